This design comes from an exercise in tuning for small area, a short achievable clock period and few clock cycles on the open sky130 flow, not from production work.
Where RTL was checked, it was by simulation tests only, not by an equivalence proof against the original.
Runs are listed by start time; runs that overlapped did not see each other's results, and the first one shown may already differ from the original design.
The series may have gaps, and a smaller design here may also do less where the tests do not look.
Only the layout flow was run in runs 5 to 7, 9 to 13, 21 and 22; the RTL was not checked for function there.
Power and IR drop assume default switching activity.

$ cat flow/design.v
`default_nettype	none
module	div(i_clk, i_rst, i_wr, i_signed, i_numerator, i_denominator,
		o_busy, o_valid, o_err, o_quotient, o_flags);
	parameter		BW=32, LGBW = 5;
	input	wire		i_clk, i_rst;
	input	wire		i_wr, i_signed;
	input	wire [(BW-1):0]	i_numerator, i_denominator;
	output	reg		o_busy, o_valid, o_err;
	output	reg [(BW-1):0]	o_quotient;
	output	wire	[3:0]	o_flags;
	reg			r_busy;
	reg	[(2*BW-2):0]	r_divisor;
	reg	[(BW-1):0]	r_dividend;
	wire	[(BW):0]	diff;  
	assign	diff = r_dividend - r_divisor[(BW-1):0];
	reg		r_sign, pre_sign, r_z, r_c, last_bit;
	reg	[(LGBW-1):0]	r_bit;
	reg	zero_divisor;
	always @(posedge i_clk)
		if (i_rst)
			r_busy <= 1'b0;
		else if (i_wr)
			r_busy <= 1'b1;
		else if ((last_bit)||(zero_divisor))
			r_busy <= 1'b0;
	always @(posedge i_clk)
		if (i_rst)
			o_busy <= 1'b0;
		else if (i_wr)
			o_busy <= 1'b1;
		else if (((last_bit)&&(!r_sign))||(zero_divisor))
			o_busy <= 1'b0;
		else if (!r_busy)
			o_busy <= 1'b0;
	always @(posedge i_clk)
		if (i_rst)
			zero_divisor <= 1'b0;
		else if (i_wr)
			zero_divisor <= (i_denominator == 0);
		else if (!r_busy)
			zero_divisor <= 1'b0;
	always @(posedge i_clk)
		if (i_rst)
			o_valid <= 1'b0;
		else if (r_busy)
		begin
			if ((last_bit)||(zero_divisor))
				o_valid <= (zero_divisor)||(!r_sign);
		end else if (r_sign)
		begin
			o_valid <= (!zero_divisor);  
		end else
			o_valid <= 1'b0;
	always @(posedge i_clk)
		if((i_rst)||(o_valid))
			o_err <= 1'b0;
		else if (((r_busy)||(r_sign))&&(zero_divisor))
			o_err <= 1'b1;
		else
			o_err <= 1'b0;
	always @(posedge i_clk)
		if ((r_busy)&&(!pre_sign))
			r_bit <= r_bit + {(LGBW){1'b1}};
		else
			r_bit <= {(LGBW){1'b1}};
	always @(posedge i_clk)
		if (r_busy)
			last_bit <= (r_bit == {{(LGBW-1){1'b0}},1'b1});
		else
			last_bit <= 1'b0;
	always @(posedge i_clk)
		if (i_wr)
			pre_sign <= i_signed;
		else
			pre_sign <= 1'b0;
	always @(posedge i_clk)
		if (i_wr)
			r_z <= 1'b1;
		else if((r_busy)&&(r_divisor[(2*BW-2):(BW)] == 0)&&(!diff[BW]))
			r_z <= 1'b0;
		else if ((!r_busy)&&(!r_sign))
			r_z <= 1'b1;
	always @(posedge i_clk)
		if (pre_sign)
		begin
			if (r_dividend[BW-1])
				r_dividend <= -r_dividend;
		end else if((r_busy)&&(r_divisor[(2*BW-2):(BW)]==0)&&(!diff[BW]))
			r_dividend <= diff[(BW-1):0];
		else if (!r_busy)
			r_dividend <=  i_numerator;
	always @(posedge i_clk)
		if (pre_sign)
		begin
			if (r_divisor[(2*BW-2)])
				r_divisor[(2*BW-2):(BW-1)]
					<= -r_divisor[(2*BW-2):(BW-1)];
		end else if (r_busy)
			r_divisor <= { 1'b0, r_divisor[(2*BW-2):1] };
		else
			r_divisor <= {  i_denominator, {(BW-1){1'b0}} };
	always @(posedge i_clk)
		if (pre_sign)
			r_sign <= ((r_divisor[(2*BW-2)])^(r_dividend[(BW-1)]));
		else if (r_busy)
			r_sign <= (r_sign)&&(!zero_divisor);
		else
			r_sign <= 1'b0;
	always @(posedge i_clk)
		if (r_busy)
		begin
			o_quotient <= { o_quotient[(BW-2):0], 1'b0 };
			if ((r_divisor[(2*BW-2):(BW)] == 0)&&(!diff[BW]))
			begin
				o_quotient[0] <= 1'b1;
			end
		end else if (r_sign)
			o_quotient <= -o_quotient;
		else
			o_quotient <= 0;
	always @(posedge i_clk)
		r_c <= (r_busy)&&((diff == 0)||(r_dividend == 0));
	wire	w_n;
	assign w_n = o_quotient[(BW-1)];
	assign o_flags = { 1'b0, w_n, r_c, r_z };
endmodule
$ cat flow/run.sh
#!/bin/bash
# synth_recipe.tcl (not shown) runs the flow's synth.tcl, then flattens the netlist and writes it again
# the make line also repeats each setting of config.mk as NAME=value (left out here)
make -C /OpenROAD-flow-scripts/flow DESIGN_CONFIG=/design/flow/config.mk WORK_HOME=/design/flow/orfs CLKGATE_MAP_FILE= SYNTH_SCRIPT=/design/flow/synth_recipe.tcl finish
$ cat flow/config.mk
export PLATFORM = sky130hd
export DESIGN_NAME = div
export DESIGN_NICKNAME = div
export VERILOG_FILES = /design/flow/design.v
export SDC_FILE = /design/flow/constraint.sdc
export NUM_CORES = 4
export LEC_CHECK = 0
export CAP_MARGIN = 20
export CORE_MARGIN = 2
export CORE_UTILIZATION = 40
export SLEW_MARGIN = 20
$ cat flow/constraint.sdc
create_clock -name core_clock -period 5.0 [get_ports {i_clk}]
set_input_delay 1.0000 -clock core_clock [delete_from_list [all_inputs] [get_ports {i_clk}]]
set_output_delay 1.0000 -clock core_clock [all_outputs]
set_load 0.01 [all_outputs]
==> flow_metrics.env, run 1 <==
export IMPL_crit_path_frequent_cell="o31ai_1"
export IMPL_die_w_um=161.8
export IMPL_syn_inst=1118
export IMPL_clock_root_buffer="clkbuf_16"
export IMPL_cts_resized=0
export IMPL_cpMaxStageDelayCell="o31ai_1"
export IMPL_fin_crit_sh_pct=80.01
export IMPL_switchingPower_uw=1198
export IMPL_synth_cell_type_count=83
export IMPL_place_ws_ns=0.9748
export IMPL_netlist_area_um2=9955
export IMPL_postRouteWirelength_um=27490
export IMPL_drive_above_1_share_pct=4.809
export IMPL_critPathMaxStageDelay_ns=0.64
export IMPL_drc=0
export IMPL_syn_area_per_cell_um2=8.904
export IMPL_hp_class="reg2reg"
export IMPL_cts_setup_buffers=0
export IMPL_tightest_slew_ns=1.014
export IMPL_grt_max_degree=74
export IMPL_ys_flop_type="edfxtp_1"
export IMPL_drt_wirelength_per_cell_um=17.97
export IMPL_synth_top_cell_area_share_pct=28.36
export IMPL_yosys_register_bits=142
export IMPL_worstPathArrival_ns=4.36
export IMPL_switching_share_pct=33.17
export IMPL_vias_per_cell=5.739
export IMPL_cp_start_kind="flip-flop"
export IMPL_grt_pass1_wl_um=44330
export IMPL_ant_nets=0
export IMPL_pwr_share_clk_pct=33.5
export IMPL_drt_pass1_iterations=5
export IMPL_core_area_um2=24390
export IMPL_ys_seq_area_share_pct=38.01
export IMPL_hold_buffers=0
export IMPL_synth_top_family_by_area="simple AND/OR/NAND/NOR gates"
export IMPL_io_pin_count=107
export IMPL_path_clk_slew_ns=0.06
export IMPL_finish_utilization_pct=48.17
export IMPL_setup_viol_count_final=0
export IMPL_ff2ff_setup_slack_ns=1.0
export IMPL_synthTopCellsByArea="edfxtp_1, dfxtp_1, mux2i_1"
export IMPL_ys_warnings_count=1
export IMPL_hold_ws_ns=0.4256
export IMPL_synthAdderAreaFrac_pct=4.977
export IMPL_grt_use_total_pct=21.01
export IMPL_fin_nets=1300
export IMPL_vias=8780
export IMPL_rsz0062_at_grt="false"
export IMPL_clock_sinks=142
export IMPL_synth_top_area_cell="edfxtp_1"
export IMPL_h_tree_depth=4
export IMPL_p_per_area_nw_per_um2=307.4
export IMPL_drv_max_cap_violation_count=0
export IMPL_syn_to_final_growth_pct=18.02
export IMPL_clockBufferDepth=2
export IMPL_cts_tree="done"
export IMPL_first_global_vias=8361
export IMPL_period_needed_ns=4.001
export IMPL_fin_worst_skew_ns=0.01819
export IMPL_drtIter0Drc=551
export IMPL_critPathKind="reg2reg"
export IMPL_crit_chain="inv_1 > ha_1 > nor2b_1 > o31ai_1 > a2111oi_1 > o31ai_1 > nor3b_1 > o221ai_1 > nor4_1 > nand4_1 > nand2_1"
export IMPL_floorplan_rows=57
export IMPL_io_buffer_count=105
export IMPL_power_report_internal_total_uw=2413
export IMPL_p_seq_share_pct=40.7
export IMPL_async_flop_share_pct=0
export IMPL_critPathRequiredTime_ns=5.36
export IMPL_synth_xor_xnor_area_share_pct=6.511
export IMPL_power_frac_comb_pct=25.9
export IMPL_slew_headroom_pct=30.67
export IMPL_synthSimpleGateAreaFrac_pct=19.97
export IMPL_crit_family="compound AO/OA/AOI/OAI gates"
export IMPL_hold_viol=0
export IMPL_gr_total_overflow=0
export IMPL_vdd_drop_max_uv=229.6
export IMPL_synth_mux_area_share_pct=5.568
export IMPL_start_util_pct=40.81
export IMPL_numCtsBuffers=17
export IMPL_die_h_um=161.8
export IMPL_status="complete, no violations"
export IMPL_setup_slack_ns=0.9993
export IMPL_fmax_ghz=0.2500
export IMPL_cp_max_fo=6
export IMPL_die_area_um2=26160
export IMPL_synth_edff_count=94
export IMPL_diodes=0
export IMPL_synth_compound_area_share_pct=19.44
export IMPL_setup_tns_final_ns=0
export IMPL_clk_latency_ns=0.43
export IMPL_leakagePower_uw=0.004285
export IMPL_antenna_found_initial=0
export IMPL_slew_viol_final=0
export IMPL_dp_hpwl_um=19710
export IMPL_crit_buf_inv=1
export IMPL_fillers=2410
export IMPL_globalplace_congestion=0.8700
export IMPL_synth_fp_nets=1225
export IMPL_end_kind="flip-flop"
synthesized netlist by cell type (11+ instances only):
library cell and count:
a21oi_1 53, a22o_1 15, a31oi_1 15, clkbuf_1 38
dfxtp_1 48, edfxtp_1 94, ha_1 38, inv_1 70
mux2i_1 52, nand2_1 80, nand2b_1 11, nand3_1 17
nand4_1 18, nor2_1 102, nor2b_1 18, nor3_1 41
nor4_1 29, o21a_1 12, o21ai_0 38, o21ai_1 15
o22ai_1 61, or3_1 12, or4_1 12, xnor2_1 39
xor2_1 35
kinds of logic (layout without fill, tap and decap cells):
kind of cell	after synthesis	in the layout
AO/OA/AOI/OAI	292	292
XOR/XNOR	74	74
adder cells (fa/ha/maj)	39	39
buffers and inverters	129	217
flip-flops	142	142
multiplexers	55	55
other	1	1
AND/OR/NAND/NOR	386	386
metal layers:
layer  up-vias  track usage [%]  part of all wire (%)  wire length, µm
li1       4344                -                     -                -
met1      4194            30.14                    48            13320
met2       221            33.37                    45            12450
met3        21            3.728                   5.4             1494
met4         0            4.304                  0.79              218
met5         -                0                     0                0
power by group through the flow:
stage	combinational, µW	sequential (µW)	clock, µW
floorplan	679	1450	0
global placement	919	1490	0
detailed placement	922	1490	0
CTS	927	1470	1230
global route	1040	1480	1280
finish	934	1470	1210
area by class of cell:
| class | count | area [µm²] | area share (%) |
|---|---|---|---|
| Clock inverter | 11 | 83.83 | 0.7135 |
| Inverter | 72 | 270.3 | 2.300 |
| Timing Repair Buffer | 113 | 1111 | 9.457 |
| Tap cell | 324 | 405.4 | 3.450 |
| Sequential cell | 142 | 3789 | 32.25 |
| Multi-Input combinational cell | 847 | 5629 | 47.91 |
| Clock buffer | 21 | 460.4 | 3.919 |
final timing paths:
path | from | end | cells after the start
worst max-delay path | r_divisor[1] | r_c | 11
worst min-delay path | r_bit[0] | r_bit[0] | 1
worst max register to register | r_divisor[1] | r_c | 11
worst min register to register | r_bit[0] | r_bit[0] | 1
placed cells by master, fill, tap and decap left out, types with 18 or more instances in the layout:
cell type          n
o21ai_0           38
nand2_1           80
o22ai_1           61
nor3_1            41
a21oi_1           53
nor4_1            29
edfxtp_1          94
nor2b_1           18
nor2_1           102
dfxtp_1           46
nand4_1           18
clkdlybuf4s50_1  105
inv_1             70
ha_1              38
mux2i_1           52
xnor2_1           39
xor2_1            35
sequential cells by signal, indices dropped and copies added, names as in the netlist:
name          count
o_quotient       32
o_err             1
last_bit          1
r_divisor        63
r_z               1
o_busy            1
r_busy            1
r_bit             5
r_sign            1
pre_sign          1
r_dividend       32
r_c               1
o_valid           1
zero_divisor      1
metrics by stage:
| step | area (µm²) | cells | total power, µW |
|---|---|---|---|
| final | 11750 | 1530 | 3611 |
| after global placement | 11200 | 1498 | 2410 |
| after global routing | 11750 | 1530 | 3799 |
| after CTS | 11750 | 1530 | 3626 |
| after floorplan | 9955 | 1118 | 2129 |
| after detailed placement | 11200 | 1498 | 2413 |
Testbench counts, summed over its fixed seeds: cycles 107,916.
==> inputs of run 2 (changes only) <==
==> flow/design.v (replaced) <==
`default_nettype	none
module	div(i_clk, i_rst, i_wr, i_signed, i_numerator, i_denominator,
		o_busy, o_valid, o_err, o_quotient, o_flags);
	parameter		BW=32, LGBW = 5;
	input	wire		i_clk, i_rst;
	input	wire		i_wr, i_signed;
	input	wire [(BW-1):0]	i_numerator, i_denominator;
	output	wire		o_busy;
	output	reg		o_valid, o_err;
	output	reg [(BW-1):0]	o_quotient;
	output	wire	[3:0]	o_flags;
	reg			r_norm, r_iter, r_sign, r_c;
	reg	[(BW-1):0]	r_dividend, r_divisor;
	reg	[(LGBW-1):0]	r_cnt;
	wire		n_neg, d_neg;
	assign	n_neg = (i_signed)&&(i_numerator[BW-1]);
	assign	d_neg = (i_signed)&&(i_denominator[BW-1]);
	wire	[BW:0]	diff;
	assign	diff = { 1'b0, r_dividend } - { 1'b0, r_divisor };
	wire	ge;
	assign	ge = !diff[BW];
	wire	zero_divisor, early, last;
	assign	zero_divisor = (r_divisor == 0);
	assign	early = (!ge)||(zero_divisor);
	assign	last  = (r_cnt == 0);
	function [LGBW-1:0] clz;
		input	[BW-1:0]	v;
		integer			i;
		begin
			clz = 0;
			for(i=0; i<BW; i=i+1)
				if (v[i])
					clz = BW-1-i;
		end
	endfunction
	wire	[(LGBW-1):0]	shift, rot;
	assign	shift = clz(r_divisor) - clz(r_dividend);
	assign	rot = (r_norm) ? shift : {(LGBW){1'b1}};
	assign	o_busy = ((r_norm)&&(!early))||((r_iter)&&(!last));
	always @(posedge i_clk)
	if (i_rst)
	begin
		r_norm  <= 1'b0;
		r_iter  <= 1'b0;
		o_valid <= 1'b0;
	end else begin
		r_norm  <= i_wr;
		r_iter  <= ((r_norm)&&(!early))||((r_iter)&&(!last));
		o_valid <= ((r_norm)&&(early))||((r_iter)&&(last));
	end
	always @(posedge i_clk)
		o_err <= (r_norm)&&(zero_divisor);
	always @(posedge i_clk)
	if (i_wr)
		r_sign <= (n_neg)^(d_neg);
	always @(posedge i_clk)
	if (i_wr)
		r_dividend <= (n_neg) ? -i_numerator : i_numerator;
	else if ((ge)&&((r_iter)||((r_norm)&&(r_sign))))
		r_dividend <= diff[(BW-1):0];
	wire	[(2*BW-1):0]	rotated;
	assign	rotated = { r_divisor, r_divisor } << rot;
	always @(posedge i_clk)
	if (i_wr)
		r_divisor <= (d_neg) ? -i_denominator : i_denominator;
	else
		r_divisor <= rotated[(2*BW-1):BW];
	always @(posedge i_clk)
	if (r_norm)
		r_cnt <= shift;
	else
		r_cnt <= r_cnt - 1'b1;
	always @(posedge i_clk)
	if (r_norm)
		o_quotient <= {(BW){(r_sign)&&(!early)}};
	else
		o_quotient <= { o_quotient[(BW-2):0], (ge ^ r_sign) };
	always @(posedge i_clk)
		r_c <= (!r_sign)&&((r_dividend == 0)||(diff[(BW-1):0] == 0));
	assign o_flags = { 1'b0, o_quotient[BW-1], r_c, (o_quotient == 0) };
endmodule
--- a/flow/config.mk
+++ b/flow/config.mk
@@ -6,4 +6,5 @@
 export NUM_CORES = 4
 export LEC_CHECK = 0
+export ABC_AREA = 1
 export CAP_MARGIN = 20
 export CORE_MARGIN = 2
==> run 2 against run 1 <==
  * Global-route usage increased by 2.1 points
  * Die area decreased by 1.7%
  * Register-to-register slack got worse by 0.50 ns
  * Clock-buffer cell count decreased by 12
  * Via count increased by 17%
  * Final cell count increased by 31%
  * Non-clock buffer count increased by 17
  * Worst hold slack improved by 0.045 ns
  * Final area decreased by 1.6%
  * Sequential share of layout area decreased by 11 points
  * Utilization decreased by 0.37 points
  * Synthesized cell count increased by 44%
  * Critical path type is now reg2out
  * Largest cell class unchanged
  * Highest routed layer unchanged
==> flow_metrics.env, run 2 <==
export IMPL_syn_to_final_growth_pct=18.20
export IMPL_first_global_vias=9491
export IMPL_ys_seq_area_share_pct=25.29
export IMPL_fin_nets=1792
export IMPL_io_buffer_count=105
export IMPL_fin_worst_skew_ns=0.009459
export IMPL_crit_chain="buf_4 > ha_1 > fa_1 > nand3b_1 > nand2_1 > nand2_1 > nand3_2 > nand2_2 > nand2_2 > inv_2 > o21ai_4 > a21oi_2 > o21ai_4 > nand3_2 > nand2_2 > nand2_2 > nand2_2 > inv_2 > o21ai_4 > nand2_2 > nor2_4 > inv_1 > nand2_1 > dlymetal6s2s_1"
export IMPL_place_ws_ns=0.4439
export IMPL_synth_compound_area_share_pct=20.14
export IMPL_synth_fp_nets=1715
export IMPL_core_area_um2=24180
export IMPL_ant_nets=0
export IMPL_whs_endpoint="o_quotient[27]"
export IMPL_setup_slack_ns=0.4889
export IMPL_synthTopCellsByArea="nand2_1, dfxtp_1, edfxtp_1"
export IMPL_synth_cell_type_count=55
export IMPL_crit_buf_inv=5
export IMPL_crit_path_frequent_cell="nand2_2"
export IMPL_synth_mux_area_share_pct=0.1024
export IMPL_cp_start_kind="flip-flop"
export IMPL_drt_pass1_iterations=6
export IMPL_synthSimpleGateAreaFrac_pct=32.21
export IMPL_top_regs="o_quotient: 32 flops, r_dividend: 32 flops, r_divisor: 32 flops"
export IMPL_end_kind="output port"
export IMPL_yosys_register_bits=107
export IMPL_clock_root_buffer="clkbuf_16"
export IMPL_critPathMaxStageDelay_ns=0.41
export IMPL_cts_tree="done"
export IMPL_path_clk_slew_ns=0.08
export IMPL_antenna_found_initial=0
export IMPL_clock_sinks=107
export IMPL_rsz0062_at_grt="true"
export IMPL_drc=0
export IMPL_reg2reg_from="r_dividend[1]"
export IMPL_die_h_um=160.3
export IMPL_dp_hpwl_um=23750
export IMPL_clockBufferDepth=2
export IMPL_hold_buffers=0
export IMPL_h_tree_depth=3
export IMPL_cpMaxStageDelayCell="fa_1"
export IMPL_tightest_slew_ns=0.5666
export IMPL_hp_class="reg2reg"
export IMPL_synth_top_cell_area_share_pct=16.47
export IMPL_syn_area_per_cell_um2=6.092
export IMPL_slew_viol_final=0
export IMPL_setup_viol_count_final=0
export IMPL_finish_utilization_pct=47.80
export IMPL_setup_tns_final_ns=0
export IMPL_hold_ws_ns=0.4711
export IMPL_numCtsBuffers=9
export IMPL_io_pin_count=107
export IMPL_critPathRequiredTime_ns=4.00
export IMPL_ys_flop_type="dfxtp_1"
export IMPL_fillers=2602
export IMPL_syn_inst=1605
export IMPL_die_w_um=160.3
export IMPL_synth_top_family_by_area="simple AND/OR/NAND/NOR gates"
export IMPL_hold_viol=0
export IMPL_slew_headroom_pct=61.88
export IMPL_gr_total_overflow=0
export IMPL_grt_pass1_wl_um=47980
export IMPL_yosysMostFrequentCell="nand2_1"
export IMPL_worstPathArrival_ns=3.51
export IMPL_postRouteWirelength_um=29830
export IMPL_drtIter0Drc=766
export IMPL_drt_wirelength_per_cell_um=14.83
export IMPL_clk_latency_ns=0.37
export IMPL_ff2ff_setup_slack_ns=0.50
export IMPL_critPathKind="reg2out"
export IMPL_synth_xor_xnor_area_share_pct=4.658
export IMPL_period_needed_ns=4.511
export IMPL_synth_top_area_cell="nand2_1"
export IMPL_vias=10240
export IMPL_worst_r2r_cell_count=45
export IMPL_min_from="o_quotient[26]"
export IMPL_synth_edff_count=33
export IMPL_min_path_cells=2
export IMPL_status="complete, no violations"
export IMPL_die_area_um2=25710
export IMPL_synthAdderAreaFrac_pct=5.529
export IMPL_vias_per_cell=5.094
export IMPL_final_cell_mix="nand2_1, inv_1, o21ai_0, nor2_1, a21oi_1"
export IMPL_grt_use_total_pct=23.10
export IMPL_floorplan_rows=57
export IMPL_drive_above_1_share_pct=5.809
export IMPL_start_util_pct=40.44
export IMPL_yosys_top_cells_count="nand2_1, inv_1, o21ai_0"
export IMPL_grt_max_degree=66
export IMPL_layout_commonest_cell="nand2_1"
export IMPL_fmax_ghz=0.2217
export IMPL_drv_max_cap_violation_count=0
export IMPL_netlist_area_um2=9777
export IMPL_diodes=0
export IMPL_ys_warnings_count=1
export IMPL_async_flop_share_pct=0
export IMPL_r2r_end="r_divisor[28]"
export IMPL_crit_family="simple AND/OR/NAND/NOR gates"
export IMPL_cp_max_fo=3
export IMPL_globalplace_congestion=0.9409
export IMPL_fin_crit_sh_pct=90.22
-- run 2: worst max-delay path by stage --
stage / start / endpoint / slack, ns / cells after the start
after floorplan: r_dividend[1] / r_divisor[13] / 0.83 / 44
after global placement: r_dividend[1] / r_divisor[7] / 0.44 / 45
after detailed placement: r_dividend[1] / r_divisor[7] / 0.44 / 45
after CTS: r_divisor[0] / o_busy / 0.07 / 24
after global routing: r_divisor[1] / r_divisor[24] / -0.009 / 44
final: r_divisor[0] / o_busy / 0.49 / 24
-- run 2: cells by family after synthesis --
| family | after synthesis |
|---|---|
| AO/OA/AOI/OAI | 357 |
| XOR/XNOR | 52 |
| adder cells (fa/ha/maj) | 42 |
| buffers and inverters | 302 |
| flip-flops | 107 |
| multiplexers | 1 |
| other | 1 |
| AND/OR/NAND/NOR | 743 |
-- run 2: repair_timing --
item | 4_1_cts | 5_1_grt
hold endpoints to repair | 0 | 0
setup buffers | 0 | 1
resized for setup | 0 | 31
endpoints found under the setup margin | 0 | 29
-- run 2: worst min-delay path: stages (launching register included) --
cell and delay (ns):
dfxtp_1 0.33, nand2_1 0.06, nand2_1 0.04
-- run 2: cell type report --
type                            instances  area (µm²)  area share [%]
Tap cell                              324       405.4           3.508
Clock inverter                          7       86.33          0.7471
Sequential cell                       107        2472           21.39
Timing Repair Buffer                  130        1304           11.28
Clock buffer                            9       225.2           1.949
Inverter                              238       893.4           7.731
Multi-Input combinational cell       1196        6170           53.39
-- run 2: layer usage --
layer	vias up	GRT usage (%)	share of wire (%)
li1	5349	-	-
met1	4588	32.20	48
met2	275	38.86	45
met3	32	2.763	5.4
met4	0	4.259	1.3
met5	-	0	0
-- run 2: metrics by stage --
step | instances | instance area, µm²
CTS | 2009 | 11500
detailed placement | 1993 | 11190
finish | 2011 | 11560
global placement | 1993 | 11190
global route | 2011 | 11560
floorplan | 1605 | 9777
Testbench counts for the RTL of run 2, summed over its fixed seeds: cycles 21,943.
Power of run 2 is not shown: the default activity estimate is doubtful for this run.
==> inputs of run 3 (changes only) <==
--- a/flow/config.mk
+++ b/flow/config.mk
@@ -6,7 +6,7 @@
 export NUM_CORES = 4
 export LEC_CHECK = 0
-export ABC_AREA = 1
 export CAP_MARGIN = 20
 export CORE_MARGIN = 2
 export CORE_UTILIZATION = 40
+export SETUP_SLACK_MARGIN = 1.5
 export SLEW_MARGIN = 20
==> run 3 against run 2 <==
  * Utilization up 4.2 points
  * Sequential cell count is the same
  * Synthesized cell count is 25% lower
  * Final area grew 5.2%
  * Final cell count decreased by 18%
  * Clock-buffer cell count grew 2
  * Wire length rose by 1.0%
  * First-iteration DRC count rose by 9.3%
  * Critical path depth decreased by 5
  * Non-clock buffer count grew 32
  * Area after synthesis fell by 2.8%
  * Die area down 2.8%
  * Critical path type is now reg2reg
==> flow_metrics.env, run 3 <==
export IMPL_antenna_found_initial=0
export IMPL_whs_endpoint="o_quotient[5]"
export IMPL_first_global_vias=8814
export IMPL_final_cell_mix="mux2i_1, nand2_1, clkdlybuf4s50_1, inv_1, nor2_1"
export IMPL_ys_flop_type="dfxtp_1"
export IMPL_ys_warnings_count=1
export IMPL_crit_start="r_divisor[3]"
export IMPL_fin_nets=1435
export IMPL_cts_tree="done"
export IMPL_yosys_register_bits=107
export IMPL_fin_worst_skew_ns=0.006928
export IMPL_async_flop_share_pct=0
export IMPL_synth_top_cell_area_share_pct=15.59
export IMPL_cp_start_kind="flip-flop"
export IMPL_io_buffer_count=105
export IMPL_synth_edff_count=33
export IMPL_die_h_um=158.1
export IMPL_vias=9322
export IMPL_layout_commonest_cell="mux2i_1"
export IMPL_io_pin_count=107
export IMPL_ant_nets=0
export IMPL_cpMaxStageDelayCell="fa_2"
export IMPL_vias_per_cell=5.653
export IMPL_synthTopCellsByArea="dfxtp_1, mux2i_1, edfxtp_1"
export IMPL_end_kind="flip-flop"
export IMPL_ff2ff_setup_slack_ns=0.65
export IMPL_drv_max_cap_violation_count=0
export IMPL_setup_viol_count_final=0
export IMPL_slew_headroom_pct=28.30
export IMPL_start_util_pct=40.60
export IMPL_netlist_area_um2=9500
export IMPL_drt_pass1_iterations=5
export IMPL_gr_total_overflow=0
export IMPL_worst_r2r_cell_count=19
export IMPL_hp_class="reg2reg"
export IMPL_reg2reg_from="r_divisor[3]"
export IMPL_synth_top_area_cell="dfxtp_1"
export IMPL_crit_chain="o311ai_2 > a311oi_2 > o31ai_1 > a211oi_1 > nor3_1 > nor3_1 > o311ai_1 > a311oi_1 > nor3_2 > fa_2 > buf_6 > nand2b_4 > a21oi_4 > mux2i_1 > mux2i_1 > mux2i_1 > and3_1 > a211oi_2 > a31oi_1"
export IMPL_clk_latency_ns=0.37
export IMPL_yosysMostFrequentCell="mux2i_1"
export IMPL_postRouteWirelength_um=30130
export IMPL_top_regs="o_quotient: 32 flops, r_dividend: 32 flops, r_divisor: 32 flops"
export IMPL_syn_to_final_growth_pct=27.97
export IMPL_syn_inst=1201
export IMPL_tightest_slew_ns=1.074
export IMPL_place_ws_ns=0.3849
export IMPL_min_from="o_quotient[4]"
export IMPL_globalplace_congestion=0.8871
export IMPL_ys_seq_area_share_pct=26.02
export IMPL_critPathMaxStageDelay_ns=0.55
export IMPL_synth_cell_type_count=73
export IMPL_worstPathArrival_ns=4.57
export IMPL_setup_tns_final_ns=0
export IMPL_hold_viol=0
export IMPL_drtIter0Drc=837
export IMPL_drt_wirelength_per_cell_um=18.27
export IMPL_critPathKind="reg2reg"
export IMPL_syn_area_per_cell_um2=7.910
export IMPL_numCtsBuffers=9
export IMPL_clockBufferDepth=2
export IMPL_r2r_end="r_divisor[1]"
export IMPL_fmax_ghz=0.2301
export IMPL_setup_slack_ns=0.6535
export IMPL_clock_root_buffer="clkbuf_16"
export IMPL_floorplan_rows=56
export IMPL_cp_max_fo=7
export IMPL_grt_use_total_pct=24.16
export IMPL_period_needed_ns=4.347
export IMPL_path_clk_slew_ns=0.07
export IMPL_critPathRequiredTime_ns=5.22
export IMPL_rsz0062_at_grt="true"
export IMPL_min_path_cells=2
export IMPL_dp_hpwl_um=22250
export IMPL_clock_sinks=107
export IMPL_hold_buffers=0
export IMPL_diodes=0
export IMPL_crit_path_frequent_cell="mux2i_1"
export IMPL_slew_viol_final=0
export IMPL_drc=0
export IMPL_grt_max_degree=67
export IMPL_status="complete, no violations"
export IMPL_yosys_top_cells_count="mux2i_1, nand2_1, nor2_1"
export IMPL_die_w_um=158.1
export IMPL_fillers=2263
export IMPL_fin_crit_sh_pct=86.93
export IMPL_core_area_um2=23400
export IMPL_grt_pass1_wl_um=47160
export IMPL_h_tree_depth=3
export IMPL_die_area_um2=25000
export IMPL_drive_above_1_share_pct=14.89
export IMPL_synth_fp_nets=1311
==> run 3: cell types whose count changed in the layout (fill, tap and decap cells not counted), sizes merged, moves of 33 or more <==
cell | previous run | this run
inv | 242 | 94
o21ai | 199 | 128
buf | 25 | 58
nand2 | 446 | 109
nor2 | 157 | 93
nand3 | 68 | 16
mux2i | 1 | 140
==> run 3: cell families after synthesis <==
kind of cell               share of synthesized area (%)
buffers and inverters                              6.216
and+or+nand+nor                                    17.23
adders and majority gates                          5.689
other                                            0.03947
muxes                                              15.22
AOI/OAI and AO/OA                                  21.47
xor gates and xnor gates                           8.113
DFF                                                26.02
==> run 3: routing by layer <==
| layer | track usage [%] | share of wire [%] | up-vias |
|---|---|---|---|
| li1 | - | - | 4591 |
| met1 | 32.14 | 45 | 4383 |
| met2 | 39.50 | 47 | 291 |
| met3 | 4.298 | 5.7 | 57 |
| met4 | 8.237 | 2.7 | 0 |
| met5 | 0 | 0 | - |
==> run 3: area by class of cell <==
cell class,count,area (µm²),share of cell area [%]
clock buffer,11,264.0,2.171
clock inverter,5,47.55,0.3911
sequential,107,2484,20.43
inverter,90,337.8,2.779
timing repair buffer,162,1593,13.10
tap,319,399.1,3.283
multi-input combinational,955,7033,57.85
==> run 3: repair_timing <==
action,CTS,global route
gates cloned,8,0
setup buffers,39,9
gates resized for setup,114,27
setup endpoints to repair,69,106
pin swaps,27,10
==> run 3: worst max-delay path: cells and delay by family (launching register included) <==
family / cells / cell delay (ns)
flip-flops: 1 / 0.36
AND/OR/NAND/NOR: 5 / 0.96
multiplexers: 3 / 0.45
buffers and inverters: 1 / 0.15
adder cells (fa/ha/maj): 1 / 0.55
AO/OA/AOI/OAI: 9 / 1.74
==> run 3: worst max path at each step <==
stage / end / slack (ns) / depth (start not counted)
floorplan: r_divisor[1] / 1.34 / 21
global placement: r_divisor[1] / 0.49 / 22
finish: r_divisor[1] / 0.65 / 19
CTS: o_busy / 0.77 / 11
global route: r_divisor[1] / 0.44 / 22
detailed placement: r_divisor[1] / 0.38 / 20
==> run 3: through the flow <==
step / std cells / hold WS, ns / cell area, µm² / utilization, %
4_1_cts: 1640 / 0.4644 / 11940 / 51.01
5_1_grt: 1649 / 0.4840 / 12160 / 51.95
2_1_floorplan: 1201 / 0.4408 / 9622 / -
3_5_place_dp: 1577 / 0.4509 / 10860 / 46.39
3_3_place_gp: 1577 / 0.4479 / 10860 / 46.39
6_report: 1649 / 0.4578 / 12160 / 51.95
Power of run 3 is not shown: the default activity estimate is doubtful for this run.
==> inputs of run 4 (changes only) <==
--- a/flow/config.mk
+++ b/flow/config.mk
@@ -9,4 +9,4 @@
 export CORE_MARGIN = 2
 export CORE_UTILIZATION = 40
-export SETUP_SLACK_MARGIN = 1.5
+export SETUP_SLACK_MARGIN = 2.5
 export SLEW_MARGIN = 20
==> run 4 against run 3 <==
  * Clock skew hardly changed
  * Still clean
  * Via count rose by 4.1%
  * Critical endpoint is now r_divisor[27]
  * Critical path type unchanged
  * Utilization up 5.1 points
  * Critical path depth is 1 lower
==> flow_metrics.env, run 4 <==
export IMPL_status="complete, no violations"
export IMPL_syn_to_final_growth_pct=40.66
export IMPL_postRouteWirelength_um=31890
export IMPL_ys_seq_area_share_pct=26.02
export IMPL_finish_utilization_pct=57.10
export IMPL_synth_xor_xnor_area_share_pct=8.113
export IMPL_die_w_um=158.1
export IMPL_worstPathArrival_ns=4.69
export IMPL_die_area_um2=25000
export IMPL_critPathRequiredTime_ns=5.26
export IMPL_vias_per_cell=5.697
export IMPL_globalplace_congestion=0.8974
export IMPL_yosys_top_cells_count="mux2i_1, nand2_1, nor2_1"
export IMPL_core_area_um2=23400
export IMPL_cp_max_fo=7
export IMPL_synthTopCellsByArea="dfxtp_1, mux2i_1, edfxtp_1"
export IMPL_synth_top_cell_area_share_pct=15.59
export IMPL_diodes=0
export IMPL_drtIter0Drc=807
export IMPL_first_global_vias=8982
export IMPL_hold_buffers=0
export IMPL_critPathKind="reg2reg"
export IMPL_rsz0062_at_grt="true"
export IMPL_die_h_um=158.1
export IMPL_ys_flop_type="dfxtp_1"
export IMPL_final_cell_mix="mux2i_1, nand2_1, inv_1, nor2_1, clkdlybuf4s50_1"
export IMPL_clockBufferDepth=2
export IMPL_yosys_register_bits=107
export IMPL_drt_pass1_iterations=5
export IMPL_grt_max_degree=66
export IMPL_grt_use_total_pct=24.94
export IMPL_layout_commonest_cell="mux2i_1"
export IMPL_slew_viol_final=0
export IMPL_top_regs="o_quotient: 32 flops, r_dividend: 32 flops, r_divisor: 32 flops"
export IMPL_synthAdderAreaFrac_pct=5.689
export IMPL_fin_nets=1490
export IMPL_min_from="o_quotient[15]"
export IMPL_async_flop_share_pct=0
export IMPL_setup_viol_count_final=0
export IMPL_yosysMostFrequentCell="mux2i_1"
export IMPL_antenna_found_initial=0
export IMPL_setup_tns_final_ns=0
export IMPL_drt_wirelength_per_cell_um=18.71
export IMPL_clock_sinks=107
export IMPL_clk_latency_ns=0.38
export IMPL_end_kind="flip-flop"
export IMPL_fin_crit_sh_pct=88.61
export IMPL_synth_top_family_by_area="compound AO/OA/AOI/OAI gates"
export IMPL_slew_headroom_pct=26.94
export IMPL_drv_max_cap_violation_count=0
export IMPL_ant_nets=0
export IMPL_dp_hpwl_um=22770
export IMPL_period_needed_ns=4.431
export IMPL_hp_class="reg2reg"
export IMPL_path_clk_slew_ns=0.08
export IMPL_fillers=2136
export IMPL_synth_cell_type_count=73
export IMPL_h_tree_depth=3
export IMPL_io_buffer_count=105
export IMPL_regArea_um2=2500
export IMPL_netlist_area_um2=9500
export IMPL_hold_viol=0
export IMPL_tightest_slew_ns=1.094
export IMPL_syn_inst=1201
export IMPL_synth_compound_area_share_pct=21.47
export IMPL_floorplan_rows=56
export IMPL_fin_worst_skew_ns=0.006899
export IMPL_synth_top_area_cell="dfxtp_1"
export IMPL_io_pin_count=107
export IMPL_drive_above_1_share_pct=26.71
export IMPL_clock_root_buffer="clkbuf_16"
export IMPL_multiInputGateArea_um2=7811
export IMPL_gr_total_overflow=0
export IMPL_synth_mux_area_share_pct=15.22
export IMPL_drc=0
export IMPL_synth_edff_count=33
export IMPL_cts_tree="done"
export IMPL_start_util_pct=40.60
export IMPL_synthSimpleGateAreaFrac_pct=17.23
export IMPL_cp_start_kind="flip-flop"
export IMPL_numCtsBuffers=9
export IMPL_synth_fp_nets=1311
export IMPL_ys_warnings_count=1
export IMPL_vias=9708
export IMPL_fmax_ghz=0.2257
export IMPL_crit_start="r_divisor[3]"
export IMPL_grt_pass1_wl_um=48400
export IMPL_syn_area_per_cell_um2=7.910
export IMPL_reg2reg_from="r_divisor[3]"
## run 4: cells by family (layout without fill, tap and decap cells)
kind of cell | Yosys count | after routing
multiplexers | 143 | 143
AO/OA/AOI/OAI | 332 | 333
buffers and inverters | 146 | 319
XOR/XNOR | 88 | 88
AND/OR/NAND/NOR | 342 | 352
other | 1 | 1
flip-flops | 107 | 107
adder cells (fa/ha/maj) | 42 | 42
## run 4: worst paths after layout
kind         slack, ns        endpoint  cells after the start
max               0.57   r_divisor[27]                     18
min               0.47  o_quotient[16]                      2
max reg2reg       0.57   r_divisor[27]                     18
min reg2reg       0.47  o_quotient[16]                      2
## run 4: cell type report
class / instances / area share [%]
Inverter: 90 / 2.547
Tap cell: 319 / 2.987
Timing Repair Buffer: 213 / 15.01
Clock buffer: 9 / 1.685
Multi-Input combinational cell: 959 / 58.46
Sequential cell: 107 / 18.71
Clock inverter: 7 / 0.6086
## run 4: repair_timing
| item | in CTS | in global routing |
|---|---|---|
| pin swaps | 46 | 42 |
| buffers inserted | 58 | 38 |
| endpoints found under the setup margin | 137 | 130 |
| gates cloned | 10 | 2 |
| resized for setup | 211 | 106 |
## run 4: routing by layer
layer  up-vias  track usage [%]  routed length [µm]  share of wire, %
met1      4630            33.79               14460                45
met5         -                0                   0                 0
met4         0            6.821                 836               2.6
met3        56            3.449                1595               5.0
met2       306            41.61               14990                47
li1       4716                -                   -                 -
## run 4: critical path: stages (launching register included)
cell and delay, ns:
dfxtp_4 0.37, o311ai_4 0.28, a311oi_2 0.14, o31ai_2 0.24
a211oi_1 0.11, nor3_1 0.27, nor3_1 0.08, o311ai_1 0.26
a311oi_1 0.15, nor3_2 0.26, fa_2 0.55, nand2b_4 0.22
buf_4 0.20, a21oi_2 0.17, mux2i_1 0.17, mux2i_1 0.29
mux2i_1 0.14, mux2i_1 0.29, o21ai_1 0.11
## run 4: through the flow
step,cells,area (µm²),hold slack (ns),setup slack (ns)
final,1704,13360,0.4663,0.5695
after global routing,1704,13360,0.4969,0.3591
after CTS,1664,12560,0.4605,0.7795
after detailed placement,1580,11100,0.4491,0.3300
after global placement,1580,11100,0.4451,0.4104
after floorplan,1201,9852,0.4407,1.344
Power of run 4 is not shown: the default activity estimate is doubtful for this run.
==> inputs of run 5 (changes only) <==
==> flow/design.v (replaced) <==
`default_nettype	none
module	div(i_clk, i_rst, i_wr, i_signed, i_numerator, i_denominator,
		o_busy, o_valid, o_err, o_quotient, o_flags);
	parameter		BW=32, LGBW = 5;
	input	wire		i_clk, i_rst;
	input	wire		i_wr, i_signed;
	input	wire [(BW-1):0]	i_numerator, i_denominator;
	output	reg		o_busy, o_valid, o_err;
	output	reg [(BW-1):0]	o_quotient;
	output	wire	[3:0]	o_flags;
	reg			r_norm, r_iter, r_sign, r_dneg, r_c;
	reg	[(BW-1):0]	r_dividend, r_divisor;
	reg	[(LGBW-1):0]	r_cnt;
	wire			n_neg, d_neg;
	wire	[(BW-1):0]	n_ones, d_ones;
	assign	n_neg = (i_signed)&&(i_numerator[BW-1]);
	assign	d_neg = (i_signed)&&(i_denominator[BW-1]);
	assign	n_ones = i_numerator ^ {(BW){n_neg}};
	assign	d_ones = i_denominator ^ {(BW){d_neg}};
	reg	[(BW-1):0]	n_smear;
	integer			k;
	always @(*)
	begin
		n_smear[BW-1] = n_ones[BW-1];
		for(k=BW-2; k>=0; k=k-1)
			n_smear[k] = n_smear[k+1] | n_ones[k];
	end
	wire	[(BW-1):0]	n_reach;
	wire			n_small;
	assign	n_reach = (n_neg) ? { n_smear[(BW-2):0], 1'b1 } : n_smear;
	assign	n_small = |(d_ones & ~n_reach);
	wire	[(BW+1):0]	sum;
	wire	[BW:0]		diff;
	assign	sum = { 1'b0, r_dividend, 1'b1 } + { 1'b0, ~r_divisor, !r_dneg };
	assign	diff = sum[(BW+1):1];
	wire	ge;
	assign	ge = diff[BW];
	wire	zero_divisor, early, last;
	assign	zero_divisor = (r_divisor == 0)&&(!r_dneg);
	assign	early = (!ge)||(zero_divisor);
	assign	last  = (r_cnt == 0);
	function [LGBW-1:0] clz;
		input	[BW-1:0]	v;
		integer			i;
		begin
			clz = BW-1;
			for(i=1; i<BW; i=i+1)
				if (v[i])
					clz = BW-1-i;
		end
	endfunction
	wire	[(LGBW-1):0]	shift;
	assign	shift = clz(d_ones) - clz(n_ones) + { {(LGBW-1){1'b0}}, n_neg };
	wire	[(2*BW-1):0]	shifted;
	assign	shifted = { r_divisor, {(BW){r_dneg}} } << r_cnt;
	always @(posedge i_clk)
	if (i_rst)
	begin
		r_norm  <= 1'b0;
		r_iter  <= 1'b0;
		o_valid <= 1'b0;
		o_busy  <= 1'b0;
	end else begin
		r_norm  <= i_wr;
		r_iter  <= ((r_norm)&&(!early))||((r_iter)&&(!last));
		o_valid <= ((r_norm)&&(early))||((r_iter)&&(last));
		if (i_wr)
			o_busy <= !n_small;
		else
			o_busy <= ((r_norm)&&(!early)&&(!last))
				||((r_iter)&&(r_cnt[(LGBW-1):1] != 0));
	end
	always @(posedge i_clk)
		o_err <= (r_norm)&&(zero_divisor);
	always @(posedge i_clk)
	if (i_wr)
	begin
		r_sign <= (n_neg)^(d_neg);
		r_dneg <= d_neg;
	end
	always @(posedge i_clk)
	if (i_wr)
		r_dividend <= n_ones + { {(BW-1){1'b0}}, n_neg };
	else if ((ge)&&((r_iter)||((r_norm)&&(r_sign))))
		r_dividend <= diff[(BW-1):0];
	always @(posedge i_clk)
	if (i_wr)
		r_divisor <= d_ones;
	else if (r_norm)
		r_divisor <= shifted[(2*BW-1):BW];
	else
		r_divisor <= r_divisor >> 1;
	always @(posedge i_clk)
	if (i_wr)
		r_cnt <= shift;
	else if (!r_norm)
		r_cnt <= r_cnt - 1'b1;
	always @(posedge i_clk)
	if (r_norm)
		o_quotient <= {(BW){(r_sign)&&(!early)}};
	else
		o_quotient <= { o_quotient[(BW-2):0], (ge ^ r_sign) };
	always @(posedge i_clk)
		r_c <= (!r_sign)&&((r_dividend == 0)||(diff[(BW-1):0] == 0));
	assign o_flags = { 1'b0, o_quotient[BW-1], r_c, (o_quotient == 0) };
endmodule
--- a/flow/config.mk
+++ b/flow/config.mk
@@ -9,4 +9,4 @@
 export CORE_MARGIN = 2
 export CORE_UTILIZATION = 40
-export SETUP_SLACK_MARGIN = 2.5
+export SETUP_SLACK_MARGIN = 1.5
 export SLEW_MARGIN = 20
==> run 5 against run 4 <==
  * Wire length up 32%
  * Register-to-register slack better by 0.67 ns
  * Utilization down 6.6 points
  * Sequential cell count up 2
  * Via count up 30%
  * Worst hold slack about the same
  * Largest cell class unchanged
==> flow_metrics.env, run 5 <==
export IMPL_ys_flop_type="dfxtp_1"
export IMPL_synth_top_cell_area_share_pct=11.75
export IMPL_floorplan_rows=62
export IMPL_top_regs="o_quotient: 32 flops, r_dividend: 32 flops, r_divisor: 32 flops"
export IMPL_yosys_top_cells_count="nand2_1, o21ai_0, nor2_1"
export IMPL_die_area_um2=30330
export IMPL_critPathMaxStageDelay_ns=0.39
export IMPL_grt_pass1_wl_um=63850
export IMPL_io_buffer_count=105
export IMPL_period_needed_ns=4.422
export IMPL_synthTopCellsByArea="dfxtp_1, edfxtp_1, o21ai_0"
export IMPL_cp_start_kind="input port"
export IMPL_core_area_um2=28630
export IMPL_grt_use_met3_pct=3.303
export IMPL_dp_hpwl_um=33310
export IMPL_fin_worst_skew_ns=0.01532
export IMPL_synth_fp_nets=1751
export IMPL_drt_pass1_iterations=5
export IMPL_antenna_found_initial=0
export IMPL_drc=0
export IMPL_synth_top_family_by_area="compound AO/OA/AOI/OAI gates"
export IMPL_cp_max_fo=3
export IMPL_synth_xor_xnor_area_share_pct=7.563
export IMPL_die_h_um=174.2
export IMPL_synth_cell_type_count=81
export IMPL_rsz0062_at_grt="true"
export IMPL_ys_seq_area_share_pct=22.39
export IMPL_slew_headroom_pct=31.51
export IMPL_path_clk_slew_ns=0.09
export IMPL_postRouteWirelength_um=42160
export IMPL_cts_tree="done"
export IMPL_vias=12650
export IMPL_clk_latency_ns=0.37
export IMPL_total_power_uw=6137
export IMPL_critPathKind="in2reg"
export IMPL_fillers=2821
export IMPL_multiInputGateArea_um2=8544
export IMPL_grt_use_met1_pct=34.65
export IMPL_die_w_um=174.2
export IMPL_regArea_um2=2596
export IMPL_ant_nets=0
export IMPL_io_pin_count=107
export IMPL_setup_viol_count_final=0
export IMPL_slew_viol_final=0
export IMPL_synth_edff_count=41
export IMPL_worstPathArrival_ns=4.53
export IMPL_layout_commonest_cell="nand2_1"
export IMPL_grt_use_met2_pct=44.80
export IMPL_crit_chain="buf_8 > nor2_4 > nor3_2 > o311a_1 > o32ai_2 > a22oi_1 > o22ai_1 > o21ai_2 > a221oi_2 > inv_1 > a311oi_2 > a21oi_2 > ha_4 > inv_4 > fa_2 > inv_2 > a21o_1 > a21oi_2 > xor2_1 > xnor2_1 > xnor2_1 > a21oi_1"
export IMPL_clock_root_buffer="clkbuf_16"
export IMPL_syn_inst=1637
export IMPL_cpMaxStageDelayCell="fa_2"
export IMPL_fin_nets=1870
export IMPL_grt_max_degree=66
export IMPL_drive_above_1_share_pct=16.58
export IMPL_fmax_ghz=0.2261
export IMPL_start_util_pct=40.46
export IMPL_clock_sinks=109
export IMPL_hp_class="reg2reg"
export IMPL_fin_crit_sh_pct=88.44
export IMPL_diodes=0
export IMPL_hold_ws_ns=0.4666
export IMPL_vias_per_cell=5.896
export IMPL_h_tree_depth=3
export IMPL_critPathRequiredTime_ns=5.11
export IMPL_tightest_slew_ns=1.026
export IMPL_yosysMostFrequentCell="nand2_1"
export IMPL_ys_warnings_count=1
export IMPL_synth_top_area_cell="dfxtp_1"
export IMPL_final_cell_mix="nand2_1, o21ai_0, nor2_1, buf_4, a21oi_1"
export IMPL_setup_slack_ns=0.5778
export IMPL_globalplace_congestion=0.9828
export IMPL_stdcell_count=2145
export IMPL_drtIter0Drc=1153
export IMPL_synthAdderAreaFrac_pct=5.099
export IMPL_yosys_register_bits=109
export IMPL_clockBufferDepth=2
export IMPL_gr_total_overflow=0
export IMPL_synthSimpleGateAreaFrac_pct=23.61
export IMPL_first_global_vias=11550
export IMPL_dp_cells=2118
export IMPL_leakagePower_uw=0.005791
export IMPL_vdd_drop_max_uv=223.8
export IMPL_busiest_layer="met2"
export IMPL_synth_mux_area_share_pct=6.331
export IMPL_place_ws_ns=-0.4114
export IMPL_grt_use_total_pct=26.71
export IMPL_numCtsBuffers=9
export IMPL_syn_area_per_cell_um2=7.075
export IMPL_drt_wirelength_per_cell_um=19.65
export IMPL_hold_viol=0
export IMPL_p_per_area_nw_per_um2=424.4
export IMPL_synth_compound_area_share_pct=26.99
export IMPL_end_kind="flip-flop"
export IMPL_syn_to_final_growth_pct=24.85
export IMPL_status="complete, no violations"
export IMPL_drv_max_cap_violation_count=0
export IMPL_netlist_area_um2=11580
export IMPL_async_flop_share_pct=0
run 5: cell types whose count changed in the layout (fill, tap and decap cells not counted), moves of 22 or more:
cell,delta
a21oi_1,+52
buf_4,+45
mux2i_1,-93
nand2_1,+94
nand3_1,+29
nor2_1,+42
o211ai_1,+22
o21ai_0,+113
o21ai_1,-26
xnor2_1,+45
xor2_1,-24
run 5: metal layers:
| metal | wire, µm | share of wire (%) |
|---|---|---|
| met5 | 0 | 0 |
| met4 | 1869 | 4.4 |
| met3 | 2508 | 5.9 |
| met2 | 19580 | 46 |
| met1 | 18200 | 43 |
run 5: timing repair:
action / 4_1_cts / 5_1_grt
pin swaps: 41 / 50
setup endpoints to repair: 88 / 80
gates resized for setup: 102 / 100
buffers inserted: 4 / 6
hold buffers: 0 / 0
gates cloned: 1 / 0
run 5: kinds of logic after synthesis:
| family | count (synthesis) |
|---|---|
| compound gates | 507 |
| xor+xnor | 100 |
| fa+ha+maj | 46 |
| buf+inv | 242 |
| flops | 109 |
| mux | 54 |
| other cells | 1 |
| simple gates | 578 |
run 5: critical path: cells and delay by family:
kind / cells / cell delay, ns
simple gates: 2 / 0.13
xor+xnor: 3 / 0.49
fa+ha+maj: 2 / 0.71
buf+inv: 4 / 0.28
compound gates: 11 / 1.90
run 5: cell type report:
class | count | share of cell area [%]
inverter | 108 | 2.873
clock inverter | 7 | 0.5365
timing repair buffer | 242 | 14.66
sequential | 109 | 17.96
multi-input combinational | 1286 | 59.09
clock buffer | 9 | 1.558
tap | 384 | 3.323
run 5: per-stage QoR:
stage / setup TNS (ns) / instance area (µm²) / utilization (%)
finish: 0 / 14460 / 50.51
global route: 0 / 14460 / 50.51
CTS: 0 / 14200 / 49.59
detailed placement: -0.4611 / 13660 / 47.72
global placement: -0.3330 / 13660 / 47.72
floorplan: 0 / 11800 / -
run 5: path summary, 6_finish.rpt:
path / from / end / slack (ns) / cells after the start
setup / recovery: i_numerator[3] / r_cnt[4] / 0.58 / 22
hold reg to reg: o_quotient[28] / o_quotient[29] / 0.47 / 2
hold / removal: o_quotient[28] / o_quotient[29] / 0.47 / 2
setup reg to reg: r_divisor[0] / r_c / 1.24 / 14
run 5: power breakdown:
part / leakage, µW / total, µW / internal (µW) / switching [µW]
combinational: 0.00466 / 3880 / 1600 / 2280
sequential: 0.000981 / 1510 / 1240 / 267
clock: 0.000146 / 747 / 359 / 388
==> inputs of run 6 (changes only) <==
--- a/flow/design.v
+++ b/flow/design.v
@@ -18,20 +18,7 @@
 	assign	n_ones = i_numerator ^ {(BW){n_neg}};
 	assign	d_ones = i_denominator ^ {(BW){d_neg}};
-	reg	[(BW-1):0]	n_smear;
-	integer			k;
-	always @(*)
-	begin
-		n_smear[BW-1] = n_ones[BW-1];
-		for(k=BW-2; k>=0; k=k-1)
-			n_smear[k] = n_smear[k+1] | n_ones[k];
-	end
-	wire	[(BW-1):0]	n_reach;
-	wire			n_small;
-	assign	n_reach = (n_neg) ? { n_smear[(BW-2):0], 1'b1 } : n_smear;
-	assign	n_small = |(d_ones & ~n_reach);
-	wire	[(BW+1):0]	sum;
-	wire	[BW:0]		diff;
-	assign	sum = { 1'b0, r_dividend, 1'b1 } + { 1'b0, ~r_divisor, !r_dneg };
-	assign	diff = sum[(BW+1):1];
+	wire	[BW:0]	diff;
+	assign	diff = { 1'b0, r_dividend } + { 1'b0, ~r_divisor }
+				+ { {(BW){1'b0}}, !r_dneg };
 	wire	ge;
 	assign	ge = diff[BW];
@@ -50,6 +37,9 @@
 		end
 	endfunction
-	wire	[(LGBW-1):0]	shift;
-	assign	shift = clz(d_ones) - clz(n_ones) + { {(LGBW-1){1'b0}}, n_neg };
+	wire	[LGBW:0]	shift;
+	wire			n_small;
+	assign	shift = { 1'b0, clz(d_ones) } - { 1'b0, clz(n_ones) }
+				+ { {(LGBW){1'b0}}, n_neg };
+	assign	n_small = shift[LGBW];
 	wire	[(2*BW-1):0]	shifted;
 	assign	shifted = { r_divisor, {(BW){r_dneg}} } << r_cnt;
@@ -93,5 +83,5 @@
 	always @(posedge i_clk)
 	if (i_wr)
-		r_cnt <= shift;
+		r_cnt <= shift[(LGBW-1):0];
 	else if (!r_norm)
 		r_cnt <= r_cnt - 1'b1;
--- a/flow/config.mk
+++ b/flow/config.mk
@@ -9,4 +9,4 @@
 export CORE_MARGIN = 2
 export CORE_UTILIZATION = 40
-export SETUP_SLACK_MARGIN = 1.5
+export SETUP_SLACK_MARGIN = 1.0
 export SLEW_MARGIN = 20
==> run 6 against run 5 <==
  * Highest routed layer is now met5
  * Die area is 3.7% lower
  * Largest power group unchanged
  * Clock skew grew 0.00096 ns
  * Utilization fell by 2.5 points
  * Still clean
==> flow_metrics.env, run 6 <==
export IMPL_io_buffer_count=105
export IMPL_slew_headroom_pct=44.66
export IMPL_p_per_area_nw_per_um2=472.3
export IMPL_io_pin_count=107
export IMPL_slew_viol_final=0
export IMPL_synth_fp_nets=1611
export IMPL_drive_above_1_share_pct=14.08
export IMPL_fin_worst_skew_ns=0.01628
export IMPL_status="complete, no violations"
export IMPL_worstPathArrival_ns=4.38
export IMPL_fin_nets=1687
export IMPL_final_cell_mix="nand2_1, nor2_1, o21ai_0, a21oi_1, inv_1"
export IMPL_pwr_share_clk_pct=11.5
export IMPL_clk_latency_ns=0.37
export IMPL_synth_cell_type_count=86
export IMPL_clock_sinks=109
export IMPL_stdcell_area_um2=13250
export IMPL_crit_start="i_signed"
export IMPL_yosys_register_bits=109
export IMPL_post_dp_cell_area_um2=12560
export IMPL_die_h_um=170.9
export IMPL_grt_max_degree=64
export IMPL_setup_tns_final_ns=0
export IMPL_reg2reg_from="r_dneg"
export IMPL_ff2ff_setup_slack_ns=1.17
export IMPL_gr_total_overflow=0
export IMPL_grt_pass1_wl_um=56000
export IMPL_period_needed_ns=4.171
export IMPL_drt_pass1_iterations=5
export IMPL_end_kind="flip-flop"
export IMPL_crit_cells=20
export IMPL_grt_use_total_pct=24.41
export IMPL_crit_family="compound AO/OA/AOI/OAI gates"
export IMPL_power_report_internal_total_uw=3259
export IMPL_ys_seq_area_share_pct=23.27
export IMPL_synth_top_area_cell="dfxtp_1"
export IMPL_crit_chain="buf_8 > nand2_8 > inv_6 > or4_4 > o211ai_1 > a311o_1 > a21boi_1 > o41ai_2 > o22ai_1 > a21oi_1 > o21ai_1 > a32oi_1 > ha_1 > ha_1 > a21o_1 > a21oi_2 > o21bai_1 > a21oi_1 > xor2_1 > a221oi_1"
export IMPL_setup_viol_count_final=0
export IMPL_netlist_area_um2=11140
export IMPL_hold_buffers=0
export IMPL_clock_root_buffer="clkbuf_16"
export IMPL_critPathRequiredTime_ns=5.21
export IMPL_synth_edff_count=41
export IMPL_ys_flop_type="dfxtp_1"
export IMPL_switchingPower_uw=3001
export IMPL_dp_hpwl_um=27520
export IMPL_switching_share_pct=47.94
export IMPL_syn_area_per_cell_um2=7.448
export IMPL_crit_buf_inv=2
export IMPL_ant_nets=0
export IMPL_h_tree_depth=3
export IMPL_globalplace_congestion=0.9729
export IMPL_drv_max_cap_violation_count=0
export IMPL_die_w_um=170.9
export IMPL_critPathMaxStageDelay_ns=0.46
export IMPL_yosysMostFrequentCell="nand2_1"
export IMPL_diodes=0
export IMPL_yosys_top_cells_count="nand2_1, o21ai_0, nor2_1"
export IMPL_floorplan_rows=61
export IMPL_async_flop_share_pct=0
export IMPL_tightest_slew_ns=0.8225
export IMPL_core_area_um2=27630
export IMPL_cp_max_fo=3
export IMPL_power_frac_comb_pct=63.5
export IMPL_syn_to_final_growth_pct=18.96
export IMPL_drt_wirelength_per_cell_um=18.42
export IMPL_cp_start_kind="input port"
export IMPL_antenna_found_initial=1
export IMPL_vias_per_cell=5.810
export IMPL_drc=0
export IMPL_fillers=2811
export IMPL_p_seq_share_pct=25.1
export IMPL_start_util_pct=40.33
export IMPL_endpoint="o_busy"
export IMPL_clockBufferDepth=2
export IMPL_r2r_end="o_quotient[12]"
export IMPL_synthTopCellsByArea="dfxtp_1, edfxtp_1, xnor2_1"
export IMPL_rsz0062_at_grt="true"
export IMPL_syn_inst=1496
export IMPL_path_clk_slew_ns=0.08
export IMPL_leakagePower_uw=0.005157
export IMPL_drtIter0Drc=1118
export IMPL_postRouteWirelength_um=36010
export IMPL_worst_r2r_cell_count=13
export IMPL_vias=11360
export IMPL_hold_viol=0
export IMPL_fmax_ghz=0.2397
export IMPL_top_regs="o_quotient: 32 flops, r_dividend: 32 flops, r_divisor: 32 flops"
export IMPL_critPathKind="in2reg"
export IMPL_synth_top_cell_area_share_pct=12.22
export IMPL_cts_tree="done"
export IMPL_first_global_vias=10280
export IMPL_fin_crit_sh_pct=83.43
export IMPL_cpMaxStageDelayCell="or4_4"
export IMPL_die_area_um2=29210
export IMPL_layout_commonest_cell="nand2_1"
export IMPL_numCtsBuffers=9
export IMPL_hp_class="reg2reg"
export IMPL_ys_warnings_count=1
export IMPL_vdd_drop_max_uv=197.5
==> run 6: cell count changes in the layout (fill, tap and decap cells not counted), moves of 7 or more <==
cell | before | now
a21oi_1 | 112 | 102
nand2b_1 | 22 | 12
dlygate4sd2_1 | 3 | 21
nor3_1 | 35 | 28
o21ai_2 | 6 | 32
o21ai_0 | 178 | 124
clkbuf_2 | 11 | 0
and3_1 | 25 | 18
a211oi_1 | 7 | 18
nand2_1 | 191 | 178
inv_1 | 98 | 90
nor4_1 | 24 | 31
buf_4 | 125 | 64
or3_1 | 20 | 11
==> run 6: how the worst min path moves through the flow <==
stage	from	endpoint	slack, ns	depth (start not counted)
after floorplan	r_iter	o_valid	0.48	2
after global placement	o_quotient[3]	o_quotient[4]	0.46	2
after detailed placement	o_quotient[22]	o_quotient[23]	0.46	2
after CTS	o_quotient[3]	o_quotient[4]	0.47	2
after global routing	o_quotient[15]	o_quotient[16]	0.48	2
final	o_quotient[27]	o_quotient[28]	0.47	2
==> run 6: power by group through the flow <==
stage	Sequential, µW	Clock [µW]	Combinational (µW)
6_report	1570	717	3970
5_1_grt	1600	758	4360
4_1_cts	1560	731	3860
3_5_place_dp	1580	0	3790
3_3_place_gp	1580	0	3790
2_1_floorplan	1520	0	2680
==> run 6: repair_timing <==
item,in CTS,in global routing
resized for setup,95,25
pin swaps,45,38
endpoints found under the setup margin,39,70
cloned,1,1
setup buffers,19,3
==> run 6: kinds of logic (layout without fill, tap and decap cells) <==
kind of cell	after synthesis	in the layout	synth area share [%]
muxes	59	59	7.322
adders and majority gates	47	47	5.480
DFF	109	109	23.27
AOI/OAI and AO/OA	445	445	25.81
xor gates and xnor gates	101	101	7.939
other	1	1	0.03366
buffers and inverters	215	294	8.063
and+or+nand+nor	519	521	22.09
==> run 6: per-stage QoR <==
step	std cells	total power, µW	setup slack (ns)	utilization [%]	hold slack [ns]
5_1_grt	1955	6722	0.5243	47.97	0.4826
4_1_cts	1951	6147	0.7487	47.43	0.4709
2_1_floorplan	1496	4201	0.7781	-	0.4769
3_3_place_gp	1915	5362	0.06168	45.48	0.4557
6_report	1955	6260	0.8286	47.97	0.4699
3_5_place_dp	1915	5364	-0.1046	45.48	0.4596
==> run 6: per-layer routing <==
| layer | up-vias | track usage (%) | wire length (µm) |
|---|---|---|---|
| li1 | 5538 | - | - |
| met5 | - | 0 | 12 |
| met1 | 5272 | 35.32 | 16740 |
| met4 | 2 | 8.990 | 1098 |
| met2 | 489 | 36.91 | 15370 |
| met3 | 57 | 3.308 | 2788 |
==> run 6: cell type report <==
| class | count | area, µm² | share of cell area, % |
|---|---|---|---|
| Multi-Input combinational cell | 1174 | 7886 | 59.50 |
| Clock buffer | 10 | 239.0 | 1.803 |
| Timing Repair Buffer | 180 | 1629 | 12.29 |
| Tap cell | 378 | 473.0 | 3.568 |
| Clock inverter | 6 | 53.80 | 0.4059 |
| Sequential cell | 109 | 2597 | 19.60 |
| Inverter | 98 | 375.4 | 2.832 |
==> run 6: worst min-delay path: cells and delay by family, from the launching register on <==
kind | cells | cell delay, ns
AOI/OAI and AO/OA | 1 | 0.04
buffers and inverters | 1 | 0.06
DFF | 1 | 0.33
==> inputs of run 7 (changes only) <==
--- a/flow/config.mk
+++ b/flow/config.mk
@@ -9,4 +9,3 @@
 export CORE_MARGIN = 2
 export CORE_UTILIZATION = 40
-export SETUP_SLACK_MARGIN = 1.0
 export SLEW_MARGIN = 20
==> run 7 against run 6 <==
  * Still clean on timing, DRC and antenna
  * Fmax shrank 10%
  * First-iteration DRC count shrank 3.3%
  * Register-to-register slack lost 0.36 ns
  * Non-clock buffer count shrank 21
  * Sequential cell count is the same
  * Area after synthesis is the same
  * Sequential share of layout area grew 0.59 points
  * Total power shrank 0.95%
  * Combinational power shrank 2%
  * Global-route usage shrank 0.085 points
  * Utilization shrank 1.4 points
  * Critical path type unchanged
  * Largest cell class unchanged
==> flow_metrics.env, run 7 <==
export IMPL_status="complete, no violations"
export IMPL_start_util_pct=40.33
export IMPL_period_needed_ns=4.639
export IMPL_drt_wirelength_per_cell_um=18.52
export IMPL_critPathKind="in2reg"
export IMPL_yosys_top_cells_count="nand2_1, o21ai_0, nor2_1"
export IMPL_rsz0062_at_grt="false"
export IMPL_end_kind="flip-flop"
export IMPL_die_w_um=170.9
export IMPL_top_regs="o_quotient: 32 flops, r_dividend: 32 flops, r_divisor: 32 flops"
export IMPL_drc=0
export IMPL_worstPathArrival_ns=4.85
export IMPL_ff2ff_setup_slack_ns=0.81
export IMPL_gr_total_overflow=0
export IMPL_finish_utilization_pct=46.55
export IMPL_clock_root_buffer="clkbuf_16"
export IMPL_postRouteWirelength_um=35780
export IMPL_vias_per_cell=5.774
export IMPL_fmax_ghz=0.2156
export IMPL_clockBufferDepth=2
export IMPL_setup_tns_final_ns=0
export IMPL_numCtsBuffers=9
export IMPL_p_per_area_nw_per_um2=482.1
export IMPL_ys_flop_type="dfxtp_1"
export IMPL_grt_max_degree=77
export IMPL_io_buffer_count=105
export IMPL_setup_viol_count_final=0
export IMPL_synthTopCellsByArea="dfxtp_1, edfxtp_1, xnor2_1"
export IMPL_clock_sinks=109
export IMPL_multiInputGateArea_um2=7667
export IMPL_hp_class="reg2reg"
export IMPL_r2r_end="r_c"
export IMPL_reg2reg_from="r_dneg"
export IMPL_syn_area_per_cell_um2=7.448
export IMPL_final_cell_mix="nand2_1, o21ai_0, nor2_1, a21oi_1, clkdlybuf4s50_1"
export IMPL_grt_pass1_wl_um=55790
export IMPL_crit_buf_inv=2
export IMPL_critPathMaxStageDelay_ns=0.49
export IMPL_layout_commonest_cell="nand2_1"
export IMPL_cp_start_kind="input port"
export IMPL_vdd_drop_max_uv=236.4
export IMPL_drive_above_1_share_pct=10.10
export IMPL_hold_viol=0
export IMPL_min_from="o_quotient[3]"
export IMPL_ys_seq_area_share_pct=23.27
export IMPL_leakagePower_uw=0.004963
export IMPL_globalplace_congestion=0.9376
export IMPL_async_flop_share_pct=0
export IMPL_syn_inst=1496
export IMPL_syn_to_final_growth_pct=15.43
export IMPL_die_area_um2=29210
export IMPL_fin_crit_sh_pct=92.78
export IMPL_clk_latency_ns=0.38
export IMPL_fin_nets=1664
export IMPL_antenna_found_initial=1
export IMPL_die_h_um=170.9
export IMPL_synth_top_cell_area_share_pct=12.22
export IMPL_tightest_slew_ns=0.8610
export IMPL_synth_top_area_cell="dfxtp_1"
export IMPL_drt_pass1_iterations=6
export IMPL_regArea_um2=2596
export IMPL_floorplan_rows=61
export IMPL_yosysMostFrequentCell="nand2_1"
export IMPL_core_area_um2=27630
export IMPL_drtIter0Drc=1081
export IMPL_h_tree_depth=3
export IMPL_dp_cells=1916
export IMPL_ys_warnings_count=1
export IMPL_min_path_cells=2
export IMPL_crit_chain="clkdlybuf4s50_1 > nand2_1 > inv_2 > or4_1 > o211ai_1 > a311o_1 > a21boi_1 > o41ai_2 > o22ai_1 > a21oi_1 > o21ai_0 > a32oi_1 > ha_1 > ha_1 > a21o_1 > a21oi_2 > o21bai_1 > a21oi_1 > xor2_1 > a221oi_1"
export IMPL_crit_family="compound AO/OA/AOI/OAI gates"
export IMPL_stdcell_count=1932
export IMPL_cp_max_fo=3
export IMPL_path_clk_slew_ns=0.07
export IMPL_synth_cell_type_count=86
export IMPL_diodes=0
export IMPL_cpMaxStageDelayCell="or4_1"
export IMPL_cts_tree="done"
export IMPL_critPathRequiredTime_ns=5.21
export IMPL_yosys_register_bits=109
export IMPL_ant_nets=0
export IMPL_first_global_vias=10130
export IMPL_synth_fp_nets=1611
export IMPL_grt_use_total_pct=24.33
export IMPL_vias=11160
export IMPL_synth_edff_count=41
export IMPL_slew_viol_final=0
export IMPL_netlist_area_um2=11140
export IMPL_worst_r2r_cell_count=13
export IMPL_dp_hpwl_um=27960
export IMPL_drv_max_cap_violation_count=0
export IMPL_io_pin_count=107
export IMPL_slew_headroom_pct=42.07
export IMPL_whs_endpoint="o_quotient[4]"
export IMPL_fin_worst_skew_ns=0.02412
export IMPL_fillers=2860
-- run 7: cell types whose count changed in the layout (fill, tap and decap cells not counted), sizes merged, moves of 3 or more --
cell and delta:
clkdlybuf4s50 +32, buf -26, dlygate4sd2 -21, clkdlybuf4s15 -4, clkinv -3
-- run 7: cells by family after synthesis --
kind of cell	count (synthesis)	synth area share [%]
AO/OA/AOI/OAI	445	25.81
buffers and inverters	215	8.063
other	1	0.03366
multiplexers	59	7.322
XOR/XNOR	101	7.939
AND/OR/NAND/NOR	519	22.09
adder cells (fa/ha/maj)	47	5.480
flip-flops	109	23.27
-- run 7: power by group --
group	total [µW]	leakage (µW)	internal (µW)	switching, µW
registers	1560	0.000982	1280	284
clock network	750	0.000151	391	359
logic	3890	0.00383	1580	2310
total	6200	0.00496	3250	2950
-- run 7: timing repair --
action | CTS | global route
gates resized for setup | 0 | 4
endpoints found under the hold margin | 0 | 0
setup endpoints to repair | 0 | 2
setup buffers | 0 | 0
hold buffers | 0 | 0
-- run 7: how the worst max path moves through the flow --
stage | slack [ns] | to | from | cells past startpoint
floorplan | 0.53 | o_busy | i_numerator[31] | 20
global placement | -0.007 | o_busy | i_signed | 20
detailed placement | -0.17 | o_busy | i_signed | 20
CTS | 0.20 | o_busy | i_signed | 20
global route | 0.02 | o_busy | i_signed | 20
finish | 0.36 | o_busy | i_signed | 20
-- run 7: cell type report --
cell class,count,share of cell area (%)
Multi-Input combinational cell,1172,59.62
Sequential cell,109,20.19
Timing Repair Buffer,159,11.30
Tap cell,378,3.677
Inverter,98,2.860
Clock buffer,12,2.082
Clock inverter,4,0.2724
-- run 7: layer usage --
layer	vias to the layer above	GRT usage (%)	part of all wire [%]
li1	5470	-	-
met1	5240	36.72	49
met2	399	37.04	43
met3	44	2.151	6.0
met4	2	6.338	2.1
met5	-	0	0.022
-- run 7: worst reg2reg max path: stages (launching register included) --
cell,delay (ns)
edfxtp_1,0.54
fa_1,0.30
inv_1,0.07
fa_1,0.41
a21o_1,0.21
a22o_1,0.27
o32ai_2,0.41
xor2_1,0.28
nand2_1,0.13
a2111oi_2,0.45
nand4_1,0.17
nor4_1,0.36
and4b_1,0.30
a41o_1,0.22
-- run 7: stage by stage --
step / area, µm² / setup slack [ns] / hold WS, ns / total power (µW)
6_report: 12860 / 0.3612 / 0.4676 / 6201
5_1_grt: 12860 / 0.01992 / 0.4914 / 6651
4_1_cts: 12850 / 0.2050 / 0.4719 / 6149
3_5_place_dp: 12550 / -0.1743 / 0.4606 / 5379
3_3_place_gp: 12550 / -0.006736 / 0.4556 / 5381
2_1_floorplan: 11140 / 0.5262 / 0.4769 / 4193
==> inputs of run 8 (changes only) <==
==> flow/design.v (replaced) <==
`default_nettype	none
module	div(i_clk, i_rst, i_wr, i_signed, i_numerator, i_denominator,
		o_busy, o_valid, o_err, o_quotient, o_flags);
	parameter		BW=32, LGBW = 5;
	input	wire		i_clk, i_rst;
	input	wire		i_wr, i_signed;
	input	wire [(BW-1):0]	i_numerator, i_denominator;
	output	wire		o_busy;
	output	reg		o_valid, o_err;
	output	reg [(BW-1):0]	o_quotient;
	output	wire	[3:0]	o_flags;
	reg			r_norm, r_iter, r_sign, r_c;
	reg	[(BW-1):0]	r_dividend, r_divisor;
	reg	[(LGBW-1):0]	r_cnt;
	wire		n_neg, d_neg;
	assign	n_neg = (i_signed)&&(i_numerator[BW-1]);
	assign	d_neg = (i_signed)&&(i_denominator[BW-1]);
	wire	[BW:0]	diff;
	assign	diff = { 1'b0, r_dividend } - { 1'b0, r_divisor };
	wire	ge;
	assign	ge = !diff[BW];
	wire	zero_divisor, early, last;
	assign	zero_divisor = (r_divisor == 0);
	assign	early = (!ge)||(zero_divisor);
	assign	last  = (r_cnt == 0);
	function [LGBW-1:0] clz;
		input	[BW-1:0]	v;
		integer			i;
		begin
			clz = 0;
			for(i=0; i<BW; i=i+1)
				if (v[i])
					clz = BW-1-i;
		end
	endfunction
	wire	[(LGBW-1):0]	shift, rot;
	assign	shift = clz(r_divisor) - clz(r_dividend);
	assign	rot = (r_norm) ? shift : {(LGBW){1'b1}};
	assign	o_busy = ((r_norm)&&(!early))||((r_iter)&&(!last));
	always @(posedge i_clk)
	if (i_rst)
	begin
		r_norm  <= 1'b0;
		r_iter  <= 1'b0;
		o_valid <= 1'b0;
	end else begin
		r_norm  <= i_wr;
		r_iter  <= ((r_norm)&&(!early))||((r_iter)&&(!last));
		o_valid <= ((r_norm)&&(early))||((r_iter)&&(last));
	end
	always @(posedge i_clk)
		o_err <= (r_norm)&&(zero_divisor);
	always @(posedge i_clk)
	if (i_wr)
		r_sign <= (n_neg)^(d_neg);
	always @(posedge i_clk)
	if (i_wr)
		r_dividend <= (n_neg) ? -i_numerator : i_numerator;
	else if ((ge)&&((r_iter)||((r_norm)&&(r_sign))))
		r_dividend <= diff[(BW-1):0];
	wire	[(2*BW-1):0]	rotated;
	assign	rotated = { r_divisor, r_divisor } << rot;
	always @(posedge i_clk)
	if (i_wr)
		r_divisor <= (d_neg) ? -i_denominator : i_denominator;
	else
		r_divisor <= rotated[(2*BW-1):BW];
	always @(posedge i_clk)
	if (r_norm)
		r_cnt <= shift;
	else
		r_cnt <= r_cnt - 1'b1;
	always @(posedge i_clk)
	if (r_norm)
		o_quotient <= {(BW){(r_sign)&&(!early)}};
	else
		o_quotient <= { o_quotient[(BW-2):0], (ge ^ r_sign) };
	always @(posedge i_clk)
		r_c <= (!r_sign)&&((r_dividend == 0)||(diff[(BW-1):0] == 0));
	assign o_flags = { 1'b0, o_quotient[BW-1], r_c, (o_quotient == 0) };
endmodule
==> run 8 against run 7 <==
  * Die area is 14% lower
  * Critical endpoint is now o_busy
  * Still clean
  * Final area decreased by 13%
  * Final cell count decreased by 17%
  * Wire length is 21% lower
==> flow_metrics.env, run 8 <==
export IMPL_status="complete, no violations"
export IMPL_end_kind="output port"
export IMPL_die_w_um=158.1
export IMPL_synthTopCellsByArea="dfxtp_1, mux2i_1, edfxtp_1"
export IMPL_vias=8936
export IMPL_clockBufferDepth=2
export IMPL_drt_pass1_iterations=6
export IMPL_stdcell_area_um2=11160
export IMPL_r2r_end="r_divisor[16]"
export IMPL_dp_cells=1584
export IMPL_synth_cell_type_count=73
export IMPL_io_pin_count=107
export IMPL_clock_root_buffer="clkbuf_16"
export IMPL_critPathMaxStageDelay_ns=0.55
export IMPL_fin_worst_skew_ns=0.008658
export IMPL_clock_sinks=107
export IMPL_floorplan_rows=56
export IMPL_hp_class="reg2reg"
export IMPL_diodes=0
export IMPL_synth_fp_nets=1311
export IMPL_fin_nets=1386
export IMPL_ys_seq_area_share_pct=26.02
export IMPL_vias_per_cell=5.585
export IMPL_dp_hpwl_um=22690
export IMPL_whs_endpoint="o_quotient[4]"
export IMPL_crit_path_frequent_cell="a211oi_2"
export IMPL_cpMaxStageDelayCell="clkdlybuf4s50_1"
export IMPL_min_path_cells=2
export IMPL_yosys_register_bits=107
export IMPL_post_dp_cell_area_um2=10830
export IMPL_drtIter0Drc=680
export IMPL_period_needed_ns=4.745
export IMPL_final_cell_mix="mux2i_1, nand2_1, clkdlybuf4s50_1, nor2_1"
export IMPL_yosys_top_cells_count="mux2i_1, nand2_1, nor2_1"
export IMPL_postRouteWirelength_um=28280
export IMPL_io_buffer_count=105
export IMPL_critPathRequiredTime_ns=4.00
export IMPL_grt_max_degree=65
export IMPL_antenna_found_initial=0
export IMPL_cp_start_kind="flip-flop"
export IMPL_die_h_um=158.1
export IMPL_grt_pass1_wl_um=44230
export IMPL_top_regs="o_quotient: 32 flops, r_dividend: 32 flops, r_divisor: 32 flops"
export IMPL_drive_above_1_share_pct=5.074
export IMPL_netlist_area_um2=9500
export IMPL_synth_edff_count=33
export IMPL_worst_r2r_cell_count=18
export IMPL_tightest_slew_ns=0.8552
export IMPL_layout_commonest_cell="mux2i_1"
export IMPL_reg2reg_from="r_divisor[3]"
export IMPL_drt_wirelength_per_cell_um=17.68
export IMPL_clk_latency_ns=0.37
export IMPL_ff2ff_setup_slack_ns=0.27
export IMPL_syn_area_per_cell_um2=7.910
export IMPL_drc=0
export IMPL_min_from="o_quotient[3]"
export IMPL_stdcell_count=1600
export IMPL_synth_top_area_cell="dfxtp_1"
export IMPL_cts_setup_buffers=0
export IMPL_ys_flop_type="dfxtp_1"
export IMPL_core_area_um2=23400
export IMPL_hold_ws_ns=0.4591
export IMPL_ys_warnings_count=1
export IMPL_numCtsBuffers=9
export IMPL_async_flop_share_pct=0
export IMPL_slew_viol_final=0
export IMPL_syn_to_final_growth_pct=17.42
export IMPL_setup_tns_final_ns=0
export IMPL_critPathKind="reg2out"
export IMPL_cp_max_fo=5
export IMPL_syn_inst=1201
export IMPL_yosysMostFrequentCell="mux2i_1"
export IMPL_ant_nets=0
export IMPL_crit_chain="inv_1 > ha_1 > nand2_1 > or3_1 > a221oi_2 > a211oi_2 > a211oi_2 > o21ai_1 > a21oi_2 > a22o_1 > clkdlybuf4s50_1"
export IMPL_first_global_vias=8261
export IMPL_grt_use_total_pct=22.64
export IMPL_setup_viol_count_final=0
export IMPL_h_tree_depth=3
export IMPL_hold_viol=0
export IMPL_worstPathArrival_ns=3.75
export IMPL_gr_total_overflow=0
export IMPL_fmax_ghz=0.2107
export IMPL_cts_tree="done"
export IMPL_synth_top_cell_area_share_pct=15.59
export IMPL_drv_max_cap_violation_count=0
export IMPL_start_util_pct=40.60
export IMPL_fin_crit_sh_pct=94.91
export IMPL_die_area_um2=25000
export IMPL_globalplace_congestion=0.9462
export IMPL_slew_headroom_pct=42.46
export IMPL_path_clk_slew_ns=0.08
run 8: cell types whose count changed after synthesis, moves of 10 or more:
| cell | change |
|---|---|
| o21ai_0 | -46 |
| nand2_1 | -71 |
| xnor2_1 | -36 |
| o211ai_1 | -22 |
| nand3_1 | -24 |
| clkbuf_1 | -52 |
| o21ai_2 | -29 |
| a211oi_1 | -10 |
| a21oi_1 | -17 |
| xor2_1 | +23 |
| nor2_1 | -34 |
| o21ai_1 | +35 |
| mux2i_1 | +108 |
| mux4_2 | -15 |
run 8: what timing repair did:
| item | in CTS | in global routing |
|---|---|---|
| gates resized for setup | 0 | 4 |
| hold buffers | 0 | 0 |
| setup endpoints to repair | 0 | 13 |
run 8: metrics by stage:
step	worst slack [ns]	util, %
6_report	0.2547	47.67
5_1_grt	-0.01320	47.67
4_1_cts	0.2505	47.59
3_5_place_dp	0.2916	46.27
3_3_place_gp	0.4397	46.27
2_1_floorplan	0.8334	-
run 8: how the worst max path moves through the flow:
stage | startpoint | end | slack [ns] | depth (start not counted)
CTS | r_divisor[0] | r_divisor[1] | 0.25 | 20
finish | r_divisor[11] | o_busy | 0.25 | 11
detailed placement | r_divisor[0] | r_divisor[1] | 0.29 | 20
floorplan | r_dividend[10] | r_dividend[0] | 0.83 | 10
global route | r_divisor[0] | r_divisor[16] | -0.01 | 19
global placement | r_dividend[1] | r_divisor[20] | 0.44 | 21
run 8: cells by family after synthesis:
kind of cell	Yosys count	synth area share [%]
adders and majority gates	42	5.689
xor gates and xnor gates	88	8.113
AOI/OAI and AO/OA	332	21.47
other	1	0.03947
muxes	143	15.22
DFF	107	26.02
buffers and inverters	146	6.216
and+or+nand+nor	342	17.23
run 8: area by class of cell:
class	count	area [µm²]
clock buffers	9	225.2
clock inverters	7	83.83
fillers	2337	12250
inverters	90	337.8
multi-input cells	948	6464
flip-flops and latches	107	2472
well taps	319	399.1
repair buffers	120	1174
run 8: critical path: cells and delay by family (launching register included):
| kind | cells | cell delay [ns] |
|---|---|---|
| flops | 1 | 0.43 |
| simple gates | 2 | 0.57 |
| compound gates | 6 | 1.32 |
| buf+inv | 2 | 0.67 |
| fa+ha+maj | 1 | 0.40 |
run 8: layer usage:
metal,vias up,track usage [%],wire length (µm)
met5,-,0,0
met4,0,5.620,447
met3,24,3.531,1383
met2,203,37.35,13190
met1,4232,30.95,13260
li1,4477,-,-
Testbench counts for the RTL of run 8, summed over its fixed seeds: cycles 21,943.
Power of run 8 is not shown: the default activity estimate is doubtful for this run.
==> inputs of run 9 (changes only) <==
==> flow/design.v (replaced) <==
`default_nettype	none
module	div(i_clk, i_rst, i_wr, i_signed, i_numerator, i_denominator,
		o_busy, o_valid, o_err, o_quotient, o_flags);
	parameter		BW=32, LGBW = 5;
	input	wire		i_clk, i_rst;
	input	wire		i_wr, i_signed;
	input	wire [(BW-1):0]	i_numerator, i_denominator;
	output	wire		o_busy;
	output	reg		o_valid, o_err;
	output	wire [(BW-1):0]	o_quotient;
	output	wire	[3:0]	o_flags;
	reg			r_norm, r_iter, r_sign, r_nneg, r_dneg, r_c, r_zero;
	reg	[(BW-1):0]	r_dividend, r_divisor, r_quotient;
	reg	[(LGBW-1):0]	r_cnt, r_nlz;
	function [LGBW-1:0] clz;
		input	[BW-1:0]	v;
		integer			i;
		begin
			clz = BW-1;
			for(i=1; i<BW; i=i+1)
				if (v[i])
					clz = BW-1-i;
		end
	endfunction
	wire			n_neg, d_neg;
	wire	[(BW-1):0]	n_ones, d_ones;
	assign	n_neg = (i_signed)&&(i_numerator[BW-1]);
	assign	d_neg = (i_signed)&&(i_denominator[BW-1]);
	assign	n_ones = i_numerator ^ {(BW){n_neg}};
	assign	d_ones = i_denominator ^ {(BW){d_neg}};
	wire	[LGBW:0]	shift;
	wire			n_small;
	assign	shift = { 1'b0, r_cnt } - { 1'b0, r_nlz }
				+ { {(LGBW){1'b0}}, r_nneg };
	assign	n_small = shift[LGBW];
	wire	[(BW+1):0]	sum;
	wire	[(BW-1):0]	diff;
	wire			ge;
	assign	sum = { 1'b0, r_dividend, 1'b1 } + { 1'b0, ~r_divisor, !r_dneg };
	assign	diff = sum[BW:1];
	assign	ge = sum[BW+1];
	wire	zero_divisor, quick, early, last;
	assign	zero_divisor = (r_divisor == 0)&&(!r_dneg);
	assign	quick = (n_small)||(zero_divisor);
	assign	early = (quick)||(!ge);
	assign	last  = (r_cnt == 0);
	assign	o_busy = ((r_norm)&&(!quick))||((r_iter)&&(!last));
	wire	[(2*BW-1):0]	shifted;
	assign	shifted = { r_divisor, {(BW){r_dneg}} } << shift[(LGBW-1):0];
	always @(posedge i_clk)
	if (i_rst)
	begin
		r_norm  <= 1'b0;
		r_iter  <= 1'b0;
		o_valid <= 1'b0;
	end else begin
		r_norm  <= i_wr;
		r_iter  <= ((r_norm)&&(!early))||((r_iter)&&(!last));
		o_valid <= ((r_norm)&&(early))||((r_iter)&&(last));
	end
	always @(posedge i_clk)
		o_err <= (r_norm)&&(zero_divisor);
	always @(posedge i_clk)
	if (i_wr)
	begin
		r_sign <= (n_neg)^(d_neg);
		r_nneg <= n_neg;
		r_dneg <= d_neg;
		r_nlz  <= clz(n_ones);
	end
	always @(posedge i_clk)
	if (i_wr)
		r_dividend <= n_ones + { {(BW-1){1'b0}}, n_neg };
	else if ((ge)&&((r_iter)||((r_norm)&&(r_sign))))
		r_dividend <= diff;
	always @(posedge i_clk)
	if (i_wr)
		r_divisor <= d_ones;
	else if (r_norm)
		r_divisor <= shifted[(2*BW-1):BW];
	else
		r_divisor <= r_divisor >> 1;
	always @(posedge i_clk)
	if (i_wr)
		r_cnt <= clz(d_ones);
	else if (r_norm)
		r_cnt <= shift[(LGBW-1):0];
	else
		r_cnt <= r_cnt - 1'b1;
	always @(posedge i_clk)
	if (r_norm)
		r_zero <= early;
	always @(posedge i_clk)
	if (r_norm)
		r_quotient <= {(BW){r_sign}};
	else
		r_quotient <= { r_quotient[(BW-2):0], (ge ^ r_sign) };
	assign	o_quotient = r_quotient & {(BW){!r_zero}};
	always @(posedge i_clk)
		r_c <= (!r_sign)&&((r_dividend == 0)||(diff == 0));
	assign o_flags = { 1'b0, o_quotient[BW-1], r_c, (o_quotient == 0) };
endmodule
--- a/flow/config.mk
+++ b/flow/config.mk
@@ -9,3 +9,4 @@
 export CORE_MARGIN = 2
 export CORE_UTILIZATION = 40
+export SETUP_SLACK_MARGIN = 1.0
 export SLEW_MARGIN = 20
==> run 9 against run 8 <==
  * Die area grew 15%
  * Worst hold slack gained 0.00080 ns
  * Critical path depth grew 2
  * Still clean
  * Register-to-register slack improved by 0.93 ns
==> flow_metrics.env, run 9 <==
export IMPL_crit_family="compound AO/OA/AOI/OAI gates"
export IMPL_clockBufferDepth=2
export IMPL_wl_met2_um=15950
export IMPL_die_h_um=169.6
export IMPL_setup_slack_ns=1.150
export IMPL_critPathMaxStageDelay_ns=0.35
export IMPL_r2r_end="r_dividend[0]"
export IMPL_slew_viol_final=0
export IMPL_fin_worst_skew_ns=0.01454
export IMPL_pwr_share_clk_pct=16.1
export IMPL_path_clk_slew_ns=0.07
export IMPL_critPathRequiredTime_ns=4.00
export IMPL_drive_above_1_share_pct=8.068
export IMPL_place_ws_ns=0.5473
export IMPL_cts_tree="done"
export IMPL_status="complete, no violations"
export IMPL_vias=11270
export IMPL_hold_buffers=0
export IMPL_yosysMostFrequentCell="nand2_1"
export IMPL_p_seq_share_pct=20.4
export IMPL_numCtsBuffers=17
export IMPL_drt_pass1_iterations=6
export IMPL_worstPathArrival_ns=2.85
export IMPL_power_frac_comb_pct=63.5
export IMPL_gr_total_overflow=0
export IMPL_core_area_um2=26950
export IMPL_cp_start_kind="flip-flop"
export IMPL_setup_tns_final_ns=0
export IMPL_die_w_um=169.6
export IMPL_clk_latency_ns=0.44
export IMPL_clock_sinks=115
export IMPL_worst_r2r_cell_count=13
export IMPL_drtIter0Drc=1051
export IMPL_top_regs="r_dividend: 32 flops, r_divisor: 32 flops, r_quotient: 32 flops"
export IMPL_switching_share_pct=50.20
export IMPL_critPathKind="reg2out"
export IMPL_min_path_cells=2
export IMPL_p_per_area_nw_per_um2=607.4
export IMPL_diodes=0
export IMPL_leakagePower_uw=0.005160
export IMPL_yosys_register_bits=115
export IMPL_cp_max_fo=3
export IMPL_power_report_internal_total_uw=3937
export IMPL_antenna_found_initial=0
export IMPL_layout_commonest_cell="nand2_1"
export IMPL_ant_nets=0
export IMPL_dp_hpwl_um=27310
export IMPL_grt_max_degree=79
export IMPL_min_from="r_quotient[2]"
export IMPL_async_flop_share_pct=0
export IMPL_floorplan_rows=60
export IMPL_syn_to_final_growth_pct=18.65
export IMPL_total_power_uw=7906
export IMPL_synth_cell_type_count=84
export IMPL_globalplace_congestion=0.9286
export IMPL_fmax_ghz=0.2597
export IMPL_stdcell_count=1878
export IMPL_top_layer="met4"
export IMPL_reg2reg_from="r_divisor[12]"
export IMPL_cpMaxStageDelayCell="dfxtp_2"
export IMPL_hp_class="reg2reg"
export IMPL_postRouteWirelength_um=35840
export IMPL_tightest_slew_ns=1.103
export IMPL_start_util_pct=40.71
export IMPL_period_needed_ns=3.850
export IMPL_die_area_um2=28770
export IMPL_crit_chain="inv_1 > ha_1 > inv_1 > ha_1 > a21o_1 > a21oi_4 > o21bai_1 > a21oi_2 > xor2_2 > nor2_2 > nand2_1 > nand2_1 > clkdlybuf4s15_1"
export IMPL_h_tree_depth=4
export IMPL_rsz0062_at_grt="false"
export IMPL_crit_buf_inv=3
export IMPL_synth_fp_nets=1586
export IMPL_end_kind="output port"
export IMPL_io_pin_count=107
export IMPL_dp_cells=1840
export IMPL_synth_top_area_cell="dfxtp_1"
export IMPL_drv_max_cap_violation_count=0
export IMPL_yosys_top_cells_count="nand2_1, o21ai_0, nor2_1"
export IMPL_io_buffer_count=105
export IMPL_fin_crit_sh_pct=77.00
export IMPL_vias_per_cell=6.003
export IMPL_ys_warnings_count=1
export IMPL_hold_viol=0
export IMPL_vdd_drop_max_uv=467.4
export IMPL_syn_inst=1471
export IMPL_synth_top_cell_area_share_pct=13.14
export IMPL_ff2ff_setup_slack_ns=1.20
export IMPL_synthTopCellsByArea="dfxtp_1, edfxtp_1, o21ai_0"
export IMPL_clock_root_buffer="clkbuf_16"
export IMPL_wl_met1_um=16190
export IMPL_grt_use_total_pct=24.47
export IMPL_whs_endpoint="r_quotient[3]"
export IMPL_ys_seq_area_share_pct=24.91
export IMPL_setup_viol_count_final=0
export IMPL_ys_flop_type="dfxtp_1"
export IMPL_grt_pass1_wl_um=55430
export IMPL_final_cell_mix="nand2_1, o21ai_0, nor2_1, clkdlybuf4s50_1, inv_1"
export IMPL_first_global_vias=10150
export IMPL_switchingPower_uw=3968
export IMPL_slew_headroom_pct=25.44
export IMPL_fin_nets=1639
export IMPL_fillers=2738
export IMPL_netlist_area_um2=10970
export IMPL_met3_length_um=2747
export IMPL_syn_area_per_cell_um2=7.458
export IMPL_drc=0
export IMPL_synth_edff_count=43
export IMPL_drt_wirelength_per_cell_um=19.08
==> run 9: changes by cell type after synthesis, moves of 30 or more <==
| cell | change |
|---|---|
| nand2_1 | +68 |
| o21ai_1 | -37 |
| o21ai_0 | +49 |
| clkbuf_1 | +52 |
| nor2_1 | +37 |
| xnor2_1 | +30 |
| mux2i_1 | -114 |
==> run 9: area by class of cell <==
cell class	instances	area (µm²)	area share, %
timing repair buffer	135	1299	9.978
clock inverter	14	151.4	1.163
clock buffer	18	450.4	3.461
sequential	115	2735	21.01
inverter	98	371.6	2.855
tap	341	426.7	3.278
multi-input combinational	1157	7582	58.25
==> run 9: stage by stage <==
step / hold WS (ns) / util (%) / cell area (µm²)
2_1_floorplan: 0.4363 / - / 10980
3_3_place_gp: 0.4408 / 45.52 / 12270
3_5_place_dp: 0.4512 / 45.52 / 12270
4_1_cts: 0.4631 / 47.93 / 12920
5_1_grt: 0.4907 / 48.30 / 13020
6_report: 0.4599 / 48.30 / 13020
==> run 9: metal layers <==
layer	track usage (%)	vias up
li1	-	5447
met1	33.91	5283
met2	38.56	468
met3	4.501	76
met4	7.729	0
met5	0	-
==> run 9: logic make-up after synthesis <==
family                   after synthesis  share of synthesized area [%]
multiplexers                          45                          5.657
flip-flops                           115                          24.91
AND/OR/NAND/NOR                      538                          23.52
AO/OA/AOI/OAI                        425                          25.34
other                                  1                        0.03418
XOR/XNOR                             101                          8.063
adder cells (fa/ha/maj)               47                          5.497
buffers and inverters                199                          6.980
==> run 9: worst max path at each step <==
stage               startpoint        endpoint  slack (ns)  cells after the start
2_1_floorplan         i_signed  r_dividend[30]        1.05                     16
3_3_place_gp   i_numerator[31]  r_dividend[30]        0.63                     14
3_5_place_dp   i_numerator[31]  r_dividend[30]        0.55                     14
4_1_cts               r_cnt[0]          o_busy        1.05                     13
5_1_grt               r_cnt[0]          o_busy        1.03                     13
6_report              r_cnt[0]          o_busy        1.15                     13
==> run 9: repair_timing <==
item / 4_1_cts / 5_1_grt
pin swaps: 3 / 3
buffers inserted: 1 / 5
resized for setup: 9 / 15
endpoints found under the setup margin: 23 / 50
hold endpoints to repair: 0 / 0
==> run 9: power groups by stage <==
stage | Combinational (µW) | Clock [µW] | Sequential [µW]
detailed placement | 4770 | 0 | 1620
global placement | 4740 | 0 | 1620
CTS | 4840 | 1280 | 1600
global route | 5450 | 1320 | 1640
floorplan | 3480 | 0 | 1480
finish | 5020 | 1270 | 1620
==> run 9: worst reg2reg max path, stage by stage (launching register included) <==
cell and delay (ns):
dfxtp_1 0.49, inv_1 0.14, ha_1 0.38, a21o_1 0.23, a21oi_2 0.21, o21ai_2 0.11, a221o_1 0.41, a211oi_2 0.29
nor2_1 0.14, a311oi_2 0.33, o21bai_1 0.15, a21oi_4 0.27, o21bai_4 0.21, buf_12 0.21
==> inputs of run 10 (changes only) <==
--- a/flow/design.v
+++ b/flow/design.v
@@ -46,6 +46,10 @@
 	assign	last  = (r_cnt == 0);
 	assign	o_busy = ((r_norm)&&(!quick))||((r_iter)&&(!last));
-	wire	[(2*BW-1):0]	shifted;
-	assign	shifted = { r_divisor, {(BW){r_dneg}} } << shift[(LGBW-1):0];
+	wire	[(BW-1):0]	sh0, sh1, sh2, sh3, shifted;
+	assign	sh0 = (shift[0]) ? { r_divisor[(BW-2):0], r_dneg } : r_divisor;
+	assign	sh1 = (shift[1]) ? { sh0[(BW-3):0], {( 2){r_dneg}} } : sh0;
+	assign	sh2 = (shift[2]) ? { sh1[(BW-5):0], {( 4){r_dneg}} } : sh1;
+	assign	sh3 = (shift[3]) ? { sh2[(BW-9):0], {( 8){r_dneg}} } : sh2;
+	assign	shifted = (shift[4]) ? { sh3[(BW-17):0], {(16){r_dneg}} } : sh3;
 	always @(posedge i_clk)
 	if (i_rst)
@@ -69,7 +73,15 @@
 		r_nlz  <= clz(n_ones);
 	end
+	reg	[(BW-1):0]	n_below;
+	integer		k;
+	always @(*)
+	begin
+		n_below[0] = 1'b0;
+		for(k=1; k<BW; k=k+1)
+			n_below[k] = n_below[k-1] | i_numerator[k-1];
+	end
 	always @(posedge i_clk)
 	if (i_wr)
-		r_dividend <= n_ones + { {(BW-1){1'b0}}, n_neg };
+		r_dividend <= i_numerator ^ ({(BW){n_neg}} & n_below);
 	else if ((ge)&&((r_iter)||((r_norm)&&(r_sign))))
 		r_dividend <= diff;
@@ -78,5 +90,5 @@
 		r_divisor <= d_ones;
 	else if (r_norm)
-		r_divisor <= shifted[(2*BW-1):BW];
+		r_divisor <= shifted;
 	else
 		r_divisor <= r_divisor >> 1;
@@ -99,4 +111,4 @@
 	always @(posedge i_clk)
 		r_c <= (!r_sign)&&((r_dividend == 0)||(diff == 0));
-	assign o_flags = { 1'b0, o_quotient[BW-1], r_c, (o_quotient == 0) };
+	assign o_flags = { 1'b0, o_quotient[BW-1], r_c, r_zero };
 endmodule
==> run 10 against run 9 <==
  * Critical path type unchanged
  * Largest power group unchanged
  * Critical endpoint unchanged
  * Sequential power fell by 2%
  * Clock-buffer cell count shrank 1
  * Highest routed layer unchanged
  * First-iteration DRC count grew 19%
  * Die area decreased by 2.9%
==> flow_metrics.env, run 10 <==
export IMPL_crit_start="r_cnt[1]"
export IMPL_ys_flop_type="dfxtp_1"
export IMPL_post_dp_cell_area_um2=11930
export IMPL_clock_sinks=115
export IMPL_stdcell_count=1849
export IMPL_grt_max_degree=73
export IMPL_die_w_um=167.1
export IMPL_grt_use_total_pct=23.43
export IMPL_vdd_drop_max_uv=281.5
export IMPL_place_ws_ns=0.6195
export IMPL_fin_worst_skew_ns=0.01241
export IMPL_ff2ff_setup_slack_ns=1.21
export IMPL_gr_total_overflow=0
export IMPL_vias_per_cell=5.853
export IMPL_top_regs="r_dividend: 32 flops, r_divisor: 32 flops, r_quotient: 32 flops"
export IMPL_reg2reg_from="r_divisor[19]"
export IMPL_postRouteWirelength_um=33640
export IMPL_path_clk_slew_ns=0.06
export IMPL_synth_cell_type_count=79
export IMPL_dp_hpwl_um=25380
export IMPL_critPathRequiredTime_ns=4.00
export IMPL_setup_slack_ns=1.148
export IMPL_hold_viol=0
export IMPL_r2r_end="r_dividend[29]"
export IMPL_async_flop_share_pct=0
export IMPL_regArea_um2=2738
export IMPL_start_util_pct=40.85
export IMPL_fmax_ghz=0.2596
export IMPL_status="complete, no violations"
export IMPL_die_area_um2=27930
export IMPL_slew_headroom_pct=33.47
export IMPL_synthTopCellsByArea="dfxtp_1, edfxtp_1, nand2_1"
export IMPL_drt_wirelength_per_cell_um=18.19
export IMPL_io_pin_count=107
export IMPL_min_from="r_quotient[18]"
export IMPL_drc=0
export IMPL_core_area_um2=26060
export IMPL_dp_cells=1813
export IMPL_fin_crit_sh_pct=77.04
export IMPL_synth_top_cell_area_share_pct=13.54
export IMPL_endpoint="o_busy"
export IMPL_h_tree_depth=4
export IMPL_layout_commonest_cell="nand2_1"
export IMPL_netlist_area_um2=10650
export IMPL_ant_nets=0
export IMPL_fin_nets=1615
export IMPL_p_per_area_nw_per_um2=610.0
export IMPL_multiInputGateArea_um2=7238
export IMPL_drt_pass1_iterations=5
export IMPL_clock_root_buffer="clkbuf_16"
export IMPL_ys_seq_area_share_pct=25.67
export IMPL_fillers=2628
export IMPL_cp_max_fo=3
export IMPL_numCtsBuffers=17
export IMPL_syn_inst=1453
export IMPL_synth_edff_count=43
export IMPL_die_h_um=167.1
export IMPL_stdcell_area_um2=12660
export IMPL_yosysMostFrequentCell="nand2_1"
export IMPL_globalplace_congestion=0.9886
export IMPL_synth_top_area_cell="dfxtp_1"
export IMPL_leakagePower_uw=0.005043
export IMPL_cts_tree="done"
export IMPL_setup_tns_final_ns=0
export IMPL_drv_max_cap_violation_count=0
export IMPL_worstPathArrival_ns=2.85
export IMPL_drive_above_1_share_pct=7.662
export IMPL_clockBufferDepth=2
export IMPL_synth_fp_nets=1567
export IMPL_slew_viol_final=0
export IMPL_diodes=0
export IMPL_tightest_slew_ns=0.9943
export IMPL_io_buffer_count=105
export IMPL_final_cell_mix="nand2_1, o21ai_0, nor2_1, clkdlybuf4s50_1, inv_1"
export IMPL_grt_pass1_wl_um=52960
export IMPL_drtIter0Drc=1248
export IMPL_floorplan_rows=59
export IMPL_syn_area_per_cell_um2=7.326
export IMPL_yosys_top_cells_count="nand2_1, o21ai_0, nor2_1"
export IMPL_rsz0062_at_grt="false"
export IMPL_cp_start_kind="flip-flop"
export IMPL_period_needed_ns=3.852
export IMPL_critPathKind="reg2out"
export IMPL_first_global_vias=9873
export IMPL_antenna_found_initial=0
export IMPL_yosys_register_bits=115
export IMPL_worst_r2r_cell_count=14
export IMPL_ys_warnings_count=1
export IMPL_total_power_uw=7721
export IMPL_clk_latency_ns=0.43
export IMPL_syn_to_final_growth_pct=18.89
export IMPL_hp_class="reg2reg"
export IMPL_vias=10820
export IMPL_setup_viol_count_final=0
export IMPL_end_kind="output port"
==> run 10: changes by cell type in the layout (fill, tap and decap cells not counted), sizes merged, moves of 7 or more <==
| cell | before | now |
|---|---|---|
| nor4 | 30 | 23 |
| a31oi | 21 | 6 |
| nand3 | 45 | 36 |
| nand2 | 177 | 188 |
| and2 | 12 | 3 |
| xnor2 | 72 | 60 |
==> run 10: logic make-up after synthesis <==
group           Yosys count  share of synthesized area (%)
simple gates            536                          23.90
compound gates          425                          25.68
buf+inv                 202                          7.311
flops                   115                          25.67
xor+xnor                 89                          7.322
fa+ha+maj                46                          5.548
mux                      39                          4.537
other cells               1                        0.03523
==> run 10: per-stage QoR <==
stage	hold slack, ns	utilization [%]
floorplan	0.4363	-
global placement	0.4486	45.76
detailed placement	0.4521	45.76
CTS	0.4612	48.19
global route	0.4874	48.57
finish	0.4542	48.57
==> run 10: how the worst min path moves through the flow <==
stage                endpoint  slack [ns]  cells past startpoint
3_3_place_gp   r_quotient[25]        0.45                      2
3_5_place_dp   r_quotient[24]        0.45                      2
4_1_cts        r_quotient[19]        0.46                      2
2_1_floorplan  r_quotient[10]        0.44                      2
5_1_grt         r_quotient[6]        0.49                      2
6_report       r_quotient[19]        0.45                      2
==> run 10: layout make-up <==
type / count / share of cell area (%)
sequential: 115 / 21.63
inverter: 98 / 2.936
clock buffer: 17 / 3.361
timing repair buffer: 133 / 10.10
tap: 335 / 3.312
clock inverter: 15 / 1.463
multi-input combinational: 1136 / 57.19
==> run 10: what timing repair did <==
action / 4_1_cts / 5_1_grt
buffers inserted: 0 / 4
cloned: 0 / 0
hold endpoints to repair: 0 / 0
hold buffers: 0 / 0
setup endpoints to repair: 2 / 41
pin swaps: 1 / 8
gates resized for setup: 6 / 19
==> run 10: routing by layer <==
metal | track usage [%] | share of wire [%]
met1 | 32.38 | 46
met2 | 36.27 | 45
met3 | 5.011 | 6.7
met4 | 8.175 | 2.7
met5 | 0 | 0
==> run 10: where the power goes <==
| part | leakage [µW] | switching, µW | internal [µW] |
|---|---|---|---|
| clock network | 0.000299 | 528 | 760 |
| logic | 0.00372 | 3050 | 1800 |
| registers | 0.00103 | 273 | 1310 |
| total | 0.00504 | 3850 | 3870 |
==> run 10: worst max-delay path, cell delays in order, from the launching register on <==
cell and delay (ns):
dfxtp_2 0.35, ha_1 0.34, ha_1 0.29, a21o_1 0.21, a21oi_4 0.18, o21bai_1 0.10, a21oi_2 0.23, xor2_4 0.27
nor2_2 0.06, nand2_1 0.08, nand2_1 0.07, clkdlybuf4s15_1 0.25
==> inputs of run 11 (changes only) <==
--- a/flow/config.mk
+++ b/flow/config.mk
@@ -9,4 +9,4 @@
 export CORE_MARGIN = 2
 export CORE_UTILIZATION = 40
-export SETUP_SLACK_MARGIN = 1.0
+export SETUP_SLACK_MARGIN = 1.5
 export SLEW_MARGIN = 20
==> run 11 against run 10 <==
  * Still clean on timing, DRC and antenna
  * Wire length is 5.2% higher
  * Synthesized cell count stayed put
  * Clock skew is 0.0037 ns lower
  * Utilization is 2.1 points higher
  * Combinational power is 9.3% higher
  * Final area is 4.2% higher
  * First-iteration DRC count is 10% lower
  * Critical path depth is 3 lower
  * Final cell count is 1.4% higher
  * Critical endpoint unchanged
==> flow_metrics.env, run 11 <==
export IMPL_min_path_cells=2
export IMPL_final_cell_mix="nand2_1, nor2_1, o21ai_0, inv_1, clkdlybuf4s50_1"
export IMPL_vias_per_cell=5.847
export IMPL_rsz0062_at_grt="true"
export IMPL_synth_top_area_cell="dfxtp_1"
export IMPL_status="complete, no violations"
export IMPL_drv_max_cap_violation_count=0
export IMPL_drive_above_1_share_pct=13.64
export IMPL_hp_class="reg2reg"
export IMPL_drc=0
export IMPL_worstPathArrival_ns=2.62
export IMPL_period_needed_ns=3.617
export IMPL_ys_warnings_count=1
export IMPL_min_from="r_quotient[23]"
export IMPL_cp_max_fo=5
export IMPL_ant_nets=0
export IMPL_floorplan_rows=59
export IMPL_fin_nets=1641
export IMPL_layout_commonest_cell="nand2_1"
export IMPL_path_clk_slew_ns=0.06
export IMPL_synth_fp_nets=1567
export IMPL_vias=10960
export IMPL_postRouteWirelength_um=35380
export IMPL_syn_inst=1453
export IMPL_switchingPower_uw=4078
export IMPL_clock_root_buffer="clkbuf_16"
export IMPL_power_report_internal_total_uw=4042
export IMPL_h_tree_depth=4
export IMPL_die_area_um2=27930
export IMPL_grt_use_met1_pct=34.27
export IMPL_busiest_layer="met2"
export IMPL_ff2ff_setup_slack_ns=1.40
export IMPL_r2r_end="r_divisor[30]"
export IMPL_first_global_vias=9731
export IMPL_crit_path_frequent_cell="nand2_2"
export IMPL_io_buffer_count=105
export IMPL_grt_max_degree=71
export IMPL_critPathKind="reg2out"
export IMPL_globalplace_congestion=0.9571
export IMPL_drt_pass1_iterations=5
export IMPL_ys_seq_area_share_pct=25.67
export IMPL_io_pin_count=107
export IMPL_critPathMaxStageDelay_ns=0.51
export IMPL_grt_use_met2_pct=37.59
export IMPL_tightest_slew_ns=1.266
export IMPL_die_w_um=167.1
export IMPL_slew_viol_final=0
export IMPL_cp_start_kind="flip-flop"
export IMPL_syn_to_final_growth_pct=23.91
export IMPL_grt_use_total_pct=24.00
export IMPL_antenna_found_initial=0
export IMPL_reg2reg_from="r_nlz[0]"
export IMPL_fin_crit_sh_pct=72.34
export IMPL_synth_top_cell_area_share_pct=13.54
export IMPL_clock_sinks=115
export IMPL_grt_pass1_wl_um=53930
export IMPL_dp_hpwl_um=25980
export IMPL_netlist_area_um2=10650
export IMPL_diodes=0
export IMPL_cpMaxStageDelayCell="edfxtp_1"
export IMPL_drt_wirelength_per_cell_um=18.87
export IMPL_yosys_register_bits=115
export IMPL_gr_total_overflow=0
export IMPL_pwr_share_clk_pct=15.1
export IMPL_stdcell_count=1875
export IMPL_slew_headroom_pct=14.44
export IMPL_cts_tree="done"
export IMPL_worst_r2r_cell_count=10
export IMPL_fin_worst_skew_ns=0.008735
export IMPL_setup_tns_final_ns=0
export IMPL_critPathRequiredTime_ns=4.00
export IMPL_p_seq_share_pct=19.7
export IMPL_whs_endpoint="r_quotient[24]"
export IMPL_crit_chain="buf_4 > nor4_1 > nand4_1 > nor3_2 > nor2_4 > nand2_2 > nand2_2 > buf_6"
export IMPL_numCtsBuffers=17
export IMPL_hold_viol=0
export IMPL_clk_latency_ns=0.44
export IMPL_grt_use_met3_pct=4.065
export IMPL_p_per_area_nw_per_um2=615.6
export IMPL_top_regs="r_dividend: 32 flops, r_divisor: 32 flops, r_quotient: 32 flops"
export IMPL_leakagePower_uw=0.005203
export IMPL_drtIter0Drc=1117
export IMPL_yosysMostFrequentCell="nand2_1"
export IMPL_dp_cells=1811
export IMPL_start_util_pct=40.85
export IMPL_die_h_um=167.1
export IMPL_async_flop_share_pct=0
export IMPL_switching_share_pct=50.22
export IMPL_synth_edff_count=43
export IMPL_ys_flop_type="dfxtp_1"
export IMPL_setup_viol_count_final=0
export IMPL_fmax_ghz=0.2765
export IMPL_synthTopCellsByArea="dfxtp_1, edfxtp_1, nand2_1"
export IMPL_power_frac_comb_pct=65.2
export IMPL_clockBufferDepth=2
export IMPL_synth_cell_type_count=79
export IMPL_yosys_top_cells_count="nand2_1, o21ai_0, nor2_1"
export IMPL_vdd_drop_max_uv=275.7
export IMPL_core_area_um2=26060
export IMPL_syn_area_per_cell_um2=7.326
export IMPL_end_kind="output port"
## run 11: cell families after synthesis
kind of cell | count (synthesis) | synth area share [%]
buf+inv | 202 | 7.311
compound gates | 425 | 25.68
xor+xnor | 89 | 7.322
other cells | 1 | 0.03523
simple gates | 536 | 23.90
mux | 39 | 4.537
flops | 115 | 25.67
fa+ha+maj | 46 | 5.548
## run 11: routing by layer
metal  part of all wire (%)  vias to the layer above
met5                      0                        -
met4                    2.0                        0
met3                    6.2                       50
met2                     45                      349
met1                     47                     5178
li1                       -                     5386
## run 11: power groups by stage
| stage | logic [µW] | registers, µW | clock network, µW |
|---|---|---|---|
| 2_1_floorplan | 3380 | 1460 | 0 |
| 3_3_place_gp | 4620 | 1600 | 0 |
| 3_5_place_dp | 4640 | 1600 | 0 |
| 4_1_cts | 4800 | 1580 | 1240 |
| 5_1_grt | 5770 | 1620 | 1280 |
| 6_report | 5300 | 1600 | 1220 |
## run 11: worst max-delay path, delay by kind of cell (launching register included)
family / cells / cell delay [ns]
AND/OR/NAND/NOR: 6 / 1.33
flip-flops: 1 / 0.51
buffers and inverters: 2 / 0.33
## run 11: area by class of cell
cell class                      count  area, µm²
Fill cell                        2546      12870
Multi-Input combinational cell   1136       7562
Sequential cell                   115       2751
Timing Repair Buffer              158       1493
Clock buffer                       18      450.4
Tap cell                          335      419.2
Inverter                           98      379.1
Clock inverter                     14      127.6
Timing Repair inverter              1      7.507
## run 11: through the flow
| stage | area, µm² | setup WS, ns | util (%) | total power [µW] | hold slack (ns) |
|---|---|---|---|---|---|
| floorplan | 10670 | 1.268 | - | 4835 | 0.4363 |
| global placement | 11920 | 0.6530 | 45.74 | 6221 | 0.4476 |
| detailed placement | 11920 | 0.6213 | 45.74 | 6239 | 0.4517 |
| CTS | 12750 | 1.378 | 48.94 | 7613 | 0.4616 |
| global route | 13190 | 1.273 | 50.62 | 8666 | 0.4908 |
| finish | 13190 | 1.383 | 50.62 | 8120 | 0.4563 |
## run 11: worst max-delay path by stage
stage,startpoint,endpoint,slack [ns]
global route,r_nlz[0],o_busy,1.27
finish,r_dneg,o_busy,1.38
floorplan,i_numerator[1],r_dividend[30],1.27
CTS,r_nlz[0],o_busy,1.38
global placement,i_numerator[1],r_dividend[30],0.65
detailed placement,i_numerator[1],r_dividend[30],0.62
## run 11: repair_timing
action | in CTS | in global routing
cloned | 0 | 4
gates resized for setup | 80 | 79
setup buffers | 14 | 14
hold buffers | 0 | 0
setup endpoints to repair | 65 | 75
pin swaps | 17 | 25
==> inputs of run 12 (changes only) <==
--- a/flow/design.v
+++ b/flow/design.v
@@ -41,5 +41,6 @@
 	assign	ge = sum[BW+1];
 	wire	zero_divisor, quick, early, last;
-	assign	zero_divisor = (r_divisor == 0)&&(!r_dneg);
+	assign	zero_divisor = (r_cnt == {(LGBW){1'b1}})&&(!r_divisor[0])
+				&&(!r_dneg);
 	assign	quick = (n_small)||(zero_divisor);
 	assign	early = (quick)||(!ge);
@@ -105,10 +106,14 @@
 	always @(posedge i_clk)
 	if (r_norm)
-		r_quotient <= {(BW){r_sign}};
+		r_quotient <= {(BW){(r_sign)&&(!early)}};
 	else
 		r_quotient <= { r_quotient[(BW-2):0], (ge ^ r_sign) };
-	assign	o_quotient = r_quotient & {(BW){!r_zero}};
+	assign	o_quotient = r_quotient;
 	always @(posedge i_clk)
-		r_c <= (!r_sign)&&((r_dividend == 0)||(diff == 0));
+	if (r_norm)
+		r_c <= (!r_sign)&&(r_nlz == {(LGBW){1'b1}})
+				&&(!r_dividend[0])&&(!r_nneg);
+	else if (r_iter)
+		r_c <= (r_c)||((!r_sign)&&(diff == 0));
 	assign o_flags = { 1'b0, o_quotient[BW-1], r_c, r_zero };
 endmodule
==> flow/flow/run.sh (new file) <==
#!/bin/bash
# Standard layout, with the smallest buffer on every input and output port.
set -euo pipefail
export BUFFER_PORTS_ARGS="-buffer_cell sky130_fd_sc_hd__buf_1"
bash standard.sh > standard.log 2>&1
==> flow/standard.sh (new file) <==
#!/bin/bash
# synth_recipe.tcl (not shown) runs the flow's synth.tcl, then flattens the netlist and writes it again
# the make line also repeats each setting of config.mk as NAME=value (left out here)
make -C /OpenROAD-flow-scripts/flow DESIGN_CONFIG=/design/flow/config.mk WORK_HOME=/design/flow/orfs CLKGATE_MAP_FILE= SYNTH_SCRIPT=/design/flow/synth_recipe.tcl "${@:-finish}"
--- a/flow/config.mk
+++ b/flow/config.mk
@@ -9,4 +9,4 @@
 export CORE_MARGIN = 2
 export CORE_UTILIZATION = 40
-export SETUP_SLACK_MARGIN = 1.5
+export SETUP_SLACK_MARGIN = 1.0
 export SLEW_MARGIN = 20
removed: flow/run.sh
==> run 12 against run 11 <==
  * Worst setup slack got worse by 0.25 ns
  * Final cell count fell by 5.4%
  * Die area down 1.8%
  * Synthesized cell count is 5.1% lower
  * Sequential cell count unchanged
  * Non-clock buffer count down 32
  * Still clean
  * First-iteration DRC count shrank 9.8%
  * Total power is 5.9% lower
  * Register-to-register slack worse by 0.17 ns
  * Largest cell class unchanged
==> flow_metrics.env, run 12 <==
export IMPL_worstPathArrival_ns=2.87
export IMPL_ys_seq_area_share_pct=26.25
export IMPL_clk_latency_ns=0.42
export IMPL_synthTopCellsByArea="dfxtp_1, edfxtp_1, o21ai_0"
export IMPL_slew_viol_final=0
export IMPL_globalplace_congestion=0.9640
export IMPL_yosys_register_bits=115
export IMPL_fin_worst_skew_ns=0.01335
export IMPL_fmax_ghz=0.2585
export IMPL_slew_headroom_pct=37.80
export IMPL_critPathKind="reg2out"
export IMPL_ant_nets=0
export IMPL_fin_nets=1541
export IMPL_die_h_um=165.6
export IMPL_path_clk_slew_ns=0.06
export IMPL_setup_slack_ns=1.132
export IMPL_period_needed_ns=3.868
export IMPL_gr_total_overflow=0
export IMPL_drtIter0Drc=1007
export IMPL_io_pin_count=107
export IMPL_core_area_um2=25840
export IMPL_drt_pass1_iterations=5
export IMPL_hold_ws_ns=0.4391
export IMPL_io_buffer_count=105
export IMPL_leakagePower_uw=0.004602
export IMPL_syn_inst=1379
export IMPL_finish_utilization_pct=45.16
export IMPL_ys_warnings_count=1
export IMPL_hold_viol=0
export IMPL_fin_crit_sh_pct=77.36
export IMPL_dp_hpwl_um=25090
export IMPL_cp_start_kind="flip-flop"
export IMPL_p_per_area_nw_per_um2=655.1
export IMPL_async_flop_share_pct=0
export IMPL_yosysMostFrequentCell="nand2_1"
export IMPL_drt_wirelength_per_cell_um=18.50
export IMPL_synth_top_area_cell="dfxtp_1"
export IMPL_critPathRequiredTime_ns=4.00
export IMPL_synth_fp_nets=1494
export IMPL_h_tree_depth=4
export IMPL_grt_pass1_wl_um=51540
export IMPL_netlist_area_um2=10450
export IMPL_synth_top_cell_area_share_pct=13.60
export IMPL_grt_max_degree=85
export IMPL_cts_tree="done"
export IMPL_layout_commonest_cell="nand2_1"
export IMPL_place_ws_ns=1.275
export IMPL_setup_viol_count_final=0
export IMPL_antenna_found_initial=0
export IMPL_clock_sinks=115
export IMPL_final_cell_mix="nand2_1, o21ai_0, inv_1, buf_1, nor2_1"
export IMPL_post_dp_cell_area_um2=11040
export IMPL_first_global_vias=9233
export IMPL_syn_to_final_growth_pct=11.68
export IMPL_synth_cell_type_count=86
export IMPL_synth_edff_count=44
export IMPL_clockBufferDepth=2
export IMPL_crit_family="compound AO/OA/AOI/OAI gates"
export IMPL_status="complete, no violations"
export IMPL_clock_root_buffer="clkbuf_16"
export IMPL_die_area_um2=27430
export IMPL_numCtsBuffers=17
export IMPL_drc=0
export IMPL_crit_chain="inv_1 > ha_1 > inv_1 > ha_1 > a21o_1 > a21oi_4 > o21bai_1 > a21oi_1 > xnor2_1 > o31ai_1 > o21ai_1 > buf_1"
export IMPL_floorplan_rows=59
export IMPL_vias=10410
export IMPL_postRouteWirelength_um=32820
export IMPL_setup_tns_final_ns=0
export IMPL_die_w_um=165.6
export IMPL_cp_max_fo=4
export IMPL_syn_area_per_cell_um2=7.576
export IMPL_tightest_slew_ns=0.9264
export IMPL_ys_flop_type="dfxtp_1"
export IMPL_cpMaxStageDelayCell="dfxtp_1"
export IMPL_start_util_pct=40.44
export IMPL_hp_class="reg2reg"
export IMPL_vdd_drop_max_uv=359.0
export IMPL_grt_use_total_pct=23.30
export IMPL_rsz0062_at_grt="false"
export IMPL_drive_above_1_share_pct=6.741
export IMPL_stdcell_area_um2=11670
export IMPL_critPathMaxStageDelay_ns=0.40
export IMPL_top_regs="r_dividend: 32 flops, r_divisor: 32 flops, r_quotient: 32 flops"
export IMPL_yosys_top_cells_count="nand2_1, o21ai_0, inv_1"
export IMPL_end_kind="output port"
export IMPL_crit_buf_inv=3
export IMPL_drv_max_cap_violation_count=0
export IMPL_diodes=0
export IMPL_vias_per_cell=5.870
## run 12: final timing paths
path	startpoint	to	slack (ns)	depth (start not counted)
max	r_cnt[0]	o_busy	1.13	12
min	r_quotient[15]	r_quotient[16]	0.44	2
max reg2reg	r_cnt[0]	r_divisor[30]	1.23	12
min reg2reg	r_quotient[15]	r_quotient[16]	0.44	2
## run 12: per-layer routing
metal  part of all wire (%)  track usage [%]
met5                      0                0
met4                    2.2            6.616
met3                    7.4            4.922
met2                     45            35.76
met1                     46            33.08
## run 12: worst min-delay path, stage by stage, from the launching register on
cell	delay, ns
dfxtp_1	0.31
inv_1	0.05
o21ai_1	0.05
## run 12: layout make-up
| class | count | area (µm²) |
|---|---|---|
| repair buffers | 126 | 555.5 |
| clock buffers | 18 | 450.4 |
| inverters | 106 | 397.9 |
| flip-flops and latches | 115 | 2744 |
| clock inverters | 14 | 138.9 |
| well taps | 335 | 419.2 |
| multi-input cells | 1060 | 6962 |
| fillers | 2640 | 14170 |
## run 12: cells by family (layout without fill, tap and decap cells)
family	after synthesis	in the layout	share of synthesized area (%)
AND/OR/NAND/NOR	456	456	20.73
AO/OA/AOI/OAI	422	422	26.50
buffers and inverters	204	264	7.677
flip-flops	115	115	26.25
XOR/XNOR	95	95	7.964
adder cells (fa/ha/maj)	47	47	5.772
multiplexers	39	39	5.066
other	1	1	0.03589
## run 12: where the power goes
| part | internal (µW) | switching, µW | total, µW |
|---|---|---|---|
| logic | 1780 | 3050 | 4830 |
| registers | 1340 | 234 | 1580 |
| clock network | 728 | 511 | 1240 |
| total | 3850 | 3790 | 7640 |
## run 12: what timing repair did
| item | 4_1_cts | 5_1_grt |
|---|---|---|
| resized for setup | 2 | 3 |
| setup buffers | 0 | 1 |
| hold buffers | 0 | 0 |
| setup endpoints to repair | 1 | 36 |
| pin swaps | 0 | 1 |
## run 12: per-stage QoR
stage               std cells  total power, µW
floorplan                1379             4975
global placement         1741             6237
detailed placement       1741             6252
CTS                      1773             7533
global route             1774             8202
finish                   1774             7643
==> inputs of run 13 (changes only) <==
==> flow/run.sh (new file) <==
#!/bin/bash
# synth_recipe.tcl (not shown) runs the flow's synth.tcl, then flattens the netlist and writes it again
# the make line also repeats each setting of config.mk as NAME=value (left out here)
make -C /OpenROAD-flow-scripts/flow DESIGN_CONFIG=/design/flow/config.mk WORK_HOME=/design/flow/orfs CLKGATE_MAP_FILE= SYNTH_SCRIPT=/design/flow/synth_recipe.tcl finish
removed: flow/flow/run.sh
removed: flow/standard.sh
==> run 13 against run 12 <==
  * Combinational power increased by 3%
  * Sequential cell count unchanged
  * Fmax increased by 1.8%
  * Wire length decreased by 0.39%
  * Via count decreased by 0.94%
  * Clock skew about the same
  * Final cell count about the same
  * Highest routed layer unchanged
  * Utilization increased by 2.6 points
  * Sequential power about the same
  * Worst hold slack improved by 0.0024 ns
  * Critical path type unchanged
  * Clock power increased by 4%
==> flow_metrics.env, run 13 <==
export IMPL_vias_per_cell=5.811
export IMPL_synth_top_family_by_area="compound AO/OA/AOI/OAI gates"
export IMPL_busiest_layer="met2"
export IMPL_async_flop_share_pct=0
export IMPL_synthAdderAreaFrac_pct=5.772
export IMPL_hold_ws_ns=0.4416
export IMPL_period_needed_ns=3.799
export IMPL_rsz0062_at_grt="false"
export IMPL_syn_to_final_growth_pct=18.18
export IMPL_first_global_vias=9417
export IMPL_p_per_area_nw_per_um2=633.0
export IMPL_synthSimpleGateAreaFrac_pct=20.73
export IMPL_ant_nets=0
export IMPL_critPathKind="reg2out"
export IMPL_setup_tns_final_ns=0
export IMPL_antenna_found_initial=0
export IMPL_start_util_pct=40.44
export IMPL_synth_compound_area_share_pct=26.50
export IMPL_fin_worst_skew_ns=0.01328
export IMPL_worstPathArrival_ns=2.80
export IMPL_syn_area_per_cell_um2=7.576
export IMPL_cp_max_fo=3
export IMPL_ys_seq_area_share_pct=26.25
export IMPL_final_cell_mix="nand2_1, o21ai_0, inv_1, clkdlybuf4s50_1, nor2_1"
export IMPL_slew_viol_final=0
export IMPL_fin_crit_sh_pct=75.98
export IMPL_fin_nets=1542
export IMPL_syn_inst=1379
export IMPL_synth_fp_nets=1494
export IMPL_io_pin_count=107
export IMPL_drive_above_1_share_pct=6.944
export IMPL_die_h_um=165.6
export IMPL_netlist_area_um2=10450
export IMPL_synth_mux_area_share_pct=5.066
export IMPL_clock_root_buffer="clkbuf_16"
export IMPL_layout_commonest_cell="nand2_1"
export IMPL_vdd_drop_max_uv=275.5
export IMPL_drtIter0Drc=1124
export IMPL_critPathMaxStageDelay_ns=0.37
export IMPL_total_power_uw=7816
export IMPL_globalplace_congestion=0.9070
export IMPL_gr_total_overflow=0
export IMPL_grt_use_total_pct=23.27
export IMPL_drt_pass1_iterations=5
export IMPL_synth_top_area_cell="dfxtp_1"
export IMPL_status="complete, no violations"
export IMPL_io_buffer_count=105
export IMPL_cpMaxStageDelayCell="edfxtp_1"
export IMPL_ys_flop_type="dfxtp_1"
export IMPL_fillers=2611
export IMPL_cp_start_kind="flip-flop"
export IMPL_critPathRequiredTime_ns=4.00
export IMPL_synthTopCellsByArea="dfxtp_1, edfxtp_1, o21ai_0"
export IMPL_regArea_um2=2745
export IMPL_path_clk_slew_ns=0.07
export IMPL_grt_use_met2_pct=36.79
export IMPL_ys_warnings_count=1
export IMPL_vias=10320
export IMPL_crit_family="compound AO/OA/AOI/OAI gates"
export IMPL_clockBufferDepth=2
export IMPL_numCtsBuffers=17
export IMPL_floorplan_rows=59
export IMPL_drv_max_cap_violation_count=0
export IMPL_dp_hpwl_um=24840
export IMPL_finish_utilization_pct=47.79
export IMPL_drt_wirelength_per_cell_um=18.42
export IMPL_synth_edff_count=44
export IMPL_cts_tree="done"
export IMPL_grt_pass1_wl_um=51560
export IMPL_synth_xor_xnor_area_share_pct=7.964
export IMPL_synth_top_cell_area_share_pct=13.60
export IMPL_die_w_um=165.6
export IMPL_clock_sinks=115
export IMPL_leakagePower_uw=0.004882
export IMPL_crit_path_frequent_cell="ha_1"
export IMPL_yosys_top_cells_count="nand2_1, o21ai_0, inv_1"
export IMPL_clk_latency_ns=0.43
export IMPL_slew_headroom_pct=32.97
export IMPL_hold_buffers=0
export IMPL_end_kind="output port"
export IMPL_core_area_um2=25840
export IMPL_crit_chain="inv_1 > ha_1 > ha_1 > a21o_1 > a21oi_4 > o21bai_1 > a21oi_1 > xnor2_1 > o31ai_1 > o21ai_1 > dlygate4sd2_1"
export IMPL_hold_viol=0
export IMPL_crit_buf_inv=2
export IMPL_synth_cell_type_count=86
export IMPL_postRouteWirelength_um=32700
export IMPL_grt_max_degree=81
export IMPL_hp_class="reg2reg"
export IMPL_yosysMostFrequentCell="nand2_1"
export IMPL_setup_viol_count_final=0
export IMPL_grt_use_met3_pct=3.823
export IMPL_h_tree_depth=4
export IMPL_yosys_register_bits=115
export IMPL_grt_use_met1_pct=32.80
export IMPL_fmax_ghz=0.2632
export IMPL_multiInputGateArea_um2=6960
export IMPL_place_ws_ns=0.9352
export IMPL_die_area_um2=27430
export IMPL_cts_setup_buffers=0
export IMPL_setup_slack_ns=1.201
export IMPL_top_regs="r_dividend: 32 flops, r_divisor: 32 flops, r_quotient: 32 flops"
export IMPL_tightest_slew_ns=1.001
export IMPL_diodes=0
export IMPL_drc=0
[run 13: cell counts after synthesis]
Identical to the previous run, type by type.
[run 13: worst paths after layout]
| check | from | to | slack [ns] | depth (start not counted) |
|---|---|---|---|---|
| setup / recovery | r_nlz[1] | o_busy | 1.20 | 11 |
| hold / removal | r_quotient[30] | r_quotient[31] | 0.44 | 2 |
| setup reg to reg | r_cnt[0] | r_divisor[30] | 1.24 | 13 |
| hold reg to reg | r_quotient[30] | r_quotient[31] | 0.44 | 2 |
[run 13: per-stage QoR]
| step | area (µm²) | std cells |
|---|---|---|
| after floorplan | 10450 | 1379 |
| after global placement | 11710 | 1743 |
| after detailed placement | 11710 | 1743 |
| after CTS | 12320 | 1775 |
| after global routing | 12350 | 1775 |
| final | 12350 | 1775 |
[run 13: worst reg2reg max path, cell delays in order (launching register included)]
cell,delay [ns]
dfxtp_2,0.35
inv_1,0.09
ha_1,0.28
inv_1,0.06
ha_4,0.16
fa_1,0.55
buf_4,0.28
clkinvlp_4,0.38
mux2i_1,0.35
nor2_1,0.07
a21oi_1,0.27
mux2i_1,0.17
a22oi_1,0.29
o311ai_0,0.18
[run 13: kinds of logic (layout without fill, tap and decap cells)]
kind of cell,count (synthesis),in the layout
compound gates,422,422
buf+inv,204,265
xor+xnor,95,95
other cells,1,1
flops,115,115
mux,39,39
simple gates,456,456
fa+ha+maj,47,47
[run 13: repair_timing]
action,4_1_cts,5_1_grt
endpoints found under the setup margin,1,44
cloned,0,0
resized for setup,4,3
[run 13: per-layer routing]
layer | part of all wire [%] | wire (µm) | vias to the layer above
li1 | - | - | 5064
met1 | 45 | 14810 | 4772
met2 | 45 | 14810 | 427
met3 | 7.2 | 2348 | 52
met4 | 2.2 | 728 | 0
met5 | 0 | 0 | -
[run 13: report_power, final]
group | total (µW) | switching (µW) | internal [µW] | leakage [µW]
logic | 4960 | 3030 | 1930 | 0.00356
clock network | 1290 | 547 | 742 | 0.000299
registers | 1570 | 223 | 1340 | 0.00102
[run 13: final cells by class]
| class | instances | share of cell area [%] |
|---|---|---|
| multi-input cells | 1060 | 56.37 |
| well taps | 335 | 3.395 |
| clock buffers | 18 | 3.648 |
| flip-flops and latches | 115 | 22.23 |
| repair buffers | 127 | 9.820 |
| inverters | 106 | 3.253 |
| clock inverters | 14 | 1.277 |
==> inputs of run 14 (changes only) <==
--- a/flow/design.v
+++ b/flow/design.v
@@ -29,9 +29,10 @@
 	assign	n_ones = i_numerator ^ {(BW){n_neg}};
 	assign	d_ones = i_denominator ^ {(BW){d_neg}};
-	wire	[LGBW:0]	shift;
+	wire	[(BW-1):0]	n_lead;
+	assign	n_lead = (n_neg) ? { n_ones[(BW-2):0], 1'b1 } : i_numerator;
+	wire	[(LGBW-1):0]	shift;
 	wire			n_small;
-	assign	shift = { 1'b0, r_cnt } - { 1'b0, r_nlz }
-				+ { {(LGBW){1'b0}}, r_nneg };
-	assign	n_small = shift[LGBW];
+	assign	shift = r_cnt - r_nlz;
+	assign	n_small = (r_nlz > r_cnt);
 	wire	[(BW+1):0]	sum;
 	wire	[(BW-1):0]	diff;
@@ -72,17 +73,9 @@
 		r_nneg <= n_neg;
 		r_dneg <= d_neg;
-		r_nlz  <= clz(n_ones);
-	end
-	reg	[(BW-1):0]	n_below;
-	integer		k;
-	always @(*)
-	begin
-		n_below[0] = 1'b0;
-		for(k=1; k<BW; k=k+1)
-			n_below[k] = n_below[k-1] | i_numerator[k-1];
+		r_nlz  <= clz(n_lead);
 	end
 	always @(posedge i_clk)
 	if (i_wr)
-		r_dividend <= i_numerator ^ ({(BW){n_neg}} & n_below);
+		r_dividend <= (n_neg) ? -i_numerator : i_numerator;
 	else if ((ge)&&((r_iter)||((r_norm)&&(r_sign))))
 		r_dividend <= diff;
==> flow/flow/run.sh (new file) <==
#!/bin/bash
# Standard layout, with the smallest buffer on every input and output port.
set -euo pipefail
export BUFFER_PORTS_ARGS="-buffer_cell sky130_fd_sc_hd__buf_1"
bash standard.sh > standard.log 2>&1
==> flow/standard.sh (new file) <==
#!/bin/bash
# synth_recipe.tcl (not shown) runs the flow's synth.tcl, then flattens the netlist and writes it again
# the make line also repeats each setting of config.mk as NAME=value (left out here)
make -C /OpenROAD-flow-scripts/flow DESIGN_CONFIG=/design/flow/config.mk WORK_HOME=/design/flow/orfs CLKGATE_MAP_FILE= SYNTH_SCRIPT=/design/flow/synth_recipe.tcl "${@:-finish}"
removed: flow/run.sh
==> run 14 against run 13 <==
  * Combinational power shrank 28%
  * Area after synthesis down 3.0%
  * Largest cell class unchanged
  * Wire length decreased by 4.9%
  * First-iteration DRC count is 23% lower
  * Final area fell by 8.4%
  * Register-to-register slack barely moved
  * Via count decreased by 4.1%
  * Utilization fell by 2.6 points
  * Fmax up 1.3%
==> flow_metrics.env, run 14 <==
export IMPL_die_w_um=163.2
export IMPL_ff2ff_setup_slack_ns=1.25
export IMPL_io_pin_count=107
export IMPL_drt_wirelength_per_cell_um=18.35
export IMPL_critPathRequiredTime_ns=5.29
export IMPL_antenna_found_initial=0
export IMPL_cp_start_kind="flip-flop"
export IMPL_hold_viol=0
export IMPL_drv_max_cap_violation_count=0
export IMPL_grt_pass1_wl_um=49240
export IMPL_period_needed_ns=3.749
export IMPL_first_global_vias=9065
export IMPL_syn_area_per_cell_um2=7.753
export IMPL_async_flop_share_pct=0
export IMPL_drc=0
export IMPL_yosysMostFrequentCell="nand2_1"
export IMPL_h_tree_depth=4
export IMPL_worst_r2r_cell_count=14
export IMPL_ys_flop_type="dfxtp_1"
export IMPL_ys_warnings_count=1
export IMPL_synth_fp_nets=1418
export IMPL_io_buffer_count=105
export IMPL_critPathKind="reg2reg"
export IMPL_vias_per_cell=5.837
export IMPL_min_path_cells=2
export IMPL_start_util_pct=40.47
export IMPL_hp_class="reg2reg"
export IMPL_dp_hpwl_um=23190
export IMPL_crit_chain="inv_1 > ha_1 > a21o_1 > a21o_1 > a21oi_2 > o21ai_1 > a311o_1 > o221a_4 > o22a_1 > a31oi_4 > o21a_1 > nand4b_1 > buf_4 > o21ai_0"
export IMPL_clk_latency_ns=0.44
export IMPL_grt_max_degree=76
export IMPL_vdd_drop_max_uv=227.7
export IMPL_clockBufferDepth=2
export IMPL_rsz0062_at_grt="false"
export IMPL_core_area_um2=25040
export IMPL_synth_top_cell_area_share_pct=14.03
export IMPL_slew_headroom_pct=31.81
export IMPL_fin_crit_sh_pct=74.98
export IMPL_final_cell_mix="nand2_1, o21ai_0, buf_1, inv_1, a21oi_1"
export IMPL_postRouteWirelength_um=31100
export IMPL_fmax_ghz=0.2667
export IMPL_setup_tns_final_ns=0
export IMPL_worstPathArrival_ns=4.04
export IMPL_cp_max_fo=32
export IMPL_slew_viol_final=0
export IMPL_floorplan_rows=58
export IMPL_vias=9894
export IMPL_whs_endpoint="r_quotient[9]"
export IMPL_reg2reg_from="r_divisor[9]"
export IMPL_die_h_um=163.2
export IMPL_layout_commonest_cell="nand2_1"
export IMPL_critPathMaxStageDelay_ns=0.41
export IMPL_setup_viol_count_final=0
export IMPL_fin_nets=1463
export IMPL_syn_inst=1307
export IMPL_tightest_slew_ns=1.016
export IMPL_r2r_end="r_quotient[31]"
export IMPL_cpMaxStageDelayCell="dfxtp_1"
export IMPL_die_area_um2=26620
export IMPL_total_power_uw=6270
export IMPL_top_regs="r_dividend: 32 flops, r_divisor: 32 flops, r_quotient: 32 flops"
export IMPL_ant_nets=0
export IMPL_clock_root_buffer="clkbuf_16"
export IMPL_crit_path_frequent_cell="a21o_1"
export IMPL_globalplace_congestion=0.9160
export IMPL_drive_above_1_share_pct=6.520
export IMPL_min_from="r_quotient[8]"
export IMPL_cts_tree="done"
export IMPL_end_kind="flip-flop"
export IMPL_leakagePower_uw=0.004439
export IMPL_synthTopCellsByArea="dfxtp_1, edfxtp_1, nand2_1"
export IMPL_synth_edff_count=44
export IMPL_ys_seq_area_share_pct=27.07
export IMPL_drtIter0Drc=870
export IMPL_numCtsBuffers=17
export IMPL_grt_use_total_pct=23.32
export IMPL_diodes=0
export IMPL_synth_top_area_cell="dfxtp_1"
export IMPL_clock_sinks=115
export IMPL_p_per_area_nw_per_um2=554.4
export IMPL_gr_total_overflow=0
export IMPL_drt_pass1_iterations=5
export IMPL_status="complete, no violations"
export IMPL_fin_worst_skew_ns=0.01137
export IMPL_syn_to_final_growth_pct=11.61
export IMPL_netlist_area_um2=10130
export IMPL_synth_cell_type_count=81
export IMPL_yosys_register_bits=115
export IMPL_yosys_top_cells_count="nand2_1, o21ai_0, inv_1"
export IMPL_path_clk_slew_ns=0.07
## run 14: how the worst max path moves through the flow
stage	end	slack, ns	start	cells after the start
2_1_floorplan	r_dividend[0]	1.42	r_divisor[11]	12
3_3_place_gp	r_cnt[0]	1.06	i_signed	15
3_5_place_dp	r_cnt[0]	0.98	i_signed	15
4_1_cts	r_c	1.27	r_divisor[9]	14
5_1_grt	r_c	1.01	r_divisor[0]	14
6_report	r_quotient[31]	1.25	r_divisor[9]	14
## run 14: stage by stage
stage / utilization (%) / setup WS [ns] / std cells / area, µm² / hold WS [ns]
after floorplan: - / 1.424 / 1307 / 10140 / 0.4324
after global placement: 42.80 / 1.062 / 1662 / 10720 / 0.4257
after detailed placement: 42.80 / 0.9812 / 1662 / 10720 / 0.4353
after CTS: 45.12 / 1.269 / 1694 / 11300 / 0.4494
after global routing: 45.17 / 1.007 / 1695 / 11310 / 0.4663
final: 45.17 / 1.251 / 1695 / 11310 / 0.4426
## run 14: kinds of logic after synthesis
kind of cell             after synthesis  share of synthesized area (%)
AND/OR/NAND/NOR                      420                          19.92
AO/OA/AOI/OAI                        385                          24.52
buffers and inverters                195                          7.569
flip-flops                           115                          27.07
XOR/XNOR                              96                          8.297
multiplexers                          52                          7.137
adder cells (fa/ha/maj)               43                          5.457
other                                  1                        0.03701
## run 14: what timing repair did
item                       CTS  global route
setup buffers                0             0
resized for setup            0             1
setup endpoints to repair    0             1
hold buffers                 0             0
## run 14: worst max-delay path, delay by kind of cell (launching register included)
| family | cells | cell delay [ns] |
|---|---|---|
| AOI/OAI and AO/OA | 10 | 2.28 |
| DFF | 1 | 0.41 |
| buffers and inverters | 2 | 0.38 |
| adders and majority gates | 1 | 0.38 |
| and+or+nand+nor | 1 | 0.15 |
## run 14: final cells by class
cell class / count / area [µm²]
Fill cell: 2535 / 13730
Multi-Input combinational cell: 997 / 6656
Sequential cell: 115 / 2744
Timing Repair Buffer: 127 / 563.0
Clock buffer: 17 / 425.4
Tap cell: 330 / 412.9
Inverter: 94 / 352.8
Clock inverter: 15 / 155.1
## run 14: routing by layer
| layer | track usage, % | vias to the layer above | wire [µm] |
|---|---|---|---|
| li1 | - | 4818 | - |
| met1 | 32.74 | 4671 | 14290 |
| met2 | 36.92 | 367 | 14170 |
| met3 | 3.987 | 38 | 2046 |
| met4 | 6.356 | 0 | 604 |
| met5 | 0 | - | 0 |
## run 14: power breakdown
| group | switching [µW] | internal [µW] |
|---|---|---|
| combinational | 2170 | 1390 |
| sequential | 198 | 1280 |
| clock | 565 | 668 |
| total | 2930 | 3340 |
Testbench counts for the RTL of run 14, summed over its fixed seeds: cycles 22,269.
==> inputs of run 15 (changes only) <==
--- a/flow/config.mk
+++ b/flow/config.mk
@@ -9,4 +9,4 @@
 export CORE_MARGIN = 2
 export CORE_UTILIZATION = 40
-export SETUP_SLACK_MARGIN = 1.0
+export SETUP_SLACK_MARGIN = 1.5
 export SLEW_MARGIN = 20
==> run 15 against run 14 <==
  * Critical endpoint is now r_c
  * Critical path type unchanged
  * Sequential share of layout area down 0.69 points
  * Fmax up 10%
  * Utilization up 1.7 points
  * First-iteration DRC count down 1.6%
  * Synthesized cell count unchanged
  * Sequential power about the same
  * Combinational power up 8.4%
  * Critical path depth unchanged
==> flow_metrics.env, run 15 <==
export IMPL_status="complete, no violations"
export IMPL_crit_path_frequent_cell="nand4b_1"
export IMPL_first_global_vias=9078
export IMPL_drt_pass1_iterations=5
export IMPL_regArea_um2=2769
export IMPL_h_tree_depth=4
export IMPL_ff2ff_setup_slack_ns=1.60
export IMPL_yosysMostFrequentCell="nand2_1"
export IMPL_floorplan_rows=58
export IMPL_die_w_um=163.2
export IMPL_fillers=2515
export IMPL_hp_class="reg2reg"
export IMPL_postRouteWirelength_um=31610
export IMPL_syn_area_per_cell_um2=7.753
export IMPL_total_power_uw=6563
export IMPL_clock_root_buffer="clkbuf_16"
export IMPL_multiInputGateArea_um2=6880
export IMPL_dp_hpwl_um=23160
export IMPL_synth_cell_type_count=81
export IMPL_antenna_found_initial=0
export IMPL_fmax_ghz=0.2940
export IMPL_hold_buffers=0
export IMPL_hold_viol=0
export IMPL_diodes=0
export IMPL_fin_worst_skew_ns=0.01993
export IMPL_synth_fp_nets=1418
export IMPL_cpMaxStageDelayCell="ha_2"
export IMPL_top_regs="r_dividend: 32 flops, r_divisor: 32 flops, r_quotient: 32 flops"
export IMPL_vias=10010
export IMPL_die_h_um=163.2
export IMPL_setup_tns_final_ns=0
export IMPL_drtIter0Drc=856
export IMPL_clock_sinks=115
export IMPL_synth_edff_count=44
export IMPL_gr_total_overflow=0
export IMPL_yosys_register_bits=115
export IMPL_finish_utilization_pct=46.92
export IMPL_ys_seq_area_share_pct=27.07
export IMPL_fin_nets=1486
export IMPL_period_needed_ns=3.402
export IMPL_vias_per_cell=5.824
export IMPL_ys_flop_type="dfxtp_1"
export IMPL_crit_chain="buf_4 > inv_1 > ha_2 > and3_4 > and2_1 > nand4_1 > o31a_1 > and2_4 > xnor2_2 > and4_1 > nand4b_1 > and4bb_1 > nand4b_1 > o31ai_2"
export IMPL_leakagePower_uw=0.004583
export IMPL_io_buffer_count=105
export IMPL_critPathMaxStageDelay_ns=0.43
export IMPL_cts_tree="done"
export IMPL_p_per_area_nw_per_um2=558.7
export IMPL_tightest_slew_ns=0.9912
export IMPL_clk_latency_ns=0.44
export IMPL_synth_top_cell_area_share_pct=14.03
export IMPL_netlist_area_um2=10130
export IMPL_crit_buf_inv=2
export IMPL_ant_nets=0
export IMPL_path_clk_slew_ns=0.06
export IMPL_yosys_top_cells_count="nand2_1, o21ai_0, inv_1"
export IMPL_globalplace_congestion=0.9376
export IMPL_slew_viol_final=0
export IMPL_synthTopCellsByArea="dfxtp_1, edfxtp_1, nand2_1"
export IMPL_rsz0062_at_grt="true"
export IMPL_cp_start_kind="flip-flop"
export IMPL_die_area_um2=26620
export IMPL_slew_headroom_pct=33.45
export IMPL_drv_max_cap_violation_count=0
export IMPL_place_ws_ns=0.8669
export IMPL_core_area_um2=25040
export IMPL_io_pin_count=107
export IMPL_grt_use_total_pct=23.43
export IMPL_syn_to_final_growth_pct=15.93
export IMPL_fin_crit_sh_pct=68.03
export IMPL_drt_wirelength_per_cell_um=18.40
export IMPL_drive_above_1_share_pct=11.60
export IMPL_critPathKind="reg2reg"
export IMPL_async_flop_share_pct=0
export IMPL_setup_slack_ns=1.598
export IMPL_setup_viol_count_final=0
export IMPL_worstPathArrival_ns=3.68
export IMPL_syn_inst=1307
export IMPL_cp_max_fo=7
export IMPL_clockBufferDepth=2
export IMPL_vdd_drop_max_uv=237.6
export IMPL_end_kind="flip-flop"
export IMPL_drc=0
export IMPL_ys_warnings_count=1
export IMPL_start_util_pct=40.47
export IMPL_numCtsBuffers=17
export IMPL_final_cell_mix="nand2_1, o21ai_0, buf_1, inv_1, nor2_1"
export IMPL_critPathRequiredTime_ns=5.27
export IMPL_grt_pass1_wl_um=49070
export IMPL_crit_family="simple AND/OR/NAND/NOR gates"
export IMPL_synth_top_area_cell="dfxtp_1"
export IMPL_layout_commonest_cell="nand2_1"
export IMPL_grt_max_degree=82
run 15: repair_timing:
item | 4_1_cts | 5_1_grt
gates resized for setup | 16 | 59
gates cloned | 1 | 1
endpoints found under the setup margin | 69 | 75
buffers inserted | 6 | 11
pin swaps | 1 | 28
run 15: worst reg2reg max path, cell delays in order, from the launching register on:
cell and delay, ns:
dfxtp_1 0.30, buf_4 0.16, inv_1 0.09, ha_2 0.43
and3_4 0.23, and2_1 0.19, nand4_1 0.11, o31a_1 0.36
and2_4 0.19, xnor2_2 0.18, and4_1 0.24, nand4b_1 0.10
and4bb_1 0.27, nand4b_1 0.17, o31ai_2 0.24
run 15: metrics by stage:
| stage | std cells | cell area, µm² | hold WS [ns] |
|---|---|---|---|
| finish | 1718 | 11750 | 0.4435 |
| CTS | 1706 | 11460 | 0.4454 |
| floorplan | 1307 | 10140 | 0.4324 |
| detailed placement | 1667 | 10760 | 0.4361 |
| global placement | 1667 | 10760 | 0.4295 |
| global route | 1718 | 11750 | 0.4527 |
run 15: path summary, 6_finish.rpt:
check,startpoint,endpoint,cells after the start
worst max-delay path,r_divisor[14],r_c,14
worst min-delay path,r_quotient[30],r_quotient[31],2
worst max register to register,r_divisor[14],r_c,14
worst min register to register,r_quotient[30],r_quotient[31],2
run 15: kinds of logic (layout without fill, tap and decap cells):
logic type                 Yosys count  after routing  synth area share, %
and+or+nand+nor                    420            421                19.92
muxes                               52             52                7.137
DFF                                115            115                27.07
adders and majority gates           43             43                5.457
AOI/OAI and AO/OA                  385            385                24.52
xor gates and xnor gates            96             96                8.297
buffers and inverters              195            275                7.569
other                                1              1              0.03701
run 15: cell type report:
cell class	instances	area share, %
clock buffer	17	3.621
clock inverter	15	1.321
inverter	94	3.035
multi-input combinational	998	58.57
sequential	115	23.57
tap	330	3.515
timing repair buffer	148	6.327
timing repair inverter	1	0.04260
run 15: routing by layer:
metal  part of all wire [%]  GRT usage (%)
met5                      0              0
met4                    3.0          7.804
met3                    6.2          4.038
met2                     45          36.11
met1                     46          33.13
run 15: power breakdown:
part	internal (µW)	switching [µW]	total, µW
Sequential	1290	199	1490
Clock	666	549	1220
Combinational	1570	2290	3860
Total	3530	3030	6560
==> inputs of run 16 (changes only) <==
--- a/flow/config.mk
+++ b/flow/config.mk
@@ -9,4 +9,4 @@
 export CORE_MARGIN = 2
 export CORE_UTILIZATION = 40
-export SETUP_SLACK_MARGIN = 1.5
+export SETUP_SLACK_MARGIN = 2.0
 export SLEW_MARGIN = 20
==> run 16 against run 15 <==
  * Still clean on timing, DRC and antenna
  * Total power grew 14%
  * Synthesized cell count unchanged
  * Largest power group unchanged
  * Clock skew fell by 0.0059 ns
  * Highest routed layer unchanged
  * Die area stayed put
  * Register-to-register slack barely moved
  * Non-clock buffer count grew 55
==> flow_metrics.env, run 16 <==
export IMPL_status="complete, no violations"
export IMPL_synthSimpleGateAreaFrac_pct=19.92
export IMPL_yosys_register_bits=115
export IMPL_finish_utilization_pct=52.50
export IMPL_h_tree_depth=4
export IMPL_yosys_top_cells_count="nand2_1, o21ai_0, inv_1"
export IMPL_synth_fp_nets=1418
export IMPL_start_util_pct=40.47
export IMPL_gr_total_overflow=0
export IMPL_clock_root_buffer="clkbuf_16"
export IMPL_end_kind="flip-flop"
export IMPL_yosysMostFrequentCell="nand2_1"
export IMPL_clockBufferDepth=2
export IMPL_power_frac_comb_pct=63.7
export IMPL_fin_worst_skew_ns=0.01402
export IMPL_cpMaxStageDelayCell="edfxtp_1"
export IMPL_synth_top_family_by_area="compound AO/OA/AOI/OAI gates"
export IMPL_vdd_drop_max_uv=294.1
export IMPL_drv_max_cap_violation_count=0
export IMPL_switching_share_pct=45.50
export IMPL_synth_edff_count=44
export IMPL_die_h_um=163.2
export IMPL_syn_inst=1307
export IMPL_crit_chain="fa_2 > nand2b_4 > a21boi_2 > o21ai_2 > nand2b_1 > a21oi_1 > o21ai_1 > nor2b_1 > o311a_1 > nand4b_1 > nor4bb_1 > nand4b_1 > o31ai_2"
export IMPL_diodes=0
export IMPL_syn_to_final_growth_pct=29.72
export IMPL_p_seq_share_pct=20.1
export IMPL_critPathMaxStageDelay_ns=0.51
export IMPL_p_per_area_nw_per_um2=570.6
export IMPL_path_clk_slew_ns=0.07
export IMPL_postRouteWirelength_um=34560
export IMPL_setup_viol_count_final=0
export IMPL_min_path_cells=2
export IMPL_switchingPower_uw=3413
export IMPL_fin_nets=1543
export IMPL_clk_latency_ns=0.44
export IMPL_synthTopCellsByArea="dfxtp_1, edfxtp_1, nand2_1"
export IMPL_io_buffer_count=105
export IMPL_synth_xor_xnor_area_share_pct=8.297
export IMPL_power_report_internal_total_uw=4088
export IMPL_syn_area_per_cell_um2=7.753
export IMPL_grt_max_degree=77
export IMPL_core_area_um2=25040
export IMPL_fin_crit_sh_pct=68.02
export IMPL_drt_pass1_iterations=5
export IMPL_cp_max_fo=2
export IMPL_ant_nets=0
export IMPL_worst_r2r_cell_count=13
export IMPL_cp_start_kind="flip-flop"
export IMPL_drc=0
export IMPL_first_global_vias=9578
export IMPL_layout_commonest_cell="nand2_1"
export IMPL_rsz0062_at_grt="true"
export IMPL_vias=10460
export IMPL_hold_viol=0
export IMPL_slew_viol_final=0
export IMPL_grt_pass1_wl_um=52050
export IMPL_floorplan_rows=58
export IMPL_netlist_area_um2=10130
export IMPL_synth_compound_area_share_pct=24.52
export IMPL_drt_wirelength_per_cell_um=19.47
export IMPL_antenna_found_initial=0
export IMPL_clock_sinks=115
export IMPL_io_pin_count=107
export IMPL_numCtsBuffers=17
export IMPL_critPathKind="reg2reg"
export IMPL_die_w_um=163.2
export IMPL_die_area_um2=26620
export IMPL_async_flop_share_pct=0
export IMPL_ys_flop_type="dfxtp_1"
export IMPL_ys_warnings_count=1
export IMPL_period_needed_ns=3.401
export IMPL_setup_tns_final_ns=0
export IMPL_drive_above_1_share_pct=24.08
export IMPL_pwr_share_clk_pct=16.2
export IMPL_grt_use_total_pct=24.86
export IMPL_synthAdderAreaFrac_pct=5.457
export IMPL_critPathRequiredTime_ns=5.27
export IMPL_tightest_slew_ns=0.7586
export IMPL_dp_hpwl_um=23160
export IMPL_synth_mux_area_share_pct=7.137
export IMPL_top_regs="r_dividend: 32 flops, r_divisor: 32 flops, r_quotient: 32 flops"
export IMPL_globalplace_congestion=0.9078
export IMPL_slew_headroom_pct=49.43
export IMPL_cts_tree="done"
export IMPL_fmax_ghz=0.2940
export IMPL_vias_per_cell=5.894
export IMPL_synth_top_area_cell="dfxtp_1"
export IMPL_hp_class="reg2reg"
export IMPL_drtIter0Drc=980
export IMPL_crit_path_frequent_cell="nand4b_1"
export IMPL_final_cell_mix="nand2_1, buf_1, inv_1, o21ai_0, nor2_1"
export IMPL_ys_seq_area_share_pct=27.07
export IMPL_synth_top_cell_area_share_pct=14.03
export IMPL_leakagePower_uw=0.005107
export IMPL_synth_cell_type_count=81
export IMPL_ff2ff_setup_slack_ns=1.60
export IMPL_worstPathArrival_ns=3.67
==> run 16: final timing paths <==
kind | startpoint | endpoint
min reg2reg | r_quotient[1] | r_quotient[2]
max | r_dneg | r_c
max reg2reg | r_dneg | r_c
min | r_quotient[1] | r_quotient[2]
==> run 16: final cells by class <==
class | instances | area, µm²
multi-input cells | 999 | 7566
flip-flops and latches | 115 | 2789
clock buffers | 17 | 425.4
fillers | 2294 | 11890
repair inverters | 2 | 13.76
clock inverters | 15 | 157.7
inverters | 94 | 375.4
repair buffers | 203 | 1405
well taps | 330 | 412.9
==> run 16: repair_timing <==
action | 4_1_cts | 5_1_grt
pin swaps | 36 | 44
gates cloned | 8 | 2
setup endpoints to repair | 113 | 114
hold buffers | 0 | 0
resized for setup | 108 | 169
setup buffers | 36 | 37
==> run 16: cells by family (layout without fill, tap and decap cells) <==
kind of cell / Yosys count / count (layout)
compound gates: 385 / 386
xor+xnor: 96 / 97
fa+ha+maj: 43 / 43
buf+inv: 195 / 331
flops: 115 / 115
mux: 52 / 52
other cells: 1 / 1
simple gates: 420 / 420
==> run 16: per-stage QoR <==
stage / total power [µW] / setup WS, ns / instances / cell area [µm²] / hold WS (ns)
after global placement: 4976 / 1.051 / 1660 / 10820 / 0.4316
after CTS: 6742 / 1.671 / 1736 / 12230 / 0.4350
after global routing: 7912 / 1.464 / 1775 / 13150 / 0.4602
after floorplan: 4096 / 1.764 / 1307 / 10320 / 0.4324
final: 7501 / 1.599 / 1775 / 13150 / 0.4415
after detailed placement: 4978 / 0.9981 / 1660 / 10820 / 0.4322
==> run 16: critical path, delay by kind of cell, from the launching register on <==
kind / cells / cell delay [ns]
AND/OR/NAND/NOR: 6 / 1.23
AO/OA/AOI/OAI: 6 / 1.23
flip-flops: 1 / 0.51
adder cells (fa/ha/maj): 1 / 0.28
==> run 16: layer usage <==
| layer | GRT usage (%) | part of all wire (%) |
|---|---|---|
| met1 | 33.28 | 43 |
| met2 | 38.70 | 46 |
| met3 | 4.952 | 7.0 |
| met4 | 11.22 | 4.0 |
| met5 | 0 | 0 |
==> run 16: power by group through the flow <==
stage / logic, µW / clock network (µW) / registers (µW)
global route: 5120 / 1260 / 1530
finish: 4780 / 1210 / 1510
CTS: 4030 / 1230 / 1490
global placement: 3480 / 0 / 1500
floorplan: 2650 / 0 / 1450
detailed placement: 3480 / 0 / 1490
==> inputs of run 17 (changes only) <==
--- a/flow/design.v
+++ b/flow/design.v
@@ -10,5 +10,5 @@
 	output	wire [(BW-1):0]	o_quotient;
 	output	wire	[3:0]	o_flags;
-	reg			r_norm, r_iter, r_sign, r_nneg, r_dneg, r_c, r_zero;
+	reg			r_norm, r_iter, r_sign, r_dneg, r_c, r_zero;
 	reg	[(BW-1):0]	r_dividend, r_divisor, r_quotient;
 	reg	[(LGBW-1):0]	r_cnt, r_nlz;
@@ -71,5 +71,4 @@
 	begin
 		r_sign <= (n_neg)^(d_neg);
-		r_nneg <= n_neg;
 		r_dneg <= d_neg;
 		r_nlz  <= clz(n_lead);
@@ -106,5 +105,5 @@
 	if (r_norm)
 		r_c <= (!r_sign)&&(r_nlz == {(LGBW){1'b1}})
-				&&(!r_dividend[0])&&(!r_nneg);
+				&&(!r_dividend[0]);
 	else if (r_iter)
 		r_c <= (r_c)||((!r_sign)&&(diff == 0));
--- a/flow/config.mk
+++ b/flow/config.mk
@@ -8,5 +8,5 @@
 export CAP_MARGIN = 20
 export CORE_MARGIN = 2
-export CORE_UTILIZATION = 40
-export SETUP_SLACK_MARGIN = 2.0
+export CORE_UTILIZATION = 60
+export SETUP_SLACK_MARGIN = 1.5
 export SLEW_MARGIN = 20
==> run 17 against run 16 <==
  * Register-to-register slack worse by 0.34 ns
  * Final cell count fell by 8.5%
  * Worst hold slack gained 0.0023 ns
  * Total power fell by 9.9%
  * Die area fell by 33%
  * Area after synthesis is 0.30% lower
  * Sequential share of layout area is 2.4 points higher
  * Sequential cell count is 1 lower
  * Via count decreased by 2.8%
  * Utilization grew 17 points
  * Fmax down 9.1%
  * Clock-buffer cell count is the same
  * Critical endpoint unchanged
  * Largest cell class unchanged
  * Highest routed layer unchanged
==> flow_metrics.env, run 17 <==
export IMPL_status="complete, no violations"
export IMPL_switchingPower_uw=3063
export IMPL_syn_inst=1314
export IMPL_h_tree_depth=4
export IMPL_setup_tns_final_ns=0
export IMPL_pwr_share_clk_pct=18.3
export IMPL_syn_to_final_growth_pct=14.43
export IMPL_die_h_um=133.8
export IMPL_power_report_internal_total_uw=3693
export IMPL_drtIter0Drc=1021
export IMPL_crit_chain="inv_1 > ha_1 > nor2b_2 > o2111ai_2 > a31oi_2 > o211ai_1 > o21ai_1 > o211a_1 > o31a_1 > or3_4 > a2111o_1 > or4_4 > o31ai_2"
export IMPL_synth_cell_type_count=72
export IMPL_vdd_drop_max_uv=329.1
export IMPL_grt_max_degree=88
export IMPL_critPathRequiredTime_ns=5.26
export IMPL_leakagePower_uw=0.004625
export IMPL_dp_hpwl_um=22620
export IMPL_postRouteWirelength_um=30990
export IMPL_critPathKind="reg2reg"
export IMPL_post_dp_cell_area_um2=10640
export IMPL_busiest_layer="met2"
export IMPL_fillers=1434
export IMPL_synth_edff_count=43
export IMPL_fin_nets=1502
export IMPL_yosys_top_cells_count="nand2_1, o21ai_0, inv_1"
export IMPL_hold_buffers=0
export IMPL_gr_total_overflow=0
export IMPL_grt_use_met1_pct=48.56
export IMPL_worstPathArrival_ns=4.00
export IMPL_ys_seq_area_share_pct=26.85
export IMPL_slew_viol_final=0
export IMPL_cpMaxStageDelayCell="or4_4"
export IMPL_netlist_area_um2=10100
export IMPL_grt_use_met3_pct=6.202
export IMPL_cp_start_kind="flip-flop"
export IMPL_grt_use_total_pct=34.43
export IMPL_end_kind="flip-flop"
export IMPL_synthTopCellsByArea="dfxtp_1, edfxtp_1, o21ai_0"
export IMPL_synth_fp_nets=1425
export IMPL_diodes=0
export IMPL_stdcell_area_um2=11560
export IMPL_drive_above_1_share_pct=10.04
export IMPL_switching_share_pct=45.34
export IMPL_first_global_vias=9128
export IMPL_period_needed_ns=3.740
export IMPL_die_w_um=133.8
export IMPL_drv_max_cap_violation_count=0
export IMPL_fin_worst_skew_ns=0.01033
export IMPL_critPathMaxStageDelay_ns=0.54
export IMPL_synth_top_area_cell="dfxtp_1"
export IMPL_clock_sinks=114
export IMPL_synth_top_cell_area_share_pct=14.07
export IMPL_power_frac_comb_pct=60.1
export IMPL_slew_headroom_pct=28.91
export IMPL_clk_latency_ns=0.43
export IMPL_core_area_um2=16520
export IMPL_top_regs="r_dividend: 32 flops, r_divisor: 32 flops, r_quotient: 32 flops"
export IMPL_cts_tree="done"
export IMPL_vias_per_cell=6.259
export IMPL_grt_use_met2_pct=53.76
export IMPL_path_clk_slew_ns=0.06
export IMPL_drc=0
export IMPL_die_area_um2=17890
export IMPL_total_power_uw=6756
export IMPL_ant_nets=0
export IMPL_syn_area_per_cell_um2=7.689
export IMPL_floorplan_rows=47
export IMPL_start_util_pct=61.14
export IMPL_yosys_register_bits=114
export IMPL_rsz0062_at_grt="true"
export IMPL_clock_root_buffer="clkbuf_16"
export IMPL_io_buffer_count=105
export IMPL_ys_flop_type="dfxtp_1"
export IMPL_fin_crit_sh_pct=74.80
export IMPL_vias=10170
export IMPL_globalplace_congestion=0.9504
export IMPL_antenna_found_initial=0
export IMPL_p_per_area_nw_per_um2=584.4
export IMPL_yosysMostFrequentCell="nand2_1"
export IMPL_fmax_ghz=0.2674
export IMPL_tightest_slew_ns=1.061
export IMPL_io_pin_count=107
export IMPL_hold_ws_ns=0.4438
export IMPL_hp_class="reg2reg"
export IMPL_numCtsBuffers=17
export IMPL_hold_viol=0
export IMPL_grt_pass1_wl_um=48960
export IMPL_drt_wirelength_per_cell_um=19.08
export IMPL_clockBufferDepth=2
export IMPL_p_seq_share_pct=21.6
export IMPL_layout_commonest_cell="nand2_1"
export IMPL_ys_warnings_count=1
export IMPL_setup_viol_count_final=0
export IMPL_final_cell_mix="nand2_1, o21ai_0, buf_1, inv_1, a21oi_1"
export IMPL_drt_pass1_iterations=5
export IMPL_async_flop_share_pct=0
export IMPL_cp_max_fo=6
[run 17: cells by family (layout without fill, tap and decap cells)]
| kind of cell | after synthesis | in the layout | synth area share [%] |
|---|---|---|---|
| AOI/OAI and AO/OA | 408 | 408 | 25.78 |
| xor gates and xnor gates | 94 | 94 | 8.149 |
| adders and majority gates | 43 | 43 | 5.474 |
| buffers and inverters | 194 | 284 | 7.368 |
| DFF | 114 | 114 | 26.85 |
| muxes | 53 | 53 | 7.232 |
| other | 1 | 1 | 0.03712 |
| and+or+nand+nor | 407 | 407 | 19.11 |
[run 17: repair_timing]
action                     4_1_cts  5_1_grt
setup endpoints to repair       25       82
pin swaps                        9       17
gates resized for setup         10       43
buffers inserted                17        5
[run 17: path summary, 6_finish.rpt]
check | from | end | slack (ns) | cells past startpoint
worst max-delay path | r_divisor[0] | r_c | 1.26 | 13
worst min-delay path | r_quotient[19] | r_quotient[20] | 0.44 | 2
worst max register to register | r_divisor[0] | r_c | 1.26 | 13
worst min register to register | r_quotient[19] | r_quotient[20] | 0.44 | 2
[run 17: layout make-up]
| type | count | area, µm² | share of cell area [%] |
|---|---|---|---|
| clock inverter | 15 | 160.2 | 1.385 |
| multi-input combinational | 1006 | 6815 | 58.95 |
| timing repair buffer | 149 | 769.5 | 6.656 |
| sequential | 114 | 2729 | 23.60 |
| clock buffer | 17 | 425.4 | 3.680 |
| inverter | 103 | 386.6 | 3.344 |
| tap | 220 | 275.3 | 2.381 |
[run 17: stage by stage]
step,worst slack (ns),instances,util (%)
3_5_place_dp,1.140,1570,64.38
5_1_grt,1.117,1624,69.96
6_report,1.260,1624,69.96
2_1_floorplan,1.524,1314,-
3_3_place_gp,1.218,1570,64.38
4_1_cts,1.266,1619,68.90
[run 17: critical path, delay by kind of cell, from the launching register on]
| kind | cells | cell delay [ns] |
|---|---|---|
| fa+ha+maj | 1 | 0.29 |
| simple gates | 3 | 1.05 |
| flops | 1 | 0.38 |
| compound gates | 8 | 1.78 |
| buf+inv | 1 | 0.08 |
[run 17: power by group through the flow]
stage	Clock (µW)	Combinational [µW]	Sequential, µW
4_1_cts	1240	3710	1450
3_5_place_dp	0	3430	1460
6_report	1240	4060	1460
2_1_floorplan	0	2550	1430
3_3_place_gp	0	3420	1460
5_1_grt	1280	4400	1480
[run 17: metal layers]
metal,part of all wire [%],vias to the layer above
li1,-,4914
met2,46,453
met1,44,4741
met4,2.6,0
met5,0,-
met3,7.4,57
Testbench counts for the RTL of run 17, summed over its fixed seeds: cycles 22,269.
==> inputs of run 18 (changes only) <==
--- a/flow/config.mk
+++ b/flow/config.mk
@@ -8,5 +8,7 @@
 export CAP_MARGIN = 20
 export CORE_MARGIN = 2
-export CORE_UTILIZATION = 60
+export CORE_UTILIZATION = 40
+export CTS_BUF_LIST = sky130_fd_sc_hd__clkbuf_8
+export CTS_CLUSTER_SIZE = 30
 export SETUP_SLACK_MARGIN = 1.5
 export SLEW_MARGIN = 20
==> run 18 against run 17 <==
  * Still clean on timing, DRC and antenna
  * Sequential power about the same
  * Sequential cell count did not move
  * Fmax grew 0.92%
  * Synthesized cell count did not move
  * Critical path type unchanged
  * Critical endpoint unchanged
  * Highest routed layer unchanged
==> flow_metrics.env, run 18 <==
export IMPL_tightest_slew_ns=0.9005
export IMPL_h_tree_depth=4
export IMPL_floorplan_rows=58
export IMPL_end_kind="flip-flop"
export IMPL_clockBufferDepth=2
export IMPL_synth_top_family_by_area="compound AO/OA/AOI/OAI gates"
export IMPL_period_needed_ns=3.706
export IMPL_fmax_ghz=0.2698
export IMPL_yosys_register_bits=114
export IMPL_antenna_found_initial=0
export IMPL_synthTopCellsByArea="dfxtp_1, edfxtp_1, o21ai_0"
export IMPL_drt_wirelength_per_cell_um=18.07
export IMPL_die_h_um=162.9
export IMPL_drv_max_cap_violation_count=0
export IMPL_hp_class="reg2reg"
export IMPL_min_from="r_quotient[22]"
export IMPL_grt_pass1_wl_um=48980
export IMPL_p_per_area_nw_per_um2=540.4
export IMPL_syn_to_final_growth_pct=14.69
export IMPL_first_global_vias=9050
export IMPL_status="complete, no violations"
export IMPL_synth_compound_area_share_pct=25.78
export IMPL_critPathRequiredTime_ns=5.29
export IMPL_yosys_top_cells_count="nand2_1, o21ai_0, inv_1"
export IMPL_synth_top_cell_area_share_pct=14.07
export IMPL_setup_viol_count_final=0
export IMPL_io_pin_count=107
export IMPL_slew_viol_final=0
export IMPL_top_regs="r_dividend: 32 flops, r_divisor: 32 flops, r_quotient: 32 flops"
export IMPL_fin_crit_sh_pct=74.13
export IMPL_start_util_pct=40.47
export IMPL_dp_hpwl_um=23270
export IMPL_gr_total_overflow=0
export IMPL_synth_xor_xnor_area_share_pct=8.149
export IMPL_drtIter0Drc=969
export IMPL_numCtsBuffers=17
export IMPL_fin_nets=1506
export IMPL_synthSimpleGateAreaFrac_pct=19.11
export IMPL_worstPathArrival_ns=4.00
export IMPL_drc=0
export IMPL_cp_start_kind="flip-flop"
export IMPL_diodes=0
export IMPL_reg2reg_from="r_dividend[0]"
export IMPL_grt_max_degree=85
export IMPL_ys_flop_type="dfxtp_1"
export IMPL_synth_cell_type_count=72
export IMPL_drive_above_1_share_pct=10.37
export IMPL_globalplace_congestion=0.8766
export IMPL_synth_top_area_cell="dfxtp_1"
export IMPL_syn_inst=1314
export IMPL_post_dp_cell_area_um2=10780
export IMPL_ys_warnings_count=1
export IMPL_vias_per_cell=5.799
export IMPL_synth_mux_area_share_pct=7.232
export IMPL_grt_use_total_pct=23.33
export IMPL_drt_pass1_iterations=8
export IMPL_leakagePower_uw=0.004522
export IMPL_cts_tree="done"
export IMPL_netlist_area_um2=10100
export IMPL_cp_max_fo=4
export IMPL_syn_area_per_cell_um2=7.689
export IMPL_yosysMostFrequentCell="nand2_1"
export IMPL_clock_root_buffer="clkbuf_8"
export IMPL_ant_nets=0
export IMPL_slew_headroom_pct=39.74
export IMPL_setup_tns_final_ns=0
export IMPL_die_area_um2=26550
export IMPL_clock_sinks=114
export IMPL_crit_start="r_dividend[0]"
export IMPL_final_cell_mix="nand2_1, o21ai_0, buf_1, inv_1, a21oi_1"
export IMPL_die_w_um=162.9
export IMPL_clk_latency_ns=0.46
export IMPL_path_clk_slew_ns=0.08
export IMPL_hold_viol=0
export IMPL_fin_worst_skew_ns=0.02106
export IMPL_io_buffer_count=105
export IMPL_rsz0062_at_grt="true"
export IMPL_async_flop_share_pct=0
export IMPL_critPathKind="reg2reg"
export IMPL_synthAdderAreaFrac_pct=5.474
export IMPL_vias=10080
export IMPL_core_area_um2=24960
export IMPL_postRouteWirelength_um=31400
export IMPL_layout_commonest_cell="nand2_1"
export IMPL_ys_seq_area_share_pct=26.85
export IMPL_vdd_drop_max_uv=242.3
export IMPL_synth_edff_count=43
export IMPL_synth_fp_nets=1425
export IMPL_stdcell_area_um2=11590
==> run 18: layout make-up <==
| cell class | instances | area, µm² |
|---|---|---|
| clock buffers | 17 | 234.0 |
| fillers | 2562 | 13380 |
| flip-flops and latches | 114 | 2741 |
| inverters | 103 | 390.4 |
| repair buffers | 152 | 767.0 |
| multi-input cells | 1007 | 6880 |
| well taps | 330 | 412.9 |
| clock inverters | 15 | 161.4 |
==> run 18: critical path: stages (launching register included) <==
cell	delay [ns]
edfxtp_1	0.41
ha_1	0.30
nor2b_1	0.15
o2111ai_2	0.26
a31oi_4	0.13
o211ai_1	0.20
buf_4	0.16
o21ai_1	0.06
o211a_1	0.11
o31a_1	0.28
or3_4	0.34
a2111o_1	0.42
or4_4	0.56
o31ai_4	0.17
==> run 18: through the flow <==
step,std cells,setup WS [ns],total power (µW),hold slack (ns),util (%)
after floorplan,1314,1.524,3983,0.4324,-
after global placement,1680,1.106,4884,0.4347,43.17
after detailed placement,1680,1.055,4882,0.4436,43.17
after CTS,1730,1.261,6049,0.4549,45.56
after global routing,1738,1.131,6695,0.4726,46.42
final,1738,1.294,6262,0.4525,46.42
==> run 18: timing repair <==
action,4_1_cts,5_1_grt
hold endpoints to repair,0,0
resized for setup,15,33
buffers inserted,17,7
hold buffers,0,0
endpoints found under the setup margin,34,70
pin swaps,9,12
gates cloned,1,0
==> run 18: cells by family (layout without fill, tap and decap cells) <==
family	after synthesis	count (layout)
adder cells (fa/ha/maj)	43	43
multiplexers	53	53
AO/OA/AOI/OAI	408	408
flip-flops	114	114
buffers and inverters	194	287
AND/OR/NAND/NOR	407	408
other	1	1
XOR/XNOR	94	94
==> run 18: final timing paths <==
check,endpoint,slack (ns),cells past startpoint
max,r_c,1.29,13
min,r_quotient[23],0.45,2
min reg2reg,r_quotient[23],0.45,2
max reg2reg,r_c,1.29,13
==> run 18: where the power goes <==
group / leakage [µW] / internal, µW / switching (µW)
logic: 0.00331 / 1630 / 2250
registers: 0.00101 / 1270 / 198
clock network: 0.000201 / 418 / 492
==> run 18: layer usage <==
metal | share of wire [%] | routed length, µm | global-route usage (%) | vias to the layer above
met5 | 0 | 0 | 0 | -
met4 | 2.4 | 769 | 7.160 | 0
met3 | 6.3 | 1968 | 3.412 | 45
met2 | 46 | 14450 | 36.27 | 362
met1 | 45 | 14220 | 33.40 | 4739
li1 | - | - | - | 4933
==> inputs of run 19 (changes only) <==
==> flow/config.mk (replaced) <==
export PLATFORM = sky130hd
export DESIGN_NAME = div
export DESIGN_NICKNAME = div
export VERILOG_FILES = /design/flow/design.v
export SDC_FILE = /design/flow/constraint.sdc
export NUM_CORES = 4
export LEC_CHECK = 0
export ABC_AREA = 1
export CAP_MARGIN = 20
export CORE_MARGIN = 2
export CORE_UTILIZATION = 40
export SETUP_SLACK_MARGIN = 2.0
export SLEW_MARGIN = 20
==> run 19 against run 18 <==
  * Wire length grew 1.7%
  * Final cell count grew 13%
  * First-iteration DRC count shrank 13%
  * Synthesized cell count grew 11%
  * Fmax grew 13%
  * Clock power grew 32%
  * Clock skew shrank 0.011 ns
  * Combinational power grew 25%
  * Register-to-register slack gained 0.46 ns
  * Critical path depth shrank 2
  * Worst hold slack lost 0.010 ns
  * Still clean
  * Utilization grew 6.5 points
==> flow_metrics.env, run 19 <==
export IMPL_status="complete, no violations"
export IMPL_die_h_um=160.1
export IMPL_netlist_area_um2=9748
export IMPL_floorplan_rows=57
export IMPL_ys_flop_type="dfxtp_1"
export IMPL_fin_crit_sh_pct=65.59
export IMPL_first_global_vias=9466
export IMPL_syn_inst=1461
export IMPL_yosys_top_cells_count="nand2_1, inv_1, o21ai_0"
export IMPL_hold_ws_ns=0.4423
export IMPL_final_cell_mix="nand2_1, inv_1, o21ai_0, buf_1, nor2_1"
export IMPL_reg2reg_from="r_nlz[2]"
export IMPL_die_area_um2=25640
export IMPL_critPathRequiredTime_ns=4.00
export IMPL_io_buffer_count=105
export IMPL_hold_viol=0
export IMPL_cp_max_fo=2
export IMPL_numCtsBuffers=17
export IMPL_clockBufferDepth=2
export IMPL_slew_viol_final=0
export IMPL_clk_latency_ns=0.43
export IMPL_rsz0062_at_grt="true"
export IMPL_dp_hpwl_um=22420
export IMPL_synth_cell_type_count=64
export IMPL_worst_r2r_cell_count=23
export IMPL_grt_pass1_wl_um=48960
export IMPL_critPathMaxStageDelay_ns=0.45
export IMPL_start_util_pct=40.44
export IMPL_leakagePower_uw=0.005745
export IMPL_crit_cells=11
export IMPL_fin_worst_skew_ns=0.01015
export IMPL_worstPathArrival_ns=2.28
export IMPL_path_clk_slew_ns=0.06
export IMPL_crit_start="r_nlz[2]"
export IMPL_antenna_found_initial=0
export IMPL_ant_nets=0
export IMPL_setup_tns_final_ns=0
export IMPL_drtIter0Drc=846
export IMPL_ys_warnings_count=1
export IMPL_fmax_ghz=0.3049
export IMPL_total_power_uw=7582
export IMPL_min_from="r_quotient[30]"
export IMPL_top_regs="r_dividend: 32 flops, r_divisor: 32 flops, r_quotient: 32 flops"
export IMPL_drv_max_cap_violation_count=0
export IMPL_clock_root_buffer="clkbuf_16"
export IMPL_postRouteWirelength_um=31950
export IMPL_synth_top_cell_area_share_pct=17.06
export IMPL_cts_tree="done"
export IMPL_slew_headroom_pct=57.13
export IMPL_p_per_area_nw_per_um2=594.4
export IMPL_syn_to_final_growth_pct=30.84
export IMPL_die_w_um=160.1
export IMPL_synth_fp_nets=1572
export IMPL_io_pin_count=107
export IMPL_crit_family="compound AO/OA/AOI/OAI gates"
export IMPL_crit_chain="inv_2 > ha_4 > a21oi_2 > inv_1 > a31oi_1 > or2_4 > a21oi_2 > o21a_1 > nand2_2 > nand2_2 > buf_6"
export IMPL_grt_max_degree=63
export IMPL_vias_per_cell=5.207
export IMPL_globalplace_congestion=0.9361
export IMPL_drt_pass1_iterations=5
export IMPL_end_kind="output port"
export IMPL_diodes=0
export IMPL_synth_top_area_cell="nand2_1"
export IMPL_hp_class="reg2reg"
export IMPL_ys_seq_area_share_pct=27.83
export IMPL_drc=0
export IMPL_drive_above_1_share_pct=20.38
export IMPL_tightest_slew_ns=0.6431
export IMPL_cpMaxStageDelayCell="edfxtp_1"
export IMPL_critPathKind="reg2out"
export IMPL_yosys_register_bits=114
export IMPL_vdd_drop_max_uv=281.3
export IMPL_crit_buf_inv=3
export IMPL_synthTopCellsByArea="nand2_1, dfxtp_1, edfxtp_1"
export IMPL_fin_nets=1742
export IMPL_clock_sinks=114
export IMPL_h_tree_depth=4
export IMPL_drt_wirelength_per_cell_um=16.24
export IMPL_core_area_um2=24110
export IMPL_min_path_cells=2
export IMPL_layout_commonest_cell="nand2_1"
export IMPL_vias=10250
export IMPL_cp_start_kind="flip-flop"
export IMPL_gr_total_overflow=0
export IMPL_syn_area_per_cell_um2=6.672
export IMPL_yosysMostFrequentCell="nand2_1"
export IMPL_period_needed_ns=3.279
export IMPL_synth_edff_count=43
export IMPL_setup_viol_count_final=0
export IMPL_async_flop_share_pct=0
export IMPL_grt_use_total_pct=23.93
-- run 19: kinds of logic (layout without fill, tap and decap cells) --
kind of cell / after synthesis / count (layout) / synth area share (%)
xor+xnor: 84 / 84 / 7.817
simple gates: 632 / 634 / 27.07
fa+ha+maj: 43 / 43 / 5.673
buf+inv: 244 / 424 / 10.15
compound gates: 324 / 325 / 19.47
mux: 19 / 19 / 1.951
flops: 114 / 114 / 27.83
other cells: 1 / 1 / 0.03847
-- run 19: path summary, 6_finish.rpt --
path,endpoint,slack [ns]
min,r_quotient[31],0.44
max reg2reg,r_iter,1.75
min reg2reg,r_quotient[31],0.44
max,o_busy,1.72
-- run 19: repair_timing --
action	in CTS	in global routing
gates cloned	5	5
buffers inserted	44	38
setup endpoints to repair	108	109
resized for setup	98	145
hold buffers	0	0
pin swaps	23	66
-- run 19: layer usage --
| layer | up-vias | track usage, % | share of wire, % |
|---|---|---|---|
| li1 | 5178 | - | - |
| met1 | 4703 | 33.34 | 47 |
| met2 | 317 | 37.43 | 45 |
| met3 | 49 | 3.455 | 5.8 |
| met4 | 0 | 9.378 | 2.4 |
| met5 | - | 0 | 0 |
-- run 19: cell type report --
class,instances,area [µm²]
sequential,114,2733
clock inverter,13,110.1
timing repair buffer,207,1439
fill,2447,11350
inverter,183,732.0
tap,324,405.4
multi-input combinational,1106,6859
timing repair inverter,2,12.51
clock buffer,19,464.2
-- run 19: worst reg2reg max path, cell delays in order (launching register included) --
cell,delay [ns]
edfxtp_1,0.45
inv_2,0.11
ha_4,0.21
a21oi_2,0.14
inv_1,0.05
a31oi_1,0.20
or2_4,0.17
a21oi_2,0.05
o21a_1,0.20
nand2_2,0.07
nand2_2,0.08
buf_6,0.12
buf_4,0.12
buf_4,0.12
buf_4,0.12
buf_4,0.12
buf_4,0.12
buf_4,0.12
buf_4,0.12
buf_4,0.13
buf_6,0.11
buf_4,0.12
nand3b_1,0.07
inv_1,0.04
-- run 19: metrics by stage --
stage	area [µm²]	util [%]	setup WS (ns)	cells
after detailed placement	10410	43.20	1.075	1844
final	12750	52.91	1.721	1968
after global placement	10410	43.20	1.109	1844
after global routing	12750	52.91	1.650	1968
after CTS	11900	49.37	1.803	1925
after floorplan	9803	-	1.926	1461
-- run 19: power by group --
| part | total [µW] | internal, µW | switching, µW |
|---|---|---|---|
| Clock | 1200 | 691 | 507 |
| Combinational | 4860 | 1910 | 2950 |
| Sequential | 1520 | 1300 | 218 |
==> inputs of run 20 (changes only) <==
--- a/flow/config.mk
+++ b/flow/config.mk
@@ -10,4 +10,4 @@
 export CORE_MARGIN = 2
 export CORE_UTILIZATION = 40
-export SETUP_SLACK_MARGIN = 2.0
+export SETUP_SLACK_MARGIN = 1.5
 export SLEW_MARGIN = 20
==> run 20 against run 19 <==
  * Still clean
  * Clock power is 4% higher
  * Sequential power is 3% lower
  * Worst hold slack better by 0.0053 ns
  * Sequential share of layout area is 2.9 points higher
  * Critical path type unchanged
==> flow_metrics.env, run 20 <==
export IMPL_die_area_um2=25640
export IMPL_hp_class="reg2reg"
export IMPL_vias_per_cell=5.148
export IMPL_total_power_uw=6605
export IMPL_diodes=0
export IMPL_synth_edff_count=43
export IMPL_top_regs="r_dividend: 32 flops, r_divisor: 32 flops, r_quotient: 32 flops"
export IMPL_yosysMostFrequentCell="nand2_1"
export IMPL_final_cell_mix="nand2_1, inv_1, o21ai_0, buf_1, nor2_1"
export IMPL_ant_nets=0
export IMPL_p_per_area_nw_per_um2=592.8
export IMPL_grt_use_total_pct=22.24
export IMPL_syn_to_final_growth_pct=14.30
export IMPL_drive_above_1_share_pct=7.885
export IMPL_tightest_slew_ns=0.7955
export IMPL_reg2reg_from="r_cnt[0]"
export IMPL_synth_fp_nets=1572
export IMPL_netlist_area_um2=9748
export IMPL_clock_root_buffer="clkbuf_16"
export IMPL_synthTopCellsByArea="nand2_1, dfxtp_1, edfxtp_1"
export IMPL_synth_cell_type_count=64
export IMPL_rsz0062_at_grt="false"
export IMPL_vdd_drop_max_uv=252.6
export IMPL_worst_r2r_cell_count=12
export IMPL_vias=9699
export IMPL_leakagePower_uw=0.005146
export IMPL_ys_warnings_count=1
export IMPL_min_path_cells=2
export IMPL_dp_hpwl_um=22300
export IMPL_yosys_register_bits=114
export IMPL_ys_seq_area_share_pct=27.83
export IMPL_setup_viol_count_final=0
export IMPL_place_ws_ns=1.278
export IMPL_syn_inst=1461
export IMPL_slew_viol_final=0
export IMPL_drt_wirelength_per_cell_um=15.26
export IMPL_r2r_end="r_divisor[31]"
export IMPL_synth_top_area_cell="nand2_1"
export IMPL_critPathRequiredTime_ns=4.00
export IMPL_synth_top_cell_area_share_pct=17.06
export IMPL_cp_start_kind="flip-flop"
export IMPL_fin_crit_sh_pct=66.11
export IMPL_io_pin_count=107
export IMPL_status="complete, no violations"
export IMPL_min_from="r_quotient[13]"
export IMPL_whs_endpoint="r_quotient[14]"
export IMPL_period_needed_ns=3.306
export IMPL_drtIter0Drc=686
export IMPL_h_tree_depth=4
export IMPL_drv_max_cap_violation_count=0
export IMPL_first_global_vias=8925
export IMPL_ys_flop_type="dfxtp_1"
export IMPL_setup_tns_final_ns=0
export IMPL_gr_total_overflow=0
export IMPL_path_clk_slew_ns=0.06
export IMPL_fillers=2584
export IMPL_fin_worst_skew_ns=0.01043
export IMPL_drt_pass1_iterations=6
export IMPL_floorplan_rows=57
export IMPL_clk_latency_ns=0.43
export IMPL_grt_pass1_wl_um=45600
export IMPL_slew_headroom_pct=46.89
export IMPL_hold_buffers=0
export IMPL_setup_slack_ns=1.694
export IMPL_core_area_um2=24110
export IMPL_ff2ff_setup_slack_ns=1.73
export IMPL_globalplace_congestion=0.9189
export IMPL_async_flop_share_pct=0
export IMPL_worstPathArrival_ns=2.31
export IMPL_critPathKind="reg2out"
export IMPL_start_util_pct=40.44
export IMPL_hold_viol=0
export IMPL_critPathMaxStageDelay_ns=0.44
export IMPL_die_w_um=160.1
export IMPL_crit_chain="inv_1 > ha_4 > a21oi_1 > inv_1 > a31oi_1 > or2_2 > a21oi_1 > o21a_2 > nand2_1 > nand2_1 > clkbuf_2"
export IMPL_fmax_ghz=0.3025
export IMPL_stdcell_area_um2=11140
export IMPL_antenna_found_initial=0
export IMPL_fin_nets=1658
export IMPL_cp_max_fo=4
export IMPL_syn_area_per_cell_um2=6.672
export IMPL_end_kind="output port"
export IMPL_io_buffer_count=105
export IMPL_finish_utilization_pct=46.22
export IMPL_numCtsBuffers=17
export IMPL_yosys_top_cells_count="nand2_1, inv_1, o21ai_0"
export IMPL_die_h_um=160.1
export IMPL_clock_sinks=114
export IMPL_layout_commonest_cell="nand2_1"
export IMPL_post_dp_cell_area_um2=10380
export IMPL_clockBufferDepth=2
export IMPL_cpMaxStageDelayCell="edfxtp_1"
export IMPL_drc=0
export IMPL_postRouteWirelength_um=28750
export IMPL_grt_max_degree=57
export IMPL_cts_tree="done"
-- run 20: worst max-delay path by stage --
| stage | start | to |
|---|---|---|
| finish | r_nlz[2] | o_busy |
| global route | r_divisor[18] | r_quotient[0] |
| CTS | r_cnt[0] | r_divisor[9] |
| detailed placement | i_signed | r_cnt[0] |
| global placement | i_signed | r_cnt[0] |
| floorplan | r_dividend[17] | r_dividend[0] |
-- run 20: area by class of cell --
class                   count  area [µm²]  share of cell area [%]
multi-input cells        1104        6151                   55.21
flip-flops and latches    114        2714                   24.36
inverters                 183       694.4                   6.232
repair buffers            126       570.5                   5.121
clock buffers              19       464.2                   4.166
well taps                 324       405.4                   3.638
clock inverters            13       137.6                   1.235
repair inverters            1       5.005                 0.04492
-- run 20: through the flow --
step	cells	hold WS, ns
final	1884	0.4476
after CTS	1878	0.4438
after global placement	1846	0.4300
after global routing	1884	0.4653
after floorplan	1461	0.4324
after detailed placement	1846	0.4370
-- run 20: power breakdown --
group	internal (µW)	switching, µW
combinational	1330	2550
clock	743	510
sequential	1290	186
-- run 20: per-layer routing --
layer  part of all wire [%]  GRT usage, %  up-vias
met5                      0             0        -
met4                    2.9         8.272        0
met3                    5.4         3.429       43
met2                     42         33.67      281
met1                     49         31.93     4364
li1                       -             -     5011
-- run 20: worst max-delay path: cells and delay by family (launching register included) --
kind | cells | cell delay [ns]
AOI/OAI and AO/OA | 4 | 0.62
adders and majority gates | 1 | 0.22
buffers and inverters | 3 | 0.31
DFF | 1 | 0.44
and+or+nand+nor | 3 | 0.28
-- run 20: cell families after synthesis --
logic type	count (synthesis)	share of synthesized area, %
AO/OA/AOI/OAI	324	19.47
buffers and inverters	244	10.15
flip-flops	114	27.83
multiplexers	19	1.951
AND/OR/NAND/NOR	632	27.07
adder cells (fa/ha/maj)	43	5.673
XOR/XNOR	84	7.817
other	1	0.03847
-- run 20: what timing repair did --
action                     in CTS  in global routing
setup endpoints to repair       2                 81
gates resized for setup         2                 23
gates cloned                    0                  2
buffers inserted                0                  4
pin swaps                       0                  3
==> inputs of run 21 (changes only) <==
--- a/flow/design.v
+++ b/flow/design.v
@@ -47,5 +47,5 @@
 	assign	early = (quick)||(!ge);
 	assign	last  = (r_cnt == 0);
-	assign	o_busy = ((r_norm)&&(!quick))||((r_iter)&&(!last));
+	assign	o_busy = ((r_norm)&&(!n_small))||((r_iter)&&(!last));
 	wire	[(BW-1):0]	sh0, sh1, sh2, sh3, shifted;
 	assign	sh0 = (shift[0]) ? { r_divisor[(BW-2):0], r_dneg } : r_divisor;
==> run 21 against run 20 <==
  * Still clean on timing, DRC and antenna
  * Total power rose by 1.3%
  * Final area rose by 0.90%
  * Worst hold slack improved by 0.015 ns
  * First-iteration DRC count rose by 14%
  * Combinational power rose by 4%
  * Clock skew rose by 0.00056 ns
  * Critical endpoint unchanged
  * Largest cell class unchanged
  * Largest power group unchanged
==> flow_metrics.env, run 21 <==
export IMPL_status="complete, no violations"
export IMPL_vias_per_cell=5.305
export IMPL_place_ws_ns=1.152
export IMPL_crit_start="r_nlz[2]"
export IMPL_drtIter0Drc=785
export IMPL_globalplace_congestion=0.9630
export IMPL_reg2reg_from="r_cnt[0]"
export IMPL_numCtsBuffers=17
export IMPL_synth_top_area_cell="nand2_1"
export IMPL_critPathRequiredTime_ns=4.00
export IMPL_clk_latency_ns=0.43
export IMPL_antenna_found_initial=1
export IMPL_syn_area_per_cell_um2=6.700
export IMPL_clock_sinks=114
export IMPL_tightest_slew_ns=0.7772
export IMPL_multiInputGateArea_um2=6221
export IMPL_die_area_um2=25530
export IMPL_clock_root_buffer="clkbuf_16"
export IMPL_fmax_ghz=0.2955
export IMPL_cts_tree="done"
export IMPL_drt_wirelength_per_cell_um=16.87
export IMPL_hold_viol=0
export IMPL_slew_viol_final=0
export IMPL_worstPathArrival_ns=2.38
export IMPL_vias=9953
export IMPL_critPathKind="reg2out"
export IMPL_diodes=0
export IMPL_ys_seq_area_share_pct=27.94
export IMPL_synthTopCellsByArea="nand2_1, dfxtp_1, edfxtp_1"
export IMPL_p_per_area_nw_per_um2=595.0
export IMPL_h_tree_depth=4
export IMPL_period_needed_ns=3.384
export IMPL_yosys_register_bits=114
export IMPL_io_pin_count=107
export IMPL_io_buffer_count=105
export IMPL_yosysMostFrequentCell="nand2_1"
export IMPL_regArea_um2=2713
export IMPL_setup_tns_final_ns=0
export IMPL_cp_max_fo=4
export IMPL_fin_nets=1650
export IMPL_rsz0062_at_grt="true"
export IMPL_syn_to_final_growth_pct=15.80
export IMPL_stdcell_count=1876
export IMPL_async_flop_share_pct=0
export IMPL_gr_total_overflow=0
export IMPL_drt_pass1_iterations=6
export IMPL_fillers=2593
export IMPL_core_area_um2=24110
export IMPL_top_regs="r_dividend: 32 flops, r_divisor: 32 flops, r_quotient: 32 flops"
export IMPL_total_power_uw=6689
export IMPL_min_from="r_quotient[14]"
export IMPL_ant_nets=0
export IMPL_drv_max_cap_violation_count=0
export IMPL_path_clk_slew_ns=0.06
export IMPL_die_w_um=159.8
export IMPL_leakagePower_uw=0.005141
export IMPL_netlist_area_um2=9708
export IMPL_start_util_pct=40.27
export IMPL_yosys_top_cells_count="nand2_1, inv_1, o21ai_0"
export IMPL_hold_buffers=0
export IMPL_grt_pass1_wl_um=48700
export IMPL_layout_commonest_cell="nand2_1"
export IMPL_ys_warnings_count=1
export IMPL_dp_cells=1830
export IMPL_drc=0
export IMPL_synth_top_cell_area_share_pct=15.81
export IMPL_final_cell_mix="nand2_1, inv_1, o21ai_0, buf_1, nor2_1"
export IMPL_first_global_vias=9286
export IMPL_grt_use_total_pct=24.14
export IMPL_syn_inst=1449
export IMPL_cp_start_kind="flip-flop"
export IMPL_dp_hpwl_um=24260
export IMPL_synth_edff_count=43
export IMPL_clockBufferDepth=2
export IMPL_setup_slack_ns=1.616
export IMPL_drive_above_1_share_pct=9.987
export IMPL_fin_worst_skew_ns=0.01099
export IMPL_setup_viol_count_final=0
export IMPL_ys_flop_type="dfxtp_1"
export IMPL_slew_headroom_pct=47.71
export IMPL_postRouteWirelength_um=31650
export IMPL_grt_max_degree=56
export IMPL_ff2ff_setup_slack_ns=1.66
export IMPL_floorplan_rows=57
export IMPL_vdd_drop_max_uv=296.0
export IMPL_synth_fp_nets=1560
export IMPL_fin_crit_sh_pct=67.68
export IMPL_die_h_um=159.8
export IMPL_end_kind="output port"
export IMPL_synth_cell_type_count=60
export IMPL_hp_class="reg2reg"
## run 21: cell count changes in the layout (fill, tap and decap cells not counted), sizes merged, moves of 3 or more
cell / previous run / this run
xnor2: 15 / 19
o22ai: 6 / 9
buf: 123 / 127
xor2: 69 / 63
inv: 184 / 177
a21oi: 78 / 75
nor2: 96 / 89
nand4: 9 / 12
## run 21: worst max-delay path, stage by stage, from the launching register on
cell and delay (ns):
edfxtp_1 0.45, inv_1 0.09, ha_1 0.34, a21oi_1 0.16, inv_1 0.05, a31oi_1 0.20
or2_2 0.17, nand2_1 0.06, a21oi_2 0.19, o21ai_0 0.10, buf_1 0.16
## run 21: timing repair
| action | CTS | global route |
|---|---|---|
| setup endpoints to repair | 6 | 97 |
| buffers inserted | 0 | 11 |
| pin swaps | 0 | 12 |
| resized for setup | 4 | 47 |
| cloned | 0 | 2 |
## run 21: final timing paths
kind | endpoint | cells after the start
max | o_busy | 10
min | r_quotient[15] | 2
max reg2reg | r_divisor[11] | 10
min reg2reg | r_quotient[15] | 2
## run 21: through the flow
step	utilization [%]	hold WS (ns)	area (µm²)
after floorplan	-	0.4528	9712
after global placement	42.86	0.4434	10330
after detailed placement	42.86	0.4435	10330
after CTS	45.27	0.4632	10910
after global routing	46.64	0.4757	11240
final	46.64	0.4623	11240
## run 21: routing by layer
| metal | global-route usage (%) | routed length (µm) | vias to the layer above |
|---|---|---|---|
| li1 | - | - | 4983 |
| met1 | 32.61 | 14210 | 4566 |
| met2 | 38.78 | 14340 | 343 |
| met3 | 4.078 | 2107 | 59 |
| met4 | 9.009 | 970 | 2 |
| met5 | 0 | 12 | - |
## run 21: cells by family after synthesis
| group | Yosys count | share of synthesized area, % |
|---|---|---|
| buffers and inverters | 240 | 9.821 |
| multiplexers | 20 | 2.062 |
| adder cells (fa/ha/maj) | 43 | 5.697 |
| flip-flops | 114 | 27.94 |
| other | 1 | 0.03863 |
| XOR/XNOR | 82 | 7.398 |
| AND/OR/NAND/NOR | 626 | 27.53 |
| AO/OA/AOI/OAI | 323 | 19.51 |
## run 21: report_power, final
group	switching (µW)	internal (µW)
registers	175	1300
clock network	494	681
logic	2660	1380
total	3330	3360
## run 21: layout make-up
type / count / share of cell area (%)
repair inverters: 1 / 0.04452
clock buffers: 19 / 4.129
well taps: 324 / 3.606
multi-input cells: 1096 / 55.34
clock inverters: 13 / 0.8792
inverters: 179 / 6.043
repair buffers: 130 / 5.832
flip-flops and latches: 114 / 24.13
==> inputs of run 22 (changes only) <==
--- a/flow/config.mk
+++ b/flow/config.mk
@@ -10,4 +10,4 @@
 export CORE_MARGIN = 2
 export CORE_UTILIZATION = 40
-export SETUP_SLACK_MARGIN = 1.5
+export SETUP_SLACK_MARGIN = 1.7
 export SLEW_MARGIN = 20
==> run 22 against run 21 <==
  * Worst hold slack about the same
  * Worst setup slack better by 0.15 ns
  * Non-clock buffer count grew 11
  * Utilization rose by 1.5 points
  * Register-to-register slack improved by 0.19 ns
  * Largest power group unchanged
  * Total power up 3.1%
  * Sequential cell count is the same
  * Clock-buffer cell count did not move
  * Still clean
  * Final cell count up 0.69%
==> flow_metrics.env, run 22 <==
export IMPL_r2r_end="r_divisor[17]"
export IMPL_slew_headroom_pct=47.85
export IMPL_crit_chain="inv_2 > ha_4 > a21oi_1 > inv_1 > a31oi_2 > or2_2 > nand2_1 > a21oi_2 > o21ai_0 > buf_2"
export IMPL_leakagePower_uw=0.005252
export IMPL_final_cell_mix="nand2_1, inv_1, o21ai_0, buf_1, nor2_1"
export IMPL_finish_utilization_pct=48.13
export IMPL_cp_max_fo=4
export IMPL_vias=10050
export IMPL_h_tree_depth=4
export IMPL_yosys_register_bits=114
export IMPL_slew_viol_final=0
export IMPL_drc=0
export IMPL_tightest_slew_ns=0.7793
export IMPL_critPathMaxStageDelay_ns=0.48
export IMPL_synth_top_cell_area_share_pct=15.81
export IMPL_clockBufferDepth=2
export IMPL_synthTopCellsByArea="nand2_1, dfxtp_1, edfxtp_1"
export IMPL_start_util_pct=40.27
export IMPL_clock_root_buffer="clkbuf_16"
export IMPL_path_clk_slew_ns=0.06
export IMPL_ys_seq_area_share_pct=27.94
export IMPL_cts_tree="done"
export IMPL_die_area_um2=25530
export IMPL_ff2ff_setup_slack_ns=1.85
export IMPL_floorplan_rows=57
export IMPL_dp_hpwl_um=24260
export IMPL_setup_viol_count_final=0
export IMPL_worstPathArrival_ns=2.24
export IMPL_min_path_cells=2
export IMPL_vdd_drop_max_uv=306.2
export IMPL_period_needed_ns=3.235
export IMPL_synth_fp_nets=1560
export IMPL_yosys_top_cells_count="nand2_1, inv_1, o21ai_0"
export IMPL_end_kind="output port"
export IMPL_worst_r2r_cell_count=11
export IMPL_postRouteWirelength_um=32380
export IMPL_critPathRequiredTime_ns=4.00
export IMPL_fmax_ghz=0.3091
export IMPL_syn_inst=1449
export IMPL_setup_tns_final_ns=0
export IMPL_vias_per_cell=5.319
export IMPL_syn_to_final_growth_pct=19.50
export IMPL_fin_nets=1663
export IMPL_yosysMostFrequentCell="nand2_1"
export IMPL_status="complete, no violations"
export IMPL_ys_flop_type="dfxtp_1"
export IMPL_synth_cell_type_count=60
export IMPL_fin_crit_sh_pct=64.70
export IMPL_diodes=0
export IMPL_numCtsBuffers=17
export IMPL_io_buffer_count=105
export IMPL_syn_area_per_cell_um2=6.700
export IMPL_gr_total_overflow=0
export IMPL_clk_latency_ns=0.43
export IMPL_die_h_um=159.8
export IMPL_drt_wirelength_per_cell_um=17.14
export IMPL_hold_ws_ns=0.4621
export IMPL_first_global_vias=9321
export IMPL_critPathKind="reg2out"
export IMPL_cpMaxStageDelayCell="edfxtp_1"
export IMPL_setup_slack_ns=1.765
export IMPL_ys_warnings_count=1
export IMPL_grt_pass1_wl_um=48820
export IMPL_layout_commonest_cell="nand2_1"
export IMPL_io_pin_count=107
export IMPL_grt_max_degree=56
export IMPL_synth_top_area_cell="nand2_1"
export IMPL_drive_above_1_share_pct=13.10
export IMPL_p_per_area_nw_per_um2=594.7
export IMPL_core_area_um2=24110
export IMPL_cp_start_kind="flip-flop"
export IMPL_top_regs="r_dividend: 32 flops, r_divisor: 32 flops, r_quotient: 32 flops"
export IMPL_drtIter0Drc=808
export IMPL_min_from="r_quotient[19]"
export IMPL_hold_buffers=0
export IMPL_rsz0062_at_grt="true"
export IMPL_globalplace_congestion=0.9630
export IMPL_reg2reg_from="r_cnt[0]"
export IMPL_async_flop_share_pct=0
export IMPL_netlist_area_um2=9708
export IMPL_die_w_um=159.8
export IMPL_place_ws_ns=1.152
export IMPL_ant_nets=0
export IMPL_synth_edff_count=43
export IMPL_grt_use_total_pct=24.18
export IMPL_whs_endpoint="r_quotient[20]"
export IMPL_hold_viol=0
export IMPL_clock_sinks=114
export IMPL_hp_class="reg2reg"
export IMPL_drv_max_cap_violation_count=0
export IMPL_antenna_found_initial=1
export IMPL_fin_worst_skew_ns=0.01261
export IMPL_drt_pass1_iterations=5
run 22: where the power goes:
part	switching, µW	internal, µW
logic	2730	1500
clock network	498	681
registers	185	1310
total	3420	3480
run 22: area by class of cell:
cell class	instances	area, µm²
Fill cell	2533	12500
Multi-Input combinational cell	1097	6455
Sequential cell	114	2714
Timing Repair Buffer	141	774.5
Inverter	179	679.4
Clock buffer	19	464.2
Tap cell	324	405.4
Clock inverter	13	98.84
Timing Repair inverter	2	10.01
run 22: timing repair:
action,4_1_cts,5_1_grt
endpoints found under the setup margin,84,91
setup buffers,4,17
resized for setup,17,85
gates cloned,0,5
pin swaps,3,22
run 22: worst max-delay path: cells and delay by family, from the launching register on:
kind            cells  cell delay [ns]
simple gates        2             0.21
fa+ha+maj           1             0.22
compound gates      4             0.52
flops               1             0.48
buf+inv             3             0.36
run 22: worst max-delay path by stage:
stage               slack, ns  depth (start not counted)             to          from
global placement         1.18                         36       r_cnt[0]      i_signed
global route             1.55                         36       r_cnt[0]      i_signed
detailed placement       1.15                         36       r_cnt[0]      i_signed
floorplan                1.76                         17  r_dividend[0]  r_divisor[2]
CTS                      1.65                         17            r_c        r_dneg
finish                   1.76                         10         o_busy      r_nlz[2]
run 22: through the flow:
step / total power (µW) / std cells / area (µm²)
4_1_cts: 6524 / 1866 / 11020
5_1_grt: 7443 / 1889 / 11600
3_5_place_dp: 5275 / 1830 / 10330
6_report: 6899 / 1889 / 11600
3_3_place_gp: 5279 / 1830 / 10330
2_1_floorplan: 4293 / 1449 / 9712
run 22: layer usage:
layer  up-vias  track usage (%)  share of wire (%)
li1       5013                -                  -
met4         2            9.009                3.1
met2       347            38.82                 46
met5         -                0              0.037
met1      4628            32.54                 45
met3        57            4.312                6.3
run 22: cells by family (layout without fill, tap and decap cells):
logic type	Yosys count	count (layout)	synth area share, %
compound gates	323	323	19.51
xor+xnor	82	82	7.398
mux	20	20	2.062
simple gates	626	628	27.53
flops	114	114	27.94
other cells	1	1	0.03863
fa+ha+maj	43	43	5.697
buf+inv	240	354	9.821
==> inputs of run 23 (changes only) <==
--- a/flow/design.v
+++ b/flow/design.v
@@ -47,5 +47,5 @@
 	assign	early = (quick)||(!ge);
 	assign	last  = (r_cnt == 0);
-	assign	o_busy = ((r_norm)&&(!n_small))||((r_iter)&&(!last));
+	assign	o_busy = ((r_norm)&&(!quick))||((r_iter)&&(!last));
 	wire	[(BW-1):0]	sh0, sh1, sh2, sh3, shifted;
 	assign	sh0 = (shift[0]) ? { r_divisor[(BW-2):0], r_dneg } : r_divisor;
--- a/flow/config.mk
+++ b/flow/config.mk
@@ -9,5 +9,5 @@
 export CAP_MARGIN = 20
 export CORE_MARGIN = 2
-export CORE_UTILIZATION = 40
-export SETUP_SLACK_MARGIN = 1.7
+export CORE_UTILIZATION = 50
+export SETUP_SLACK_MARGIN = 1.5
 export SLEW_MARGIN = 20
==> run 23 against run 22 <==
  * Still clean
  * Clock-buffer cell count shrank 2
  * Wire length shrank 13%
  * Worst setup slack worse by 0.13 ns
==> flow_metrics.env, run 23 <==
export IMPL_ff2ff_setup_slack_ns=1.74
export IMPL_gr_total_overflow=0
export IMPL_h_tree_depth=4
export IMPL_status="complete, no violations"
export IMPL_wl_met1_um=13570
export IMPL_total_power_uw=6460
export IMPL_critPathRequiredTime_ns=4.00
export IMPL_io_buffer_count=105
export IMPL_top_layer="met4"
export IMPL_clock_sinks=114
export IMPL_syn_to_final_growth_pct=11.96
export IMPL_floorplan_rows=51
export IMPL_worstPathArrival_ns=2.37
export IMPL_fmax_ghz=0.2970
export IMPL_syn_area_per_cell_um2=6.672
export IMPL_postRouteWirelength_um=28200
export IMPL_p_per_area_nw_per_um2=591.9
export IMPL_vias_per_cell=5.340
export IMPL_die_area_um2=20630
export IMPL_pwr_share_clk_pct=18.0
export IMPL_end_kind="output port"
export IMPL_fin_worst_skew_ns=0.009983
export IMPL_die_w_um=143.6
export IMPL_stdcell_count=1818
export IMPL_period_needed_ns=3.367
export IMPL_rsz0062_at_grt="true"
export IMPL_syn_inst=1461
export IMPL_power_frac_comb_pct=59.2
export IMPL_hp_class="reg2reg"
export IMPL_yosysMostFrequentCell="nand2_1"
export IMPL_cp_max_fo=4
export IMPL_die_h_um=143.6
export IMPL_synth_cell_type_count=64
export IMPL_drc=0
export IMPL_final_cell_mix="nand2_1, inv_1, o21ai_0, buf_1, nor2_1"
export IMPL_cts_tree="done"
export IMPL_path_clk_slew_ns=0.06
export IMPL_numCtsBuffers=17
export IMPL_drt_wirelength_per_cell_um=15.51
export IMPL_vias=9709
export IMPL_hold_buffers=0
export IMPL_yosys_top_cells_count="nand2_1, inv_1, o21ai_0"
export IMPL_cpMaxStageDelayCell="edfxtp_1"
export IMPL_place_ws_ns=1.015
export IMPL_fillers=2005
export IMPL_critPathMaxStageDelay_ns=0.41
export IMPL_crit_family="simple AND/OR/NAND/NOR gates"
export IMPL_drive_above_1_share_pct=6.954
export IMPL_wl_met2_um=12380
export IMPL_synthTopCellsByArea="nand2_1, dfxtp_1, edfxtp_1"
export IMPL_power_report_internal_total_uw=3233
export IMPL_fin_nets=1651
export IMPL_crit_chain="inv_1 > ha_1 > a21oi_1 > inv_1 > a31oi_1 > or2_2 > a21oi_1 > o21a_2 > nand2_1 > nand2_1 > clkbuf_2"
export IMPL_fin_crit_sh_pct=67.34
export IMPL_met3_length_um=1535
export IMPL_vdd_drop_max_uv=335.1
export IMPL_slew_viol_final=0
export IMPL_netlist_area_um2=9748
export IMPL_switching_share_pct=49.94
export IMPL_antenna_found_initial=0
export IMPL_hold_ws_ns=0.4454
export IMPL_tightest_slew_ns=0.9208
export IMPL_io_pin_count=107
export IMPL_async_flop_share_pct=0
export IMPL_slew_headroom_pct=38.61
export IMPL_synth_top_area_cell="nand2_1"
export IMPL_leakagePower_uw=0.005085
export IMPL_cts_setup_buffers=0
export IMPL_setup_tns_final_ns=0
export IMPL_grt_use_total_pct=27.38
export IMPL_grt_max_degree=38
export IMPL_first_global_vias=8657
export IMPL_clockBufferDepth=2
export IMPL_synth_top_cell_area_share_pct=17.06
export IMPL_dp_hpwl_um=22160
export IMPL_yosys_register_bits=114
export IMPL_drt_pass1_iterations=5
export IMPL_clock_root_buffer="clkbuf_16"
export IMPL_diodes=0
export IMPL_start_util_pct=50.58
export IMPL_setup_viol_count_final=0
export IMPL_drtIter0Drc=792
export IMPL_clk_latency_ns=0.43
export IMPL_ys_seq_area_share_pct=27.83
export IMPL_top_regs="r_dividend: 32 flops, r_divisor: 32 flops, r_quotient: 32 flops"
export IMPL_layout_commonest_cell="nand2_1"
export IMPL_cp_start_kind="flip-flop"
export IMPL_dp_cells=1786
export IMPL_synth_fp_nets=1572
export IMPL_drv_max_cap_violation_count=0
export IMPL_hold_viol=0
export IMPL_ant_nets=0
export IMPL_crit_buf_inv=3
export IMPL_switchingPower_uw=3226
export IMPL_p_seq_share_pct=22.8
export IMPL_core_area_um2=19270
export IMPL_setup_slack_ns=1.633
export IMPL_globalplace_congestion=0.9527
export IMPL_ys_warnings_count=1
export IMPL_ys_flop_type="dfxtp_1"
export IMPL_grt_pass1_wl_um=43780
export IMPL_synth_edff_count=43
export IMPL_critPathKind="reg2out"
run 23: cell count changes in the layout (fill, tap and decap cells not counted), sizes merged, moves of 3 or more:
cell,change
inv,+11
buf,-20
xor2,+6
a21oi,+3
nor2,+7
xnor2,-4
o22ai,-3
nand4,-3
clkinv,-5
run 23: power by group through the flow:
stage	logic (µW)	registers [µW]	clock network (µW)
finish	3830	1470	1160
detailed placement	3700	1470	0
global placement	3710	1480	0
global route	4260	1500	1210
floorplan	2790	1450	0
CTS	3740	1460	1180
run 23: stage by stage:
stage	area [µm²]	utilization, %
2_1_floorplan	9752	-
3_3_place_gp	10300	53.43
3_5_place_dp	10300	53.43
4_1_cts	10860	56.35
5_1_grt	10910	56.64
6_report	10910	56.64
run 23: repair_timing:
item | in CTS | in global routing
gates cloned | 0 | 0
endpoints found under the setup margin | 4 | 40
resized for setup | 2 | 13
run 23: final cells by class:
cell class	count	area (µm²)	area share, %
Multi-Input combinational cell	1103	6111	55.99
Clock buffer	17	425.4	3.898
Timing Repair Buffer	121	523.0	4.792
Clock inverter	15	123.9	1.135
Sequential cell	114	2713	24.85
Inverter	183	686.9	6.294
Tap cell	265	331.6	3.038
run 23: per-layer routing:
layer  track usage [%]  up-vias
met5                 0        -
met4             10.68        0
met3             3.565       44
met2             42.46      323
met1             38.69     4361
li1                  -     4981
run 23: cells by family after synthesis:
| kind of cell | count (synthesis) | share of synthesized area, % |
|---|---|---|
| flops | 114 | 27.83 |
| mux | 19 | 1.951 |
| compound gates | 324 | 19.47 |
| xor+xnor | 84 | 7.817 |
| fa+ha+maj | 43 | 5.673 |
| other cells | 1 | 0.03847 |
| simple gates | 632 | 27.07 |
| buf+inv | 244 | 10.15 |
run 23: final timing paths:
kind,endpoint,start,depth (start not counted)
worst max-delay path,o_busy,r_nlz[2],11
worst min-delay path,r_quotient[12],r_quotient[11],2
worst max register to register,r_c,r_dividend[0],19
worst min register to register,r_quotient[12],r_quotient[11],2
run 23: worst min-delay path, delay by kind of cell (launching register included):
kind	cells	cell delay, ns
flops	1	0.31
simple gates	2	0.10
Testbench counts for the RTL of run 23, summed over its fixed seeds: cycles 22,269.
==> inputs of run 24 (changes only) <==
--- a/flow/config.mk
+++ b/flow/config.mk
@@ -9,5 +9,6 @@
 export CAP_MARGIN = 20
 export CORE_MARGIN = 2
-export CORE_UTILIZATION = 50
+export CORE_UTILIZATION = 40
+export GPL_ROUTABILITY_DRIVEN = 0
 export SETUP_SLACK_MARGIN = 1.5
 export SLEW_MARGIN = 20
==> run 24 against run 23 <==
  * Still clean
  * Sequential share of layout area fell by 0.29 points
  * First-iteration DRC count is 4.5% lower
  * Register-to-register slack hardly changed
  * Total power is 0.18% lower
  * Utilization is 11 points lower
  * Largest cell class unchanged
==> flow_metrics.env, run 24 <==
export IMPL_status="complete, no violations"
export IMPL_cts_tree="done"
export IMPL_crit_chain="inv_1 > ha_1 > a21oi_1 > inv_1 > a31oi_1 > or2_2 > a21oi_1 > o21a_2 > nand2_1 > nand2_1 > buf_1"
export IMPL_cp_start_kind="flip-flop"
export IMPL_cp_max_fo=4
export IMPL_clockBufferDepth=2
export IMPL_fin_nets=1659
export IMPL_io_pin_count=107
export IMPL_slew_viol_final=0
export IMPL_switchingPower_uw=3209
export IMPL_top_regs="r_dividend: 32 flops, r_divisor: 32 flops, r_quotient: 32 flops"
export IMPL_cpMaxStageDelayCell="edfxtp_1"
export IMPL_end_kind="output port"
export IMPL_tightest_slew_ns=0.7766
export IMPL_finish_utilization_pct=45.84
export IMPL_hp_class="reg2reg"
export IMPL_first_global_vias=9031
export IMPL_leakagePower_uw=0.005110
export IMPL_die_area_um2=25640
export IMPL_drv_max_cap_violation_count=0
export IMPL_ys_flop_type="dfxtp_1"
export IMPL_clk_latency_ns=0.43
export IMPL_clock_root_buffer="clkbuf_16"
export IMPL_switching_share_pct=49.76
export IMPL_synth_fp_nets=1572
export IMPL_slew_headroom_pct=47.88
export IMPL_fin_crit_sh_pct=66.46
export IMPL_fin_worst_skew_ns=0.01387
export IMPL_postRouteWirelength_um=28550
export IMPL_layout_commonest_cell="nand2_1"
export IMPL_p_seq_share_pct=22.9
export IMPL_dp_hpwl_um=22280
export IMPL_grt_use_total_pct=22.03
export IMPL_critPathRequiredTime_ns=4.00
export IMPL_power_frac_comb_pct=59.7
export IMPL_setup_tns_final_ns=0
export IMPL_synth_cell_type_count=64
export IMPL_antenna_found_initial=0
export IMPL_start_util_pct=40.44
export IMPL_drive_above_1_share_pct=7.628
export IMPL_vias=9710
export IMPL_drt_wirelength_per_cell_um=15.16
export IMPL_die_w_um=160.1
export IMPL_io_buffer_count=105
export IMPL_grt_pass1_wl_um=45620
export IMPL_clock_sinks=114
export IMPL_die_h_um=160.1
export IMPL_hold_viol=0
export IMPL_syn_inst=1461
export IMPL_grt_max_degree=57
export IMPL_ys_warnings_count=1
export IMPL_critPathMaxStageDelay_ns=0.38
export IMPL_h_tree_depth=4
export IMPL_yosys_register_bits=114
export IMPL_period_needed_ns=3.323
export IMPL_hold_buffers=0
export IMPL_final_cell_mix="nand2_1, inv_1, o21ai_0, buf_1, nor2_1"
export IMPL_setup_viol_count_final=0
export IMPL_diodes=0
export IMPL_drt_pass1_iterations=5
export IMPL_yosys_top_cells_count="nand2_1, inv_1, o21ai_0"
export IMPL_crit_buf_inv=3
export IMPL_rsz0062_at_grt="true"
export IMPL_gr_total_overflow=0
export IMPL_path_clk_slew_ns=0.06
export IMPL_p_per_area_nw_per_um2=583.6
export IMPL_syn_to_final_growth_pct=13.35
export IMPL_pwr_share_clk_pct=17.4
export IMPL_synth_edff_count=43
export IMPL_synth_top_area_cell="nand2_1"
export IMPL_fmax_ghz=0.3009
export IMPL_drc=0
export IMPL_numCtsBuffers=17
export IMPL_vias_per_cell=5.154
export IMPL_critPathKind="reg2out"
export IMPL_synth_top_cell_area_share_pct=17.06
export IMPL_ant_nets=0
export IMPL_vdd_drop_max_uv=295.5
export IMPL_syn_area_per_cell_um2=6.672
export IMPL_netlist_area_um2=9748
export IMPL_crit_family="simple AND/OR/NAND/NOR gates"
export IMPL_power_report_internal_total_uw=3239
export IMPL_yosysMostFrequentCell="nand2_1"
export IMPL_synthTopCellsByArea="nand2_1, dfxtp_1, edfxtp_1"
export IMPL_async_flop_share_pct=0
export IMPL_floorplan_rows=57
export IMPL_ys_seq_area_share_pct=27.83
export IMPL_core_area_um2=24110
export IMPL_worstPathArrival_ns=2.32
export IMPL_drtIter0Drc=756
## run 24: cell counts after synthesis
No cell type changed its count.
## run 24: path summary, 6_finish.rpt
path,start,depth (start not counted),endpoint,slack [ns]
max reg2reg,r_dividend[0],18,r_c,1.74
max,r_nlz[2],11,o_busy,1.68
min reg2reg,r_quotient[30],2,r_quotient[31],0.44
min,r_quotient[30],2,r_quotient[31],0.44
## run 24: worst register-to-register path, stage by stage (launching register included)
cell	delay, ns
edfxtp_1	0.38
inv_1	0.13
fa_1	0.47
o21ai_2	0.22
a21boi_2	0.10
o21ai_2	0.21
a21oi_2	0.12
o21ai_1	0.22
nand3_1	0.11
nand2_1	0.12
xnor2_1	0.14
inv_1	0.08
nor2_1	0.11
nand3_1	0.13
nor3_4	0.20
nand4_1	0.17
nand2_1	0.09
nand2_1	0.05
nand2_1	0.07
## run 24: timing repair
action                                  CTS  global route
gates resized for setup                   2            19
pin swaps                                 0             1
setup buffers                             0             2
endpoints found under the setup margin    2            50
cloned                                    0             2
## run 24: layer usage
metal  wire (µm)  GRT usage (%)  part of all wire, %  up-vias
met4         688          7.535                  2.4        0
met3        1641          2.883                  5.7       45
li1            -              -                    -     4995
met1       13880          31.41                   49     4362
met5           0              0                    0        -
met2       12340          34.32                   43      308
## run 24: logic make-up after synthesis
logic type               share of synthesized area (%)
other                                          0.03847
XOR/XNOR                                         7.817
AND/OR/NAND/NOR                                  27.07
buffers and inverters                            10.15
AO/OA/AOI/OAI                                    19.47
multiplexers                                     1.951
adder cells (fa/ha/maj)                          5.673
flip-flops                                       27.83
## run 24: stage by stage
stage                     total power, µW  setup slack [ns]  area (µm²)  cells  hold slack (ns)
after floorplan                      4239             1.705        9752   1461           0.4324
after global placement               5171             1.280       10400   1849           0.4305
after detailed placement             5172             1.275       10400   1849           0.4366
after CTS                            6339             1.519       10940   1880           0.4425
after global routing                 6987             1.455       11050   1884           0.4616
final                                6448             1.677       11050   1884           0.4429
## run 24: power by group through the flow
stage	Clock, µW	Combinational [µW]	Sequential [µW]
after floorplan	0	2790	1450
after global placement	0	3690	1480
after detailed placement	0	3690	1480
after CTS	1140	3730	1470
after global routing	1180	4310	1500
final	1120	3850	1480
## run 24: layout make-up
cell class	instances	area [µm²]
fillers	2621	13060
clock inverters	14	102.6
inverters	183	694.4
well taps	324	405.4
multi-input cells	1104	6126
flip-flops and latches	114	2714
repair buffers	127	576.8
clock buffers	17	425.4
repair inverters	1	5.005
==> inputs of run 25 (changes only) <==
--- a/flow/config.mk
+++ b/flow/config.mk
@@ -11,4 +11,4 @@
 export CORE_UTILIZATION = 40
 export GPL_ROUTABILITY_DRIVEN = 0
-export SETUP_SLACK_MARGIN = 1.5
+export SETUP_SLACK_MARGIN = 1.6
 export SLEW_MARGIN = 20
==> run 25 against run 24 <==
  * Via count up 0.43%
  * Fmax down 0.13%
  * Still clean
  * Sequential cell count unchanged
  * Largest power group unchanged
  * Wire length up 0.22%
  * Clock-buffer cell count unchanged
  * Critical path depth unchanged
  * First-iteration DRC count up 3.0%
  * Combinational power up 2%
  * Utilization up 0.35 points
  * Clock skew up 0.0037 ns
  * Die area unchanged
  * Final area up 0.77%
==> flow_metrics.env, run 25 <==
export IMPL_grt_use_met3_pct=2.883
export IMPL_vias=9752
export IMPL_crit_family="compound AO/OA/AOI/OAI gates"
export IMPL_clock_sinks=114
export IMPL_drc=0
export IMPL_grt_use_total_pct=22.03
export IMPL_layout_commonest_cell="nand2_1"
export IMPL_core_area_um2=24110
export IMPL_io_pin_count=107
export IMPL_syn_area_per_cell_um2=6.672
export IMPL_critPathKind="reg2out"
export IMPL_postRouteWirelength_um=28620
export IMPL_die_area_um2=25640
export IMPL_vdd_drop_max_uv=296.9
export IMPL_syn_inst=1461
export IMPL_pwr_share_clk_pct=17.2
export IMPL_hold_buffers=0
export IMPL_async_flop_share_pct=0
export IMPL_fin_nets=1663
export IMPL_synth_edff_count=43
export IMPL_crit_cells=11
export IMPL_whs_endpoint="r_quotient[31]"
export IMPL_top_regs="r_dividend: 32 flops, r_divisor: 32 flops, r_quotient: 32 flops"
export IMPL_ys_seq_area_share_pct=27.83
export IMPL_yosysMostFrequentCell="nand2_1"
export IMPL_h_tree_depth=4
export IMPL_final_cell_mix="nand2_1, inv_1, o21ai_0, buf_1, nor2_1"
export IMPL_synth_top_cell_area_share_pct=17.06
export IMPL_cts_tree="done"
export IMPL_leakagePower_uw=0.005133
export IMPL_hp_class="reg2reg"
export IMPL_drtIter0Drc=779
export IMPL_grt_use_met2_pct=34.32
export IMPL_reg2reg_from="r_dividend[0]"
export IMPL_tightest_slew_ns=0.7628
export IMPL_regArea_um2=2714
export IMPL_die_w_um=160.1
export IMPL_setup_tns_final_ns=0
export IMPL_diodes=0
export IMPL_numCtsBuffers=17
export IMPL_hold_viol=0
export IMPL_slew_viol_final=0
export IMPL_ys_flop_type="dfxtp_1"
export IMPL_dp_hpwl_um=22280
export IMPL_path_clk_slew_ns=0.06
export IMPL_crit_buf_inv=3
export IMPL_post_dp_cell_area_um2=10400
export IMPL_dp_cells=1849
export IMPL_fin_crit_sh_pct=66.55
export IMPL_clockBufferDepth=2
export IMPL_yosys_top_cells_count="nand2_1, inv_1, o21ai_0"
export IMPL_fin_worst_skew_ns=0.01759
export IMPL_min_path_cells=2
export IMPL_critPathRequiredTime_ns=4.00
export IMPL_clock_root_buffer="clkbuf_16"
export IMPL_rsz0062_at_grt="true"
export IMPL_drt_pass1_iterations=5
export IMPL_status="complete, no violations"
export IMPL_netlist_area_um2=9748
export IMPL_period_needed_ns=3.327
export IMPL_worstPathArrival_ns=2.33
export IMPL_setup_viol_count_final=0
export IMPL_fillers=2608
export IMPL_gr_total_overflow=0
export IMPL_slew_headroom_pct=48.81
export IMPL_synthTopCellsByArea="nand2_1, dfxtp_1, edfxtp_1"
export IMPL_yosys_register_bits=114
export IMPL_synth_top_area_cell="nand2_1"
export IMPL_multiInputGateArea_um2=6165
export IMPL_synth_cell_type_count=64
export IMPL_grt_use_met1_pct=31.41
export IMPL_first_global_vias=9031
export IMPL_ant_nets=0
export IMPL_die_h_um=160.1
export IMPL_ys_warnings_count=1
export IMPL_drive_above_1_share_pct=8.120
export IMPL_drt_wirelength_per_cell_um=15.16
export IMPL_switching_share_pct=49.73
export IMPL_stdcell_area_um2=11130
export IMPL_fmax_ghz=0.3005
export IMPL_grt_pass1_wl_um=45620
export IMPL_p_seq_share_pct=22.7
export IMPL_worst_r2r_cell_count=18
export IMPL_grt_max_degree=57
export IMPL_switchingPower_uw=3241
export IMPL_antenna_found_initial=0
export IMPL_ff2ff_setup_slack_ns=1.78
export IMPL_end_kind="output port"
export IMPL_power_frac_comb_pct=60.0
export IMPL_critPathMaxStageDelay_ns=0.38
export IMPL_stdcell_count=1888
export IMPL_vias_per_cell=5.165
export IMPL_crit_chain="inv_1 > ha_4 > a21oi_1 > inv_1 > a31oi_2 > or2_2 > a21oi_1 > o21a_2 > nand2_1 > nand2_1 > clkbuf_2"
export IMPL_cp_start_kind="flip-flop"
export IMPL_floorplan_rows=57
export IMPL_drv_max_cap_violation_count=0
export IMPL_synth_fp_nets=1572
export IMPL_min_from="r_quotient[30]"
export IMPL_syn_to_final_growth_pct=14.22
export IMPL_clk_latency_ns=0.43
export IMPL_busiest_layer="met2"
export IMPL_cpMaxStageDelayCell="edfxtp_1"
export IMPL_start_util_pct=40.44
export IMPL_io_buffer_count=105
export IMPL_power_report_internal_total_uw=3275
export IMPL_r2r_end="r_c"
export IMPL_p_per_area_nw_per_um2=585.2
export IMPL_cp_max_fo=4
## run 25: how the worst max path moves through the flow
stage / from / to
global route: i_denominator[31] / r_cnt[0]
global placement: i_signed / r_cnt[0]
detailed placement: i_signed / r_cnt[0]
CTS: r_cnt[0] / r_divisor[31]
floorplan: r_dividend[17] / r_dividend[0]
finish: r_nlz[2] / o_busy
## run 25: area by class of cell
class                           count  share of cell area [%]
Clock buffer                       17                   3.821
Clock inverter                     14                  0.9215
Inverter                          183                   6.259
Multi-Input combinational cell   1104                   55.37
Sequential cell                   114                   24.37
Tap cell                          324                   3.641
Timing Repair Buffer              131                   5.574
Timing Repair inverter              1                 0.04495
## run 25: cell families after synthesis
kind of cell,after synthesis,share of synthesized area [%]
buffers and inverters,244,10.15
multiplexers,19,1.951
other,1,0.03847
AND/OR/NAND/NOR,632,27.07
flip-flops,114,27.83
AO/OA/AOI/OAI,324,19.47
adder cells (fa/ha/maj),43,5.673
XOR/XNOR,84,7.817
## run 25: worst reg2reg max path: cells and delay by family, from the launching register on
family | cells | cell delay, ns
compound gates | 8 | 1.34
fa+ha+maj | 1 | 0.47
simple gates | 7 | 0.44
flops | 1 | 0.38
xor+xnor | 1 | 0.20
buf+inv | 1 | 0.13
## run 25: routing by layer
layer	part of all wire (%)	vias up
met3	5.7	48
met1	49	4411
met2	43	285
met4	2.4	0
met5	0	-
li1	-	5008
## run 25: through the flow
| step | total power, µW | utilization [%] | setup slack, ns | hold WS [ns] |
|---|---|---|---|---|
| finish | 6516 | 46.19 | 1.673 | 0.4445 |
| global route | 7050 | 46.19 | 1.485 | 0.4616 |
| CTS | 6344 | 45.41 | 1.603 | 0.4425 |
| detailed placement | 5172 | 43.14 | 1.275 | 0.4366 |
| global placement | 5171 | 43.14 | 1.280 | 0.4305 |
| floorplan | 4239 | - | 1.705 | 0.4324 |
## run 25: timing repair
action                                  in CTS  in global routing
endpoints found under the hold margin        0                  0
buffers inserted                             0                  6
endpoints found under the setup margin      35                 88
resized for setup                            3                 28
cloned                                       0                  2
## run 25: power by group through the flow
| stage | Sequential [µW] | Combinational, µW | Clock (µW) |
|---|---|---|---|
| 3_5_place_dp | 1480 | 3690 | 0 |
| 4_1_cts | 1470 | 3730 | 1140 |
| 2_1_floorplan | 1450 | 2790 | 0 |
| 6_report | 1480 | 3910 | 1120 |
| 3_3_place_gp | 1480 | 3690 | 0 |
| 5_1_grt | 1500 | 4370 | 1180 |

==> separate check: timing with driven ports <==
How much do the figures lean on ideal ports? The routed layouts below were timed once more, with nothing changed but the port constraints.
Step 1 sets driving cells, clkbuf_16 on the clock port and buf_2 on the other inputs (assumed; they add their load-dependent delay and slew).
Step 2 also shifts input and output timing later by t, the mid clock arrival at the registers, as if the neighbouring blocks saw the same clock.
Three values: ideal, step 1, step 2; two values: the first two.
| run | t (ns) | setup WS [ns] | worst setup path after step 2 |
|---|---|---|---|
| run 1 | 0.469 | 0.999 / 0.999 / 0.999 | register to register |
| run 2 | 0.413 | 0.489 / 0.443 / 0.498 | register to register |
| run 3 | 0.409 | 0.653 / 0.615 / 0.653 | register to register |
| run 4 | 0.420 | 0.569 / 0.569 / 0.569 | register to register |
| run 5 | 0.405 | 0.578 / 0.579 / 0.174 | input to register |
| run 6 | 0.407 | 0.829 / 0.834 / 0.427 | input to register |
| run 7 | 0.416 | 0.361 / 0.391 / -0.025 | input to register |
| run 8 | 0.410 | 0.255 / 0.208 / 0.273 | register to register |
| run 9 | 0.483 | 1.150 / 1.100 / 0.830 | input to register |
| run 10 | 0.475 | 1.148 / 1.099 / 0.726 | input to register |
| run 11 | 0.487 | 1.383 / 1.335 / 1.163 | input to register |
| run 12 | 0.465 | 1.132 / 1.085 / 1.230 | register to register |
| run 13 | 0.468 | 1.201 / 1.158 / 0.909 | input to register |
| run 14 | 0.479 | 1.251 / 1.251 / 0.907 | input to register |
| run 15 | 0.477 | 1.598 / 1.561 / 1.281 | input to register |
| run 16 | 0.477 | 1.599 / 1.599 / 1.482 | input to register |
| run 17 | 0.473 | 1.260 / 1.260 / 1.260 | register to register |
| run 18 | 0.493 | 1.294 / 1.294 / 1.294 | register to register |
| run 19 | 0.474 | 1.721 / 1.675 / 1.355 | input to register |
| run 20 | 0.474 | 1.694 / 1.646 / 1.413 | input to register |
| run 21 | 0.468 | 1.616 / 1.569 / 1.171 | input to register |
| run 22 | 0.472 | 1.765 / 1.718 / 1.346 | input to register |
| run 23 | 0.473 | 1.633 / 1.584 / 1.349 | input to register |
| run 24 | 0.469 | 1.677 / 1.631 / 1.417 | input to register |
| run 25 | 0.471 | 1.673 / 1.627 / 1.441 | input to register |
With both steps, setup timing fails in run 7, where it was met with ideal ports. For run 21, which loses most, drivers alone change the setup slack by -0.047 ns; drivers and shift together by -0.445 ns.
